Background: an optimization exercise with open tools, aiming at small area and a short achievable clock period. Do not read the settings as production practice.
Where RTL was checked, it was by simulation tests only, not by an equivalence proof against the original.
Runs are listed by start time; runs that overlapped did not see each other's results, and the first one shown may already differ from the original design.
The series may have gaps, and a smaller design here may also do less where the tests do not look.
Function not checked in runs 4 to 9, 12 and 15: the RTL went through the layout flow alone.

$ cat design/flow/run.sh
#!/bin/bash
# synth_recipe.tcl (not shown) runs the flow's synth.tcl, then flattens the netlist and writes it again
# the make line also repeats each setting of config.mk as NAME=value (left out here)
make -C /OpenROAD-flow-scripts/flow DESIGN_CONFIG=/design/flow/config.mk WORK_HOME=/design/flow/orfs CLKGATE_MAP_FILE= SYNTH_SCRIPT=/design/flow/synth_recipe.tcl finish
$ cat design/flow/config.mk
export PLATFORM = sky130hd
export DESIGN_NAME = top
export DESIGN_NICKNAME = top
export VERILOG_FILES = /design/flow/design.v
export SDC_FILE = /design/flow/constraint.sdc
export NUM_CORES = 4
export LEC_CHECK = 0
export CAP_MARGIN = 50
export CORE_MARGIN = 2
export CORE_UTILIZATION = 25
export PLACE_DENSITY = 0.35
export SETUP_SLACK_MARGIN = 1.0
export SLEW_MARGIN = 50
$ cat design/flow/constraint.sdc
create_clock -name core_clock -period 7.5 [get_ports {clk}]
set_input_delay 1.5000 -clock core_clock [delete_from_list [all_inputs] [get_ports {clk}]]
set_output_delay 1.5000 -clock core_clock [all_outputs]
set_load 0.01 [all_outputs]
$ cat design/flow/design.v
module d_register
#(
    parameter WIDTH = 8
)
(
    input [WIDTH - 1 : 0] d ,
    input clk,
    input rst,
    output reg [WIDTH - 1 : 0] q
);
always @ (posedge clk or posedge rst) begin
    if (rst)
        q <= 0;
    else
        q <= d;
end
endmodule
module d_flipflop
(
    input d,
    input clk,
    input rst,
    output reg q
);
always @ (posedge clk or posedge rst) begin
    if (rst)
        q <= 1'b0;
    else
        q <= d;
end
endmodule
module negator
#(
parameter INPUT_WIDTH = 7
)
(
input [INPUT_WIDTH - 1 : 0] in,
input  en,
output [INPUT_WIDTH : 0] out
);
assign out = (en) ? ( (~{1'b0,in}) + 1 ): {1'b0, in}; 
endmodule
module memory
#(
parameter WORD_SIZE = 8,
parameter ADDRESS_SIZE = 8
)
(
input [ADDRESS_SIZE - 1 : 0] addr,
output [WORD_SIZE - 1 : 0] r_data,
input [WORD_SIZE - 1 : 0] w_data,
input w_en,
input rst,
input clk,
output [5:0] leds,
input button
);
integer i;
reg [WORD_SIZE - 1 : 0] mem [0 : 2**ADDRESS_SIZE - 2];
assign r_data = (addr != 2**ADDRESS_SIZE - 1) ? mem[addr]: {7'b0000000, button};
assign leds = {mem[2**ADDRESS_SIZE - 2][0],mem[2**ADDRESS_SIZE - 3][0],mem[2**ADDRESS_SIZE - 4][0],mem[2**ADDRESS_SIZE - 5][0],mem[2**ADDRESS_SIZE - 6][0], mem[2**ADDRESS_SIZE - 7][0]};
always @ (posedge clk or posedge rst) begin
    if (rst) begin
        for (i = 0; i < 2**ADDRESS_SIZE - 1; i = i + 1) begin
            mem[i] <= 0;
        end
    end 
    else begin
        if (w_en) begin
            if (addr != 2**ADDRESS_SIZE - 1)
                mem[addr] <= w_data;
        end
    end
end
endmodule
module register_file
#
(
parameter DATA_WIDTH = 8,
parameter REGISTER_ID_WIDTH = 2
)
(
    input [REGISTER_ID_WIDTH - 1 : 0] reg1,
    input [REGISTER_ID_WIDTH - 1 : 0] reg2,
    input [REGISTER_ID_WIDTH - 1 : 0] w_reg,
    input [DATA_WIDTH - 1 : 0] w_data,
    input w_en,
    input clk,
    input rst,
    output [DATA_WIDTH - 1 : 0] read1,
    output [DATA_WIDTH - 1 : 0] read2
);
reg [DATA_WIDTH - 1 : 0] data [0 : 2**REGISTER_ID_WIDTH - 1];
integer i;
assign read1 = data [reg1];
assign read2 = data [reg2];
always @ (posedge clk or posedge rst) begin
    if (rst)
    begin
        for (i = 0; i < 2**REGISTER_ID_WIDTH; i = i + 1) begin
            data[i] <= 0;
        end
    end else 
    begin
        if (w_en)
            data [w_reg] <= w_data;
    end 
end
endmodule
module alu 
# 
(
    parameter WIDTH = 8
)
(
    input wire [WIDTH - 1 : 0] a,
    input wire [WIDTH - 1 : 0] b,
    output reg [WIDTH - 1 : 0] c,
    input wire [1:0] op,
    output wire gt
);
assign gt = a > b;
always @ (a or b or op) begin
    case (op)
        2'b00: c = a + b;
        2'b01: c = ~(a & b);
        default: c = a >> b;
    endcase
end
endmodule
module control_unit
(
input [2:0] instruction,
output [1:0] op,
output branch,
output ldh,
output rd_ram,
output ldc,
output w_reg,
output w_ram
);
assign op = rom_output[7:6];
assign branch = rom_output[5];
assign ldh = rom_output[4];
assign rd_ram = rom_output[3];
assign ldc = rom_output[2];
assign w_reg = rom_output[1];
assign w_ram = rom_output[0];
reg [7:0] rom_output;
always @ (instruction) begin
    case (instruction)
        0: rom_output = 8'b00000010;
        1: rom_output = 8'b01000010;
        2: rom_output = 8'b10000010;
        3: rom_output = 8'b00100000;
        4: rom_output = 8'b00001010;
        5: rom_output = 8'b00000001;
        6: rom_output = 8'b00000110;
        7: rom_output = 8'b00010110;
    endcase
end
endmodule
module top
(
    input rst,
    input clk,
    input button,
    output [5:0] leds,
    output [7:0] imem_addr,
    input [7:0] imem_data
);
wire [5:0] raw_leds;
wire [7:0] negator_output;
wire [7:0] pc_counter_adder_a;
wire [7:0] pc_counter_adder_out;
wire [7:0] pc_counter_out;
wire take_Branch;
wire [7:0] current_instruction;
wire branch;
wire ldh;
wire rd_ram;
wire ldc;
wire w_ram;
wire w_reg;
wire [1:0] op;
wire [7:0] read1;
wire [7:0] read2;
wire gt;
wire last_cycle_gt;
wire [7:0] alu_output;
wire [7:0] r_data;
wire [1:0] parsed_reg1;
wire [1:0] parsed_reg1_alt;
wire [1:0] parsed_reg2;
wire parsed_Direction;
wire parsed_direction;
wire [3:0] parsed_constant;
wire [6:0] negator_input;
wire [7:0] ldh_constant;
wire [7:0] ldl_constant;
wire [7:0] ldc_value;
wire [1:0] reg1;
wire [7:0] alu_output_or_r_data;
wire [7:0] w_data;
assign pc_counter_adder_a = (take_Branch) ? negator_output: 1;
assign pc_counter_adder_out = pc_counter_adder_a + pc_counter_out;
assign take_Branch = branch & last_cycle_gt;
assign parsed_reg1 = current_instruction[4:3];
assign parsed_reg2 = current_instruction[2:1];
assign parsed_reg1_alt = {1'b0, parsed_direction};
assign parsed_direction = current_instruction[4];
assign parsed_constant = current_instruction[3:0];
assign ldh_constant = {parsed_constant, read1[3:0]};
assign ldl_constant = {read1[7:4], parsed_constant};
assign ldc_value = (ldh) ? ldh_constant: ldl_constant;
assign negator_input = {3'b000, parsed_constant};
assign reg1 = (ldc) ? parsed_reg1_alt: parsed_reg1;
assign alu_output_or_r_data = (rd_ram) ? r_data: alu_output;
assign w_data = (ldc) ? ldc_value: alu_output_or_r_data;
assign leds = ~raw_leds;
d_register #(.WIDTH(8)) pc_counter (.d(pc_counter_adder_out), .q(pc_counter_out), .rst(rst), .clk(clk));
d_flipflop gt_flipflop (.d(gt), .q(last_cycle_gt), .rst(rst), .clk(clk));
memory #(.WORD_SIZE(8), .ADDRESS_SIZE(8)) data_memory (.addr(read2), .r_data(r_data), .w_data(read1), .w_en(w_ram), .rst(rst), .clk(clk), .leds(raw_leds), .button(button));
assign imem_addr = pc_counter_out;
assign current_instruction = imem_data;
alu #(.WIDTH(8)) main_alu (.a(read1),.b(read2),.c(alu_output), .op(op), .gt(gt));
negator #(.INPUT_WIDTH(7)) negate (.in(negator_input), .en(parsed_direction), .out(negator_output));
control_unit cu (.instruction(current_instruction[7:5]), .op(op), .branch(branch), .ldh(ldh), .rd_ram(rd_ram), .ldc(ldc), .w_reg(w_reg), .w_ram(w_ram));
register_file #(.DATA_WIDTH(8), .REGISTER_ID_WIDTH(2)) registers (.reg1(reg1), .reg2(parsed_reg2), .w_reg(reg1), .w_data(w_data), .w_en(w_reg), .clk(clk), .rst(rst), .read1(read1), .read2(read2));
endmodule
==> qor.yml, run 1 <==
yosys.area_share.xor_xnor: 0.00140
syn_area_sq_mm: 0.0936
hold_viol_final: 0
cts_tree: "done"
vias: 108428
fin_skew_ps: 75.4
grt_remaining_overflow: 0
worstMarginPinSlew_ps: 1000
chipHeight_microns: 616
period_share: 0.906
setup_violations: 0
slew_viol_final: 0
clk_pin_slew_ps: 60
synth.mux.area_fraction: 0.0180
synth_common_cells: "2508 x nand2_1, 2116 x o21ai_0, 2081 x dfrtp_1"
arrival_ps: 7620
timing.hold.ws_ps: 473
finalWorstSetupSlack_ps: 702
synth_cells: 10121
yosys_register_bits: 2081
preCtsSetupSlack_ps: -660
ctsLongestPathBuffers: 4
slew-limit-headroom: 0.322
io_buffers: 24
synth.area.top_cells: "dfrtp_1 56%, o21ai_0 11%, nand2_1 10%"
numCtsBuffers: 275
ios: 25
cts-root-buf: "clkbuf_16"
gp_congestion: 1.13
synth_top_family_by_area: "compound AO/OA/AOI/OAI gates"
async_flop_share: 1.00
synth-seq-area-share: 0.556
synth_most_common_cell: "nand2_1"
grt_max_degree: 102
ys_types: 100
cts_num_sinks: 2081
nets: 11494
synth_edf_count: 0
start_kind: "input pin"
grt_pass1_wl_microns: 1240000
insertion_delay_ps: 1020
synthSimpleGateAreaFrac: 0.156
yosysTopAreaCell: "dfrtp_1"
antenna_found_initial: 233
dr.first_iter.drc_count: 19629
place_hpwl_microns: 778000
path_class: "input pin to register"
rsz0062_at_grt: "false"
synth_fa_ha_area_frac: 0.00369
hold_path.class: "register to register"
synth-compound-area-share: 0.223
coreArea_sq_mm: 0.372
wl_per_cell_microns: 60.4
r2r_setup_slack_ps: 1500
post-route-min-period_ps: 6800
syn_to_final_growth_pct: 36.6
initial_core_util: 0.251
grt_usage: 0.524
yosys.area.top_type_share: 0.556
ys_warn_count: 8
drcViolationCount: 0
synth_ff_type: "dfrtp_1"
syn-num-nets: 10159
fillCellCount: 38066
cp-end-kind: "register"
first_pass_iters: 9
drive_gt1_frac: 0.237
crit_fanout: 17
fp.dieArea_sq_mm: 0.379
syn_area_per_cell_sq_um: 9.25
routed_wl_microns: 1020000
maxCapViolations: 0
worstPathRequired_ps: 8320
die_w_microns: 616
antenna_left: 0
rows: 224
status: "complete, no violations"
fmax_mhz: 147
cts_max_level: 5
grt_pass1_vias: 95429
avgViaCountPerCell: 6.43
==> stage by stage <==
step | cells | area (sq um) | util | TNS [ps]
floorplan | 10121 | 93600 | - | -
global placement | 16018 | 115000 | 0.309 | -35800
detailed placement | 16103 | 117000 | 0.314 | -8900
CTS | 16620 | 127000 | 0.340 | 0
global route | 16684 | 127000 | 0.342 | 0
finish | 16863 | 128000 | 0.343 | 0
==> final timing paths <==
path | endpoint | startpoint | depth (start not counted)
max | registers.data[1][3] | imem_data[1] | 18
max reg2reg | registers.data[1][3] | registers.data[1][5] | 16
min reg2reg | data_memory.mem[197][3] | data_memory.mem[197][3] | 2
max in group asynchronous | data_memory.mem[81][1] | rst | 7
min in group asynchronous | data_memory.mem[76][3] | rst | 2
min | data_memory.mem[197][3] | data_memory.mem[197][3] | 2
==> per-layer routing <==
metal	global-route usage	vias up	routed length (microns)
met4	0.486	54	112000
met5	0.00202	-	423
met3	0.257	2965	140000
li1	-	39083	-
met2	0.677	10485	385000
met1	0.625	55841	381000
==> kinds of logic (layout without fill, tap and decap cells) <==
family,count (synthesis),count (layout)
compound gates,3447,3447
simple gates,3457,3457
mux,148,148
fa+ha+maj,27,27
flops,2081,2081
xor+xnor,15,15
other cells,0,221
buf+inv,946,2495
==> what timing repair did <==
action,CTS,global route
pin swaps,17,20
setup buffers,24,10
gates resized for setup,57,34
hold buffers,0,0
endpoints found under the setup margin,24,29
gates cloned,2,2
==> registers in the layout, indices dropped and copies added, names as in the netlist <==
name,flops
data_memory.mem,2040
registers.data,32
pc_counter.q,8
gt_flipflop.q,1
==> critical path: stages <==
cell             delay (ps)
clkdlybuf4s50_1         500
buf_12                  180
mux4_4                  450
buf_12                  250
buf_4                   390
nand4bb_2               370
buf_4                   390
nor2_1                  270
buf_4                   240
a221oi_1                340
nand3_1                 640
nor4_1                  790
buf_4                   270
nand4bb_4               140
buf_4                   210
a221oi_2                280
buf_4                   200
o31ai_1                  70
==> final cells by class <==
type / instances / area (sq um) / area share
Antenna cell: 221 / 553 / 0.00432
Clock buffer: 405 / 8120 / 0.0635
Clock inverter: 86 / 1180 / 0.00925
Inverter: 41 / 180 / 0.00141
Multi-Input combinational cell: 7094 / 39600 / 0.309
Sequential cell: 2081 / 52100 / 0.407
Tap cell: 4972 / 6220 / 0.0487
Timing Repair Buffer: 1963 / 20000 / 0.156
==> cell usage in the layout, fill, tap and decap left out, types with 57 or more instances in the layout <==
master / instances
nand2_1: 2487
o21ai_0: 2107
dfrtp_1: 2068
buf_4: 1484
a22oi_1: 389
buf_12: 344
clkbuf_16: 279
nor2_1: 239
diode_2: 221
a32oi_1: 183
nand3_1: 156
a21oi_1: 137
nor3_1: 110
a22o_1: 107
nand4_1: 91
mux2i_1: 88
o22ai_1: 82
clkbuf_8: 72
clkbuf_1: 57
Power of run 1 is not shown: the default activity estimate is doubtful for this run.
==> inputs of run 2 (changes only) <==
==> design/flow/design.v (replaced) <==
module d_register
#(
    parameter WIDTH = 8
)
(
    input [WIDTH - 1 : 0] d ,
    input clk,
    input rst,
    output reg [WIDTH - 1 : 0] q
);
always @ (posedge clk or posedge rst) begin
    if (rst)
        q <= 0;
    else
        q <= d;
end
endmodule
module d_flipflop
(
    input d,
    input clk,
    input rst,
    output reg q
);
always @ (posedge clk or posedge rst) begin
    if (rst)
        q <= 1'b0;
    else
        q <= d;
end
endmodule
module negator
#(
parameter INPUT_WIDTH = 7
)
(
input [INPUT_WIDTH - 1 : 0] in,
input  en,
output [INPUT_WIDTH : 0] out
);
assign out = (en) ? ( (~{1'b0,in}) + 1 ): {1'b0, in}; 
endmodule
module mem_byte
(
    input            clk,
    input            we,
    input            hold,
    input      [7:0] wd,
    output reg [7:0] q
);
always @(posedge clk)
    q <= ({8{we}} & wd) | ({8{hold}} & q);
endmodule
module mem_tri
(
    input        clk,
    input  [2:0] sel,
    input        str,
    input        clr,
    input  [7:0] wd,
    output [7:0] y_n,
    output [2:0] bit0
);
wire [2:0] we   = sel & {3{str}};
wire [2:0] hold = ~(we | {3{clr}});
wire [7:0] q0, q1, q2;
mem_byte b0 (.clk(clk), .we(we[0]), .hold(hold[0]), .wd(wd), .q(q0));
mem_byte b1 (.clk(clk), .we(we[1]), .hold(hold[1]), .wd(wd), .q(q1));
mem_byte b2 (.clk(clk), .we(we[2]), .hold(hold[2]), .wd(wd), .q(q2));
assign bit0 = {q2[0], q1[0], q0[0]};
assign y_n = ~(({8{sel[0]}} & q0) | ({8{sel[1]}} & q1) | ({8{sel[2]}} & q2));
endmodule
module register_file
#
(
parameter DATA_WIDTH = 8,
parameter REGISTER_ID_WIDTH = 2
)
(
    input [REGISTER_ID_WIDTH - 1 : 0] reg1,
    input [REGISTER_ID_WIDTH - 1 : 0] reg2,
    input [REGISTER_ID_WIDTH - 1 : 0] w_reg,
    input [DATA_WIDTH - 1 : 0] w_data,
    input w_en,
    input clk,
    input rst,
    output [DATA_WIDTH - 1 : 0] read1,
    output [DATA_WIDTH - 1 : 0] read2
);
reg [DATA_WIDTH - 1 : 0] data [0 : 2**REGISTER_ID_WIDTH - 1];
integer i;
assign read1 = data [reg1];
assign read2 = data [reg2];
always @ (posedge clk or posedge rst) begin
    if (rst)
    begin
        for (i = 0; i < 2**REGISTER_ID_WIDTH; i = i + 1) begin
            data[i] <= 0;
        end
    end else 
    begin
        if (w_en)
            data [w_reg] <= w_data;
    end 
end
endmodule
module alu 
# 
(
    parameter WIDTH = 8
)
(
    input wire [WIDTH - 1 : 0] a,
    input wire [WIDTH - 1 : 0] b,
    output reg [WIDTH - 1 : 0] c,
    input wire [1:0] op,
    output wire gt
);
assign gt = a > b;
always @ (a or b or op) begin
    case (op)
        2'b00: c = a + b;
        2'b01: c = ~(a & b);
        default: c = a >> b;
    endcase
end
endmodule
module control_unit
(
input [2:0] instruction,
output [1:0] op,
output branch,
output ldh,
output rd_ram,
output ldc,
output w_reg,
output w_ram
);
assign op = rom_output[7:6];
assign branch = rom_output[5];
assign ldh = rom_output[4];
assign rd_ram = rom_output[3];
assign ldc = rom_output[2];
assign w_reg = rom_output[1];
assign w_ram = rom_output[0];
reg [7:0] rom_output;
always @ (instruction) begin
    case (instruction)
        0: rom_output = 8'b00000010;
        1: rom_output = 8'b01000010;
        2: rom_output = 8'b10000010;
        3: rom_output = 8'b00100000;
        4: rom_output = 8'b00001010;
        5: rom_output = 8'b00000001;
        6: rom_output = 8'b00000110;
        7: rom_output = 8'b00010110;
    endcase
end
endmodule
module top
(
    input rst,
    input clk,
    input button,
    output [5:0] leds,
    output [7:0] imem_addr,
    input [7:0] imem_data
);
reg [7:0] pc;
reg       flag;
reg [7:0] ra, rb, rc, rd;
reg       clr;
wire [7:0] I  = imem_data;
wire [2:0] op = I[7:5];
wire is_add = (op == 3'd0);
wire is_nand = (op == 3'd1);
wire is_shr = (op == 3'd2);
wire is_bgt = (op == 3'd3);
wire is_ld  = (op == 3'd4);
wire is_str = (op == 3'd5);
wire is_ldc = op[2] & op[1];
wire is_ldh = (op == 3'd7);
wire [1:0] s1 = is_ldc ? {1'b0, I[4]} : I[4:3];
wire [1:0] s2 = I[2:1];
reg [7:0] a, b;
always @(*) begin
    case (s1)
        2'd0: a = ra;
        2'd1: a = rb;
        2'd2: a = rc;
        default: a = rd;
    endcase
    case (s2)
        2'd0: b = ra;
        2'd1: b = rb;
        2'd2: b = rc;
        default: b = rd;
    endcase
end
wire [15:0] lo_sel, hi_sel;
genvar gi;
generate
    for (gi = 0; gi < 16; gi = gi + 1) begin : pre_g
        assign lo_sel[gi] = (b[3:0] == gi);
        assign hi_sel[gi] = (b[7:4] == gi);
    end
endgenerate
wire [254:0] sel;
wire [7:0]   y_n [0:84];
wire [2:0]   bit0 [0:84];
generate
    for (gi = 0; gi < 255; gi = gi + 1) begin : sel_g
        assign sel[gi] = hi_sel[gi / 16] & lo_sel[gi % 16];
    end
    for (gi = 0; gi < 85; gi = gi + 1) begin : tri_g
        mem_tri u (.clk(clk), .sel(sel[3*gi+2:3*gi]), .str(is_str), .clr(clr),
                   .wd(a), .y_n(y_n[gi]), .bit0(bit0[gi]));
    end
endgenerate
reg [7:0] mem_rd;
integer k;
always @(*) begin
    mem_rd = 8'd0;
    for (k = 0; k < 85; k = k + 1)
        mem_rd = mem_rd | ~y_n[k];
end
wire       is255  = hi_sel[15] & lo_sel[15];
wire [7:0] r_data = is255 ? {7'b0, button} : (clr ? 8'd0 : mem_rd);
assign leds = ~{bit0[84], bit0[83]} | {6{clr}};
wire [7:0] sum  = a + b;
wire [7:0] nnd  = ~(a & b);
wire [7:0] shr  = (b[7:3] != 5'd0) ? 8'd0 : (a >> b[2:0]);
wire       gt   = a > b;
reg [7:0] wdata;
always @(*) begin
    case (op)
        3'd0: wdata = sum;
        3'd1: wdata = nnd;
        3'd2: wdata = shr;
        3'd4: wdata = r_data;
        3'd6: wdata = {a[7:4], I[3:0]};
        3'd7: wdata = {I[3:0], a[3:0]};
        default: wdata = sum;
    endcase
end
wire wreg = ~(is_bgt | is_str);
always @(posedge clk or posedge rst) begin
    if (rst) begin
        ra <= 8'd0;
        rb <= 8'd0;
        rc <= 8'd0;
        rd <= 8'd0;
    end else if (wreg) begin
        case (s1)
            2'd0: ra <= wdata;
            2'd1: rb <= wdata;
            2'd2: rc <= wdata;
            default: rd <= wdata;
        endcase
    end
end
wire [7:0] off  = I[4] ? (8'd0 - {4'd0, I[3:0]}) : {4'd0, I[3:0]};
wire       take = is_bgt & flag;
wire [7:0] pc_next = pc + (take ? off : 8'd1);
always @(posedge clk or posedge rst) begin
    if (rst) begin
        pc   <= 8'd0;
        flag <= 1'b0;
        clr  <= 1'b1;
    end else begin
        pc   <= pc_next;
        flag <= gt;
        clr  <= 1'b0;
    end
end
assign imem_addr = pc;
endmodule
==> design/flow/config.mk (replaced) <==
export PLATFORM = sky130hd
export DESIGN_NAME = top
export DESIGN_NICKNAME = top
export VERILOG_FILES = /design/flow/design.v
export SDC_FILE = /design/flow/constraint.sdc
export NUM_CORES = 4
export LEC_CHECK = 0
export CAP_MARGIN = 20
export CORE_MARGIN = 2
export CORE_UTILIZATION = 55
export PLACE_DENSITY = 0.65
export SETUP_SLACK_MARGIN = 0
export SLEW_MARGIN = 20
export SYNTH_HIERARCHICAL = 1
==> qor.yml, run 2 <==
status: "complete, no violations"  # unchanged
start_kind: "input pin"  # unchanged
largestRegisters: "tri_g.u.b0.q: 680 flops, tri_g.u.b1.q: 680 flops, tri_g.u.b2.q: 680 flops"  # was data_memory.mem: 2040 flops, registers.data: 32 flops, pc_counter.q: 8 flops
fin_skew_ps: 39.2  # was 75.4 ps
chipHeight_microns: 389  # was 616 microns
die_w_microns: 389  # was 616 microns
cp-end-kind: "register"  # unchanged
vias: 64280  # was 108428
cts_tree: "done"  # unchanged
cts_num_sinks: 2082  # was 2081
ys_types: 65  # was 100
initial_core_util: 0.552  # was 0.251
ys_warn_count: 8  # unchanged
worstPathRequired_ps: 8190  # was 8320 ps
synth_cells: 7003  # was 10121
syn-num-nets: 7040  # was 10159
synth_ff_type: "dfxtp_1"  # was dfrtp_1
nets: 6748  # was 11494
cts_resized: 0  # was 57
fmax_mhz: 143  # was 147 MHz
numCtsBuffers: 204  # was 275
insertion_delay_ps: 840  # was 1020 ps
hold_path.class: "register to register"  # unchanged
arrival_ps: 7680  # was 7620 ps
cpPeakStageDelay_ps: 940  # was 790 ps
yosysTopAreaCell: "dfxtp_1"  # was dfrtp_1
grt_max_degree: 162  # was 102
synth-seq-area-share: 0.515  # was 0.556
synth_most_common_cell: "a22o_1"  # was nand2_1
rows: 141  # was 224
place_hpwl_microns: 167000  # was 778000 microns
gp_congestion: 0.974  # was 1.13
crit_slowest_cell: "clkdlybuf4s50_1"  # was nor4_1
post_dp_cell_area_sq_mm: 0.0799  # was 0.117 sq mm
avgViaCountPerCell: 7.29  # was 6.43
grt_usage: 0.333  # was 0.524
syn_area_sq_mm: 0.0813  # was 0.0936 sq mm
cp_top_family: "simple AND/OR/NAND/NOR gates"  # was buffers and inverters
setup_violations: 0  # unchanged
dr.first_iter.drc_count: 10443  # was 19629
path_class: "input pin to register"  # unchanged
maxCapViolations: 0  # unchanged
post-cts-setup-buffers: 0  # was 24
crit_fanout: 14  # was 17
fin_area_sq_mm: 0.0871  # was 0.128 sq mm
routed_wl_microns: 263000  # was 1020000 microns
hold_viol_final: 0  # unchanged
grt_pass1_wl_microns: 394000  # was 1240000 microns
period_share: 0.932  # was 0.906
ios: 25  # unchanged
slew_viol_final: 0  # unchanged
cts_hold_buffers: 0  # unchanged
clk_pin_slew_ps: 60  # about the same
fp.dieArea_sq_mm: 0.151  # was 0.379 sq mm
post-route-min-period_ps: 6990  # was 6800 ps
synth_edf_count: 0  # unchanged
drcViolationCount: 0  # unchanged
cts-root-buf: "clkbuf_16"  # unchanged
ctsLongestPathBuffers: 3  # was 4
antenna_left: 0  # unchanged
io_buffers: 24  # unchanged
cp_common_cell: "buf_4"  # unchanged
wl_per_cell_microns: 29.8  # was 60.4 microns
first_pass_iters: 10  # was 9
worstMarginPinSlew_ps: 1320  # was 1000 ps
yosys.area.top_type_share: 0.502  # was 0.556
grt_remaining_overflow: 0  # unchanged
mostFrequentLayoutCells: "2041 x a22o_1, 2040 x dfxtp_1, 680 x a222oi_1"  # was 2487 x nand2_1, 2107 x o21ai_0, 2068 x dfrtp_1
yosys_register_bits: 2082  # was 2081
rsz0062_at_grt: "false"  # unchanged
synth_common_cells: "2041 x a22o_1, 2040 x dfxtp_1, 680 x a222oi_1"  # was 2508 x nand2_1, 2116 x o21ai_0, 2081 x dfrtp_1
final_common_cell: "a22o_1"  # was nand2_1
coreArea_sq_mm: 0.147  # was 0.372 sq mm
cts_max_level: 4  # was 5
drive_gt1_frac: 0.114  # was 0.237
synth.area.top_cells: "dfxtp_1 50%, a22o_1 22%, a222oi_1 8.4%"  # was dfrtp_1 56%, o21ai_0 11%, nand2_1 10%
slew-limit-headroom: 0.110  # was 0.322
antenna_found_initial: 11  # was 233
async_flop_share: 0.0202  # was 1.00
cp_cell_sequence: "clkdlybuf4s50_1 -> mux4_2 -> inv_1 -> nor2_1 -> nand2_2 -> buf_4 -> nor2_1 -> buf_4 -> a222oi_1 -> nand4_1 -> nor4_1 -> buf_4 -> nand4_1 -> or4_1 -> a211oi_1 -> a21oi_1 -> mux2_2"  # was clkdlybuf4s50_1 -> buf_12 -> mux4_4 -> buf_12 -> buf_4 -> nand4bb_2 -> buf_4 -> nor2_1 -> buf_4 -> a221oi_1 -> nand3_1 -> nor4_1 -> buf_4 -> nand4bb_4 -> buf_4 -> a221oi_2 -> buf_4 -> o31ai_1
crit_buf_inv: 5  # was 9
syn_area_per_cell_sq_um: 11.6  # was 9.25 sq um
grt_pass1_vias: 59731  # was 95429
syn_to_final_growth_pct: 7.02  # was 36.6%
[run 2: cell types whose count changed in the layout (fill, tap and decap cells not counted), moves of 163 or more]
cell	delta
a22o_1	+1934
buf_12	-327
diode_2	-218
dfxtp_1	+2040
nand2_1	-2438
a32oi_1	-183
a222oi_1	+658
and2_1	+163
dfrtp_1	-2027
o21ai_0	-2089
a22oi_1	-381
buf_4	-1206
[run 2: cell families after synthesis]
kind of cell / Yosys count / share of synthesized area
AOI/OAI and AO/OA: 3102 / 0.330
xor gates and xnor gates: 12 / 0.00129
adders and majority gates: 26 / 0.00418
buffers and inverters: 862 / 0.0844
DFF: 2082 / 0.515
muxes: 40 / 0.00681
other: 1 / 0.0000461
and+or+nand+nor: 878 / 0.0586
[run 2: path summary, 6_finish.rpt]
kind                                     from                  to  slack, ps  cells after the start
max                              imem_data[2]               rb[3]        510                     17
min                        tri_g[3].u.b2.q[7]  tri_g[3].u.b2.q[7]        470                      1
max reg2reg                             rb[3]               rb[3]       1660                     16
min reg2reg                tri_g[3].u.b2.q[7]  tri_g[3].u.b2.q[7]        470                      1
max in group asynchronous                 rst               rd[3]       5950                      3
min in group asynchronous                 rst               pc[2]       1100                      3
[run 2: cell type report]
cell class	instances	area [sq um]
fill	12037	60300
sequential	2082	41900
multi-input combinational	4059	32700
clock buffer	311	6170
timing repair buffer	323	2710
tap	1930	2410
clock inverter	65	938
inverter	41	199
antenna	3	7.51
[run 2: per-stage QoR]
| stage | worst slack [ps] | hold WS [ps] | std cells | TNS, ps | util |
|---|---|---|---|---|---|
| finish | 510 | 469 | 8814 | 0 | 0.591 |
| global route | 485 | 480 | 8811 | 0 | 0.591 |
| CTS | 776 | 472 | 8809 | 0 | 0.591 |
| detailed placement | -63.0 | 452 | 8433 | -215 | 0.542 |
| global placement | -44.1 | 451 | 8430 | -178 | 0.542 |
| floorplan | -1420 | 438 | 7003 | -37710 | - |
[run 2: worst register-to-register path: stages (launching register included)]
cell	delay [ps]
dfrtp_1	440
mux4_2	590
inv_1	140
nor2_1	110
nand2_2	290
buf_4	410
nor2_1	230
buf_4	240
a222oi_1	450
nand4_1	360
nor4_1	660
buf_4	250
nand4_1	250
or4_1	600
a211oi_1	260
a21oi_1	150
mux2_2	300
[run 2: metal layers]
metal / GRT usage / vias up / wire length [microns]
met2: 0.489 / 3695 / 113000
met1: 0.477 / 32166 / 112000
met3: 0.0678 / 541 / 26300
li1: - / 27868 / -
met5: 0 / - / 69
met4: 0.137 / 10 / 11100
[run 2: Yosys stat by module (local to each module, per instance)]
module,flip-flops and latches,cells inside,copies in the design,cell area (sq um)
mem_byte,8,18,255,246
top,42,968,1,6370
mem_tri,0,17,85,143
Power of run 2 is not shown: the default activity estimate is doubtful for this run.
==> inputs of run 3 (changes only) <==
--- a/design/flow/config.mk
+++ b/design/flow/config.mk
@@ -11,3 +11,3 @@
 export PLACE_DENSITY = 0.65
-export SETUP_SLACK_MARGIN = 0
+export SETUP_SLACK_MARGIN = 3.0
 export SLEW_MARGIN = 20
==> qor.yml, run 3 <==
status: "complete, no violations"  # unchanged
ios: 25  # unchanged
die_w_microns: 389  # unchanged
cts_num_sinks: 2082  # unchanged
first_pass_iters: 10  # unchanged
grt_remaining_overflow: 0  # unchanged
insertion_delay_ps: 860  # was 840 ps
worstPathRequired_ps: 8190  # about the same
ys_warn_count: 8  # unchanged
grt_pass1_vias: 59682  # was 59731
fp.dieArea_sq_mm: 0.151  # unchanged
ctsLongestPathBuffers: 3  # unchanged
rows: 141  # unchanged
crit_slowest_cell: "or4_4"  # was clkdlybuf4s50_1
cpPeakStageDelay_ps: 640  # was 940 ps
io_buffers: 24  # unchanged
drive_gt1_frac: 0.155  # was 0.114
wl_per_cell_microns: 29.6  # was 29.8 microns
fmax_mhz: 184  # was 143 MHz
yosys_register_bits: 2082  # unchanged
routed_wl_microns: 267000  # was 263000 microns
post_dp_cell_area_sq_mm: 0.0802  # was 0.0799 sq mm
yosys.area.top_type_share: 0.502  # unchanged
hold_path.class: "register to register"  # unchanged
hold_viol_final: 0  # unchanged
rsz0062_at_grt: "true"  # was false
synth.area.top_cells: "dfxtp_1 50%, a22o_1 22%, a222oi_1 8.4%"  # unchanged
yosysTopAreaCell: "dfxtp_1"  # unchanged
synth_edf_count: 0  # unchanged
worstHoldPathCells: 1  # unchanged
post-route-min-period_ps: 5440  # was 6990 ps
arrival_ps: 6130  # was 7680 ps
ff2ff_path_depth: 16  # unchanged
synth_most_common_cell: "a22o_1"  # unchanged
vias: 65303  # was 64280
layout.cells.non_filler: 9007  # was 8814
slew-limit-headroom: 0.203  # was 0.110
dp_cells: 8481  # was 8433
place_hpwl_microns: 165000  # was 167000 microns
grt_pass1_wl_microns: 395000  # was 394000 microns
syn_area_sq_mm: 0.0813  # unchanged
initial_core_util: 0.552  # unchanged
grt_max_degree: 216  # was 162
cp_cell_sequence: "buf_8 -> buf_12 -> mux4_2 -> inv_2 -> nor2_2 -> nand2_4 -> buf_12 -> nor2_2 -> buf_4 -> a222oi_1 -> nand4_1 -> nor4_4 -> buf_4 -> nand4_1 -> or4_4 -> a211oi_2 -> a21oi_2 -> mux2_4"  # was clkdlybuf4s50_1 -> mux4_2 -> inv_1 -> nor2_1 -> nand2_2 -> buf_4 -> nor2_1 -> buf_4 -> a222oi_1 -> nand4_1 -> nor4_1 -> buf_4 -> nand4_1 -> or4_1 -> a211oi_1 -> a21oi_1 -> mux2_2
slew_viol_final: 0  # unchanged
avgViaCountPerCell: 7.25  # was 7.29
worstMarginPinSlew_ps: 1200  # was 1320 ps
final.setup.tns_ps: 0  # unchanged
drcViolationCount: 0  # unchanged
ys_types: 65  # unchanged
clk_pin_slew_ps: 60  # about the same
largestRegisters: "tri_g.u.b0.q: 680 flops, tri_g.u.b1.q: 680 flops, tri_g.u.b2.q: 680 flops"  # unchanged
fin_skew_ps: 65.2  # was 39.2 ps
dr.first_iter.drc_count: 11407  # was 10443
antenna_found_initial: 5  # was 11
syn_to_final_growth_pct: 10.5  # was 7.02%
start_kind: "input pin"  # unchanged
syn-num-nets: 7040  # unchanged
gp_congestion: 0.903  # was 0.974
syn_area_per_cell_sq_um: 11.6  # unchanged
async_flop_share: 0.0202  # unchanged
fin_area_sq_mm: 0.0899  # was 0.0871 sq mm
grt_usage: 0.336  # was 0.333
cts_tree: "done"  # unchanged
cts-root-buf: "clkbuf_16"  # unchanged
final_common_cell: "a22o_1"  # unchanged
synth_common_cells: "2041 x a22o_1, 2040 x dfxtp_1, 680 x a222oi_1"  # unchanged
setup_violations: 0  # unchanged
coreArea_sq_mm: 0.147  # unchanged
synth_cells: 7003  # unchanged
maxCapViolations: 0  # unchanged
cp-end-kind: "register"  # unchanged
crit_fanout: 10  # was 14
path_class: "input pin to register"  # unchanged
numCtsBuffers: 205  # was 204
synth-seq-area-share: 0.515  # unchanged
antenna_left: 0  # unchanged
chipHeight_microns: 389  # unchanged
cts_max_level: 4  # unchanged
synth_ff_type: "dfxtp_1"  # unchanged
mostFrequentLayoutCells: "2041 x a22o_1, 2040 x dfxtp_1, 680 x a222oi_1"  # unchanged
period_share: 0.725  # was 0.932
nets: 6938  # was 6748
-- run 3: cell types whose count changed in the layout (fill, tap and decap cells not counted), moves of 10 or more --
cell,change
nor2_1,-45
buf_4,+116
nand2_1,-22
nor2_2,+36
buf_6,+31
nor4_1,-16
nand2_4,+13
buf_12,+26
nor4_2,+10
-- run 3: metal layers --
| layer | share of wire | routed length [microns] | GRT usage |
|---|---|---|---|
| met5 | 0.000037 | 10 | 0 |
| met4 | 0.044 | 11700 | 0.146 |
| met3 | 0.099 | 26300 | 0.0626 |
| met2 | 0.43 | 116000 | 0.491 |
| met1 | 0.42 | 113000 | 0.482 |
-- run 3: final timing paths --
check / endpoint / from / slack, ps
worst min register to register: tri_g[72].u.b2.q[3] / tri_g[72].u.b2.q[3] / 470
min in group asynchronous: pc[2] / rst / 1090
worst max-delay path: rb[3] / imem_data[1] / 2060
max in group asynchronous: ra[3] / rst / 5990
worst min-delay path: tri_g[72].u.b2.q[3] / tri_g[72].u.b2.q[3] / 470
worst max register to register: rb[3] / rb[5] / 2510
-- run 3: logic make-up (layout without fill, tap and decap cells) --
kind of cell,after synthesis,count (layout),synth area share
compound gates,3102,3102,0.330
flops,2082,2082,0.515
simple gates,878,878,0.0586
buf+inv,862,932,0.0844
mux,40,40,0.00681
fa+ha+maj,26,26,0.00418
xor+xnor,12,12,0.00129
other cells,1,5,0.0000461
-- run 3: modules after synthesis (local to each module, per instance) --
module	area [sq um]	copies in the design	flops+latches
top	6370	1	42
mem_byte	246	255	8
mem_tri	143	85	0
-- run 3: critical path, delay by kind of cell --
| family | cells | cell delay (ps) |
|---|---|---|
| muxes | 2 | 830 |
| and+or+nand+nor | 7 | 2060 |
| AOI/OAI and AO/OA | 3 | 810 |
| buffers and inverters | 6 | 890 |
-- run 3: per-stage QoR --
stage	hold slack (ps)	util	worst slack [ps]
5_1_grt	476	0.610	2070
3_3_place_gp	451	0.545	348
6_report	470	0.610	2060
4_1_cts	472	0.603	2270
2_1_floorplan	438	-	-1230
3_5_place_dp	452	0.545	267
-- run 3: cell type report --
| cell class | count | area, sq um |
|---|---|---|
| Fill cell | 11712 | 57400 |
| Sequential cell | 2082 | 41900 |
| Multi-Input combinational cell | 4059 | 33300 |
| Clock buffer | 303 | 6100 |
| Timing Repair Buffer | 512 | 4800 |
| Tap cell | 1930 | 2410 |
| Clock inverter | 76 | 1130 |
| Inverter | 41 | 206 |
| Antenna cell | 4 | 10.0 |
-- run 3: repair_timing --
action / CTS / global route
hold endpoints to repair: 0 / 0
setup endpoints to repair: 130 / 158
resized for setup: 158 / 112
cloned: 5 / 0
pin swaps: 81 / 103
setup buffers: 73 / 63
hold buffers: 0 / 0
Power of run 3 is not shown: the default activity estimate is doubtful for this run.
==> inputs of run 4 (changes only) <==
--- a/design/flow/design.v
+++ b/design/flow/design.v
@@ -70,3 +70,3 @@
 assign bit0 = {q2[0], q1[0], q0[0]};
-assign y_n = ~(({8{sel[0]}} & q0) | ({8{sel[1]}} & q1) | ({8{sel[2]}} & q2));
+assign y_n  = ~(({8{sel[0]}} & q0) | ({8{sel[1]}} & q1) | ({8{sel[2]}} & q2));
 endmodule
@@ -174,10 +174,5 @@
 wire [2:0] op = I[7:5];
-wire is_add = (op == 3'd0);
-wire is_nand = (op == 3'd1);
-wire is_shr = (op == 3'd2);
 wire is_bgt = (op == 3'd3);
-wire is_ld  = (op == 3'd4);
 wire is_str = (op == 3'd5);
 wire is_ldc = op[2] & op[1];
-wire is_ldh = (op == 3'd7);
 wire [1:0] s1 = is_ldc ? {1'b0, I[4]} : I[4:3];
@@ -199,17 +194,31 @@
 end
-wire [15:0] lo_sel, hi_sel;
-genvar gi;
+wire [3:0] s2_oh = 4'd1 << s2;
+wire [15:0] lo_r [0:3];
+wire [15:0] hi_r [0:3];
+genvar gi, gr;
 generate
     for (gi = 0; gi < 16; gi = gi + 1) begin : pre_g
-        assign lo_sel[gi] = (b[3:0] == gi);
-        assign hi_sel[gi] = (b[7:4] == gi);
+        assign lo_r[0][gi] = (ra[3:0] == gi);
+        assign lo_r[1][gi] = (rb[3:0] == gi);
+        assign lo_r[2][gi] = (rc[3:0] == gi);
+        assign lo_r[3][gi] = (rd[3:0] == gi);
+        assign hi_r[0][gi] = (ra[7:4] == gi);
+        assign hi_r[1][gi] = (rb[7:4] == gi);
+        assign hi_r[2][gi] = (rc[7:4] == gi);
+        assign hi_r[3][gi] = (rd[7:4] == gi);
     end
 endgenerate
-wire [254:0] sel;
-wire [7:0]   y_n [0:84];
-wire [2:0]   bit0 [0:84];
+wire [15:0] lo_sel = ({16{s2_oh[0]}} & lo_r[0]) | ({16{s2_oh[1]}} & lo_r[1]) |
+                     ({16{s2_oh[2]}} & lo_r[2]) | ({16{s2_oh[3]}} & lo_r[3]);
+wire [15:0] hi_sel = ({16{s2_oh[0]}} & hi_r[0]) | ({16{s2_oh[1]}} & hi_r[1]) |
+                     ({16{s2_oh[2]}} & hi_r[2]) | ({16{s2_oh[3]}} & hi_r[3]);
+wire [255:0] sel;
 generate
-    for (gi = 0; gi < 255; gi = gi + 1) begin : sel_g
+    for (gi = 0; gi < 256; gi = gi + 1) begin : sel_g
         assign sel[gi] = hi_sel[gi / 16] & lo_sel[gi % 16];
     end
+endgenerate
+wire [7:0] y_n [0:84];
+wire [2:0] bit0 [0:84];
+generate
     for (gi = 0; gi < 85; gi = gi + 1) begin : tri_g
@@ -226,4 +235,3 @@
 end
-wire       is255  = hi_sel[15] & lo_sel[15];
-wire [7:0] r_data = is255 ? {7'b0, button} : (clr ? 8'd0 : mem_rd);
+wire [7:0] r_data = (mem_rd & {8{~clr}}) | {7'b0, sel[255] & button};
 assign leds = ~{bit0[84], bit0[83]} | {6{clr}};
==> qor.yml, run 4 <==
grt_remaining_overflow: 0  # unchanged
clk_pin_slew_ps: 60  # about the same
rows: 141  # unchanged
syn_area_per_cell_sq_um: 11.5  # was 11.6 sq um
reg2reg_from: "rc[0]"  # was rb[5]
crit_slowest_cell: "a222oi_1"  # was or4_4
cts_hold_buffers: 0  # unchanged
ff2ff_path_depth: 15  # was 16
final_core_util: 0.608  # was 0.610
drcViolationCount: 0  # unchanged
start_kind: "input pin"  # unchanged
cts-root-buf: "clkbuf_16"  # unchanged
post-route-min-period_ps: 5020  # was 5440 ps
routed_wl_microns: 265000  # was 267000 microns
hold_path.class: "register to register"  # unchanged
wl_per_cell_microns: 29.4  # was 29.6 microns
period_share: 0.669  # was 0.725
setup_violations: 0  # unchanged
path_class: "input pin to register"  # unchanged
ys_types: 72  # was 65
drive_gt1_frac: 0.139  # was 0.155
chipHeight_microns: 391  # was 389 microns
vias: 65596  # was 65303
fillCellCount: 11843  # was 11712
async_flop_share: 0.0202  # unchanged
synth-seq-area-share: 0.509  # was 0.515
worstMarginPinSlew_ps: 1400  # was 1200 ps
yosys.area.top_type_share: 0.497  # was 0.502
r2r_setup_slack_ps: 2710  # was 2510 ps
cp.depth: 17  # was 18
cp_cell_sequence: "buf_12 -> nor2b_4 -> nand3b_1 -> buf_4 -> o22ai_4 -> nor3_4 -> buf_12 -> nor2_4 -> buf_6 -> a222oi_1 -> nand4_1 -> nor4_4 -> nand4_1 -> o21ai_2 -> o211ai_1 -> a21oi_2 -> a21oi_1"  # was buf_8 -> buf_12 -> mux4_2 -> inv_2 -> nor2_2 -> nand2_4 -> buf_12 -> nor2_2 -> buf_4 -> a222oi_1 -> nand4_1 -> nor4_4 -> buf_4 -> nand4_1 -> or4_4 -> a211oi_2 -> a21oi_2 -> mux2_4
coreArea_sq_mm: 0.148  # was 0.147 sq mm
synth_common_cells: "2041 x a22o_1, 2040 x dfxtp_1, 681 x a222oi_1"  # was 2041 x a22o_1, 2040 x dfxtp_1, 680 x a222oi_1
die_w_microns: 391  # was 389 microns
final_common_cell: "a22o_1"  # unchanged
avgViaCountPerCell: 7.28  # was 7.25
synth.area.top_cells: "dfxtp_1 50%, a22o_1 22%, a222oi_1 8.3%"  # was dfxtp_1 50%, a22o_1 22%, a222oi_1 8.4%
slew-limit-headroom: 0.0667  # was 0.203
ctsLongestPathBuffers: 3  # unchanged
grt_pass1_wl_microns: 396000  # was 395000 microns
rsz0062_at_grt: "true"  # unchanged
worstPathRequired_ps: 8160  # was 8190 ps
antenna_left: 0  # unchanged
status: "complete, no violations"  # unchanged
fp.dieArea_sq_mm: 0.153  # was 0.151 sq mm
nets: 6936  # was 6938
cpPeakStageDelay_ps: 770  # was 640 ps
hold_viol_final: 0  # unchanged
cts_num_sinks: 2082  # unchanged
grt_pass1_vias: 60389  # was 59682
fmax_mhz: 199  # was 184 MHz
startpoint: "imem_data[2]"  # was imem_data[1]
syn_area_sq_mm: 0.0822  # was 0.0813 sq mm
antenna_found_initial: 5  # unchanged
yosysTopAreaCell: "dfxtp_1"  # unchanged
min_to: "tri_g[70].u.b1.q[0]"  # was tri_g[72].u.b2.q[3]
cp-end-kind: "register"  # unchanged
gp_congestion: 0.930  # was 0.903
slew_viol_final: 0  # unchanged
synth_ff_type: "dfxtp_1"  # unchanged
crit_buf_inv: 4  # was 6
place_hpwl_microns: 161000  # was 165000 microns
syn_to_final_growth_pct: 9.44  # was 10.5%
numCtsBuffers: 205  # unchanged
rr_endpoint: "rc[6]"  # was rb[3]
grt_usage: 0.332  # was 0.336
fin_skew_ps: 32.3  # was 65.2 ps
cp_top_family: "simple AND/OR/NAND/NOR gates"  # unchanged
cts_tree: "done"  # unchanged
arrival_ps: 5670  # was 6130 ps
cts_max_level: 4  # unchanged
crit_fanout: 7  # was 10
hp-start: "tri_g[70].u.b1.q[0]"  # was tri_g[72].u.b2.q[3]
first_pass_iters: 11  # was 10
synth_most_common_cell: "a22o_1"  # unchanged
ios: 25  # unchanged
synth_edf_count: 0  # unchanged
maxCapViolations: 0  # unchanged
io_buffers: 24  # unchanged
syn-num-nets: 7200  # was 7040
ys_warn_count: 8  # unchanged
insertion_delay_ps: 830  # was 860 ps
worstHoldPathCells: 1  # unchanged
grt_max_degree: 168  # was 216
largestRegisters: "tri_g.u.b0.q: 680 flops, tri_g.u.b1.q: 680 flops, tri_g.u.b2.q: 680 flops"  # unchanged
mostFrequentLayoutCells: "2041 x a22o_1, 2040 x dfxtp_1, 681 x a222oi_1"  # was 2041 x a22o_1, 2040 x dfxtp_1, 680 x a222oi_1
yosys_register_bits: 2082  # unchanged
dr.first_iter.drc_count: 10593  # was 11407
initial_core_util: 0.555  # was 0.552
synth_cells: 7163  # was 7003
run 4: cell count changes after synthesis, sizes merged, moves of 8 or more:
cell,before,now
o22ai,8,41
nand2b,13,29
clkbuf,50,66
nor2b,5,16
mux2i,7,16
nand3,14,22
nor3,3,35
inv,41,32
nor2,291,330
nand2,54,34
a21oi,282,293
run 4: final cells by class:
type,count,area [sq um],share of cell area
flip-flops and latches,2082,41900,0.466
well taps,1930,2410,0.0268
clock buffers,306,6150,0.0683
clock inverters,77,1030,0.0114
multi-input cells,4210,34600,0.384
inverters,33,130,0.00145
repair buffers,367,3800,0.0423
diodes,1,2.50,0.0000278
run 4: Yosys stat by module, one instance, submodules excluded:
module	cells inside	flops+latches	area, sq um	times used
mem_tri	17	0	143	85
top	1128	42	7240	1
mem_byte	18	8	246	255
run 4: timing repair:
| item | in CTS | in global routing |
|---|---|---|
| gates cloned | 5 | 1 |
| setup buffers | 111 | 35 |
| setup endpoints to repair | 384 | 103 |
| pin swaps | 155 | 103 |
| resized for setup | 223 | 78 |
run 4: worst max-delay path by stage:
stage	to	slack [ps]
2_1_floorplan	ra[7]	-20
3_3_place_gp	ra[1]	-170
3_5_place_dp	ra[1]	-210
4_1_cts	rc[1]	2760
5_1_grt	ra[6]	2560
6_report	rc[6]	2480
run 4: stage by stage:
stage | cells | TNS (ps) | instance area [sq um] | hold WS, ps | worst slack, ps
after floorplan | 7163 | -90.9 | 82400 | 438 | -22.8
after global placement | 8467 | -648 | 80100 | 451 | -171
after detailed placement | 8468 | -782 | 80100 | 452 | -214
after CTS | 8967 | 0 | 89300 | 472 | 2760
after global routing | 9005 | 0 | 90000 | 476 | 2560
final | 9006 | 0 | 90000 | 468 | 2480
run 4: layer usage:
layer / share of wire / wire length [microns] / track usage / vias to the layer above
met3: 0.095 / 25200 / 0.0633 / 573
li1: - / - / - / 28556
met1: 0.43 / 114000 / 0.478 / 32720
met2: 0.43 / 115000 / 0.490 / 3743
met4: 0.041 / 10900 / 0.126 / 4
met5: 0.00010 / 27 / 0 / -
run 4: logic make-up (layout without fill, tap and decap cells):
family,count (synthesis),after routing,synth area share
flops,2082,2082,0.509
simple gates,976,976,0.0644
other cells,1,2,0.0000456
xor+xnor,15,15,0.00160
fa+ha+maj,27,27,0.00426
mux,41,41,0.00660
buf+inv,871,783,0.0840
compound gates,3150,3150,0.330
Power of run 4 is not shown: the default activity estimate is doubtful for this run.
==> inputs of run 5 (changes only) <==
--- a/design/flow/design.v
+++ b/design/flow/design.v
@@ -47,4 +47,6 @@
     input            hold,
+    input            sel,
     input      [7:0] wd,
-    output reg [7:0] q
+    output reg [7:0] q,
+    output     [7:0] rd_n
 );
@@ -52,54 +54,30 @@
     q <= ({8{we}} & wd) | ({8{hold}} & q);
-endmodule
-module mem_tri
-(
-    input        clk,
-    input  [2:0] sel,
-    input        str,
-    input        clr,
-    input  [7:0] wd,
-    output [7:0] y_n,
-    output [2:0] bit0
-);
-wire [2:0] we   = sel & {3{str}};
-wire [2:0] hold = ~(we | {3{clr}});
-wire [7:0] q0, q1, q2;
-mem_byte b0 (.clk(clk), .we(we[0]), .hold(hold[0]), .wd(wd), .q(q0));
-mem_byte b1 (.clk(clk), .we(we[1]), .hold(hold[1]), .wd(wd), .q(q1));
-mem_byte b2 (.clk(clk), .we(we[2]), .hold(hold[2]), .wd(wd), .q(q2));
-assign bit0 = {q2[0], q1[0], q0[0]};
-assign y_n  = ~(({8{sel[0]}} & q0) | ({8{sel[1]}} & q1) | ({8{sel[2]}} & q2));
+assign rd_n = ~({8{sel}} & q);
 endmodule
 module register_file
-#
-(
-parameter DATA_WIDTH = 8,
-parameter REGISTER_ID_WIDTH = 2
-)
-(
-    input [REGISTER_ID_WIDTH - 1 : 0] reg1,
-    input [REGISTER_ID_WIDTH - 1 : 0] reg2,
-    input [REGISTER_ID_WIDTH - 1 : 0] w_reg,
-    input [DATA_WIDTH - 1 : 0] w_data,
-    input w_en,
-    input clk,
-    input rst,
-    output [DATA_WIDTH - 1 : 0] read1,
-    output [DATA_WIDTH - 1 : 0] read2
-);
-reg [DATA_WIDTH - 1 : 0] data [0 : 2**REGISTER_ID_WIDTH - 1];
-integer i;
-assign read1 = data [reg1];
-assign read2 = data [reg2];
-always @ (posedge clk or posedge rst) begin
-    if (rst)
-    begin
-        for (i = 0; i < 2**REGISTER_ID_WIDTH; i = i + 1) begin
-            data[i] <= 0;
-        end
-    end else 
-    begin
-        if (w_en)
-            data [w_reg] <= w_data;
-    end 
+(
+    input            clk,
+    input            rst,
+    input      [3:0] ld_we,
+    input      [3:0] alu_we,
+    input      [7:0] r_data,
+    input      [7:0] wdata,
+    output reg [7:0] q0,
+    output reg [7:0] q1,
+    output reg [7:0] q2,
+    output reg [7:0] q3
+);
+wire [3:0] keep = ~(ld_we | alu_we);
+always @(posedge clk or posedge rst) begin
+    if (rst) begin
+        q0 <= 8'd0;
+        q1 <= 8'd0;
+        q2 <= 8'd0;
+        q3 <= 8'd0;
+    end else begin
+        q0 <= ({8{ld_we[0]}} & r_data) | ({8{alu_we[0]}} & wdata) | ({8{keep[0]}} & q0);
+        q1 <= ({8{ld_we[1]}} & r_data) | ({8{alu_we[1]}} & wdata) | ({8{keep[1]}} & q1);
+        q2 <= ({8{ld_we[2]}} & r_data) | ({8{alu_we[2]}} & wdata) | ({8{keep[2]}} & q2);
+        q3 <= ({8{ld_we[3]}} & r_data) | ({8{alu_we[3]}} & wdata) | ({8{keep[3]}} & q3);
+    end
 end
@@ -170,3 +148,3 @@
 reg       flag;
-reg [7:0] ra, rb, rc, rd;
+wire [7:0] ra, rb, rc, rd;
 reg       clr;
@@ -175,2 +153,3 @@
 wire is_bgt = (op == 3'd3);
+wire is_ld  = (op == 3'd4);
 wire is_str = (op == 3'd5);
@@ -197,3 +176,3 @@
 wire [15:0] hi_r [0:3];
-genvar gi, gr;
+genvar gi;
 generate
@@ -220,8 +199,9 @@
 endgenerate
-wire [7:0] y_n [0:84];
-wire [2:0] bit0 [0:84];
+wire [7:0] rd_n [0:254];
+wire [7:0] mem_q [0:254];
 generate
-    for (gi = 0; gi < 85; gi = gi + 1) begin : tri_g
-        mem_tri u (.clk(clk), .sel(sel[3*gi+2:3*gi]), .str(is_str), .clr(clr),
-                   .wd(a), .y_n(y_n[gi]), .bit0(bit0[gi]));
+    for (gi = 0; gi < 255; gi = gi + 1) begin : byte_g
+        wire we = is_str & sel[gi];
+        mem_byte u (.clk(clk), .we(we), .hold(~(we | clr)), .sel(sel[gi]),
+                    .wd(a), .q(mem_q[gi]), .rd_n(rd_n[gi]));
     end
@@ -232,7 +212,8 @@
     mem_rd = 8'd0;
-    for (k = 0; k < 85; k = k + 1)
-        mem_rd = mem_rd | ~y_n[k];
+    for (k = 0; k < 255; k = k + 1)
+        mem_rd = mem_rd | ~rd_n[k];
 end
 wire [7:0] r_data = (mem_rd & {8{~clr}}) | {7'b0, sel[255] & button};
-assign leds = ~{bit0[84], bit0[83]} | {6{clr}};
+assign leds = ~{mem_q[254][0], mem_q[253][0], mem_q[252][0],
+                mem_q[251][0], mem_q[250][0], mem_q[249][0]} | {6{clr}};
 wire [7:0] sum  = a + b;
@@ -244,6 +225,4 @@
     case (op)
-        3'd0: wdata = sum;
         3'd1: wdata = nnd;
         3'd2: wdata = shr;
-        3'd4: wdata = r_data;
         3'd6: wdata = {a[7:4], I[3:0]};
@@ -253,18 +232,8 @@
 end
-wire wreg = ~(is_bgt | is_str);
-always @(posedge clk or posedge rst) begin
-    if (rst) begin
-        ra <= 8'd0;
-        rb <= 8'd0;
-        rc <= 8'd0;
-        rd <= 8'd0;
-    end else if (wreg) begin
-        case (s1)
-            2'd0: ra <= wdata;
-            2'd1: rb <= wdata;
-            2'd2: rc <= wdata;
-            default: rd <= wdata;
-        endcase
-    end
-end
+wire [3:0] s1_oh  = 4'd1 << s1;
+wire       wr_alu = ~(is_bgt | is_str | is_ld);
+register_file regs (.clk(clk), .rst(rst),
+                    .ld_we(s1_oh & {4{is_ld}}), .alu_we(s1_oh & {4{wr_alu}}),
+                    .r_data(r_data), .wdata(wdata),
+                    .q0(ra), .q1(rb), .q2(rc), .q3(rd));
 wire [7:0] off  = I[4] ? (8'd0 - {4'd0, I[3:0]}) : {4'd0, I[3:0]};
==> qor.yml, run 5 <==
preCtsSetupSlack_ps: 322  # was -214 ps
path_class: "input pin to register"  # unchanged
place_hpwl_microns: 179000  # was 161000 microns
finalWorstSetupSlack_ps: 2820  # was 2480 ps
grt_pass1_vias: 67144  # was 60389
synth-seq-area-share: 0.487  # was 0.509
clk_pin_slew_ps: 60  # about the same
synth.mux.area_fraction: 0.00307  # was 0.00660
cts_max_level: 4  # unchanged
nets: 8712  # was 6936
grt_max_degree: 148  # was 168
coreArea_sq_mm: 0.156  # was 0.148 sq mm
mostFrequentLayoutCells: "2078 x nand2_1, 2072 x a22o_1, 2040 x dfxtp_1"  # was 2041 x a22o_1, 2040 x dfxtp_1, 681 x a222oi_1
synthSimpleGateAreaFrac: 0.186  # was 0.0644
gp_congestion: 0.951  # was 0.930
io_buffers: 24  # unchanged
yosysTopAreaCell: "dfxtp_1"  # unchanged
wl_per_cell_microns: 27.1  # was 29.4 microns
syn-num-nets: 9129  # was 7200
slew-limit-headroom: 0.174  # was 0.0667
start_kind: "input pin"  # unchanged
crit_fanout: 8  # was 7
antenna_found_initial: 9  # was 5
numCtsBuffers: 209  # was 205
grt_usage: 0.356  # was 0.332
fillCellCount: 13392  # was 11843
hold_path.class: "register to register"  # unchanged
worstMarginPinSlew_ps: 1240  # was 1400 ps
ios: 25  # unchanged
met2_usage: 0.548  # was 0.490
ys_types: 72  # unchanged
die_w_microns: 399  # was 391 microns
ys_warn_count: 9  # was 8
vias: 71248  # was 65596
grt_use_met3: 0.0652  # was 0.0633
arrival_ps: 5440  # was 5670 ps
initial_core_util: 0.552  # was 0.555
synth_common_cells: "2081 x nand2_1, 2072 x a22o_1, 2040 x dfxtp_1"  # was 2041 x a22o_1, 2040 x dfxtp_1, 681 x a222oi_1
first_pass_iters: 6  # was 11
layout.cells.non_filler: 10925  # was 9006
fmax_mhz: 214  # was 199 MHz
status: "complete, no violations"  # unchanged
cts_tree: "done"  # unchanged
synth_top_family_by_area: "compound AO/OA/AOI/OAI gates"  # unchanged
worstPathRequired_ps: 8260  # was 8160 ps
cp-end-kind: "register"  # unchanged
cts-root-buf: "clkbuf_16"  # unchanged
syn_to_final_growth_pct: 8.55  # was 9.44%
timing.hold.ws_ps: 471  # was 468 ps
avgViaCountPerCell: 6.52  # was 7.28
dr.first_iter.drc_count: 8205  # was 10593
synth.area.top_cells: "dfxtp_1 48%, a22o_1 21%, nand2_1 9.1%"  # was dfxtp_1 50%, a22o_1 22%, a222oi_1 8.3%
synth-compound-area-share: 0.227  # was 0.330
ctsLongestPathBuffers: 3  # unchanged
dp_cells: 10407  # was 8468
fp.dieArea_sq_mm: 0.159  # was 0.153 sq mm
yosys_register_bits: 2082  # unchanged
syn_area_sq_mm: 0.0860  # was 0.0822 sq mm
final_common_cell: "nand2_1"  # was a22o_1
routed_wl_microns: 296000  # was 265000 microns
antenna_left: 0  # unchanged
cts_num_sinks: 2082  # unchanged
post-route-min-period_ps: 4680  # was 5020 ps
drcViolationCount: 0  # unchanged
yosys.area_share.xor_xnor: 0.00153  # was 0.00160
hold_viol_final: 0  # unchanged
cts_hold_buffers: 0  # unchanged
r2r_setup_slack_ps: 2920  # was 2710 ps
drive_gt1_frac: 0.104  # was 0.139
met1_usage: 0.482  # was 0.478
syn_area_per_cell_sq_um: 9.46  # was 11.5 sq um
final.setup.tns_ps: 0  # unchanged
largest_reg_flops: 2040
grt_pass1_wl_microns: 433000  # was 396000 microns
rsz0062_at_grt: "true"  # unchanged
rows: 145  # was 141
async_flop_share: 0.0202  # unchanged
gr-max-usage-layer: "met2"  # unchanged
slew_viol_final: 0  # unchanged
synth_cells: 9092  # was 7163
synth_edf_count: 0  # unchanged
insertion_delay_ps: 870  # was 830 ps
setup_violations: 0  # unchanged
synth_most_common_cell: "nand2_1"  # was a22o_1
period_share: 0.624  # was 0.669
grt_remaining_overflow: 0  # unchanged
synth_fa_ha_area_frac: 0.00396  # was 0.00426
synth_ff_type: "dfxtp_1"  # unchanged
yosys.area.top_type_share: 0.475  # was 0.497
regMostFlops: "byte_g.u.q"
maxCapViolations: 0  # unchanged
fin_skew_ps: 46.3  # was 32.3 ps
chipHeight_microns: 399  # was 391 microns
-- run 5: final timing paths --
path,start,end,cells past startpoint
max reg2reg,regs.q3[4],regs.q3[2],14
min in group asynchronous,rst,pc[4],2
max in group asynchronous,rst,regs.q1[2],3
min reg2reg,byte_g[155].u.q[5],byte_g[155].u.q[5],1
min,byte_g[155].u.q[5],byte_g[155].u.q[5],1
max,imem_data[2],regs.q3[4],18
-- run 5: Yosys stat by module (local to each module, per instance) --
| module | area, sq um | cells inside | flip-flops and latches | times used |
|---|---|---|---|---|
| register_file | 1440 | 109 | 32 | 1 |
| mem_byte | 288 | 27 | 8 | 255 |
| top | 11100 | 2098 | 10 | 1 |
-- run 5: final cells by class --
cell class | instances | area [sq um] | share of cell area
flip-flops and latches | 2082 | 41900 | 0.449
multi-input cells | 6049 | 38100 | 0.408
clock buffers | 313 | 6270 | 0.0672
repair buffers | 298 | 3230 | 0.0346
well taps | 2058 | 2570 | 0.0276
clock inverters | 82 | 1120 | 0.0120
inverters | 35 | 143 | 0.00153
diodes | 8 | 20.0 | 0.000215
-- run 5: worst max-delay path: stages --
cell       delay [ps]
buf_8             130
buf_12            140
buf_4             160
nand3_1           120
nor2_2            130
a211oi_4          360
buf_4             230
clkbuf_16         220
buf_4             140
nor2_1            110
nand2_1           120
nand4_1            80
nor4_1            660
nand4_1           370
nor4_2            350
nor2_1            150
a22o_1            310
a21o_1            150
-- run 5: cells by family (layout without fill, tap and decap cells) --
| kind of cell | Yosys count | after routing |
|---|---|---|
| AND/OR/NAND/NOR | 3722 | 3722 |
| AO/OA/AOI/OAI | 2265 | 2270 |
| flip-flops | 2082 | 2082 |
| buffers and inverters | 966 | 728 |
| adder cells (fa/ha/maj) | 26 | 26 |
| XOR/XNOR | 15 | 15 |
| multiplexers | 15 | 15 |
| other | 1 | 9 |
-- run 5: metrics by stage --
| step | utilization | cell area (sq um) |
|---|---|---|
| after detailed placement | 0.534 | 83100 |
| after floorplan | - | 86200 |
| after global routing | 0.599 | 93300 |
| after global placement | 0.534 | 83100 |
| final | 0.600 | 93300 |
| after CTS | 0.592 | 92100 |
-- run 5: per-layer routing --
metal / vias to the layer above / part of all wire
met5: - / 0.000047
met4: 2 / 0.053
met3: 800 / 0.094
met2: 3745 / 0.43
met1: 34726 / 0.42
li1: 31975 / -
-- run 5: timing repair --
item | CTS | global route
setup buffers | 64 | 33
pin swaps | 60 | 76
setup endpoints to repair | 2054 | 359
resized for setup | 177 | 162
gates cloned | 9 | 9
Power of run 5 is not shown: the default activity estimate is doubtful for this run.
==> inputs of run 6 (changes only) <==
==> design/flow/design.v: back to that of run 4 <==
--- a/design/flow/config.mk
+++ b/design/flow/config.mk
@@ -10,2 +10,3 @@
 export CORE_UTILIZATION = 55
+export CTS_BUF_LIST = sky130_fd_sc_hd__clkbuf_4 sky130_fd_sc_hd__clkbuf_8
 export PLACE_DENSITY = 0.65
==> qor.yml, run 6 <==
status: "complete, no violations"  # unchanged
reg2reg_from: "rd[0]"  # was regs.q3[4]
cts_max_level: 5  # was 4
final_common_cell: "a22o_1"  # was nand2_1
ctsLongestPathBuffers: 4  # was 3
crit_buf_inv: 3  # was 6
maxCapViolations: 0  # unchanged
yosysTopAreaCell: "dfxtp_1"  # unchanged
drcViolationCount: 0  # unchanged
yosys.area.top_type_share: 0.497  # was 0.475
slew-limit-headroom: 0.188  # was 0.174
die_w_microns: 391  # was 399 microns
antenna_left: 0  # unchanged
path_class: "input pin to register"  # unchanged
setup_violations: 0  # unchanged
grt_max_degree: 168  # was 148
cp_cell_sequence: "buf_12 -> nor2b_4 -> nand3b_1 -> o22ai_2 -> nor2_4 -> buf_6 -> buf_6 -> nor2_2 -> a222oi_1 -> nand4_1 -> nor4_4 -> nand4_1 -> o21ai_1 -> o21ai_1 -> a21oi_2 -> a21oi_1"  # was buf_8 -> buf_12 -> buf_4 -> nand3_1 -> nor2_2 -> a211oi_4 -> buf_4 -> clkbuf_16 -> buf_4 -> nor2_1 -> nand2_1 -> nand4_1 -> nor4_1 -> nand4_1 -> nor4_2 -> nor2_1 -> a22o_1 -> a21o_1
largestRegisters: "tri_g.u.b0.q: 680 flops, tri_g.u.b1.q: 680 flops, tri_g.u.b2.q: 680 flops"
ys_warn_count: 8  # was 9
startpoint: "imem_data[2]"  # unchanged
synth_common_cells: "2041 x a22o_1, 2040 x dfxtp_1, 681 x a222oi_1"  # was 2081 x nand2_1, 2072 x a22o_1, 2040 x dfxtp_1
slew_viol_final: 0  # unchanged
routed_wl_microns: 267000  # was 296000 microns
coreArea_sq_mm: 0.148  # was 0.156 sq mm
grt_pass1_vias: 61429  # was 67144
initial_core_util: 0.555  # was 0.552
crit_slowest_cell: "a222oi_1"  # was nor4_1
syn_to_final_growth_pct: 9.54  # was 8.55%
rsz0062_at_grt: "true"  # unchanged
insertion_delay_ps: 1030  # was 870 ps
cpPeakStageDelay_ps: 790  # was 660 ps
syn_area_per_cell_sq_um: 11.5  # was 9.46 sq um
ios: 25  # unchanged
worstMarginPinSlew_ps: 1220  # was 1240 ps
avgViaCountPerCell: 7.19  # was 6.52
rows: 141  # was 145
cts_tree: "done"  # unchanged
mostFrequentLayoutCells: "2041 x a22o_1, 2040 x dfxtp_1, 681 x a222oi_1"  # was 2078 x nand2_1, 2072 x a22o_1, 2040 x dfxtp_1
syn-num-nets: 7200  # was 9129
fmax_mhz: 207  # was 214 MHz
ys_types: 72  # unchanged
post-route-min-period_ps: 4830  # was 4680 ps
final.setup.tns_ps: 0  # unchanged
gp_congestion: 0.930  # was 0.951
start_kind: "input pin"  # unchanged
vias: 66260  # was 71248
synth-seq-area-share: 0.509  # was 0.487
fp.dieArea_sq_mm: 0.153  # was 0.159 sq mm
yosys_register_bits: 2082  # unchanged
period_share: 0.644  # was 0.624
synth_edf_count: 0  # unchanged
antenna_found_initial: 5  # was 9
synth_most_common_cell: "a22o_1"  # was nand2_1
wl_per_cell_microns: 28.9  # was 27.1 microns
grt_usage: 0.332  # was 0.356
crit_fanout: 10  # was 8
synth_cells: 7163  # was 9092
worstPathRequired_ps: 8290  # was 8260 ps
hp-start: "tri_g[14].u.b2.q[0]"  # was byte_g[155].u.q[5]
numCtsBuffers: 344  # was 209
async_flop_share: 0.0202  # unchanged
hold_path.class: "register to register"  # unchanged
grt_pass1_wl_microns: 396000  # was 433000 microns
syn_area_sq_mm: 0.0822  # was 0.0860 sq mm
dr.first_iter.drc_count: 11070  # was 8205
drive_gt1_frac: 0.173  # was 0.104
chipHeight_microns: 391  # was 399 microns
first_pass_iters: 12  # was 6
io_buffers: 24  # unchanged
synth.area.top_cells: "dfxtp_1 50%, a22o_1 22%, a222oi_1 8.3%"  # was dfxtp_1 48%, a22o_1 21%, nand2_1 9.1%
grt_remaining_overflow: 0  # unchanged
fin_skew_ps: 77.0  # was 46.3 ps
cp_top_family: "simple AND/OR/NAND/NOR gates"  # unchanged
cp-end-kind: "register"  # unchanged
arrival_ps: 5620  # was 5440 ps
nets: 7089  # was 8712
cts_num_sinks: 2082  # unchanged
hold_viol_final: 0  # unchanged
cts-root-buf: "clkbuf_8"  # was clkbuf_16
place_hpwl_microns: 161000  # was 179000 microns
r2r_setup_slack_ps: 2800  # was 2920 ps
synth_ff_type: "dfxtp_1"  # unchanged
clk_pin_slew_ps: 60  # about the same
[run 6: cells by family after synthesis]
| family | share of synthesized area |
|---|---|
| fa+ha+maj | 0.00426 |
| mux | 0.00660 |
| xor+xnor | 0.00160 |
| simple gates | 0.0644 |
| flops | 0.509 |
| buf+inv | 0.0840 |
| compound gates | 0.330 |
| other cells | 0.0000456 |
[run 6: stage by stage]
stage,instances,cell area (sq um),hold WS [ps],utilization,worst slack (ps)
after detailed placement,8468,80100,452,0.541,-214
after global routing,9215,90100,476,0.608,2760
after global placement,8467,80100,451,0.541,-171
after CTS,9141,88800,472,0.600,2940
after floorplan,7163,82400,438,-,-22.8
final,9216,90100,468,0.608,2670
[run 6: final timing paths]
| path | endpoint | cells after the start |
|---|---|---|
| max | rc[1] | 16 |
| min | tri_g[14].u.b2.q[0] | 1 |
| max reg2reg | ra[0] | 17 |
| min reg2reg | tri_g[14].u.b2.q[0] | 1 |
| max in group asynchronous | ra[4] | 3 |
| min in group asynchronous | rc[5] | 3 |
[run 6: worst register-to-register path: stages (launching register included)]
cell,delay [ps]
dfrtp_1,580
nand2b_1,300
nor2_1,100
nor3_2,240
buf_12,200
buf_4,120
nor2_1,30
buf_4,160
a222oi_1,800
nand4_1,370
nor4_2,260
buf_4,210
nand4_1,310
o21ai_1,260
o311ai_2,140
a221oi_2,230
buf_4,180
a21oi_2,60
[run 6: repair_timing]
action / 4_1_cts / 5_1_grt
buffers inserted: 94 / 65
pin swaps: 124 / 129
gates resized for setup: 168 / 145
hold buffers: 0 / 0
cloned: 2 / 5
endpoints found under the setup margin: 274 / 170
[run 6: cell type report]
class                   instances  area [sq um]
fillers                     11932         58000
flip-flops and latches       2082         41900
multi-input cells            4210         34600
clock buffers                 533          6670
repair buffers                381          3900
well taps                    1930          2410
clock inverters                44           462
inverters                      33           128
diodes                          3          7.51
[run 6: modules after synthesis, one instance, submodules excluded]
module    flops+latches  copies in the design  cells inside  area (sq um)
top                  42                     1          1128          7240
mem_byte              8                   255            18           246
mem_tri               0                    85            17           143
[run 6: metal layers]
layer  GRT usage  wire, microns
met5           0             22
met4       0.129          10400
met3      0.0611          26100
met2       0.492         116000
met1       0.476         114000
Power of run 6 is not shown: the default activity estimate is doubtful for this run.
==> inputs of run 7 (changes only) <==
==> design/flow/design.v: back to that of run 5 <==
--- a/design/flow/config.mk
+++ b/design/flow/config.mk
@@ -9,5 +9,4 @@
 export CORE_MARGIN = 2
-export CORE_UTILIZATION = 55
-export CTS_BUF_LIST = sky130_fd_sc_hd__clkbuf_4 sky130_fd_sc_hd__clkbuf_8
-export PLACE_DENSITY = 0.65
+export CORE_UTILIZATION = 70
+export PLACE_DENSITY = 0.8
 export SETUP_SLACK_MARGIN = 3.0
==> qor.yml, run 7 <==
syn_to_final_growth_pct: 7.13  # was 9.54%
cp_cell_sequence: "buf_12 -> clkbuf_16 -> nor2b_1 -> nand2_2 -> o22ai_2 -> a311oi_4 -> buf_12 -> clkbuf_16 -> nor2_2 -> nand2_1 -> nand4_1 -> nor4_2 -> nand4_1 -> nor4_4 -> nor2_2 -> a22o_1 -> a21o_1"  # was buf_12 -> nor2b_4 -> nand3b_1 -> o22ai_2 -> nor2_4 -> buf_6 -> buf_6 -> nor2_2 -> a222oi_1 -> nand4_1 -> nor4_4 -> nand4_1 -> o21ai_1 -> o21ai_1 -> a21oi_2 -> a21oi_1
met2_usage: 0.641  # was 0.492
rows: 128  # was 141
crit_slowest_cell: "nand4_1"  # was a222oi_1
rr_endpoint: "regs.q3[1]"  # was ra[0]
wl_per_cell_microns: 27.6  # was 28.9 microns
gr-max-usage-layer: "met2"  # unchanged
antenna_left: 0  # unchanged
final.setup.tns_ps: 0  # unchanged
die_w_microns: 354  # was 391 microns
gp_congestion: 1.00  # was 0.930
preCtsSetupSlack_ps: 77.6  # was -214 ps
maxCapViolations: 0  # unchanged
drcViolationCount: 0  # unchanged
syn-num-nets: 9129  # was 7200
cts-root-buf: "clkbuf_16"  # was clkbuf_8
cp-end-kind: "register"  # unchanged
arrival_ps: 5460  # was 5620 ps
grt_use_met3: 0.107  # was 0.0611
syn_area_sq_mm: 0.0860  # was 0.0822 sq mm
finalWorstSetupSlack_ps: 2770  # was 2670 ps
synth.area.top_cells: "dfxtp_1 48%, a22o_1 21%, nand2_1 9.1%"  # was dfxtp_1 50%, a22o_1 22%, a222oi_1 8.3%
crit_buf_inv: 4  # was 3
rsz0062_at_grt: "true"  # unchanged
path_class: "input pin to register"  # unchanged
yosys_register_bits: 2082  # unchanged
reg2reg_from: "regs.q3[0]"  # was rd[0]
ios: 25  # unchanged
chipHeight_microns: 354  # was 391 microns
grt_usage: 0.432  # was 0.332
regMostFlops: "byte_g.u.q"
yosysTopAreaCell: "dfxtp_1"  # unchanged
fin_area_sq_mm: 0.0921  # was 0.0901 sq mm
drive_gt1_frac: 0.102  # was 0.173
cts_max_level: 4  # was 5
post_dp_cell_area_sq_mm: 0.0822  # was 0.0801 sq mm
cpPeakStageDelay_ps: 700  # was 790 ps
fin_skew_ps: 37.8  # was 77.0 ps
slew-limit-headroom: 0.178  # was 0.188
avgViaCountPerCell: 7.04  # was 7.19
syn_area_per_cell_sq_um: 9.46  # was 11.5 sq um
period_share: 0.630  # was 0.644
initial_core_util: 0.705  # was 0.555
slew_viol_final: 0  # unchanged
post-route-min-period_ps: 4730  # was 4830 ps
worstMarginPinSlew_ps: 1230  # was 1220 ps
routed_wl_microns: 288000  # was 267000 microns
ys_warn_count: 9  # was 8
dr.first_iter.drc_count: 10457  # was 11070
ys_types: 72  # unchanged
hold_path.class: "register to register"  # unchanged
synth-seq-area-share: 0.487  # was 0.509
antenna_found_initial: 15  # was 5
synth_cells: 9092  # was 7163
setup_violations: 0  # unchanged
nets: 8682  # was 7089
r2r_setup_slack_ps: 2960  # was 2800 ps
synth_most_common_cell: "nand2_1"  # was a22o_1
grt_pass1_wl_microns: 420000  # was 396000 microns
status: "complete, no violations"  # unchanged
grt_max_degree: 152  # was 168
async_flop_share: 0.0202  # unchanged
place_hpwl_microns: 173000  # was 161000 microns
fmax_mhz: 211  # was 207 MHz
cts_num_sinks: 2082  # unchanged
synth_common_cells: "2081 x nand2_1, 2072 x a22o_1, 2040 x dfxtp_1"  # was 2041 x a22o_1, 2040 x dfxtp_1, 681 x a222oi_1
first_pass_iters: 10  # was 12
cts_tree: "done"  # unchanged
largest_reg_flops: 2040
met1_usage: 0.572  # was 0.476
final_common_cell: "nand2_1"  # was a22o_1
crit_fanout: 15  # was 10
io_buffers: 24  # unchanged
vias: 73401  # was 66260
fp.dieArea_sq_mm: 0.126  # was 0.153 sq mm
numCtsBuffers: 196  # was 344
hp-start: "byte_g[56].u.q[5]"  # was tri_g[14].u.b2.q[0]
worstPathRequired_ps: 8230  # was 8290 ps
synth_edf_count: 0  # unchanged
ff2ff_path_depth: 14  # was 17
mostFrequentLayoutCells: "2075 x nand2_1, 2072 x a22o_1, 2040 x dfxtp_1"  # was 2041 x a22o_1, 2040 x dfxtp_1, 681 x a222oi_1
grt_pass1_vias: 67576  # was 61429
timing.hold.ws_ps: 470  # was 468 ps
coreArea_sq_mm: 0.122  # was 0.148 sq mm
grt_remaining_overflow: 0  # unchanged
yosys.area.top_type_share: 0.475  # was 0.497
cp_top_family: "simple AND/OR/NAND/NOR gates"  # unchanged
insertion_delay_ps: 860  # was 1030 ps
hold_viol_final: 0  # unchanged
clk_pin_slew_ps: 60  # about the same
worstHoldPathCells: 1  # unchanged
cts_hold_buffers: 0  # unchanged
ctsLongestPathBuffers: 3  # was 4
start_kind: "input pin"  # unchanged
synth_ff_type: "dfxtp_1"  # unchanged
min_to: "byte_g[56].u.q[5]"  # was tri_g[14].u.b2.q[0]
## run 7: cell count changes after synthesis, sizes merged, moves of 11 or more
cell / previous run / this run
nor4: 45 / 139
a21o: 4 / 36
clkbuf: 66 / 145
a222oi: 681 / 0
and2: 256 / 2
nand2: 34 / 2081
a21oi: 293 / 26
mux2i: 16 / 5
o21ai: 32 / 17
a22o: 2041 / 2072
nand4: 171 / 539
nor2: 330 / 834
buf: 772 / 786
mux2: 17 / 1
## run 7: repair_timing
item / 4_1_cts / 5_1_grt
pin swaps: 43 / 91
buffers inserted: 61 / 56
gates cloned: 7 / 11
gates resized for setup: 154 / 204
setup endpoints to repair: 1979 / 184
## run 7: routing by layer
layer / wire length, microns / vias up
li1: - / 31889
met1: 110000 / 35144
met2: 122000 / 5195
met3: 36100 / 1151
met4: 19300 / 22
met5: 175 / -
## run 7: final cells by class
type / count / area (sq um)
fill: 8610 / 29800
tap: 1625 / 2030
multi-input combinational: 6049 / 38100
clock inverter: 72 / 986
inverter: 35 / 146
timing repair buffer: 281 / 3050
antenna: 5 / 12.5
clock buffer: 283 / 5910
sequential: 2082 / 41900
## run 7: how the worst max path moves through the flow
stage	endpoint	start	slack, ps	depth (start not counted)
2_1_floorplan	regs.q3[7]	imem_data[7]	830	12
3_3_place_gp	regs.q1[6]	imem_data[1]	30	15
3_5_place_dp	regs.q3[3]	imem_data[1]	80	15
4_1_cts	regs.q3[7]	imem_data[2]	2900	18
6_report	regs.q0[3]	imem_data[2]	2770	17
5_1_grt	regs.q0[3]	imem_data[2]	2820	17
## run 7: cell families after synthesis
| kind of cell | Yosys count | share of synthesized area |
|---|---|---|
| and+or+nand+nor | 3722 | 0.186 |
| other | 1 | 0.0000436 |
| DFF | 2082 | 0.487 |
| AOI/OAI and AO/OA | 2265 | 0.227 |
| buffers and inverters | 966 | 0.0912 |
| xor gates and xnor gates | 15 | 0.00153 |
| adders and majority gates | 26 | 0.00396 |
| muxes | 15 | 0.00307 |
## run 7: Yosys stat by module, one instance, submodules excluded
module	area, sq um	flops+latches
top	11100	10
register_file	1440	32
mem_byte	288	8
## run 7: through the flow
stage | utilization | instances
final | 0.756 | 10432
after global routing | 0.756 | 10427
after CTS | 0.743 | 10360
after detailed placement | 0.674 | 9937
after global placement | 0.674 | 9936
after floorplan | - | 9092
Power of run 7 is not shown: the default activity estimate is doubtful for this run.
==> inputs of run 8 (changes only) <==
--- a/design/flow/config.mk
+++ b/design/flow/config.mk
@@ -9,4 +9,6 @@
 export CORE_MARGIN = 2
-export CORE_UTILIZATION = 70
-export PLACE_DENSITY = 0.8
+export CORE_UTILIZATION = 55
+export CTS_CLUSTER_DIAMETER = 120
+export CTS_CLUSTER_SIZE = 30
+export PLACE_DENSITY = 0.65
 export SETUP_SLACK_MARGIN = 3.0
==> qor.yml, run 8 <==
status: "complete, no violations"  # unchanged
regMostFlops: "byte_g.u.q"  # unchanged
syn-num-nets: 9129  # unchanged
cts_num_sinks: 2082  # unchanged
synth_edf_count: 0  # unchanged
routed_wl_microns: 292000  # was 288000 microns
syn_area_per_cell_sq_um: 9.46  # unchanged
fp.dieArea_sq_mm: 0.159  # was 0.126 sq mm
largest_reg_flops: 2040  # unchanged
synth-seq-area-share: 0.487  # unchanged
rows: 145  # was 128
antenna_left: 0  # unchanged
grt_pass1_vias: 65635  # was 67576
path_class: "input pin to register"  # unchanged
grt_max_degree: 148  # was 152
coreArea_sq_mm: 0.156  # was 0.122 sq mm
slew_viol_final: 0  # unchanged
slew-limit-headroom: 0.127  # was 0.178
ctsLongestPathBuffers: 3  # unchanged
synth.mux.area_fraction: 0.00307  # unchanged
clk_pin_slew_ps: 110  # was 60 ps
ys_types: 72  # unchanged
cp_top_family: "simple AND/OR/NAND/NOR gates"  # unchanged
syn_to_final_growth_pct: 3.11  # was 7.13%
period_share: 0.630  # about the same
start_kind: "input pin"  # unchanged
synth_cells: 9092  # unchanged
setup_violations: 0  # unchanged
arrival_ps: 5370  # was 5460 ps
yosys.area.top_type_share: 0.475  # unchanged
cts_max_level: 3  # was 4
synth_most_common_cell: "nand2_1"  # unchanged
cts-root-buf: "clkbuf_16"  # unchanged
synthSimpleGateAreaFrac: 0.186  # unchanged
worstPathRequired_ps: 8140  # was 8230 ps
yosysTopAreaCell: "dfxtp_1"  # unchanged
post-route-min-period_ps: 4730  # about the same
cp-end-kind: "register"  # unchanged
ys_warn_count: 9  # unchanged
crit_buf_inv: 4  # unchanged
fmax_mhz: 212  # was 211 MHz
syn_area_sq_mm: 0.0860  # unchanged
die_w_microns: 399  # was 354 microns
wl_per_cell_microns: 27.5  # was 27.6 microns
grt_remaining_overflow: 0  # unchanged
vias: 70152  # was 73401
drive_gt1_frac: 0.0853  # was 0.102
yosys_register_bits: 2082  # unchanged
cp_cell_sequence: "buf_12 -> buf_8 -> nor2b_1 -> nand3_2 -> o22ai_2 -> a211oi_4 -> buf_12 -> nor2_1 -> nand2_1 -> nand4_1 -> nor4_4 -> buf_4 -> nand4_1 -> nor4_2 -> nor2_2 -> a22o_1 -> a21o_1"  # was buf_12 -> clkbuf_16 -> nor2b_1 -> nand2_2 -> o22ai_2 -> a311oi_4 -> buf_12 -> clkbuf_16 -> nor2_2 -> nand2_1 -> nand4_1 -> nor4_2 -> nand4_1 -> nor4_4 -> nor2_2 -> a22o_1 -> a21o_1
final.setup.tns_ps: 0  # unchanged
synth-compound-area-share: 0.227  # unchanged
ios: 25  # unchanged
grt_usage: 0.352  # was 0.432
final_common_cell: "nand2_1"  # unchanged
synth_fa_ha_area_frac: 0.00396  # unchanged
fillCellCount: 13788  # was 8610
synth_common_cells: "2081 x nand2_1, 2072 x a22o_1, 2040 x dfxtp_1"  # unchanged
hold_path.class: "register to register"  # unchanged
synth_top_family_by_area: "compound AO/OA/AOI/OAI gates"  # unchanged
synth.area.top_cells: "dfxtp_1 48%, a22o_1 21%, nand2_1 9.1%"  # unchanged
cpPeakStageDelay_ps: 550  # was 700 ps
cts_tree: "done"  # unchanged
crit_fanout: 10  # was 15
place_hpwl_microns: 179000  # was 173000 microns
rsz0062_at_grt: "true"  # unchanged
antenna_found_initial: 9  # was 15
insertion_delay_ps: 770  # was 860 ps
hold_viol_final: 0  # unchanged
first_pass_iters: 6  # was 10
avgViaCountPerCell: 6.60  # was 7.04
dr.first_iter.drc_count: 8042  # was 10457
initial_core_util: 0.552  # was 0.705
fin_skew_ps: 45.7  # was 37.8 ps
grt_pass1_wl_microns: 428000  # was 420000 microns
mostFrequentLayoutCells: "2076 x nand2_1, 2072 x a22o_1, 2040 x dfxtp_1"  # was 2075 x nand2_1, 2072 x a22o_1, 2040 x dfxtp_1
chipHeight_microns: 399  # was 354 microns
nets: 8596  # was 8682
io_buffers: 24  # unchanged
drcViolationCount: 0  # unchanged
numCtsBuffers: 79  # was 196
crit_slowest_cell: "a211oi_4"  # was nand4_1
maxCapViolations: 0  # unchanged
yosys.area_share.xor_xnor: 0.00153  # unchanged
worstMarginPinSlew_ps: 1310  # was 1230 ps
synth_ff_type: "dfxtp_1"  # unchanged
async_flop_share: 0.0202  # unchanged
gp_congestion: 0.951  # was 1.00
cts_hold_buffers: 0  # unchanged
[run 8: cell counts after synthesis]
Identical to the previous run, type by type.
[run 8: worst reg2reg max path, cell delays in order (launching register included)]
cell and delay, ps:
dfrtp_1 840, nor2b_1 400, a211oi_4 640, buf_12 260, nor2_1 160, nand2_1 100, nand4_1 230, nor4_4 430
buf_4 180, nand4_1 350, nor4_2 410, nor2_2 130, a22o_1 300, a21o_1 150
[run 8: repair_timing]
action / in CTS / in global routing
pin swaps: 82 / 87
setup buffers: 81 / 32
endpoints found under the setup margin: 2073 / 542
gates resized for setup: 256 / 177
cloned: 11 / 5
endpoints found under the hold margin: 0 / 0
[run 8: metal layers]
layer | wire length (microns) | track usage
met1 | 123000 | 0.484
met2 | 128000 | 0.542
met3 | 25800 | 0.0555
met4 | 15200 | 0.161
met5 | 13 | 0
[run 8: layout make-up]
cell class,count,area (sq um),share of cell area
antenna,8,20.0,0.000226
clock buffer,88,2120,0.0239
clock inverter,4,46.3,0.000522
inverter,35,143,0.00161
multi-input combinational,6049,38400,0.433
sequential,2082,41900,0.473
tap,2058,2570,0.0290
timing repair buffer,312,3450,0.0390
[run 8: kinds of logic after synthesis]
| family | after synthesis |
|---|---|
| other cells | 1 |
| simple gates | 3722 |
| flops | 2082 |
| fa+ha+maj | 26 |
| mux | 15 |
| xor+xnor | 15 |
| buf+inv | 966 |
| compound gates | 2265 |
[run 8: path summary, 6_finish.rpt]
path / start / to / slack, ps / cells after the start
worst max-delay path: imem_data[1] / regs.q3[2] / 2770 / 17
worst min-delay path: byte_g[83].u.q[5] / byte_g[83].u.q[5] / 480 / 1
worst max register to register: regs.q0[4] / regs.q3[2] / 2820 / 13
worst min register to register: byte_g[83].u.q[5] / byte_g[83].u.q[5] / 480 / 1
max in group asynchronous: rst / regs.q1[4] / 5770 / 3
min in group asynchronous: rst / pc[4] / 1310 / 2
[run 8: modules after synthesis (local to each module, per instance)]
module / cells / flip-flops and latches / times used
top: 2098 / 10 / 1
register_file: 109 / 32 / 1
mem_byte: 27 / 8 / 255
[run 8: metrics by stage]
stage	setup WS, ps	utilization	instances	area (sq um)	hold WS (ps)
6_report	2770	0.569	10636	88600	483
5_1_grt	2800	0.569	10629	88600	494
4_1_cts	2930	0.562	10591	87500	484
3_5_place_dp	322	0.534	10407	83100	453
3_3_place_gp	327	0.534	10407	83100	452
2_1_floorplan	833	-	9092	86200	440
Power of run 8 is not shown: the default activity estimate is doubtful for this run.
==> inputs of run 9 (changes only) <==
--- a/design/flow/design.v
+++ b/design/flow/design.v
@@ -60,5 +60,7 @@
     input            rst,
+    input      [3:0] ldm_we,
     input      [3:0] ld_we,
     input      [3:0] alu_we,
-    input      [7:0] r_data,
+    input      [7:0] mem_rd,
+    input            btn,
     input      [7:0] wdata,
@@ -70,2 +72,3 @@
 wire [3:0] keep = ~(ld_we | alu_we);
+wire [7:0] btn8 = {7'b0, btn};
 always @(posedge clk or posedge rst) begin
@@ -77,29 +80,35 @@
     end else begin
-        q0 <= ({8{ld_we[0]}} & r_data) | ({8{alu_we[0]}} & wdata) | ({8{keep[0]}} & q0);
-        q1 <= ({8{ld_we[1]}} & r_data) | ({8{alu_we[1]}} & wdata) | ({8{keep[1]}} & q1);
-        q2 <= ({8{ld_we[2]}} & r_data) | ({8{alu_we[2]}} & wdata) | ({8{keep[2]}} & q2);
-        q3 <= ({8{ld_we[3]}} & r_data) | ({8{alu_we[3]}} & wdata) | ({8{keep[3]}} & q3);
-    end
-end
-endmodule
-module alu 
-# 
-(
-    parameter WIDTH = 8
-)
-(
-    input wire [WIDTH - 1 : 0] a,
-    input wire [WIDTH - 1 : 0] b,
-    output reg [WIDTH - 1 : 0] c,
-    input wire [1:0] op,
-    output wire gt
-);
-assign gt = a > b;
-always @ (a or b or op) begin
-    case (op)
-        2'b00: c = a + b;
-        2'b01: c = ~(a & b);
-        default: c = a >> b;
-    endcase
-end
+        q0 <= ({8{ldm_we[0]}} & mem_rd) | ({8{ld_we[0]}} & btn8) | ({8{alu_we[0]}} & wdata) | ({8{keep[0]}} & q0);
+        q1 <= ({8{ldm_we[1]}} & mem_rd) | ({8{ld_we[1]}} & btn8) | ({8{alu_we[1]}} & wdata) | ({8{keep[1]}} & q1);
+        q2 <= ({8{ldm_we[2]}} & mem_rd) | ({8{ld_we[2]}} & btn8) | ({8{alu_we[2]}} & wdata) | ({8{keep[2]}} & q2);
+        q3 <= ({8{ldm_we[3]}} & mem_rd) | ({8{ld_we[3]}} & btn8) | ({8{alu_we[3]}} & wdata) | ({8{keep[3]}} & q3);
+    end
+end
+endmodule
+module t_nand4
+(
+    input  [7:0] a0,
+    input  [7:0] a1,
+    input  [7:0] a2,
+    input  [7:0] a3,
+    output [7:0] y
+);
+assign y = ~(a0 & a1 & a2 & a3);
+endmodule
+module t_nand3
+(
+    input  [7:0] a0,
+    input  [7:0] a1,
+    input  [7:0] a2,
+    output [7:0] y
+);
+assign y = ~(a0 & a1 & a2);
+endmodule
+module t_nor2
+(
+    input  [7:0] a0,
+    input  [7:0] a1,
+    output [7:0] y
+);
+assign y = ~(a0 | a1);
 endmodule
@@ -208,10 +217,25 @@
 endgenerate
-reg [7:0] mem_rd;
-integer k;
-always @(*) begin
-    mem_rd = 8'd0;
-    for (k = 0; k < 255; k = k + 1)
-        mem_rd = mem_rd | ~rd_n[k];
-end
-wire [7:0] r_data = (mem_rd & {8{~clr}}) | {7'b0, sel[255] & button};
+wire [7:0] l1 [0:63];
+wire [7:0] l2 [0:31];
+wire [7:0] l3 [0:7];
+wire [7:0] l4 [0:3];
+wire [7:0] mem_rd;
+generate
+    for (gi = 0; gi < 63; gi = gi + 1) begin : l1_g
+        t_nand4 u (.a0(rd_n[4*gi]), .a1(rd_n[4*gi+1]), .a2(rd_n[4*gi+2]),
+                   .a3(rd_n[4*gi+3]), .y(l1[gi]));
+    end
+    for (gi = 0; gi < 32; gi = gi + 1) begin : l2_g
+        t_nor2 u (.a0(l1[2*gi]), .a1(l1[2*gi+1]), .y(l2[gi]));
+    end
+    for (gi = 0; gi < 8; gi = gi + 1) begin : l3_g
+        t_nand4 u (.a0(l2[4*gi]), .a1(l2[4*gi+1]), .a2(l2[4*gi+2]),
+                   .a3(l2[4*gi+3]), .y(l3[gi]));
+    end
+    for (gi = 0; gi < 4; gi = gi + 1) begin : l4_g
+        t_nor2 u (.a0(l3[2*gi]), .a1(l3[2*gi+1]), .y(l4[gi]));
+    end
+endgenerate
+t_nand3 l1_last (.a0(rd_n[252]), .a1(rd_n[253]), .a2(rd_n[254]), .y(l1[63]));
+t_nand4 l5 (.a0(l4[0]), .a1(l4[1]), .a2(l4[2]), .a3(l4[3]), .y(mem_rd));
 assign leds = ~{mem_q[254][0], mem_q[253][0], mem_q[252][0],
@@ -235,4 +259,5 @@
 register_file regs (.clk(clk), .rst(rst),
-                    .ld_we(s1_oh & {4{is_ld}}), .alu_we(s1_oh & {4{wr_alu}}),
-                    .r_data(r_data), .wdata(wdata),
+                    .ldm_we(s1_oh & {4{is_ld & ~clr}}), .ld_we(s1_oh & {4{is_ld}}),
+                    .alu_we(s1_oh & {4{wr_alu}}),
+                    .mem_rd(mem_rd), .btn(sel[255] & button), .wdata(wdata),
                     .q0(ra), .q1(rb), .q2(rc), .q3(rd));
--- a/design/flow/config.mk
+++ b/design/flow/config.mk
@@ -10,4 +10,2 @@
 export CORE_UTILIZATION = 55
-export CTS_CLUSTER_DIAMETER = 120
-export CTS_CLUSTER_SIZE = 30
 export PLACE_DENSITY = 0.65
==> qor.yml, run 9 <==
synth.area.top_cells: "dfxtp_1 47%, a22o_1 21%, nand2_1 9.0%"  # was dfxtp_1 48%, a22o_1 21%, nand2_1 9.1%
grt_remaining_overflow: 0  # unchanged
regMostFlops: "byte_g.u.q"  # unchanged
status: "complete, no violations"  # unchanged
avgViaCountPerCell: 6.43  # was 6.60
syn_area_per_cell_sq_um: 9.31  # was 9.46 sq um
fmax_mhz: 218  # was 212 MHz
cp_cell_sequence: "buf_4 -> buf_4 -> nand2b_1 -> or3b_2 -> nor2_1 -> a211oi_4 -> buf_12 -> nor2_1 -> nand2_1 -> nand4_1 -> nor2_1 -> nand4_1 -> nor2_2 -> nand4_1 -> a221o_1"  # was buf_12 -> buf_8 -> nor2b_1 -> nand3_2 -> o22ai_2 -> a211oi_4 -> buf_12 -> nor2_1 -> nand2_1 -> nand4_1 -> nor4_4 -> buf_4 -> nand4_1 -> nor4_2 -> nor2_2 -> a22o_1 -> a21o_1
cts-root-buf: "clkbuf_16"  # unchanged
routed_wl_microns: 284000  # was 292000 microns
yosys.area.top_type_share: 0.472  # was 0.475
synth_top_family_by_area: "compound AO/OA/AOI/OAI gates"  # unchanged
start_kind: "input pin"  # unchanged
yosys.area_share.xor_xnor: 0.00172  # was 0.00153
nets: 8820  # was 8596
syn_to_final_growth_pct: 5.56  # was 3.11%
synth_edf_count: 0  # unchanged
fin_area_sq_mm: 0.0914  # was 0.0886 sq mm
coreArea_sq_mm: 0.156  # about the same
setup_violations: 0  # unchanged
synth_most_common_cell: "nand2_1"  # unchanged
async_flop_share: 0.0202  # unchanged
rows: 145  # unchanged
cpPeakStageDelay_ps: 840  # was 550 ps
chipHeight_microns: 401  # was 399 microns
cts_num_sinks: 2082  # unchanged
crit_fanout: 17  # was 10
cts_max_level: 4  # was 3
hold_viol_final: 0  # unchanged
numCtsBuffers: 208  # was 79
drive_gt1_frac: 0.0764  # was 0.0853
fin_skew_ps: 23.7  # was 45.7 ps
arrival_ps: 5300  # was 5370 ps
synth_common_cells: "2084 x nand2_1, 2042 x a22o_1, 2040 x dfxtp_1"  # was 2081 x nand2_1, 2072 x a22o_1, 2040 x dfxtp_1
fp.dieArea_sq_mm: 0.161  # was 0.159 sq mm
grt_pass1_vias: 66094  # was 65635
clk_pin_slew_ps: 60  # was 110 ps
synth_fa_ha_area_frac: 0.00370  # was 0.00396
ys_warn_count: 9  # unchanged
hold_path.class: "register to register"  # unchanged
first_pass_iters: 6  # unchanged
maxCapViolations: 0  # unchanged
synth.mux.area_fraction: 0.00244  # was 0.00307
cp_top_family: "simple AND/OR/NAND/NOR gates"  # unchanged
dp_cells: 10603  # was 10407
vias: 70804  # was 70152
wl_per_cell_microns: 25.8  # was 27.5 microns
synthSimpleGateAreaFrac: 0.193  # was 0.186
die_w_microns: 401  # was 399 microns
layout.cells.non_filler: 11017  # was 10636
syn_area_sq_mm: 0.0866  # was 0.0860 sq mm
antenna_left: 0  # unchanged
final_common_cell: "nand2_1"  # unchanged
ctsLongestPathBuffers: 3  # unchanged
grt_max_degree: 141  # was 148
synth_cells: 9295  # was 9092
cts_tree: "done"  # unchanged
drcViolationCount: 0  # unchanged
grt_usage: 0.338  # was 0.352
post-route-min-period_ps: 4590  # was 4730 ps
largest_reg_flops: 2040  # unchanged
synth-compound-area-share: 0.224  # was 0.227
place_hpwl_microns: 175000  # was 179000 microns
antenna_found_initial: 9  # unchanged
insertion_delay_ps: 850  # was 770 ps
syn-num-nets: 9331  # was 9129
grt_pass1_wl_microns: 421000  # was 428000 microns
initial_core_util: 0.554  # was 0.552
synth-seq-area-share: 0.484  # was 0.487
crit_slowest_cell: "a211oi_4"  # unchanged
post_dp_cell_area_sq_mm: 0.0836  # was 0.0831 sq mm
dr.first_iter.drc_count: 8760  # was 8042
worstMarginPinSlew_ps: 1190  # was 1310 ps
ys_types: 75  # was 72
mostFrequentLayoutCells: "2082 x nand2_1, 2042 x a22o_1, 2040 x dfxtp_1"  # was 2076 x nand2_1, 2072 x a22o_1, 2040 x dfxtp_1
crit_buf_inv: 3  # was 4
path_class: "input pin to register"  # unchanged
slew-limit-headroom: 0.205  # was 0.127
synth_ff_type: "dfxtp_1"  # unchanged
gp_congestion: 0.947  # was 0.951
cp-end-kind: "register"  # unchanged
final.setup.tns_ps: 0  # unchanged
slew_viol_final: 0  # unchanged
worstPathRequired_ps: 8210  # was 8140 ps
yosysTopAreaCell: "dfxtp_1"  # unchanged
io_buffers: 24  # unchanged
rsz0062_at_grt: "true"  # unchanged
ios: 25  # unchanged
yosys_register_bits: 2082  # unchanged
period_share: 0.612  # was 0.630
==> run 9: cell types whose count changed after synthesis, sizes merged, moves of 27 or more <==
cell   delta
nor2    +284
nor4    -134
nand4    +39
a21o     -30
a22o     -30
nor3b    +28
a221o    +27
==> run 9: final timing paths <==
kind	from	endpoint	slack, ps	cells past startpoint
worst max register to register	regs.q2[1]	regs.q3[2]	3200	11
worst max-delay path	imem_data[1]	regs.q3[2]	2910	15
worst min register to register	byte_g[64].u.q[5]	byte_g[64].u.q[5]	470	1
max in group asynchronous	rst	regs.q3[0]	5930	3
worst min-delay path	byte_g[64].u.q[5]	byte_g[64].u.q[5]	470	1
min in group asynchronous	rst	flag	1120	2
==> run 9: modules after synthesis, one instance, submodules excluded <==
module,flip-flops and latches,times used,cells
top,10,1,1422
t_nand3,0,1,8
t_nor2,0,36,8
t_nand4,0,72,8
register_file,32,1,116
mem_byte,8,255,27
==> run 9: what timing repair did <==
action                                  4_1_cts  5_1_grt
gates cloned                                  3        0
hold buffers                                  0        0
pin swaps                                    10       28
buffers inserted                             16       10
endpoints found under the setup margin     1987      388
resized for setup                            72       72
==> run 9: logic make-up after synthesis <==
logic type / after synthesis
other: 1
multiplexers: 12
buffers and inverters: 969
AO/OA/AOI/OAI: 2237
AND/OR/NAND/NOR: 3952
XOR/XNOR: 17
flip-flops: 2082
adder cells (fa/ha/maj): 25
==> run 9: metrics by stage <==
step	hold WS [ps]	setup slack, ps	util
floorplan	440	-324	-
global placement	452	715	0.535
detailed placement	454	810	0.535
CTS	472	2960	0.583
global route	475	2960	0.585
finish	471	2910	0.585
==> run 9: area by class of cell <==
cell class	count	area, sq um
diodes	3	7.51
clock buffers	309	6150
clock inverters	73	886
fillers	13639	64800
inverters	29	116
multi-input cells	6247	37600
flip-flops and latches	2082	41900
well taps	2058	2570
repair buffers	216	2140
==> run 9: metal layers <==
| layer | vias to the layer above | GRT usage | wire length, microns |
|---|---|---|---|
| li1 | 32218 | - | - |
| met5 | - | 0 | 13 |
| met4 | 2 | 0.132 | 10700 |
| met3 | 575 | 0.0613 | 27300 |
| met1 | 34341 | 0.490 | 126000 |
| met2 | 3668 | 0.498 | 120000 |
Power of run 9 is not shown: the default activity estimate is doubtful for this run.
==> inputs of run 10 (changes only) <==
--- a/design/flow/design.v
+++ b/design/flow/design.v
@@ -61,7 +61,7 @@
     input      [3:0] ldm_we,
-    input      [3:0] ld_we,
-    input      [3:0] alu_we,
     input      [7:0] mem_rd,
-    input            btn,
-    input      [7:0] wdata,
+    input      [7:0] rest0,
+    input      [7:0] rest1,
+    input      [7:0] rest2,
+    input      [7:0] rest3,
     output reg [7:0] q0,
@@ -71,4 +71,2 @@
 );
-wire [3:0] keep = ~(ld_we | alu_we);
-wire [7:0] btn8 = {7'b0, btn};
 always @(posedge clk or posedge rst) begin
@@ -80,6 +78,6 @@
     end else begin
-        q0 <= ({8{ldm_we[0]}} & mem_rd) | ({8{ld_we[0]}} & btn8) | ({8{alu_we[0]}} & wdata) | ({8{keep[0]}} & q0);
-        q1 <= ({8{ldm_we[1]}} & mem_rd) | ({8{ld_we[1]}} & btn8) | ({8{alu_we[1]}} & wdata) | ({8{keep[1]}} & q1);
-        q2 <= ({8{ldm_we[2]}} & mem_rd) | ({8{ld_we[2]}} & btn8) | ({8{alu_we[2]}} & wdata) | ({8{keep[2]}} & q2);
-        q3 <= ({8{ldm_we[3]}} & mem_rd) | ({8{ld_we[3]}} & btn8) | ({8{alu_we[3]}} & wdata) | ({8{keep[3]}} & q3);
+        q0 <= ({8{ldm_we[0]}} & mem_rd) | rest0;
+        q1 <= ({8{ldm_we[1]}} & mem_rd) | rest1;
+        q2 <= ({8{ldm_we[2]}} & mem_rd) | rest2;
+        q3 <= ({8{ldm_we[3]}} & mem_rd) | rest3;
     end
@@ -113,2 +111,15 @@
 assign y = ~(a0 | a1);
+endmodule
+module t_selgen
+(
+    input  [3:0]  s,
+    input  [15:0] r0,
+    input  [15:0] r1,
+    input  [15:0] r2,
+    input  [15:0] r3,
+    output [15:0] y_n
+);
+wire [15:0] p_n = ~(({16{s[0]}} & r0) | ({16{s[1]}} & r1));
+wire [15:0] q_n = ~(({16{s[2]}} & r2) | ({16{s[3]}} & r3));
+assign y_n = ~(~p_n | ~q_n);
 endmodule
@@ -198,6 +209,5 @@
 endgenerate
-wire [15:0] lo_sel = ({16{s2_oh[0]}} & lo_r[0]) | ({16{s2_oh[1]}} & lo_r[1]) |
-                     ({16{s2_oh[2]}} & lo_r[2]) | ({16{s2_oh[3]}} & lo_r[3]);
-wire [15:0] hi_sel = ({16{s2_oh[0]}} & hi_r[0]) | ({16{s2_oh[1]}} & hi_r[1]) |
-                     ({16{s2_oh[2]}} & hi_r[2]) | ({16{s2_oh[3]}} & hi_r[3]);
+wire [15:0] lo_sel_n, hi_sel_n;
+t_selgen lo_gen (.s(s2_oh), .r0(lo_r[0]), .r1(lo_r[1]), .r2(lo_r[2]), .r3(lo_r[3]), .y_n(lo_sel_n));
+t_selgen hi_gen (.s(s2_oh), .r0(hi_r[0]), .r1(hi_r[1]), .r2(hi_r[2]), .r3(hi_r[3]), .y_n(hi_sel_n));
 wire [255:0] sel;
@@ -205,3 +215,3 @@
     for (gi = 0; gi < 256; gi = gi + 1) begin : sel_g
-        assign sel[gi] = hi_sel[gi / 16] & lo_sel[gi % 16];
+        assign sel[gi] = ~(hi_sel_n[gi / 16] | lo_sel_n[gi % 16]);
     end
@@ -258,6 +268,21 @@
 wire       wr_alu = ~(is_bgt | is_str | is_ld);
-register_file regs (.clk(clk), .rst(rst),
-                    .ldm_we(s1_oh & {4{is_ld & ~clr}}), .ld_we(s1_oh & {4{is_ld}}),
-                    .alu_we(s1_oh & {4{wr_alu}}),
-                    .mem_rd(mem_rd), .btn(sel[255] & button), .wdata(wdata),
+wire [3:0] ldm_we = s1_oh & {4{is_ld & ~clr}};
+wire [3:0] ld_we  = s1_oh & {4{is_ld}};
+wire [3:0] alu_we = s1_oh & {4{wr_alu}};
+wire [3:0] keep   = ~(ld_we | alu_we);
+wire [7:0] btn8   = {7'b0, sel[255] & button};
+wire [7:0] rq [0:3];
+wire [7:0] rest [0:3];
+assign rq[0] = ra;
+assign rq[1] = rb;
+assign rq[2] = rc;
+assign rq[3] = rd;
+generate
+    for (gi = 0; gi < 4; gi = gi + 1) begin : rest_g
+        assign rest[gi] = ({8{ld_we[gi]}} & btn8) | ({8{alu_we[gi]}} & wdata) |
+                          ({8{keep[gi]}} & rq[gi]);
+    end
+endgenerate
+register_file regs (.clk(clk), .rst(rst), .ldm_we(ldm_we), .mem_rd(mem_rd),
+                    .rest0(rest[0]), .rest1(rest[1]), .rest2(rest[2]), .rest3(rest[3]),
                     .q0(ra), .q1(rb), .q2(rc), .q3(rd));
==> qor.yml, run 10 <==
vias: 72035  # was 70804
cts_max_level: 4  # unchanged
start_kind: "input pin"  # unchanged
die_w_microns: 403  # was 401 microns
synth_edf_count: 0  # unchanged
worstPathRequired_ps: 8230  # was 8210 ps
yosysTopAreaCell: "dfxtp_1"  # unchanged
ys_warn_count: 9  # unchanged
worstMarginPinSlew_ps: 1260  # was 1190 ps
numCtsBuffers: 207  # was 208
hold_path.class: "register to register"  # unchanged
fin_skew_ps: 24.4  # was 23.7 ps
post_dp_cell_area_sq_mm: 0.0842  # was 0.0836 sq mm
io_buffers: 24  # unchanged
final.setup.tns_ps: 0  # unchanged
syn_area_sq_mm: 0.0875  # was 0.0866 sq mm
insertion_delay_ps: 840  # was 850 ps
met1_usage: 0.474  # was 0.490
post-route-min-period_ps: 4570  # was 4590 ps
met2_usage: 0.523  # was 0.498
slew_viol_final: 0  # unchanged
status: "complete, no violations"  # unchanged
antenna_left: 0  # unchanged
ios: 25  # unchanged
grt_usage: 0.347  # was 0.338
rsz0062_at_grt: "true"  # unchanged
dr.first_iter.drc_count: 7881  # was 8760
grt_max_degree: 144  # was 141
slew-limit-headroom: 0.161  # was 0.205
cts-root-buf: "clkbuf_16"  # unchanged
synth_ff_type: "dfxtp_1"  # unchanged
gp_congestion: 0.970  # was 0.947
synth-seq-area-share: 0.479  # was 0.484
synth.area.top_cells: "dfxtp_1 47%, a22o_1 21%, nand2_1 9.0%"  # unchanged
first_pass_iters: 10  # was 6
place_hpwl_microns: 181000  # was 175000 microns
grt_pass1_vias: 68109  # was 66094
drive_gt1_frac: 0.0776  # was 0.0764
ctsLongestPathBuffers: 3  # unchanged
grt_pass1_wl_microns: 433000  # was 421000 microns
wl_per_cell_microns: 26.3  # was 25.8 microns
fp.dieArea_sq_mm: 0.162  # was 0.161 sq mm
fin_area_sq_mm: 0.0923  # was 0.0914 sq mm
fmax_mhz: 219  # was 218 MHz
largest_reg_flops: 2040  # unchanged
period_share: 0.609  # was 0.612
clk_pin_slew_ps: 60  # about the same
nets: 8940  # was 8820
grt_use_met3: 0.0724  # was 0.0613
drcViolationCount: 0  # unchanged
arrival_ps: 5300  # about the same
crit_fanout: 31  # was 17
synth_cells: 9468  # was 9295
ys_types: 74  # was 75
antenna_found_initial: 9  # unchanged
syn_area_per_cell_sq_um: 9.25  # was 9.31 sq um
yosys_register_bits: 2082  # unchanged
setup_violations: 0  # unchanged
syn-num-nets: 9505  # was 9331
synth_common_cells: "2107 x nand2_1, 2070 x a22o_1, 2040 x dfxtp_1"  # was 2084 x nand2_1, 2042 x a22o_1, 2040 x dfxtp_1
initial_core_util: 0.553  # was 0.554
yosys.area.top_type_share: 0.467  # was 0.472
async_flop_share: 0.0202  # unchanged
syn_to_final_growth_pct: 5.49  # was 5.56%
avgViaCountPerCell: 6.46  # was 6.43
synth_most_common_cell: "nand2_1"  # unchanged
path_class: "input pin to register"  # unchanged
gr-max-usage-layer: "met2"  # unchanged
coreArea_sq_mm: 0.158  # was 0.156 sq mm
routed_wl_microns: 294000  # was 284000 microns
grt_remaining_overflow: 0  # unchanged
cts_num_sinks: 2082  # unchanged
cts_tree: "done"  # unchanged
mostFrequentLayoutCells: "2105 x nand2_1, 2070 x a22o_1, 2040 x dfxtp_1"  # was 2082 x nand2_1, 2042 x a22o_1, 2040 x dfxtp_1
chipHeight_microns: 403  # was 401 microns
final_common_cell: "nand2_1"  # unchanged
regMostFlops: "byte_g.u.q"  # unchanged
rows: 146  # was 145
cp-end-kind: "register"  # unchanged
hold_viol_final: 0  # unchanged
maxCapViolations: 0  # unchanged
## run 10: cell count changes in the layout (fill, tap and decap cells not counted), moves of 22 or more
cell,delta
nor3_1,+30
a21o_1,+33
nor3b_1,-29
nand2_1,+23
a221oi_4,+30
o22ai_1,-25
a22o_1,+28
nor2_1,+54
a221o_1,-22
## run 10: worst paths after layout
kind	start	end	slack (ps)	depth (start not counted)
worst max-delay path	imem_data[1]	regs.q3[0]	2930	16
worst min-delay path	byte_g[130].u.q[5]	byte_g[130].u.q[5]	470	1
worst max register to register	regs.q1[3]	regs.q3[1]	3160	14
worst min register to register	byte_g[130].u.q[5]	byte_g[130].u.q[5]	470	1
max in group asynchronous	rst	regs.q1[4]	5700	2
min in group asynchronous	rst	pc[3]	1290	2
## run 10: critical path: stages
cell and delay (ps):
clkbuf_4 200, inv_1 220, nor2_4 140, buf_4 220, a22o_2 260, a221oi_4 210, buf_6 330, nor2_1 230
nand2_1 120, nand4_1 150, nor2_1 270, nand4_1 480, nor2_4 370, nand4_1 130, buf_4 200, a21o_1 180
## run 10: cell type report
| class | count | area (sq um) |
|---|---|---|
| Tap cell | 2072 | 2590 |
| Fill cell | 13805 | 65900 |
| Multi-Input combinational cell | 6370 | 38300 |
| Antenna cell | 4 | 10.0 |
| Clock inverter | 82 | 1080 |
| Clock buffer | 298 | 6210 |
| Inverter | 30 | 124 |
| Sequential cell | 2082 | 41900 |
| Timing Repair Buffer | 212 | 2100 |
## run 10: per-layer routing
| metal | part of all wire | vias to the layer above |
|---|---|---|
| met4 | 0.051 | 4 |
| met3 | 0.095 | 760 |
| met5 | 0.000092 | - |
| li1 | - | 32631 |
| met1 | 0.43 | 34898 |
| met2 | 0.43 | 3742 |
## run 10: stage by stage
step                 util  setup WS (ps)  std cells  hold WS (ps)
detailed placement  0.532            691      10717           454
global placement    0.532            448      10713           452
finish              0.584           2930      11150           469
floorplan               -            112       9468           440
global route        0.584           2870      11150           480
CTS                 0.583           3010      11144           473
## run 10: logic make-up (layout without fill, tap and decap cells)
logic type                 Yosys count  in the layout  share of synthesized area
DFF                               2082           2082                      0.479
xor gates and xnor gates            17             17                    0.00170
and+or+nand+nor                   4034           4035                      0.194
adders and majority gates           26             26                    0.00389
AOI/OAI and AO/OA                 2278           2278                      0.227
muxes                               13             13                    0.00270
buffers and inverters             1017            622                     0.0926
other                                1              5                  0.0000428
## run 10: modules after synthesis, one instance, submodules excluded, a selection
module	area, sq um	cells inside
t_nor2	30.0	8
t_nand4	50.0	8
top	7480	1562
mem_byte	288	27
t_selgen	427	40
register_file	1090	69
## run 10: timing repair
action	CTS	global route
pin swaps	14	12
gates cloned	1	0
hold buffers	0	0
setup buffers	46	2
gates resized for setup	89	50
endpoints found under the setup margin	2055	882
Power of run 10 is not shown: the default activity estimate is doubtful for this run.
==> inputs of run 11 (changes only) <==
--- a/design/flow/config.mk
+++ b/design/flow/config.mk
@@ -10,2 +10,4 @@
 export CORE_UTILIZATION = 55
+export CTS_CLUSTER_DIAMETER = 100
+export CTS_CLUSTER_SIZE = 24
 export PLACE_DENSITY = 0.65
==> qor.yml, run 11 <==
status: "complete, no violations"  # unchanged
yosysTopAreaCell: "dfxtp_1"  # unchanged
post-route-min-period_ps: 4610  # was 4570 ps
die_w_microns: 403  # unchanged
antenna_found_initial: 12  # was 9
start_kind: "input pin"  # unchanged
antenna_left: 0  # unchanged
grt_remaining_overflow: 0  # unchanged
synth_cells: 9468  # unchanged
gp_congestion: 0.970  # unchanged
worstPathRequired_ps: 8140  # was 8230 ps
multi_input_area_sq_mm: 0.0384  # was 0.0383 sq mm
startpoint: "imem_data[2]"  # was imem_data[1]
ys_types: 74  # unchanged
synth-seq-area-share: 0.479  # unchanged
drive_gt1_frac: 0.0540  # was 0.0776
cp-end-kind: "register"  # unchanged
clk_pin_slew_ps: 90  # was 60 ps
arrival_ps: 5250  # was 5300 ps
final_core_util: 0.555  # was 0.584
final.setup.tns_ps: 0  # unchanged
cp_cell_sequence: "buf_4 -> buf_6 -> nor2_4 -> buf_4 -> a22o_2 -> a221oi_4 -> buf_12 -> nor2_1 -> nand2_1 -> nand4_1 -> nor2_1 -> nand4_1 -> nor2_2 -> nand4_1 -> a21o_1"  # was clkbuf_4 -> inv_1 -> nor2_4 -> buf_4 -> a22o_2 -> a221oi_4 -> buf_6 -> nor2_1 -> nand2_1 -> nand4_1 -> nor2_1 -> nand4_1 -> nor2_4 -> nand4_1 -> buf_4 -> a21o_1
mostFrequentLayoutCells: "2105 x nand2_1, 2070 x a22o_1, 2040 x dfxtp_1"  # unchanged
rows: 146  # unchanged
fmax_mhz: 217  # was 219 MHz
first_pass_iters: 6  # was 10
syn-num-nets: 9505  # unchanged
ctsLongestPathBuffers: 3  # unchanged
largest_reg_flops: 2040  # unchanged
yosys.area.top_type_share: 0.467  # unchanged
hold_viol_final: 0  # unchanged
synth_common_cells: "2107 x nand2_1, 2070 x a22o_1, 2040 x dfxtp_1"  # unchanged
cp.depth: 15  # was 16
regMostFlops: "byte_g.u.q"  # unchanged
numCtsBuffers: 97  # was 207
syn_area_per_cell_sq_um: 9.25  # unchanged
fillCellCount: 14246  # was 13805
seq_area_sq_mm: 0.0419  # unchanged
worstMarginPinSlew_ps: 1250  # was 1260 ps
initial_core_util: 0.553  # unchanged
routed_wl_microns: 291000  # was 294000 microns
synth_edf_count: 0  # unchanged
cp-endpoint: "regs.q3[6]"  # was regs.q3[0]
async_flop_share: 0.0202  # unchanged
cts_tree: "done"  # unchanged
cts_max_level: 3  # was 4
nets: 8833  # was 8940
wl_per_cell_microns: 26.7  # was 26.3 microns
yosys_register_bits: 2082  # unchanged
syn_area_sq_mm: 0.0875  # unchanged
fp.dieArea_sq_mm: 0.162  # unchanged
ff2ff_path_depth: 13  # was 14
grt_pass1_wl_microns: 427000  # was 433000 microns
cpPeakStageDelay_ps: 350  # was 480 ps
synth.area.top_cells: "dfxtp_1 47%, a22o_1 21%, nand2_1 9.0%"  # unchanged
cts_hold_buffers: 0  # unchanged
place_hpwl_microns: 181000  # unchanged
slew_viol_final: 0  # unchanged
maxCapViolations: 0  # unchanged
fin_skew_ps: 31.7  # was 24.4 ps
chipHeight_microns: 403  # unchanged
final_common_cell: "nand2_1"  # unchanged
grt_usage: 0.341  # was 0.347
cts_num_sinks: 2082  # unchanged
cts-root-buf: "clkbuf_16"  # unchanged
synth_ff_type: "dfxtp_1"  # unchanged
r2r_setup_slack_ps: 3150  # was 3160 ps
synth_most_common_cell: "nand2_1"  # unchanged
dr.first_iter.drc_count: 7977  # was 7881
ys_warn_count: 9  # unchanged
ios: 25  # unchanged
grt_pass1_vias: 66699  # was 68109
insertion_delay_ps: 760  # was 840 ps
io_buffers: 24  # unchanged
coreArea_sq_mm: 0.158  # unchanged
rr_endpoint: "regs.q3[6]"  # was regs.q3[1]
crit_buf_inv: 4  # was 5
avgViaCountPerCell: 6.54  # was 6.46
crit_fanout: 32  # was 31
preCtsSetupSlack_ps: 691  # unchanged
slew-limit-headroom: 0.168  # was 0.161
crit_slowest_cell: "nand4_1"  # unchanged
period_share: 0.614  # was 0.609
rsz0062_at_grt: "true"  # unchanged
grt_max_degree: 144  # unchanged
path_class: "input pin to register"  # unchanged
syn_to_final_growth_pct: 0.262  # was 5.49%
reg2reg_from: "regs.q1[0]"  # was regs.q1[3]
finalWorstSetupSlack_ps: 2890  # was 2930 ps
hold_path.class: "register to register"  # unchanged
cp_top_family: "simple AND/OR/NAND/NOR gates"  # unchanged
drcViolationCount: 0  # unchanged
setup_violations: 0  # unchanged
timing.hold.ws_ps: 477  # was 469 ps
cp_common_cell: "nand4_1"  # unchanged
vias: 71215  # was 72035
## run 11: cell counts after synthesis
No cell type changed its count.
## run 11: stage by stage
step | instances | instance area (sq um)
after floorplan | 9468 | 87600
after detailed placement | 10717 | 84200
final | 10885 | 87800
after global routing | 10881 | 87800
after global placement | 10713 | 84100
after CTS | 10873 | 87500
## run 11: cell families (layout without fill, tap and decap cells)
family                   after synthesis  count (layout)  synth area share
AND/OR/NAND/NOR                     4034            4035             0.194
other                                  1               6         0.0000428
buffers and inverters               1017             356            0.0926
adder cells (fa/ha/maj)               26              26           0.00389
AO/OA/AOI/OAI                       2278            2278             0.227
XOR/XNOR                              17              17           0.00170
flip-flops                          2082            2082             0.479
multiplexers                          13              13           0.00270
## run 11: per-layer routing
metal,vias to the layer above,GRT usage,share of wire
met5,-,0,0.00040
met4,12,0.151,0.050
met3,692,0.0677,0.092
met2,3683,0.516,0.43
met1,34582,0.472,0.43
li1,32246,-,-
## run 11: worst min path at each step
stage	startpoint	end	cells after the start	slack [ps]
after detailed placement	byte_g[252].u.q[5]	byte_g[252].u.q[5]	1	450
after CTS	byte_g[110].u.q[5]	byte_g[110].u.q[5]	1	480
final	byte_g[130].u.q[5]	byte_g[130].u.q[5]	1	480
after global placement	byte_g[102].u.q[5]	byte_g[102].u.q[5]	1	450
after floorplan	byte_g[0].u.q[5]	byte_g[0].u.q[5]	1	440
after global routing	byte_g[34].u.q[6]	byte_g[34].u.q[6]	1	490
## run 11: layout make-up
cell class | count | area share
timing repair buffer | 215 | 0.0249
inverter | 30 | 0.00141
clock inverter | 6 | 0.000684
multi-input combinational | 6370 | 0.437
tap | 2072 | 0.0295
clock buffer | 105 | 0.0287
antenna | 5 | 0.000143
sequential | 2082 | 0.477
## run 11: timing repair
item                       4_1_cts  5_1_grt
pin swaps                       16       23
gates resized for setup        100       64
buffers inserted                44        5
setup endpoints to repair     2064     1193
gates cloned                     1        2
hold endpoints to repair         0        0
## run 11: per-module statistics from Yosys (local to each module, per instance)
module         flops+latches  area [sq um]
mem_byte                   8           288
register_file             32          1090
t_nand3                    0          40.0
t_nand4                    0          50.0
t_nor2                     0          30.0
t_selgen                   0           427
top                       10          7480
Power of run 11 is not shown: the default activity estimate is doubtful for this run.
==> inputs of run 12 (changes only) <==
--- a/design/flow/design.v
+++ b/design/flow/design.v
@@ -47,6 +47,4 @@
     input            hold,
-    input            sel,
     input      [7:0] wd,
-    output reg [7:0] q,
-    output     [7:0] rd_n
+    output reg [7:0] q
 );
@@ -54,3 +52,19 @@
     q <= ({8{we}} & wd) | ({8{hold}} & q);
-assign rd_n = ~({8{sel}} & q);
+endmodule
+module mem_tri
+(
+    input        clk,
+    input  [2:0] sel,
+    input  [2:0] we,
+    input  [2:0] hold,
+    input  [7:0] wd,
+    output [7:0] y_n,
+    output [7:0] q0,
+    output [7:0] q1,
+    output [7:0] q2
+);
+mem_byte b0 (.clk(clk), .we(we[0]), .hold(hold[0]), .wd(wd), .q(q0));
+mem_byte b1 (.clk(clk), .we(we[1]), .hold(hold[1]), .wd(wd), .q(q1));
+mem_byte b2 (.clk(clk), .we(we[2]), .hold(hold[2]), .wd(wd), .q(q2));
+assign y_n = ~(({8{sel[0]}} & q0) | ({8{sel[1]}} & q1) | ({8{sel[2]}} & q2));
 endmodule
@@ -61,3 +75,3 @@
     input      [3:0] ldm_we,
-    input      [7:0] mem_rd,
+    input      [7:0] mem_rd_n,
     input      [7:0] rest0,
@@ -78,6 +92,6 @@
     end else begin
-        q0 <= ({8{ldm_we[0]}} & mem_rd) | rest0;
-        q1 <= ({8{ldm_we[1]}} & mem_rd) | rest1;
-        q2 <= ({8{ldm_we[2]}} & mem_rd) | rest2;
-        q3 <= ({8{ldm_we[3]}} & mem_rd) | rest3;
+        q0 <= ({8{ldm_we[0]}} & ~mem_rd_n) | rest0;
+        q1 <= ({8{ldm_we[1]}} & ~mem_rd_n) | rest1;
+        q2 <= ({8{ldm_we[2]}} & ~mem_rd_n) | rest2;
+        q3 <= ({8{ldm_we[3]}} & ~mem_rd_n) | rest3;
     end
@@ -125,2 +139,29 @@
 endmodule
+module t_mux4oh
+(
+    input  [3:0] s,
+    input  [7:0] r0,
+    input  [7:0] r1,
+    input  [7:0] r2,
+    input  [7:0] r3,
+    output [7:0] y
+);
+assign y = ({8{s[0]}} & r0) | ({8{s[1]}} & r1) | ({8{s[2]}} & r2) | ({8{s[3]}} & r3);
+endmodule
+module t_nor3
+(
+    input  [7:0] a0,
+    input  [7:0] a1,
+    input  [7:0] a2,
+    output [7:0] y
+);
+assign y = ~(a0 | a1 | a2);
+endmodule
+module t_inv
+(
+    input  [7:0] a,
+    output [7:0] y
+);
+assign y = ~a;
+endmodule
 module control_unit
@@ -218,25 +259,28 @@
 endgenerate
-wire [7:0] rd_n [0:254];
+wire [3:0] s1w_oh = 4'd1 << I[4:3];
+wire [7:0] wd;
+t_mux4oh wd_mux (.s(s1w_oh), .r0(ra), .r1(rb), .r2(rc), .r3(rd), .y(wd));
+wire [7:0] y_n [0:84];
 wire [7:0] mem_q [0:254];
 generate
-    for (gi = 0; gi < 255; gi = gi + 1) begin : byte_g
-        wire we = is_str & sel[gi];
-        mem_byte u (.clk(clk), .we(we), .hold(~(we | clr)), .sel(sel[gi]),
-                    .wd(a), .q(mem_q[gi]), .rd_n(rd_n[gi]));
+    for (gi = 0; gi < 85; gi = gi + 1) begin : tri_g
+        wire [2:0] s3 = sel[3*gi+2:3*gi];
+        wire [2:0] we = s3 & {3{is_str}};
+        mem_tri u (.clk(clk), .sel(s3), .we(we), .hold(~(we | {3{clr}})), .wd(wd),
+                   .y_n(y_n[gi]), .q0(mem_q[3*gi]), .q1(mem_q[3*gi+1]), .q2(mem_q[3*gi+2]));
     end
 endgenerate
-wire [7:0] l1 [0:63];
-wire [7:0] l2 [0:31];
-wire [7:0] l3 [0:7];
-wire [7:0] l4 [0:3];
-wire [7:0] mem_rd;
+wire [7:0] l1 [0:21];
+wire [7:0] l2 [0:10];
+wire [7:0] l3 [0:2];
+wire [7:0] mem_rd_n;
 generate
-    for (gi = 0; gi < 63; gi = gi + 1) begin : l1_g
-        t_nand4 u (.a0(rd_n[4*gi]), .a1(rd_n[4*gi+1]), .a2(rd_n[4*gi+2]),
-                   .a3(rd_n[4*gi+3]), .y(l1[gi]));
+    for (gi = 0; gi < 21; gi = gi + 1) begin : l1_g
+        t_nand4 u (.a0(y_n[4*gi]), .a1(y_n[4*gi+1]), .a2(y_n[4*gi+2]),
+                   .a3(y_n[4*gi+3]), .y(l1[gi]));
     end
-    for (gi = 0; gi < 32; gi = gi + 1) begin : l2_g
+    for (gi = 0; gi < 11; gi = gi + 1) begin : l2_g
         t_nor2 u (.a0(l1[2*gi]), .a1(l1[2*gi+1]), .y(l2[gi]));
     end
-    for (gi = 0; gi < 8; gi = gi + 1) begin : l3_g
+    for (gi = 0; gi < 2; gi = gi + 1) begin : l3_g
         t_nand4 u (.a0(l2[4*gi]), .a1(l2[4*gi+1]), .a2(l2[4*gi+2]),
@@ -244,8 +288,6 @@
     end
-    for (gi = 0; gi < 4; gi = gi + 1) begin : l4_g
-        t_nor2 u (.a0(l3[2*gi]), .a1(l3[2*gi+1]), .y(l4[gi]));
-    end
 endgenerate
-t_nand3 l1_last (.a0(rd_n[252]), .a1(rd_n[253]), .a2(rd_n[254]), .y(l1[63]));
-t_nand4 l5 (.a0(l4[0]), .a1(l4[1]), .a2(l4[2]), .a3(l4[3]), .y(mem_rd));
+t_inv   l1_last (.a(y_n[84]), .y(l1[21]));
+t_nand3 l3_last (.a0(l2[8]), .a1(l2[9]), .a2(l2[10]), .y(l3[2]));
+t_nor3  l4 (.a0(l3[0]), .a1(l3[1]), .a2(l3[2]), .y(mem_rd_n));
 assign leds = ~{mem_q[254][0], mem_q[253][0], mem_q[252][0],
@@ -285,3 +327,3 @@
 endgenerate
-register_file regs (.clk(clk), .rst(rst), .ldm_we(ldm_we), .mem_rd(mem_rd),
+register_file regs (.clk(clk), .rst(rst), .ldm_we(ldm_we), .mem_rd_n(mem_rd_n),
                     .rest0(rest[0]), .rest1(rest[1]), .rest2(rest[2]), .rest3(rest[3]),
--- a/design/flow/config.mk
+++ b/design/flow/config.mk
@@ -13,3 +13,3 @@
 export PLACE_DENSITY = 0.65
-export SETUP_SLACK_MARGIN = 3.0
+export SETUP_SLACK_MARGIN = 3.5
 export SLEW_MARGIN = 20
==> qor.yml, run 12 <==
cts_num_sinks: 2082  # unchanged
antenna_left: 0  # unchanged
fillCellCount: 12140  # was 14246
yosys.area.top_type_share: 0.500  # was 0.467
dr.first_iter.drc_count: 12286  # was 7977
async_flop_share: 0.0202  # unchanged
gp_congestion: 0.995  # was 0.970
cp-end-kind: "register"  # unchanged
grt_remaining_overflow: 0  # unchanged
syn_to_final_growth_pct: 6.13  # was 0.262%
wl_per_cell_microns: 32.3  # was 26.7 microns
ff2ff_path_depth: 14  # was 13
vias: 66923  # was 71215
slew_viol_final: 0  # unchanged
drive_gt1_frac: 0.118  # was 0.0540
ys_types: 69  # was 74
grt_pass1_wl_microns: 419000  # was 427000 microns
ios: 25  # unchanged
initial_core_util: 0.553  # about the same
numCtsBuffers: 97  # unchanged
synth_edf_count: 0  # unchanged
rsz0062_at_grt: "true"  # unchanged
grt_usage: 0.363  # was 0.341
routed_wl_microns: 289000  # was 291000 microns
cts_max_level: 3  # unchanged
synth_cells: 7441  # was 9468
path_class: "input pin to register"  # unchanged
setup_violations: 0  # unchanged
startpoint: "imem_data[1]"  # was imem_data[2]
fp.dieArea_sq_mm: 0.151  # was 0.162 sq mm
synth_ff_type: "dfxtp_1"  # unchanged
syn_area_per_cell_sq_um: 11.0  # was 9.25 sq um
hold_viol_final: 0  # unchanged
die_w_microns: 389  # was 403 microns
final.setup.tns_ps: 0  # unchanged
cts_hold_buffers: 0  # unchanged
rows: 141  # was 146
drcViolationCount: 0  # unchanged
largestRegisters: "tri_g.u.b0.q: 680 flops, tri_g.u.b1.q: 680 flops, tri_g.u.b2.q: 680 flops"
synth-seq-area-share: 0.513  # was 0.479
reg2reg_from: "regs.q1[1]"  # was regs.q1[0]
period_share: 0.579  # was 0.614
rr_endpoint: "regs.q3[1]"  # was regs.q3[6]
yosys_register_bits: 2082  # unchanged
arrival_ps: 5000  # was 5250 ps
ys_warn_count: 9  # unchanged
yosysTopAreaCell: "dfxtp_1"  # unchanged
maxCapViolations: 0  # unchanged
synth_fa_ha_area_frac: 0.00417  # was 0.00389
start_kind: "input pin"  # unchanged
yosys.area_share.xor_xnor: 0.00161  # was 0.00170
status: "complete, no violations"  # unchanged
grt_pass1_vias: 60797  # was 66699
multi_input_area_sq_mm: 0.0354  # was 0.0384 sq mm
synth.area.top_cells: "dfxtp_1 50%, a22o_1 22%, a222oi_1 8.3%"  # was dfxtp_1 47%, a22o_1 21%, nand2_1 9.0%
ctsLongestPathBuffers: 3  # unchanged
synth_top_family_by_area: "compound AO/OA/AOI/OAI gates"  # unchanged
seq_area_sq_mm: 0.0419  # about the same
mostFrequentLayoutCells: "2061 x a22o_1, 2040 x dfxtp_1, 707 x nor2_1"  # was 2105 x nand2_1, 2070 x a22o_1, 2040 x dfxtp_1
chipHeight_microns: 389  # was 403 microns
syn_area_sq_mm: 0.0816  # was 0.0875 sq mm
cts-root-buf: "clkbuf_16"  # unchanged
insertion_delay_ps: 760  # about the same
synth_common_cells: "2064 x a22o_1, 2040 x dfxtp_1, 952 x nor2_1"  # was 2107 x nand2_1, 2070 x a22o_1, 2040 x dfxtp_1
io_buffers: 24  # unchanged
post-route-min-period_ps: 4340  # was 4610 ps
fmax_mhz: 230  # was 217 MHz
synth.mux.area_fraction: 0.00405  # was 0.00270
avgViaCountPerCell: 7.48  # was 6.54
slew-limit-headroom: 0.218  # was 0.168
worstPathRequired_ps: 8160  # was 8140 ps
fin_skew_ps: 27.1  # was 31.7 ps
final_common_cell: "a22o_1"  # was nand2_1
synth-compound-area-share: 0.327  # was 0.227
nets: 7032  # was 8833
syn-num-nets: 7478  # was 9505
r2r_setup_slack_ps: 3250  # was 3150 ps
coreArea_sq_mm: 0.147  # was 0.158 sq mm
crit_fanout: 8  # was 32
place_hpwl_microns: 178000  # was 181000 microns
antenna_found_initial: 11  # was 12
first_pass_iters: 14  # was 6
clk_pin_slew_ps: 100  # was 90 ps
synth_most_common_cell: "a22o_1"  # was nand2_1
worstMarginPinSlew_ps: 1170  # was 1250 ps
cts_tree: "done"  # unchanged
synthSimpleGateAreaFrac: 0.0743  # was 0.194
hold_path.class: "register to register"  # unchanged
cp-endpoint: "regs.q3[2]"  # was regs.q3[6]
grt_max_degree: 108  # was 144
run 12: changes by cell type in the layout (fill, tap and decap cells not counted), moves of 47 or more:
cell / previous run / this run
buf_4: 140 / 195
nand4_1: 578 / 184
nor2_1: 1101 / 707
a222oi_1: 1 / 680
nor2_4: 15 / 62
nor2_2: 50 / 185
nand2_1: 2105 / 58
run 12: kinds of logic (layout without fill, tap and decap cells):
kind of cell	Yosys count	after routing
xor+xnor	15	15
other cells	1	3
fa+ha+maj	26	26
simple gates	1382	1386
mux	20	20
buf+inv	947	510
flops	2082	2082
compound gates	2968	2969
run 12: worst max-delay path: stages:
cell and delay, ps:
buf_12 120, buf_12 120, clkinv_8 50, nor2_4 60, buf_6 150, a22o_4 230, a221oi_4 310, buf_12 230
buf_6 130, buf_6 130, nor2_4 60, a222oi_1 580, nand4_1 260, nor2_4 250, nand4_1 220, nor3_4 280
inv_2 90, a21o_1 180
run 12: per-module statistics from Yosys, one instance, submodules excluded:
module         flops+latches  cell area, sq um  cells inside  copies in the design
t_mux4oh                   0               225            28                     1
t_nand3                    0              40.0             8                     1
t_nor3                     0              80.1             8                     1
t_nor2                     0              30.0             8                    11
t_selgen                   0               427            40                     2
t_nand4                    0              50.0             8                    23
register_file             32              1120            77                     1
t_inv                      0              30.0             8                     1
mem_tri                    0              90.1            10                    85
mem_byte                   8               246            18                   255
top                       10              7280          1520                     1
run 12: how the worst min path moves through the flow:
stage | startpoint | end | slack [ps] | depth (start not counted)
6_report | tri_g[1].u.b2.q[0] | tri_g[1].u.b2.q[0] | 480 | 1
3_3_place_gp | tri_g[59].u.b0.q[6] | tri_g[59].u.b0.q[6] | 450 | 1
5_1_grt | tri_g[28].u.b0.q[0] | tri_g[28].u.b0.q[0] | 490 | 1
2_1_floorplan | tri_g[0].u.b0.q[6] | tri_g[0].u.b0.q[6] | 440 | 1
3_5_place_dp | tri_g[0].u.b2.q[3] | tri_g[0].u.b2.q[3] | 450 | 1
4_1_cts | tri_g[56].u.b2.q[3] | tri_g[56].u.b2.q[3] | 480 | 1
run 12: through the flow:
stage               hold slack (ps)   util  instances  setup WS [ps]  instance area (sq um)
finish                          477  0.587       8941           3160                  86600
global route                    488  0.587       8939           3200                  86600
CTS                             479  0.582       8905           3370                  85800
detailed placement              453  0.545       8669            833                  80400
global placement                450  0.545       8666            656                  80300
floorplan                       438      -       7441           3380                  82500
run 12: final cells by class:
type / instances / area share
antenna: 2 / 0.0000578
clock buffer: 106 / 0.0289
clock inverter: 7 / 0.00118
inverter: 49 / 0.00227
multi-input combinational: 4417 / 0.408
sequential: 2082 / 0.484
tap: 1930 / 0.0279
timing repair buffer: 348 / 0.0475
run 12: what timing repair did:
| action | in CTS | in global routing |
|---|---|---|
| cloned | 20 | 3 |
| buffers inserted | 103 | 31 |
| hold endpoints to repair | 0 | 0 |
| pin swaps | 177 | 78 |
| gates resized for setup | 352 | 151 |
| setup endpoints to repair | 2080 | 853 |
run 12: layer usage:
layer  track usage  up-vias  wire length, microns
met5             0        -                    58
met4         0.185       10                 17400
met3        0.0836      852                 35600
met2         0.528     4658                120000
met1         0.503    32760                116000
li1              -    28643                     -
Power of run 12 is not shown: the default activity estimate is doubtful for this run.
==> inputs of run 13 (changes only) <==
--- a/design/flow/design.v
+++ b/design/flow/design.v
@@ -47,4 +47,6 @@
     input            hold,
+    input            sel,
     input      [7:0] wd,
-    output reg [7:0] q
+    output reg [7:0] q,
+    output     [7:0] rd_n
 );
@@ -52,19 +54,3 @@
     q <= ({8{we}} & wd) | ({8{hold}} & q);
-endmodule
-module mem_tri
-(
-    input        clk,
-    input  [2:0] sel,
-    input  [2:0] we,
-    input  [2:0] hold,
-    input  [7:0] wd,
-    output [7:0] y_n,
-    output [7:0] q0,
-    output [7:0] q1,
-    output [7:0] q2
-);
-mem_byte b0 (.clk(clk), .we(we[0]), .hold(hold[0]), .wd(wd), .q(q0));
-mem_byte b1 (.clk(clk), .we(we[1]), .hold(hold[1]), .wd(wd), .q(q1));
-mem_byte b2 (.clk(clk), .we(we[2]), .hold(hold[2]), .wd(wd), .q(q2));
-assign y_n = ~(({8{sel[0]}} & q0) | ({8{sel[1]}} & q1) | ({8{sel[2]}} & q2));
+assign rd_n = ~({8{sel}} & q);
 endmodule
@@ -75,3 +61,3 @@
     input      [3:0] ldm_we,
-    input      [7:0] mem_rd_n,
+    input      [7:0] mem_rd,
     input      [7:0] rest0,
@@ -92,6 +78,6 @@
     end else begin
-        q0 <= ({8{ldm_we[0]}} & ~mem_rd_n) | rest0;
-        q1 <= ({8{ldm_we[1]}} & ~mem_rd_n) | rest1;
-        q2 <= ({8{ldm_we[2]}} & ~mem_rd_n) | rest2;
-        q3 <= ({8{ldm_we[3]}} & ~mem_rd_n) | rest3;
+        q0 <= ({8{ldm_we[0]}} & mem_rd) | rest0;
+        q1 <= ({8{ldm_we[1]}} & mem_rd) | rest1;
+        q2 <= ({8{ldm_we[2]}} & mem_rd) | rest2;
+        q3 <= ({8{ldm_we[3]}} & mem_rd) | rest3;
     end
@@ -150,18 +136,2 @@
 endmodule
-module t_nor3
-(
-    input  [7:0] a0,
-    input  [7:0] a1,
-    input  [7:0] a2,
-    output [7:0] y
-);
-assign y = ~(a0 | a1 | a2);
-endmodule
-module t_inv
-(
-    input  [7:0] a,
-    output [7:0] y
-);
-assign y = ~a;
-endmodule
 module control_unit
@@ -262,25 +232,25 @@
 t_mux4oh wd_mux (.s(s1w_oh), .r0(ra), .r1(rb), .r2(rc), .r3(rd), .y(wd));
-wire [7:0] y_n [0:84];
+wire [7:0] rd_n [0:254];
 wire [7:0] mem_q [0:254];
 generate
-    for (gi = 0; gi < 85; gi = gi + 1) begin : tri_g
-        wire [2:0] s3 = sel[3*gi+2:3*gi];
-        wire [2:0] we = s3 & {3{is_str}};
-        mem_tri u (.clk(clk), .sel(s3), .we(we), .hold(~(we | {3{clr}})), .wd(wd),
-                   .y_n(y_n[gi]), .q0(mem_q[3*gi]), .q1(mem_q[3*gi+1]), .q2(mem_q[3*gi+2]));
+    for (gi = 0; gi < 255; gi = gi + 1) begin : byte_g
+        wire we = is_str & sel[gi];
+        mem_byte u (.clk(clk), .we(we), .hold(~(we | clr)), .sel(sel[gi]),
+                    .wd(wd), .q(mem_q[gi]), .rd_n(rd_n[gi]));
     end
 endgenerate
-wire [7:0] l1 [0:21];
-wire [7:0] l2 [0:10];
-wire [7:0] l3 [0:2];
-wire [7:0] mem_rd_n;
+wire [7:0] l1 [0:63];
+wire [7:0] l2 [0:31];
+wire [7:0] l3 [0:7];
+wire [7:0] l4 [0:3];
+wire [7:0] mem_rd;
 generate
-    for (gi = 0; gi < 21; gi = gi + 1) begin : l1_g
-        t_nand4 u (.a0(y_n[4*gi]), .a1(y_n[4*gi+1]), .a2(y_n[4*gi+2]),
-                   .a3(y_n[4*gi+3]), .y(l1[gi]));
+    for (gi = 0; gi < 63; gi = gi + 1) begin : l1_g
+        t_nand4 u (.a0(rd_n[4*gi]), .a1(rd_n[4*gi+1]), .a2(rd_n[4*gi+2]),
+                   .a3(rd_n[4*gi+3]), .y(l1[gi]));
     end
-    for (gi = 0; gi < 11; gi = gi + 1) begin : l2_g
+    for (gi = 0; gi < 32; gi = gi + 1) begin : l2_g
         t_nor2 u (.a0(l1[2*gi]), .a1(l1[2*gi+1]), .y(l2[gi]));
     end
-    for (gi = 0; gi < 2; gi = gi + 1) begin : l3_g
+    for (gi = 0; gi < 8; gi = gi + 1) begin : l3_g
         t_nand4 u (.a0(l2[4*gi]), .a1(l2[4*gi+1]), .a2(l2[4*gi+2]),
@@ -288,6 +258,8 @@
     end
+    for (gi = 0; gi < 4; gi = gi + 1) begin : l4_g
+        t_nor2 u (.a0(l3[2*gi]), .a1(l3[2*gi+1]), .y(l4[gi]));
+    end
 endgenerate
-t_inv   l1_last (.a(y_n[84]), .y(l1[21]));
-t_nand3 l3_last (.a0(l2[8]), .a1(l2[9]), .a2(l2[10]), .y(l3[2]));
-t_nor3  l4 (.a0(l3[0]), .a1(l3[1]), .a2(l3[2]), .y(mem_rd_n));
+t_nand3 l1_last (.a0(rd_n[252]), .a1(rd_n[253]), .a2(rd_n[254]), .y(l1[63]));
+t_nand4 l5 (.a0(l4[0]), .a1(l4[1]), .a2(l4[2]), .a3(l4[3]), .y(mem_rd));
 assign leds = ~{mem_q[254][0], mem_q[253][0], mem_q[252][0],
@@ -327,3 +299,3 @@
 endgenerate
-register_file regs (.clk(clk), .rst(rst), .ldm_we(ldm_we), .mem_rd_n(mem_rd_n),
+register_file regs (.clk(clk), .rst(rst), .ldm_we(ldm_we), .mem_rd(mem_rd),
                     .rest0(rest[0]), .rest1(rest[1]), .rest2(rest[2]), .rest3(rest[3]),
==> qor.yml, run 13 <==
fin_skew_ps: 45.1  # was 27.1 ps
io_buffers: 24  # unchanged
worstPathRequired_ps: 8170  # was 8160 ps
clk_pin_slew_ps: 100  # about the same
cts_num_sinks: 2082  # unchanged
grt_usage: 0.364  # was 0.363
coreArea_sq_mm: 0.158  # was 0.147 sq mm
synth_ff_type: "dfxtp_1"  # unchanged
ctsLongestPathBuffers: 3  # unchanged
crit_fanout: 8  # unchanged
grt_remaining_overflow: 0  # unchanged
hp-start: "byte_g[200].u.q[5]"  # was tri_g[1].u.b2.q[0]
slew_viol_final: 0  # unchanged
syn_to_final_growth_pct: 3.13  # was 6.13%
fmax_mhz: 242  # was 230 MHz
vias: 72556  # was 66923
final_common_cell: "nand2_1"  # was a22o_1
hold_path.class: "register to register"  # unchanged
cts_tree: "done"  # unchanged
maxCapViolations: 0  # unchanged
drt-met1-wl_microns: 130000  # was 116000 microns
avgViaCountPerCell: 6.60  # was 7.48
routed_wl_microns: 311000  # was 289000 microns
gp_congestion: 1.02  # was 0.995
cpPeakStageDelay_ps: 410  # was 580 ps
drcViolationCount: 0  # unchanged
rr_endpoint: "regs.q0[3]"  # was regs.q3[1]
ys_warn_count: 9  # unchanged
met3_wirelength_microns: 31300  # was 35600 microns
r2r_setup_slack_ps: 3540  # was 3250 ps
syn_area_sq_mm: 0.0876  # was 0.0816 sq mm
ys_types: 67  # was 69
period_share: 0.551  # was 0.579
mostFrequentLayoutCells: "2083 x nand2_1, 2069 x a22o_1, 2040 x dfxtp_1"  # was 2061 x a22o_1, 2040 x dfxtp_1, 707 x nor2_1
reg2reg_from: "regs.q1[0]"  # was regs.q1[1]
hold_viol_final: 0  # unchanged
cp_common_cell: "buf_12"
grt_pass1_wl_microns: 448000  # was 419000 microns
worstHoldPathCells: 1  # unchanged
grt_pass1_vias: 67116  # was 60797
status: "complete, no violations"  # unchanged
crit_slowest_cell: "nand4_1"  # was a222oi_1
setup_violations: 0  # unchanged
synth_edf_count: 0  # unchanged
syn-num-nets: 9504  # was 7478
synth_cells: 9467  # was 7441
nets: 8934  # was 7032
chipHeight_microns: 403  # was 389 microns
die_w_microns: 403  # was 389 microns
rsz0062_at_grt: "true"  # unchanged
cts_max_level: 3  # unchanged
yosysTopAreaCell: "dfxtp_1"  # unchanged
syn_area_per_cell_sq_um: 9.25  # was 11.0 sq um
ios: 25  # unchanged
synth.area.top_cells: "dfxtp_1 47%, a22o_1 21%, nand2_1 9.0%"  # was dfxtp_1 50%, a22o_1 22%, a222oi_1 8.3%
dr.first_iter.drc_count: 8748  # was 12286
cts-root-buf: "clkbuf_16"  # unchanged
slew-limit-headroom: 0.161  # was 0.218
ff2ff_path_depth: 15  # was 14
fp.dieArea_sq_mm: 0.162  # was 0.151 sq mm
drive_gt1_frac: 0.0899  # was 0.118
insertion_delay_ps: 790  # was 760 ps
cp-end-kind: "register"  # unchanged
arrival_ps: 4800  # was 5000 ps
grt_max_degree: 98  # was 108
post-route-min-period_ps: 4130  # was 4340 ps
path_class: "input pin to register"  # unchanged
preCtsSetupSlack_ps: 1130  # was 833 ps
antenna_left: 0  # unchanged
place_hpwl_microns: 189000  # was 178000 microns
regMostFlops: "byte_g.u.q"
async_flop_share: 0.0202  # unchanged
layout.cells.non_filler: 10991  # was 8941
final_core_util: 0.571  # was 0.587
start_kind: "input pin"  # unchanged
final.setup.tns_ps: 0  # unchanged
synth_most_common_cell: "nand2_1"  # was a22o_1
yosys_register_bits: 2082  # unchanged
wl_per_cell_microns: 28.3  # was 32.3 microns
worstMarginPinSlew_ps: 1260  # was 1170 ps
wl_met2_microns: 132000  # was 120000 microns
cp_cell_sequence: "buf_12 -> buf_12 -> clkinv_8 -> nor2_4 -> buf_12 -> buf_6 -> a22o_4 -> a221oi_4 -> buf_12 -> buf_16 -> nor2_4 -> buf_4 -> nand2_1 -> nand4_1 -> nor2_1 -> nand4_1 -> nor2_4 -> nand4_1 -> a21o_1"  # was buf_12 -> buf_12 -> clkinv_8 -> nor2_4 -> buf_6 -> a22o_4 -> a221oi_4 -> buf_12 -> buf_6 -> buf_6 -> nor2_4 -> a222oi_1 -> nand4_1 -> nor2_4 -> nand4_1 -> nor3_4 -> inv_2 -> a21o_1
synth_common_cells: "2099 x nand2_1, 2071 x a22o_1, 2040 x dfxtp_1"  # was 2064 x a22o_1, 2040 x dfxtp_1, 952 x nor2_1
antenna_found_initial: 17  # was 11
yosys.area.top_type_share: 0.466  # was 0.500
numCtsBuffers: 96  # was 97
dp_cells: 10700  # was 8669
min_to: "byte_g[200].u.q[5]"  # was tri_g[1].u.b2.q[0]
largest_reg_flops: 2040
top_layer: "met5"  # unchanged
finalWorstSetupSlack_ps: 3370  # was 3160 ps
rows: 146  # was 141
first_pass_iters: 7  # was 14
synth-seq-area-share: 0.478  # was 0.513
initial_core_util: 0.554  # was 0.553
## run 13: cell count changes after synthesis, moves of 9 or more
cell / change
clkbuf_2: -170
o21ai_1: -9
nand4_1: +393
nor2_1: +210
a21o_1: -10
a21oi_1: +9
buf_6: +255
nand2_1: +2032
inv_1: -19
a222oi_1: -679
## run 13: logic make-up (layout without fill, tap and decap cells)
kind of cell    count (synthesis)  after routing  share of synthesized area
simple gates                 4009           4018                      0.192
compound gates               2296           2296                      0.228
flops                        2082           2082                      0.478
buf+inv                      1014            448                     0.0927
fa+ha+maj                      26             26                    0.00388
mux                            25             25                    0.00407
xor+xnor                       14             14                    0.00140
other cells                     1             10                  0.0000428
## run 13: per-layer routing
metal | GRT usage | up-vias
li1 | - | 32469
met1 | 0.503 | 35338
met2 | 0.543 | 3942
met3 | 0.0715 | 797
met4 | 0.181 | 10
met5 | 0 | -
## run 13: worst max-delay path by stage
stage,from,to,slack (ps),depth (start not counted)
5_1_grt,imem_data[1],regs.q3[4],3430,18
6_report,imem_data[1],regs.q2[1],3370,19
4_1_cts,imem_data[1],regs.q1[7],3510,17
2_1_floorplan,imem_data[3],regs.q0[6],3510,14
3_5_place_dp,imem_data[1],regs.q3[3],1130,16
3_3_place_gp,imem_data[1],regs.q1[7],1110,15
## run 13: per-stage QoR
step / area, sq um / hold slack (ps)
final: 90300 / 479
after global routing: 90300 / 492
after CTS: 88800 / 480
after detailed placement: 84100 / 454
after global placement: 84100 / 453
after floorplan: 88100 / 440
## run 13: modules after synthesis, one instance, submodules excluded
module / area (sq um) / flip-flops and latches / copies in the design
top: 7330 / 10 / 1
register_file: 1090 / 32 / 1
t_selgen: 427 / 0 / 2
mem_byte: 288 / 8 / 255
t_mux4oh: 225 / 0 / 1
t_nand4: 50.0 / 0 / 72
t_nand3: 40.0 / 0 / 1
t_nor2: 30.0 / 0 / 36
## run 13: area by class of cell
class	count	area, sq um
multi-input cells	6380	39500
flip-flops and latches	2082	41900
diodes	9	22.5
repair buffers	306	3670
fillers	14097	67800
well taps	2072	2590
inverters	31	129
clock buffers	106	2450
clock inverters	5	72.6
## run 13: timing repair
item                       in CTS  in global routing
gates resized for setup       348                204
setup buffers                  69                 78
hold buffers                    0                  0
pin swaps                      67                 87
setup endpoints to repair    2081                757
gates cloned                   19                  5
## run 13: worst max-delay path, delay by kind of cell
family / cells / cell delay [ps]
compound gates: 3 / 660
buf+inv: 8 / 1020
simple gates: 8 / 1580
Power of run 13 is not shown: the default activity estimate is doubtful for this run.
==> inputs of run 14 (changes only) <==
--- a/design/flow/config.mk
+++ b/design/flow/config.mk
@@ -13,3 +13,3 @@
 export PLACE_DENSITY = 0.65
-export SETUP_SLACK_MARGIN = 3.5
+export SETUP_SLACK_MARGIN = 4.5
 export SLEW_MARGIN = 20
==> qor.yml, run 14 <==
status: "complete, but fails checks"  # was complete, no violations
failed_checks: "max-slew violations"
numCtsBuffers: 96  # unchanged
synth_fa_ha_area_frac: 0.00388  # unchanged
synth.mux.area_fraction: 0.00407  # unchanged
first_pass_iters: 12  # was 7
io_buffers: 24  # unchanged
antenna_found_initial: 7  # was 17
clk_pin_slew_ps: 100  # about the same
syn-num-nets: 9504  # unchanged
arrival_ps: 4730  # was 4800 ps
fp.dieArea_sq_mm: 0.162  # unchanged
fin_skew_ps: 34.5  # was 45.1 ps
final_common_cell: "nand2_1"  # unchanged
post-route-min-period_ps: 4070  # was 4130 ps
synth_common_cells: "2099 x nand2_1, 2071 x a22o_1, 2040 x dfxtp_1"  # unchanged
yosysTopAreaCell: "dfxtp_1"  # unchanged
synth_top_family_by_area: "compound AO/OA/AOI/OAI gates"  # unchanged
yosys_register_bits: 2082  # unchanged
start_kind: "input pin"  # unchanged
maxCapViolations: 0  # unchanged
drcViolationCount: 0  # unchanged
slew-limit-headroom: -0.0140  # was 0.161
synth_cells: 9467  # unchanged
cts_num_sinks: 2082  # unchanged
yosys.area.top_type_share: 0.466  # unchanged
largest_reg_flops: 2040  # unchanged
cp-end-kind: "register"  # unchanged
grt_usage: 0.392  # was 0.364
insertion_delay_ps: 780  # was 790 ps
rr_endpoint: "regs.q0[3]"  # unchanged
worstMarginPinSlew_ps: 1520  # was 1260 ps
grt_max_degree: 95  # was 98
crit_fanout: 8  # unchanged
synth-seq-area-share: 0.478  # unchanged
drive_gt1_frac: 0.201  # was 0.0899
ios: 25  # unchanged
vias: 76815  # was 72556
grt_pass1_wl_microns: 480000  # was 448000 microns
nets: 9503  # was 8934
synthSimpleGateAreaFrac: 0.192  # unchanged
mostFrequentLayoutCells: "2079 x nand2_1, 2070 x a22o_1, 2040 x dfxtp_1"  # was 2083 x nand2_1, 2069 x a22o_1, 2040 x dfxtp_1
grt_pass1_vias: 71636  # was 67116
slew_viol_final: 17  # was 0
die_w_microns: 403  # unchanged
initial_core_util: 0.554  # unchanged
setup_violations: 0  # unchanged
dr.first_iter.drc_count: 9285  # was 8748
yosys.area_share.xor_xnor: 0.00140  # unchanged
rows: 146  # unchanged
synth_edf_count: 0  # unchanged
ctsLongestPathBuffers: 3  # unchanged
cts-root-buf: "clkbuf_16"  # unchanged
async_flop_share: 0.0202  # unchanged
synth_most_common_cell: "nand2_1"  # unchanged
wl_per_cell_microns: 29.1  # was 28.3 microns
ys_warn_count: 9  # unchanged
cp-endpoint: "regs.q0[1]"  # was regs.q2[1]
avgViaCountPerCell: 6.65  # was 6.60
place_hpwl_microns: 187000  # was 189000 microns
cts_max_level: 3  # unchanged
syn_area_per_cell_sq_um: 9.25  # unchanged
rsz0062_at_grt: "true"  # unchanged
r2r_setup_slack_ps: 3500  # was 3540 ps
startpoint: "imem_data[2]"  # was imem_data[1]
gp_congestion: 0.986  # was 1.02
syn_area_sq_mm: 0.0876  # unchanged
coreArea_sq_mm: 0.158  # unchanged
ff2ff_path_depth: 14  # was 15
chipHeight_microns: 403  # unchanged
worstPathRequired_ps: 8150  # was 8170 ps
period_share: 0.543  # was 0.551
hold_path.class: "register to register"  # unchanged
cts_tree: "done"  # unchanged
syn_to_final_growth_pct: 14.4  # was 3.13%
fmax_mhz: 246  # was 242 MHz
hold_viol_final: 0  # unchanged
antenna_left: 0  # unchanged
synth-compound-area-share: 0.228  # unchanged
path_class: "input pin to register"  # unchanged
synth.area.top_cells: "dfxtp_1 47%, a22o_1 21%, nand2_1 9.0%"  # unchanged
synth_ff_type: "dfxtp_1"  # unchanged
reg2reg_from: "regs.q1[5]"  # was regs.q1[0]
grt_remaining_overflow: 0  # unchanged
routed_wl_microns: 336000  # was 311000 microns
final.setup.tns_ps: 0  # unchanged
ys_types: 67  # unchanged
regMostFlops: "byte_g.u.q"  # unchanged
## run 14: cell counts after synthesis
No cell type changed its count.
## run 14: cell type report
cell class | count | area (sq um)
clock buffer | 103 | 2440
multi-input combinational | 6399 | 43200
inverter | 31 | 141
antenna | 3 | 7.51
tap | 2072 | 2590
fill | 13211 | 58000
timing repair buffer | 856 | 9890
sequential | 2082 | 41900
clock inverter | 7 | 93.8
## run 14: worst min path at each step
stage / from / end / slack (ps) / cells after the start
6_report: byte_g[208].u.q[5] / byte_g[208].u.q[5] / 480 / 1
2_1_floorplan: byte_g[100].u.q[5] / byte_g[100].u.q[5] / 440 / 1
4_1_cts: byte_g[127].u.q[5] / byte_g[127].u.q[5] / 480 / 1
5_1_grt: byte_g[216].u.q[5] / byte_g[216].u.q[5] / 490 / 1
3_3_place_gp: byte_g[64].u.q[5] / byte_g[64].u.q[5] / 450 / 1
3_5_place_dp: byte_g[241].u.q[5] / byte_g[241].u.q[5] / 450 / 1
## run 14: metrics by stage
stage	hold slack (ps)	area, sq um	setup WS, ps	cells	util
finish	480	100000	3430	11553	0.634
global route	494	100000	3450	11550	0.634
CTS	480	97100	3620	11344	0.614
detailed placement	453	86800	482	10719	0.548
global placement	452	86700	365	10717	0.548
floorplan	440	91300	3540	9467	-
## run 14: cell families (layout without fill, tap and decap cells)
family          Yosys count  after routing
simple gates           4009           4037
compound gates         2296           2296
flops                  2082           2082
buf+inv                1014            997
fa+ha+maj                26             26
mux                      25             25
xor+xnor                 14             14
other cells               1              4
## run 14: repair_timing
action / 4_1_cts / 5_1_grt
endpoints found under the setup margin: 2093 / 2081
hold buffers: 0 / 0
resized for setup: 714 / 359
cloned: 54 / 10
setup buffers: 461 / 196
pin swaps: 604 / 427
## run 14: Yosys stat by module, one instance, submodules excluded
module / cell area, sq um / flip-flops and latches / copies in the design / cells
t_nand3: 40.0 / 0 / 1 / 8
mem_byte: 288 / 8 / 255 / 27
t_nand4: 50.0 / 0 / 72 / 8
t_selgen: 427 / 0 / 2 / 40
top: 7330 / 10 / 1 / 1533
register_file: 1090 / 32 / 1 / 69
t_mux4oh: 225 / 0 / 1 / 28
t_nor2: 30.0 / 0 / 36 / 8
## run 14: critical path: stages
cell      delay, ps
buf_16          130
buf_8           120
nor2b_4         190
buf_12          180
a221oi_4        340
buf_4           180
buf_12          170
nor2_4           90
nand2_1          90
nand4_1         150
nor2_2          260
nand4_1         400
nor2_2          250
buf_4           160
nand4_1         210
a21o_1          230
## run 14: metal layers
metal	wire, microns	GRT usage	up-vias
li1	-	-	33693
met1	135000	0.528	37413
met2	138000	0.571	4591
met3	39900	0.110	1104
met4	22400	0.206	14
met5	230	0	-
Power of run 14 is not shown: the default activity estimate is doubtful for this run.
==> inputs of run 15 (changes only) <==
--- a/design/flow/design.v
+++ b/design/flow/design.v
@@ -45,6 +45,6 @@
     input            clk,
-    input            we,
-    input            hold,
     input            sel,
-    input      [7:0] wd,
+    input            rsel,
+    input            hold,
+    input      [7:0] wds,
     output reg [7:0] q,
@@ -53,4 +53,16 @@
 always @(posedge clk)
-    q <= ({8{we}} & wd) | ({8{hold}} & q);
-assign rd_n = ~({8{sel}} & q);
+    q <= ({8{sel}} & wds) | ({8{hold}} & q);
+assign rd_n = ~({8{rsel}} & q);
+endmodule
+module mem_ctl
+(
+    input  hi_n,
+    input  lo_n,
+    input  str,
+    input  clr,
+    output sel,
+    output hold
+);
+assign sel  = ~(hi_n | lo_n);
+assign hold = ~((str & sel) | clr);
 endmodule
@@ -224,10 +236,6 @@
 wire [255:0] sel;
-generate
-    for (gi = 0; gi < 256; gi = gi + 1) begin : sel_g
-        assign sel[gi] = ~(hi_sel_n[gi / 16] | lo_sel_n[gi % 16]);
-    end
-endgenerate
+assign sel[255] = ~(hi_sel_n[15] | lo_sel_n[15]);
 wire [3:0] s1w_oh = 4'd1 << I[4:3];
-wire [7:0] wd;
-t_mux4oh wd_mux (.s(s1w_oh), .r0(ra), .r1(rb), .r2(rc), .r3(rd), .y(wd));
+wire [7:0] wds;
+t_mux4oh wd_mux (.s(s1w_oh & {4{is_str}}), .r0(ra), .r1(rb), .r2(rc), .r3(rd), .y(wds));
 wire [7:0] rd_n [0:254];
@@ -236,5 +244,7 @@
     for (gi = 0; gi < 255; gi = gi + 1) begin : byte_g
-        wire we = is_str & sel[gi];
-        mem_byte u (.clk(clk), .we(we), .hold(~(we | clr)), .sel(sel[gi]),
-                    .wd(wd), .q(mem_q[gi]), .rd_n(rd_n[gi]));
+        wire hold;
+        mem_ctl c (.hi_n(hi_sel_n[gi / 16]), .lo_n(lo_sel_n[gi % 16]), .str(is_str),
+                   .clr(clr), .sel(sel[gi]), .hold(hold));
+        mem_byte u (.clk(clk), .sel(sel[gi]), .rsel(sel[gi]), .hold(hold),
+                    .wds(wds), .q(mem_q[gi]), .rd_n(rd_n[gi]));
     end
--- a/design/flow/config.mk
+++ b/design/flow/config.mk
@@ -13,3 +13,3 @@
 export PLACE_DENSITY = 0.65
-export SETUP_SLACK_MARGIN = 4.5
+export SETUP_SLACK_MARGIN = 4.0
 export SLEW_MARGIN = 20
==> qor.yml, run 15 <==
hold_path.class: "register to register"  # unchanged
syn_to_final_growth_pct: 4.63  # was 14.4%
crit_slowest_cell: "nand4_1"  # unchanged
die_w_microns: 404  # was 403 microns
cp_top_family: "simple AND/OR/NAND/NOR gates"  # unchanged
gp_congestion: 0.917  # was 0.986
slew-limit-headroom: 0.278  # was -0.0140
status: "complete, no violations"  # was complete, but fails checks
yosys_register_bits: 2082  # unchanged
path_class: "input pin to register"  # unchanged
ios: 25  # unchanged
largest_reg_flops: 2040  # unchanged
place_hpwl_microns: 167000  # was 187000 microns
numCtsBuffers: 97  # was 96
synth.area.top_cells: "dfxtp_1 46%, a22o_1 21%, nand2_1 9.0%"  # was dfxtp_1 47%, a22o_1 21%, nand2_1 9.0%
async_flop_share: 0.0202  # unchanged
cp-end-kind: "register"  # unchanged
cts_tree: "done"  # unchanged
drcViolationCount: 0  # unchanged
maxCapViolations: 0  # unchanged
slew_viol_final: 0  # was 17
nets: 8786  # was 9503
synth_common_cells: "2108 x nand2_1, 2064 x a22o_1, 2040 x dfxtp_1"  # was 2099 x nand2_1, 2071 x a22o_1, 2040 x dfxtp_1
yosys.area.top_type_share: 0.464  # was 0.466
ys_types: 74  # was 67
fin_area_sq_mm: 0.0922  # was 0.100 sq mm
grt_pass1_wl_microns: 404000  # was 480000 microns
coreArea_sq_mm: 0.159  # was 0.158 sq mm
arrival_ps: 4800  # was 4730 ps
syn-num-nets: 9110  # was 9504
routed_wl_microns: 271000  # was 336000 microns
cts_max_level: 3  # unchanged
synth_edf_count: 0  # unchanged
insertion_delay_ps: 770  # was 780 ps
final.setup.tns_ps: 0  # unchanged
worstPathRequired_ps: 8160  # was 8150 ps
io_buffers: 24  # unchanged
initial_core_util: 0.555  # was 0.554
cp_cell_sequence: "buf_12 -> clkinv_8 -> nor2_4 -> buf_6 -> a22o_4 -> a221oi_4 -> buf_12 -> buf_16 -> nor2_4 -> nand2_1 -> nand4_1 -> nor2_2 -> nand4_1 -> nor2_4 -> buf_6 -> nand4_1 -> a21o_1"  # was buf_16 -> buf_8 -> nor2b_4 -> buf_12 -> a221oi_4 -> buf_4 -> buf_12 -> nor2_4 -> nand2_1 -> nand4_1 -> nor2_2 -> nand4_1 -> nor2_2 -> buf_4 -> nand4_1 -> a21o_1
mostFrequentLayoutCells: "2089 x nand2_1, 2060 x a22o_1, 2040 x dfxtp_1"  # was 2079 x nand2_1, 2070 x a22o_1, 2040 x dfxtp_1
post-route-min-period_ps: 4140  # was 4070 ps
final_common_cell: "nand2_1"  # unchanged
fin_skew_ps: 28.0  # was 34.5 ps
post_dp_cell_area_sq_mm: 0.0853  # was 0.0868 sq mm
dr.first_iter.drc_count: 7098  # was 9285
fillCellCount: 13932  # was 13211
cts-root-buf: "clkbuf_16"  # unchanged
cpPeakStageDelay_ps: 550  # was 400 ps
crit_buf_inv: 6  # unchanged
drive_gt1_frac: 0.143  # was 0.201
synth_ff_type: "dfxtp_1"  # unchanged
setup_violations: 0  # unchanged
synth_cells: 9073  # was 9467
antenna_left: 0  # unchanged
first_pass_iters: 6  # was 12
wl_per_cell_microns: 25.0  # was 29.1 microns
period_share: 0.552  # was 0.543
hold_viol_final: 0  # unchanged
worstMarginPinSlew_ps: 1080  # was 1520 ps
yosysTopAreaCell: "dfxtp_1"  # unchanged
cts_num_sinks: 2082  # unchanged
ctsLongestPathBuffers: 3  # unchanged
clk_pin_slew_ps: 100  # about the same
rsz0062_at_grt: "true"  # unchanged
ys_warn_count: 9  # unchanged
antenna_found_initial: 4  # was 7
synth-seq-area-share: 0.476  # was 0.478
synth_most_common_cell: "nand2_1"  # unchanged
fp.dieArea_sq_mm: 0.163  # was 0.162 sq mm
syn_area_per_cell_sq_um: 9.71  # was 9.25 sq um
timing.hold.ws_ps: 478  # was 480 ps
chipHeight_microns: 404  # was 403 microns
vias: 69644  # was 76815
fmax_mhz: 242  # was 246 MHz
rows: 146  # unchanged
crit_fanout: 8  # unchanged
syn_area_sq_mm: 0.0881  # was 0.0876 sq mm
grt_pass1_vias: 64322  # was 71636
grt_max_degree: 103  # was 95
start_kind: "input pin"  # unchanged
regMostFlops: "byte_g.u.q"  # unchanged
grt_remaining_overflow: 0  # unchanged
avgViaCountPerCell: 6.43  # was 6.65
grt_usage: 0.316  # was 0.392
[run 15: repair_timing]
item	4_1_cts	5_1_grt
buffers inserted	164	70
gates resized for setup	356	122
hold endpoints to repair	0	0
gates cloned	14	9
setup endpoints to repair	2082	640
hold buffers	0	0
pin swaps	130	98
[run 15: final cells by class]
type / instances / area [sq um] / share of cell area
diodes: 1 / 2.50 / 0.0000272
clock buffers: 107 / 2530 / 0.0274
clock inverters: 7 / 105 / 0.00114
inverters: 26 / 114 / 0.00124
multi-input cells: 6132 / 40300 / 0.438
flip-flops and latches: 2082 / 41900 / 0.455
well taps: 2072 / 2590 / 0.0281
repair buffers: 409 / 4560 / 0.0495
repair inverters: 1 / 5.00 / 0.0000543
[run 15: worst paths after layout]
check,depth (start not counted),start,end,slack (ps)
setup / recovery,17,imem_data[1],regs.q2[0],3360
hold / removal,1,byte_g[216].u.q[5],byte_g[216].u.q[5],480
setup reg to reg,14,regs.q1[0],regs.q2[0],3390
hold reg to reg,1,byte_g[216].u.q[5],byte_g[216].u.q[5],480
max in group asynchronous,2,rst,regs.q1[7],5690
min in group asynchronous,2,rst,flag,1230
[run 15: modules after synthesis (local to each module, per instance), a selection]
module	copies in the design	cells inside	area, sq um
mem_ctl	255	2	15.0
t_nand3	1	8	40.0
t_nor2	36	8	30.0
register_file	1	69	1090
mem_byte	255	27	288
t_nand4	72	8	50.0
t_selgen	2	40	427
[run 15: kinds of logic after synthesis]
group | synth area share
simple gates | 0.177
compound gates | 0.252
flops | 0.476
buf+inv | 0.0866
fa+ha+maj | 0.00386
mux | 0.00321
xor+xnor | 0.00139
other cells | 0.0000426
[run 15: worst register-to-register path, delay by kind of cell (launching register included)]
family / cells / cell delay, ps
DFF: 1 / 730
AOI/OAI and AO/OA: 3 / 770
buffers and inverters: 2 / 440
and+or+nand+nor: 9 / 2070
[run 15: through the flow]
| step | util | std cells | setup WS, ps |
|---|---|---|---|
| 2_1_floorplan | - | 9073 | 289 |
| 3_3_place_gp | 0.537 | 10463 | 693 |
| 3_5_place_dp | 0.537 | 10465 | 638 |
| 4_1_cts | 0.573 | 10757 | 3540 |
| 5_1_grt | 0.581 | 10836 | 3410 |
| 6_report | 0.581 | 10837 | 3360 |
[run 15: routing by layer]
| layer | up-vias | track usage | wire length (microns) |
|---|---|---|---|
| met2 | 2642 | 0.475 | 117000 |
| met4 | 4 | 0.117 | 11400 |
| met1 | 34379 | 0.462 | 124000 |
| met5 | - | 0 | 27 |
| met3 | 471 | 0.0405 | 18900 |
| li1 | 32148 | - | - |
Power of run 15 is not shown: the default activity estimate is doubtful for this run.
==> inputs of run 16 (changes only) <==
--- a/design/flow/design.v
+++ b/design/flow/design.v
@@ -45,6 +45,6 @@
     input            clk,
-    input            sel,
-    input            rsel,
+    input            we,
     input            hold,
-    input      [7:0] wds,
+    input            sel,
+    input      [7:0] wd,
     output reg [7:0] q,
@@ -53,16 +53,4 @@
 always @(posedge clk)
-    q <= ({8{sel}} & wds) | ({8{hold}} & q);
-assign rd_n = ~({8{rsel}} & q);
-endmodule
-module mem_ctl
-(
-    input  hi_n,
-    input  lo_n,
-    input  str,
-    input  clr,
-    output sel,
-    output hold
-);
-assign sel  = ~(hi_n | lo_n);
-assign hold = ~((str & sel) | clr);
+    q <= ({8{we}} & wd) | ({8{hold}} & q);
+assign rd_n = ~({8{sel}} & q);
 endmodule
@@ -236,6 +224,10 @@
 wire [255:0] sel;
-assign sel[255] = ~(hi_sel_n[15] | lo_sel_n[15]);
+generate
+    for (gi = 0; gi < 256; gi = gi + 1) begin : sel_g
+        assign sel[gi] = ~(hi_sel_n[gi / 16] | lo_sel_n[gi % 16]);
+    end
+endgenerate
 wire [3:0] s1w_oh = 4'd1 << I[4:3];
-wire [7:0] wds;
-t_mux4oh wd_mux (.s(s1w_oh & {4{is_str}}), .r0(ra), .r1(rb), .r2(rc), .r3(rd), .y(wds));
+wire [7:0] wd;
+t_mux4oh wd_mux (.s(s1w_oh), .r0(ra), .r1(rb), .r2(rc), .r3(rd), .y(wd));
 wire [7:0] rd_n [0:254];
@@ -244,7 +236,5 @@
     for (gi = 0; gi < 255; gi = gi + 1) begin : byte_g
-        wire hold;
-        mem_ctl c (.hi_n(hi_sel_n[gi / 16]), .lo_n(lo_sel_n[gi % 16]), .str(is_str),
-                   .clr(clr), .sel(sel[gi]), .hold(hold));
-        mem_byte u (.clk(clk), .sel(sel[gi]), .rsel(sel[gi]), .hold(hold),
-                    .wds(wds), .q(mem_q[gi]), .rd_n(rd_n[gi]));
+        wire we = is_str & sel[gi];
+        mem_byte u (.clk(clk), .we(we), .hold(~(we | clr)), .sel(sel[gi]),
+                    .wd(wd), .q(mem_q[gi]), .rd_n(rd_n[gi]));
     end
==> qor.yml, run 16 <==
antenna_found_initial: 3  # was 4
rows: 146  # unchanged
r2r_setup_slack_ps: 3660  # was 3390 ps
path_class: "input pin to register"  # unchanged
numCtsBuffers: 97  # unchanged
start_kind: "input pin"  # unchanged
worstHoldPathCells: 1  # unchanged
hold_path.class: "register to register"  # unchanged
synth-compound-area-share: 0.228  # was 0.252
final.setup.tns_ps: 0  # unchanged
synth_fa_ha_area_frac: 0.00388  # was 0.00386
initial_core_util: 0.554  # was 0.555
preCtsSetupSlack_ps: 954  # was 638 ps
yosys.area.top_type_share: 0.466  # was 0.464
regMostFlops: "byte_g.u.q"  # unchanged
drive_gt1_frac: 0.123  # was 0.143
synth.mux.area_fraction: 0.00407  # was 0.00321
rsz0062_at_grt: "true"  # unchanged
grt_pass1_vias: 68297  # was 64322
yosysTopAreaCell: "dfxtp_1"  # unchanged
syn-num-nets: 9504  # was 9110
synth-seq-area-share: 0.478  # was 0.476
ff2ff_path_depth: 12  # was 14
status: "complete, no violations"  # unchanged
grt_usage: 0.363  # was 0.316
io_buffers: 24  # unchanged
cts_tree: "done"  # unchanged
grt_remaining_overflow: 0  # unchanged
reg2reg_from: "regs.q3[3]"  # was regs.q1[0]
synth_top_family_by_area: "compound AO/OA/AOI/OAI gates"  # unchanged
syn_to_final_growth_pct: 5.39  # was 4.63%
nets: 8971  # was 8786
async_flop_share: 0.0202  # unchanged
routed_wl_microns: 310000  # was 271000 microns
antenna_left: 0  # unchanged
post-route-min-period_ps: 3920  # was 4140 ps
cts_num_sinks: 2082  # unchanged
fp.dieArea_sq_mm: 0.162  # was 0.163 sq mm
slew-limit-headroom: 0.217  # was 0.278
die_w_microns: 403  # was 404 microns
slew_viol_final: 0  # unchanged
syn_area_per_cell_sq_um: 9.25  # was 9.71 sq um
wl_per_cell_microns: 28.1  # was 25.0 microns
dp_cells: 10697  # was 10465
hold_viol_final: 0  # unchanged
ys_warn_count: 9  # unchanged
dr.first_iter.drc_count: 9330  # was 7098
synthSimpleGateAreaFrac: 0.192  # was 0.177
rr_endpoint: "regs.q3[5]"  # was regs.q2[0]
synth.area.top_cells: "dfxtp_1 47%, a22o_1 21%, nand2_1 9.0%"  # was dfxtp_1 46%, a22o_1 21%, nand2_1 9.0%
cts-root-buf: "clkbuf_16"  # unchanged
ctsLongestPathBuffers: 3  # unchanged
fmax_mhz: 255  # was 242 MHz
clk_pin_slew_ps: 100  # about the same
vias: 72711  # was 69644
synth_common_cells: "2099 x nand2_1, 2071 x a22o_1, 2040 x dfxtp_1"  # was 2108 x nand2_1, 2064 x a22o_1, 2040 x dfxtp_1
first_pass_iters: 8  # was 6
final_common_cell: "nand2_1"  # unchanged
place_hpwl_microns: 187000  # was 167000 microns
grt_max_degree: 118  # was 103
maxCapViolations: 0  # unchanged
layout.cells.non_filler: 11023  # was 10837
yosys.area_share.xor_xnor: 0.00140  # was 0.00139
yosys_register_bits: 2082  # unchanged
worstMarginPinSlew_ps: 1170  # was 1080 ps
crit_fanout: 8  # unchanged
setup_violations: 0  # unchanged
mostFrequentLayoutCells: "2083 x nand2_1, 2070 x a22o_1, 2040 x dfxtp_1"  # was 2089 x nand2_1, 2060 x a22o_1, 2040 x dfxtp_1
min_to: "byte_g[27].u.q[5]"  # was byte_g[216].u.q[5]
grt_pass1_wl_microns: 450000  # was 404000 microns
finalWorstSetupSlack_ps: 3580  # was 3360 ps
cp-end-kind: "register"  # unchanged
coreArea_sq_mm: 0.158  # was 0.159 sq mm
synth_cells: 9467  # was 9073
cts_max_level: 3  # unchanged
insertion_delay_ps: 770  # about the same
synth_edf_count: 0  # unchanged
ios: 25  # unchanged
ys_types: 67  # was 74
worstPathRequired_ps: 8160  # about the same
drcViolationCount: 0  # unchanged
synth_most_common_cell: "nand2_1"  # unchanged
chipHeight_microns: 403  # was 404 microns
period_share: 0.522  # was 0.552
synth_ff_type: "dfxtp_1"  # unchanged
hp-start: "byte_g[27].u.q[5]"  # was byte_g[216].u.q[5]
largest_reg_flops: 2040  # unchanged
syn_area_sq_mm: 0.0876  # was 0.0881 sq mm
arrival_ps: 4570  # was 4800 ps
fin_skew_ps: 30.2  # was 28.0 ps
gp_congestion: 1.01  # was 0.917
avgViaCountPerCell: 6.60  # was 6.43
cts_hold_buffers: 0  # unchanged
==> run 16: changes by cell type in the layout (fill, tap and decap cells not counted), sizes merged, moves of 7 or more <==
cell,previous run,this run
nand2,2114,2107
a32oi,7,0
inv,27,34
nor2,666,1167
buf,382,307
a21oi,278,44
a22o,2074,2081
or2,0,18
nand3,27,18
==> run 16: Yosys stat by module, one instance, submodules excluded, a selection <==
module / times used / flip-flops and latches
t_nor2: 36 / 0
mem_byte: 255 / 8
top: 1 / 10
t_selgen: 2 / 0
t_mux4oh: 1 / 0
t_nand4: 72 / 0
==> run 16: what timing repair did <==
| action | in CTS | in global routing |
|---|---|---|
| setup endpoints to repair | 2083 | 1139 |
| setup buffers | 150 | 31 |
| resized for setup | 375 | 168 |
| pin swaps | 117 | 59 |
| gates cloned | 21 | 7 |
==> run 16: per-stage QoR <==
step,utilization,hold WS [ps],instance area [sq um]
final,0.584,478,92300
after global routing,0.584,491,92300
after CTS,0.578,481,91400
after detailed placement,0.541,454,85500
after global placement,0.541,452,85500
after floorplan,-,440,90300
==> run 16: layout make-up <==
type	instances	area, sq um
Sequential cell	2082	41900
Fill cell	13755	65900
Timing Repair Buffer	336	4290
Tap cell	2072	2590
Clock inverter	8	146
Clock buffer	106	2550
Multi-Input combinational cell	6386	40700
Inverter	31	125
Antenna cell	2	5.00
==> run 16: worst max-delay path by stage <==
stage | depth (start not counted) | slack [ps] | startpoint | to
floorplan | 13 | 3540 | imem_data[3] | regs.q3[4]
global placement | 12 | 920 | imem_data[2] | regs.q0[1]
detailed placement | 12 | 950 | imem_data[2] | regs.q2[1]
CTS | 15 | 3730 | imem_data[2] | regs.q0[6]
global route | 16 | 3610 | imem_data[2] | regs.q3[2]
finish | 14 | 3580 | imem_data[2] | regs.q3[5]
==> run 16: worst max-delay path, cell delays in order <==
cell and delay (ps):
buf_16 120, nor2b_4 160, buf_8 150, buf_8 140, a221oi_4 410, buf_8 240, nor2_1 170, nand2_1 90
nand4_1 130, nor2_1 200, nand4_1 330, nor2_4 340, nand4_1 290, a21o_1 260
==> run 16: cell families (layout without fill, tap and decap cells) <==
| family | count (synthesis) | count (layout) |
|---|---|---|
| AND/OR/NAND/NOR | 4009 | 4024 |
| XOR/XNOR | 14 | 14 |
| AO/OA/AOI/OAI | 2296 | 2296 |
| multiplexers | 25 | 25 |
| buffers and inverters | 1014 | 481 |
| adder cells (fa/ha/maj) | 26 | 26 |
| other | 1 | 3 |
| flip-flops | 2082 | 2082 |
==> run 16: per-layer routing <==
layer  vias to the layer above  GRT usage  wire (microns)
li1                      32575          -               -
met5                         -    0.00208              59
met4                         4      0.171           17100
met2                      4043      0.540          130000
met1                     35269      0.508          131000
met3                       820     0.0692           31000
Power of run 16 is not shown: the default activity estimate is doubtful for this run.
==> inputs of run 17 (changes only) <==
--- a/design/flow/design.v
+++ b/design/flow/design.v
@@ -114,3 +114,3 @@
 (
-    input  [3:0]  s,
+    input  [1:0]  s,
     input  [15:0] r0,
@@ -119,7 +119,12 @@
     input  [15:0] r3,
-    output [15:0] y_n
+    output reg [15:0] y
 );
-wire [15:0] p_n = ~(({16{s[0]}} & r0) | ({16{s[1]}} & r1));
-wire [15:0] q_n = ~(({16{s[2]}} & r2) | ({16{s[3]}} & r3));
-assign y_n = ~(~p_n | ~q_n);
+always @(*) begin
+    case (s)
+        2'd0: y = r0;
+        2'd1: y = r1;
+        2'd2: y = r2;
+        default: y = r3;
+    endcase
+end
 endmodule
@@ -204,3 +209,2 @@
 end
-wire [3:0] s2_oh = 4'd1 << s2;
 wire [15:0] lo_r [0:3];
@@ -220,5 +224,5 @@
 endgenerate
-wire [15:0] lo_sel_n, hi_sel_n;
-t_selgen lo_gen (.s(s2_oh), .r0(lo_r[0]), .r1(lo_r[1]), .r2(lo_r[2]), .r3(lo_r[3]), .y_n(lo_sel_n));
-t_selgen hi_gen (.s(s2_oh), .r0(hi_r[0]), .r1(hi_r[1]), .r2(hi_r[2]), .r3(hi_r[3]), .y_n(hi_sel_n));
+wire [15:0] lo_sel, hi_sel;
+t_selgen lo_gen (.s(s2), .r0(lo_r[0]), .r1(lo_r[1]), .r2(lo_r[2]), .r3(lo_r[3]), .y(lo_sel));
+t_selgen hi_gen (.s(s2), .r0(hi_r[0]), .r1(hi_r[1]), .r2(hi_r[2]), .r3(hi_r[3]), .y(hi_sel));
 wire [255:0] sel;
@@ -226,3 +230,3 @@
     for (gi = 0; gi < 256; gi = gi + 1) begin : sel_g
-        assign sel[gi] = ~(hi_sel_n[gi / 16] | lo_sel_n[gi % 16]);
+        assign sel[gi] = hi_sel[gi / 16] & lo_sel[gi % 16];
     end
==> qor.yml, run 17 <==
ctsLongestPathBuffers: 3  # unchanged
mostFrequentLayoutCells: "2089 x nand2_1, 2049 x a22o_1, 2040 x dfxtp_1"  # was 2083 x nand2_1, 2070 x a22o_1, 2040 x dfxtp_1
initial_core_util: 0.553  # was 0.554
r2r_setup_slack_ps: 3630  # was 3660 ps
fmax_mhz: 254  # was 255 MHz
slew-limit-headroom: 0.226  # was 0.217
synth.area.top_cells: "dfxtp_1 46%, a22o_1 20%, nand2_1 8.9%"  # was dfxtp_1 47%, a22o_1 21%, nand2_1 9.0%
vias: 72920  # was 72711
hp-start: "byte_g[123].u.q[6]"  # was byte_g[27].u.q[5]
period_share: 0.525  # was 0.522
ff2ff_path_depth: 13  # was 12
arrival_ps: 4580  # was 4570 ps
syn_to_final_growth_pct: 2.90  # was 5.39%
fin_area_sq_mm: 0.0913  # was 0.0923 sq mm
synth_ff_type: "dfxtp_1"  # unchanged
synth_edf_count: 0  # unchanged
timing.hold.ws_ps: 480  # was 478 ps
grt_pass1_wl_microns: 443000  # was 450000 microns
antenna_left: 0  # unchanged
grt_max_degree: 86  # was 118
dp_cells: 10703  # was 10697
post-route-min-period_ps: 3940  # was 3920 ps
startpoint: "imem_data[1]"  # was imem_data[2]
cts_max_level: 3  # unchanged
synthSimpleGateAreaFrac: 0.203  # was 0.192
status: "complete, no violations"  # unchanged
wl_per_cell_microns: 27.4  # was 28.1 microns
final.setup.tns_ps: 0  # unchanged
syn_area_per_cell_sq_um: 9.43  # was 9.25 sq um
clk_pin_slew_ps: 100  # about the same
synth_top_family_by_area: "compound AO/OA/AOI/OAI gates"  # unchanged
synth-seq-area-share: 0.472  # was 0.478
ys_types: 72  # was 67
drive_gt1_frac: 0.0916  # was 0.123
layout.cells.non_filler: 11035  # was 11023
synth_fa_ha_area_frac: 0.00384  # was 0.00388
rr_endpoint: "regs.q2[1]"  # was regs.q3[5]
fp.dieArea_sq_mm: 0.165  # was 0.162 sq mm
gp_congestion: 0.997  # was 1.01
grt_pass1_vias: 68969  # was 68297
nets: 8880  # was 8971
maxCapViolations: 0  # unchanged
fin_skew_ps: 29.7  # was 30.2 ps
rows: 147  # was 146
place_hpwl_microns: 176000  # was 187000 microns
slew_viol_final: 0  # unchanged
cts_hold_buffers: 0  # unchanged
grt_remaining_overflow: 0  # unchanged
routed_wl_microns: 302000  # was 310000 microns
hold_path.class: "register to register"  # unchanged
synth.mux.area_fraction: 0.0120  # was 0.00407
grt_usage: 0.351  # was 0.363
cp-endpoint: "regs.q0[4]"  # was regs.q3[5]
dr.first_iter.drc_count: 9550  # was 9330
die_w_microns: 406  # was 403 microns
start_kind: "input pin"  # unchanged
numCtsBuffers: 97  # unchanged
syn-num-nets: 9446  # was 9504
chipHeight_microns: 406  # was 403 microns
ys_warn_count: 10  # was 9
cts_num_sinks: 2082  # unchanged
antenna_found_initial: 29  # was 3
synth_common_cells: "2109 x nand2_1, 2049 x a22o_1, 2040 x dfxtp_1"  # was 2099 x nand2_1, 2071 x a22o_1, 2040 x dfxtp_1
cp-end-kind: "register"  # unchanged
drcViolationCount: 0  # unchanged
worstMarginPinSlew_ps: 1150  # was 1170 ps
first_pass_iters: 8  # unchanged
cts-root-buf: "clkbuf_16"  # unchanged
reg2reg_from: "regs.q0[0]"  # was regs.q3[3]
crit_fanout: 8  # unchanged
ios: 25  # unchanged
post_dp_cell_area_sq_mm: 0.0851  # was 0.0855 sq mm
synth_most_common_cell: "nand2_1"  # unchanged
yosys.area.top_type_share: 0.460  # was 0.466
fillCellCount: 14193  # was 13755
yosysTopAreaCell: "dfxtp_1"  # unchanged
coreArea_sq_mm: 0.160  # was 0.158 sq mm
cts_tree: "done"  # unchanged
setup_violations: 0  # unchanged
hold_viol_final: 0  # unchanged
regMostFlops: "byte_g.u.q"  # unchanged
largest_reg_flops: 2040  # unchanged
synth_cells: 9409  # was 9467
async_flop_share: 0.0202  # unchanged
yosys.area_share.xor_xnor: 0.00128  # was 0.00140
yosys_register_bits: 2082  # unchanged
io_buffers: 24  # unchanged
worstPathRequired_ps: 8150  # was 8160 ps
synth-compound-area-share: 0.217  # was 0.228
insertion_delay_ps: 780  # was 770 ps
final_common_cell: "nand2_1"  # unchanged
syn_area_sq_mm: 0.0887  # was 0.0876 sq mm
rsz0062_at_grt: "true"  # unchanged
avgViaCountPerCell: 6.61  # was 6.60
path_class: "input pin to register"  # unchanged
-- run 17: cell types whose count changed in the layout (fill, tap and decap cells not counted), sizes merged, moves of 8 or more --
| cell | delta |
|---|---|
| diode | +17 |
| a221oi | -31 |
| mux4 | +44 |
| a22o | -32 |
| nor2 | -522 |
| inv | +10 |
| a21oi | -16 |
| and3 | +253 |
| nand3 | +8 |
| buf | -33 |
| and2 | +253 |
| or2 | -16 |
-- run 17: worst min-delay path by stage --
stage | endpoint | slack (ps) | cells after the start
2_1_floorplan | byte_g[100].u.q[5] | 440 | 1
3_3_place_gp | byte_g[16].u.q[5] | 450 | 1
3_5_place_dp | byte_g[116].u.q[5] | 450 | 1
4_1_cts | byte_g[253].u.q[5] | 480 | 1
5_1_grt | byte_g[231].u.q[5] | 490 | 1
6_report | byte_g[123].u.q[6] | 480 | 1
-- run 17: routing by layer --
layer	share of wire	routed length (microns)	up-vias	global-route usage
met5	0.00028	86	-	0
met2	0.43	129000	4001	0.527
li1	-	-	32542	-
met4	0.048	14600	14	0.152
met3	0.10	30500	773	0.0675
met1	0.42	128000	35590	0.492
-- run 17: cell families after synthesis --
kind of cell	Yosys count
xor gates and xnor gates	13
AOI/OAI and AO/OA	2228
DFF	2082
and+or+nand+nor	3986
adders and majority gates	26
other	1
buffers and inverters	1023
muxes	50
-- run 17: what timing repair did --
| action | CTS | global route |
|---|---|---|
| buffers inserted | 137 | 34 |
| endpoints found under the setup margin | 2082 | 612 |
| gates cloned | 28 | 2 |
| resized for setup | 441 | 87 |
| pin swaps | 146 | 53 |
-- run 17: modules after synthesis (local to each module, per instance) --
module / cells / flip-flops and latches
register_file: 69 / 32
t_nand4: 8 / 0
t_nor2: 8 / 0
t_nand3: 8 / 0
t_selgen: 20 / 0
t_mux4oh: 28 / 0
mem_byte: 27 / 8
top: 1515 / 10
-- run 17: through the flow --
stage                     utilization  setup WS (ps)
final                           0.569           3560
after global routing            0.569           3620
after CTS                       0.566           3800
after detailed placement        0.530           1300
after global placement          0.530           1320
after floorplan                     -           3520
-- run 17: final cells by class --
class / instances / area [sq um] / share of cell area
sequential: 2082 / 41900 / 0.459
multi-input combinational: 6321 / 40200 / 0.441
timing repair buffer: 302 / 3660 / 0.0401
tap: 2160 / 2700 / 0.0296
clock buffer: 104 / 2470 / 0.0271
inverter: 39 / 149 / 0.00163
clock inverter: 8 / 104 / 0.00114
antenna: 19 / 47.5 / 0.000521
-- run 17: critical path, stage by stage --
cell     delay (ps)
buf_16          130
buf_12          150
mux4_2          660
buf_12          210
and2_4          170
nand2_1          70
nand4_1         180
nor2_1          180
nand4_1         450
nor2_4          390
nand4_1         230
a21o_1          220
Power of run 17 is not shown: the default activity estimate is doubtful for this run.
==> inputs of run 18 (changes only) <==
--- a/design/flow/config.mk
+++ b/design/flow/config.mk
@@ -7,3 +7,3 @@
 export LEC_CHECK = 0
-export CAP_MARGIN = 20
+export CAP_MARGIN = 10
 export CORE_MARGIN = 2
@@ -14,3 +14,3 @@
 export SETUP_SLACK_MARGIN = 4.0
-export SLEW_MARGIN = 20
+export SLEW_MARGIN = 10
 export SYNTH_HIERARCHICAL = 1
==> qor.yml, run 18 <==
crit_slowest_cell: "mux4_2"  # unchanged
final_common_cell: "nand2_1"  # unchanged
cp-endpoint: "regs.q0[4]"  # unchanged
maxCapViolations: 0  # unchanged
ff2ff_path_depth: 13  # unchanged
antenna_found_initial: 29  # unchanged
layout.cells.non_filler: 11035  # unchanged
start_kind: "input pin"  # unchanged
synth.area.top_cells: "dfxtp_1 46%, a22o_1 20%, nand2_1 8.9%"  # unchanged
ys_types: 72  # unchanged
rr_endpoint: "regs.q2[1]"  # unchanged
cts_max_level: 3  # unchanged
worstPathRequired_ps: 8150  # about the same
place_hpwl_microns: 176000  # unchanged
nets: 8880  # unchanged
clk_pin_slew_ps: 100  # about the same
yosys_register_bits: 2082  # unchanged
cp-end-kind: "register"  # unchanged
fin_skew_ps: 29.7  # unchanged
cpPeakStageDelay_ps: 660  # about the same
largest_reg_flops: 2040  # unchanged
post-route-min-period_ps: 3940  # unchanged
synth-seq-area-share: 0.472  # unchanged
rows: 147  # unchanged
grt_pass1_vias: 68969  # unchanged
cts_hold_buffers: 0  # unchanged
path_class: "input pin to register"  # unchanged
ctsLongestPathBuffers: 3  # unchanged
setup_violations: 0  # unchanged
syn_to_final_growth_pct: 2.90  # unchanged
cts_tree: "done"  # unchanged
yosysTopAreaCell: "dfxtp_1"  # unchanged
slew-limit-headroom: 0.226  # unchanged
reg2reg_from: "regs.q0[0]"  # unchanged
synth_ff_type: "dfxtp_1"  # unchanged
rsz0062_at_grt: "true"  # unchanged
dr.first_iter.drc_count: 9550  # unchanged
status: "complete, no violations"  # unchanged
first_pass_iters: 8  # unchanged
final_core_util: 0.569  # unchanged
avgViaCountPerCell: 6.61  # unchanged
slew_viol_final: 0  # unchanged
routed_wl_microns: 302000  # unchanged
grt_remaining_overflow: 0  # unchanged
cp_common_cell: "nand4_1"  # unchanged
final.setup.tns_ps: 0  # unchanged
crit_fanout: 8  # unchanged
cp_cell_sequence: "buf_16 -> buf_12 -> mux4_2 -> buf_12 -> and2_4 -> nand2_1 -> nand4_1 -> nor2_1 -> nand4_1 -> nor2_4 -> nand4_1 -> a21o_1"  # unchanged
synth_common_cells: "2109 x nand2_1, 2049 x a22o_1, 2040 x dfxtp_1"  # unchanged
ios: 25  # unchanged
drcViolationCount: 0  # unchanged
period_share: 0.525  # unchanged
cts_num_sinks: 2082  # unchanged
grt_usage: 0.351  # unchanged
cp.depth: 12  # unchanged
antenna_left: 0  # unchanged
wl_per_cell_microns: 27.4  # unchanged
ys_warn_count: 10  # unchanged
drive_gt1_frac: 0.0916  # unchanged
yosys.area.top_type_share: 0.460  # unchanged
synth_edf_count: 0  # unchanged
hold_path.class: "register to register"  # unchanged
coreArea_sq_mm: 0.160  # unchanged
crit_buf_inv: 3  # unchanged
vias: 72920  # unchanged
gp_congestion: 0.997  # unchanged
hold_viol_final: 0  # unchanged
arrival_ps: 4580  # about the same
startpoint: "imem_data[1]"  # unchanged
synth_most_common_cell: "nand2_1"  # unchanged
die_w_microns: 406  # unchanged
grt_max_degree: 86  # unchanged
insertion_delay_ps: 780  # about the same
grt_pass1_wl_microns: 443000  # unchanged
fmax_mhz: 254  # unchanged
async_flop_share: 0.0202  # unchanged
chipHeight_microns: 406  # unchanged
syn_area_sq_mm: 0.0887  # unchanged
r2r_setup_slack_ps: 3630  # about the same
syn_area_per_cell_sq_um: 9.43  # unchanged
cts-root-buf: "clkbuf_16"  # unchanged
io_buffers: 24  # unchanged
syn-num-nets: 9446  # unchanged
fp.dieArea_sq_mm: 0.165  # unchanged
numCtsBuffers: 97  # unchanged
mostFrequentLayoutCells: "2089 x nand2_1, 2049 x a22o_1, 2040 x dfxtp_1"  # unchanged
cp_top_family: "simple AND/OR/NAND/NOR gates"  # unchanged
worstMarginPinSlew_ps: 1150  # unchanged
synth_cells: 9409  # unchanged
initial_core_util: 0.553  # unchanged
dp_cells: 10703  # unchanged
regMostFlops: "byte_g.u.q"  # unchanged
-- run 18: cell counts after synthesis --
Identical to the previous run, type by type.
-- run 18: layer usage --
layer	global-route usage	wire, microns	vias to the layer above
met1	0.492	128000	35590
met4	0.152	14600	14
met5	0	86	-
met3	0.0675	30500	773
met2	0.527	129000	4001
li1	-	-	32542
-- run 18: through the flow --
stage,hold slack [ps],worst slack [ps],instance area [sq um]
after floorplan,440,3520,89700
final,480,3560,91300
after global placement,452,1320,85100
after CTS,478,3800,90800
after global routing,490,3620,91300
after detailed placement,453,1300,85100
-- run 18: area by class of cell --
cell class                      instances  area (sq um)
Multi-Input combinational cell       6321         40200
Fill cell                           14193         69100
Clock buffer                          104          2470
Clock inverter                          8           104
Inverter                               39           149
Sequential cell                      2082         41900
Tap cell                             2160          2700
Timing Repair Buffer                  302          3660
Antenna cell                           19          47.5
-- run 18: worst register-to-register path, cell delays in order (launching register included) --
cell      delay [ps]
dfrtp_2          590
nand2b_1         240
nor3_1            60
mux4_4           660
buf_12           190
buf_12           170
and2_4           190
nand2_1           60
nand4_1          130
nor2_2           200
nand4_1          460
nor2_4           370
nand4_1          230
a21o_1           220
-- run 18: modules after synthesis (local to each module, per instance) --
module | flip-flops and latches | cells inside | cell area (sq um)
t_selgen | 0 | 20 | 424
t_nor2 | 0 | 8 | 30.0
top | 10 | 1515 | 8470
register_file | 32 | 69 | 1090
t_mux4oh | 0 | 28 | 225
t_nand4 | 0 | 8 | 50.0
t_nand3 | 0 | 8 | 40.0
mem_byte | 8 | 27 | 288
-- run 18: kinds of logic (layout without fill, tap and decap cells) --
| kind of cell | Yosys count | after routing | synth area share |
|---|---|---|---|
| simple gates | 3986 | 3992 | 0.203 |
| compound gates | 2228 | 2228 | 0.217 |
| flops | 2082 | 2082 | 0.472 |
| buf+inv | 1023 | 453 | 0.0915 |
| mux | 50 | 61 | 0.0120 |
| fa+ha+maj | 26 | 26 | 0.00384 |
| xor+xnor | 13 | 13 | 0.00128 |
| other cells | 1 | 20 | 0.0000423 |
-- run 18: how the worst min path moves through the flow --
stage / startpoint / endpoint / cells after the start
floorplan: byte_g[100].u.q[5] / byte_g[100].u.q[5] / 1
global placement: byte_g[16].u.q[5] / byte_g[16].u.q[5] / 1
detailed placement: byte_g[116].u.q[5] / byte_g[116].u.q[5] / 1
CTS: byte_g[253].u.q[5] / byte_g[253].u.q[5] / 1
global route: byte_g[231].u.q[5] / byte_g[231].u.q[5] / 1
finish: byte_g[123].u.q[6] / byte_g[123].u.q[6] / 1
-- run 18: repair_timing --
item	CTS	global route
endpoints found under the setup margin	2082	612
setup buffers	137	34
gates cloned	28	2
endpoints found under the hold margin	0	0
resized for setup	441	87
pin swaps	146	53
Power of run 18 is not shown: the default activity estimate is doubtful for this run.

re-timing with driven ports:
The flow's constraints put no driver on any port. The routed layouts listed below were extracted and timed again, unchanged, in two steps.
Step 1 assumes that a clkbuf_16 drives the clock port and a buf_2 every other input.
Step 2, shift: input delay + t, output delay - t, t = (earliest + latest rising clock arrival at the registers) / 2. This alone moves slack from input paths to output paths.
Three values: ideal ports, drivers, drivers and shift; two values: the first two.
| run | t, ns | slack for setup (ns) | worst setup path at the end | latest minus earliest clock arrival (ns) |
|---|---|---|---|---|
| run 1 | 1.110 | 0.702 / 0.795 / -0.315 | input to register | 0.078 / 0.078 |
| run 2 | 0.906 | 0.510 / 0.569 / -0.337 | input to register | 0.041 / 0.040 |
| run 3 | 0.911 | 2.062 / 2.094 / 1.183 | input to register | 0.072 / 0.072 |
| run 4 | 0.899 | 2.482 / 2.446 / 1.547 | input to register | 0.041 / 0.042 |
| run 5 | 0.930 | 2.817 / 2.846 / 1.915 | input to register | 0.047 / 0.047 |
| run 6 | 1.070 | 2.670 / 2.556 / 1.486 | input to register | 0.081 / 0.081 |
| run 7 | 0.929 | 2.771 / 2.783 / 1.854 | input to register | 0.040 / 0.040 |
| run 8 | 0.831 | 2.773 / 2.800 / 1.969 | input to register | 0.046 / 0.046 |
| run 9 | 0.921 | 2.912 / 2.976 / 2.054 | input to register | 0.031 / 0.031 |
| run 10 | 0.916 | 2.933 / 2.919 / 2.003 | input to register | 0.031 / 0.030 |
| run 11 | 0.824 | 2.895 / 2.939 / 2.116 | input to register | 0.033 / 0.033 |
| run 12 | 0.846 | 3.156 / 3.179 / 2.333 | input to register | 0.040 / 0.040 |
| run 13 | 0.845 | 3.367 / 3.307 / 2.462 | input to register | 0.048 / 0.047 |
| run 14 | 0.853 | 3.428 / 3.406 / 2.553 | input to register | 0.038 / 0.037 |
| run 15 | 0.841 | 3.361 / 3.289 / 2.447 | input to register | 0.039 / 0.039 |
| run 16 | 0.847 | 3.581 / 3.429 / 2.582 | input to register | 0.042 / 0.042 |
| run 17 | 0.843 | 3.564 / 3.346 / 2.503 | input to register | 0.039 / 0.039 |
| run 18 | 0.843 | 3.564 / 3.346 / 2.503 | input to register | 0.039 / 0.039 |
Met with ideal ports but missed after step 2: setup timing in run 1 and run 2. The setup slack of run 6, which loses most, moves by -0.114 ns with the drivers and by -1.184 ns with both steps.
